This is an optimization exercise on Yosys and OpenROAD, whose aim is a short achievable clock period and few clock cycles, not a production implementation.
RTL that was checked went through simulation tests only; none was proved equivalent to the original.
Runs are listed by start time; runs that overlapped did not see each other's results, and the first one shown may already differ from the original design.
Not every run is shown, and edits may drop behaviour that the tests do not exercise.
No functional check of the RTL was part of runs 2 to 4.
Power figures rest on the tool's default switching activity, not on a simulated workload.

File: design/flow/config.mk
export PLATFORM = sky130hd
export DESIGN_NAME = cpu
export DESIGN_NICKNAME = cpu
export VERILOG_FILES = /design/flow/design.v
export SDC_FILE = /design/flow/constraint.sdc
export NUM_CORES = 4
export LEC_CHECK = 0
export CAP_MARGIN = 20
export CORE_MARGIN = 2
export CORE_UTILIZATION = 40
export SLEW_MARGIN = 20
File: design/flow/constraint.sdc
create_clock -name core_clock -period 9.5 [get_ports {clk}]
set_input_delay 1.9000 -clock core_clock [delete_from_list [all_inputs] [get_ports {clk}]]
set_output_delay 1.9000 -clock core_clock [all_outputs]
set_load 0.01 [all_outputs]
File: design/flow/design.v
package pcmux; 
typedef enum bit {
    pc_plus4  = 1'b0
    ,alu_plus4 = 1'b1
} pcmux_sel_t;
endpackage
package marmux;
typedef enum bit {
    pc_out = 1'b0
    ,alu_out = 1'b1
} marmux_sel_t;
endpackage
package cmpmux;
typedef enum bit {
    rs2_out = 1'b0
    ,i_imm = 1'b1
} cmpmux_sel_t;
endpackage
package alumux;
typedef enum bit {
    rs1_out = 1'b0
    ,pc_out = 1'b1
} alumux1_sel_t;
typedef enum bit [2:0] {
    i_imm    = 3'b000
    ,u_imm   = 3'b001
    ,b_imm   = 3'b010
    ,s_imm   = 3'b011
    ,j_imm   = 3'b100
    ,rs2_out = 3'b101
} alumux2_sel_t;
typedef enum bit {
    alu_out  = 1'b0
    ,cmp_out = 1'b1
} arithmux_sel_t;
endpackage
package regfilemux;
typedef enum bit [3:0] {
    alu_out   = 4'b0000
    ,br_en    = 4'b0001
    ,u_imm    = 4'b0010
    ,lw       = 4'b0011
    ,pc_plus4 = 4'b0100
    ,lb        = 4'b0101
    ,lbu       = 4'b0110   
    ,lh        = 4'b0111
    ,lhu       = 4'b1000   
} regfilemux_sel_t;
endpackage
package iaddrmux;
typedef enum bit [1:0] {
    always_pc   = 2'b00
    ,always_alu = 2'b01
    ,br_en      = 2'b10
} iaddrmux_sel_t;
endpackage
package rv32i_types;
typedef logic [31:0] rv32i_word;
typedef logic [4:0] rv32i_reg;
typedef logic [3:0] rv32i_mem_wmask;
typedef enum bit [6:0] {
    op_lui   = 7'b0110111,  
    op_auipc = 7'b0010111,  
    op_jal   = 7'b1101111,  
    op_jalr  = 7'b1100111,  
    op_br    = 7'b1100011,  
    op_load  = 7'b0000011,  
    op_store = 7'b0100011,  
    op_imm   = 7'b0010011,  
    op_reg   = 7'b0110011,  
    op_csr   = 7'b1110011   
} rv32i_opcode;
typedef enum bit [2:0] {
    beq  = 3'b000,
    bne  = 3'b001,
    blt  = 3'b100,
    bge  = 3'b101,
    bltu = 3'b110,
    bgeu = 3'b111
} branch_funct3_t;
typedef enum bit [2:0] {
    lb  = 3'b000,
    lh  = 3'b001,
    lw  = 3'b010,
    lbu = 3'b100,
    lhu = 3'b101
} load_funct3_t;
typedef enum bit [2:0] {
    sb = 3'b000,
    sh = 3'b001,
    sw = 3'b010
} store_funct3_t;
typedef enum bit [2:0] {
    add  = 3'b000,  
    sll  = 3'b001,
    slt  = 3'b010,
    sltu = 3'b011,
    axor = 3'b100,
    sr   = 3'b101,  
    aor  = 3'b110,
    aand = 3'b111
} arith_funct3_t;
typedef enum bit [2:0] {
    alu_add = 3'b000,
    alu_sll = 3'b001,
    alu_sra = 3'b010,
    alu_sub = 3'b011,
    alu_xor = 3'b100,
    alu_srl = 3'b101,
    alu_or  = 3'b110,
    alu_and = 3'b111
} alu_ops;
typedef struct packed {
    logic load_latch;
    logic icache_read;
    logic load_pc;
    logic [2:0] aluop;      
    logic alumux1_sel;         
    logic [2:0] alumux2_sel;   
    logic [2:0] cmpop;      
    logic cmpmux_sel;          
    logic arithmux_sel;        
    logic [1:0] iaddrmux_sel;  
    logic dcache_write;
    logic dcache_read;
    logic [3:0] regfilemux_sel;  
    logic load_regfile;
} rv32i_control_word;
typedef struct packed {
    logic [2:0] funct3;
    logic [6:0] funct7;
    logic [6:0] opcode;     
    logic word_valid;
} rv32i_funct_word;
endpackage
package forwardermux; 
typedef enum bit [1:0] {
    no_hazard      = 2'b00
    ,ex_hazard     = 2'b01
    ,mem_hazard    = 2'b10
    ,double_hazard = 2'b11
} forwardermux_sel_t;
endpackage
module alu
(
    input logic [2:0] aluop,
    input [31:0] a, b,
    output logic [31:0] f
);
always_comb
begin
    unique case (aluop)
        rv32i_types::alu_add:  f = a + b;
        rv32i_types::alu_sll:  f = a << b[4:0];
        rv32i_types::alu_sra:  f = $signed(a) >>> b[4:0];
        rv32i_types::alu_sub:  f = a - b;
        rv32i_types::alu_xor:  f = a ^ b;
        rv32i_types::alu_srl:  f = a >> b[4:0];
        rv32i_types::alu_or:   f = a | b;
        rv32i_types::alu_and:  f = a & b;
    endcase
end
endmodule
module cmp
(
    input logic [2:0] cmpop,
    input [31:0] a, b,
    output logic br_en
);
always_comb
begin
    unique case (cmpop)
        rv32i_types::beq:   br_en = (a == b) ? 1'b1:1'b0;
        rv32i_types::bne:   br_en = (a != b) ? 1'b1:1'b0;
        rv32i_types::blt:   br_en = ($signed(a) <  $signed(b)) ? 1'b1:1'b0;
        rv32i_types::bge:   br_en = ($signed(a) >= $signed(b)) ? 1'b1:1'b0;
        rv32i_types::bltu:  br_en = (a <  b) ? 1'b1:1'b0;
        rv32i_types::bgeu:  br_en = (a >= b) ? 1'b1:1'b0;
        default: br_en = 1'bx;
    endcase
end
endmodule
module regfile
(
    input clk,
    input rst,
    input load,
    input [31:0] in,
    input [4:0] src_a, src_b, dest,
    output logic [31:0] reg_a, reg_b
);
logic [31:0] data [32];
always_ff @(posedge clk)
begin
    if (rst)
    begin
        for (int i=0; i<32; i=i+1) begin
            data[i] <= '0;
        end
    end
    else if (load && dest)
    begin
        data[dest] <= in;
    end
end
always_comb
begin  
    reg_a = src_a ? ((src_a == dest & load) ? in : data[src_a]) : 0;
    reg_b = src_b ? ((src_b == dest & load) ? in : data[src_b]) : 0;
end
endmodule
module pc_register #(parameter width = 32)
(
    input clk,
    input rst,
    input load,
    input [width-1:0] in,
    output logic [width-1:0] out
);
logic [width-1:0] data;
always_ff @(posedge clk)
begin
    if (rst)
    begin
        data <= 32'h00000060;
    end
    else if (load)
    begin
        data <= in;
    end
    else
    begin
        data <= data;
    end
end
always_comb
begin
    out = data;
end
endmodule
module ilatch
(
    input clk,
    input rst,
    input load,
    input valid_in,  
    input valid_ctl,  
    input [31:0] instr_latch_in,
    input [31:0] pc_latch_in,
    input [31:0] rs1_latch_in,
    input [31:0] rs2_latch_in,
    input [31:0] alu_latch_in,
    input [31:0] dc_latch_in,
    output [2:0] funct3,
    output [6:0] funct7,
    output logic [6:0] opcode,
    output [31:0] i_imm,
    output [31:0] s_imm,
    output [31:0] b_imm,
    output [31:0] u_imm,
    output [31:0] j_imm,
    output [4:0] rs1,
    output [4:0] rs2,
    output [4:0] rd,
    output valid_out,
    output [31:0] instr_latch_out,
    output [31:0] pc_latch_out,
    output [31:0] rs1_latch_out,
    output [31:0] rs2_latch_out,
    output [31:0] alu_latch_out,
    output [31:0] dc_latch_out
);
logic valid_hold;
logic [31:0] instr_data, pc_data, rs1_data, rs2_data, alu_data, dc_data;
assign funct3 = instr_data[14:12];
assign funct7 = instr_data[31:25];
assign opcode = (instr_data[6:0]);
assign i_imm = {{21{instr_data[31]}}, instr_data[30:20]};
assign s_imm = {{21{instr_data[31]}}, instr_data[30:25], instr_data[11:7]};
assign b_imm = {{20{instr_data[31]}}, instr_data[7], instr_data[30:25], instr_data[11:8], 1'b0};
assign u_imm = {instr_data[31:12], 12'h000};
assign j_imm = {{12{instr_data[31]}}, instr_data[19:12], instr_data[20], instr_data[30:21], 1'b0};
assign rs1 = instr_data[19:15];
assign rs2 = instr_data[24:20];
assign rd = instr_data[11:7];
assign valid_out = valid_hold;
assign instr_latch_out = instr_data;
assign pc_latch_out = pc_data;
assign rs1_latch_out = rs1_data;
assign rs2_latch_out = rs2_data;
assign alu_latch_out = alu_data;
assign dc_latch_out = dc_data;
always_ff @(posedge clk)
begin
    if (rst)
    begin
        valid_hold <= '0;
        instr_data <= '0;
        pc_data <= '0;
        rs1_data <= '0;
        rs2_data <= '0;
        alu_data <= '0;
        dc_data <= '0;
    end
    else if (load == 1)
    begin
        valid_hold <= valid_in & valid_ctl;
        instr_data <= instr_latch_in;
        pc_data <= pc_latch_in;
        rs1_data <= rs1_latch_in;
        rs2_data <= rs2_latch_in;
        alu_data <= alu_latch_in;
        dc_data <= dc_latch_in;
    end
    else
    begin
        valid_hold <= valid_hold;
        instr_data <= instr_data;
        pc_data <= pc_data;
        rs1_data <= rs1_data;
        rs2_data <= rs2_data;
        alu_data <= alu_data;
        dc_data <= dc_data;
    end
end
endmodule
module forwarder(
    input [31:0] de_rs1_latch_out, de_rs2_latch_out,
    input [31:0] em_alu_latch_out,
    input [31:0] regfilemux_out,  
    input [4:0] de_rs1, de_rs2,
    input [4:0] em_rd, mw_rd,
    input logic [6:0] em_opcode, mw_opcode,
    input em_valid_out, mw_valid_out,
    output logic [31:0] rs1_forwarder_out,
    output logic [31:0] rs2_forwarder_out
);
always_comb
begin
    rs1_forwarder_out = de_rs1_latch_out;
    case ({de_rs1 == mw_rd && mw_valid_out &&
           !(mw_opcode == rv32i_types::op_br || mw_opcode == rv32i_types::op_store || mw_rd == '0),
           de_rs1 == em_rd && em_valid_out &&
           !(em_opcode == rv32i_types::op_br || em_opcode == rv32i_types::op_store || em_rd == '0)})
        forwardermux::no_hazard:
            rs1_forwarder_out = de_rs1_latch_out;
        forwardermux::ex_hazard:
            rs1_forwarder_out = em_alu_latch_out;
        forwardermux::mem_hazard:
            rs1_forwarder_out = regfilemux_out;
        forwardermux::double_hazard:
            rs1_forwarder_out = em_alu_latch_out;
    endcase
    rs2_forwarder_out = de_rs2_latch_out;
    case ({de_rs2 == mw_rd && mw_valid_out &&
           !(mw_opcode == rv32i_types::op_br || mw_opcode == rv32i_types::op_store || mw_rd == '0),
           de_rs2 == em_rd && em_valid_out &&
           !(em_opcode == rv32i_types::op_br || em_opcode == rv32i_types::op_store || em_rd == '0)})
        forwardermux::no_hazard:
            rs2_forwarder_out = de_rs2_latch_out;
        forwardermux::ex_hazard:
            rs2_forwarder_out = em_alu_latch_out;
        forwardermux::mem_hazard:
            rs2_forwarder_out = regfilemux_out;
        forwardermux::double_hazard:
            rs2_forwarder_out = em_alu_latch_out;
    endcase
end
endmodule
module control(
    input icache_resp,
    input dcache_resp,
    input rv32i_types::rv32i_funct_word fd_word,
    input rv32i_types::rv32i_funct_word de_word,
    input rv32i_types::rv32i_funct_word em_word,
    input rv32i_types::rv32i_funct_word mw_word,
    output rv32i_types::rv32i_control_word ctl_word
);
function void set_default();
    ctl_word.load_latch = 1'b1;
    ctl_word.icache_read = 1'b0;
    ctl_word.load_pc = 1'b0;
    ctl_word.aluop = rv32i_types::alu_add;
    ctl_word.alumux1_sel = alumux::rs1_out;
    ctl_word.alumux2_sel = alumux::rs2_out;
    ctl_word.cmpop = rv32i_types::beq;
    ctl_word.cmpmux_sel = cmpmux::rs2_out;
    ctl_word.arithmux_sel = alumux::alu_out;
    ctl_word.iaddrmux_sel = iaddrmux::always_pc;
    ctl_word.dcache_write = 1'b0;
    ctl_word.dcache_read = 1'b0;
    ctl_word.regfilemux_sel = regfilemux::alu_out;
    ctl_word.load_regfile = 1'b0;
endfunction
function void if_stage();
   ctl_word.icache_read = 1'b1;
   ctl_word.load_pc     = 1'b1;
endfunction
function void id_stage(rv32i_types::rv32i_funct_word fd_word);
endfunction
function void set_imm(logic [2:0] funct3, logic bit30);
    case((funct3))
        rv32i_types::slt:  ctl_word.cmpop = rv32i_types::blt;
        rv32i_types::sltu: ctl_word.cmpop = rv32i_types::bltu;
        rv32i_types::sr: begin  
            if(bit30)  
                ctl_word.aluop = rv32i_types::alu_sra;
            else  
                ctl_word.aluop = rv32i_types::alu_srl;
        end
        rv32i_types::add, rv32i_types::sll, rv32i_types::axor, rv32i_types::aor, rv32i_types::aand:
            ctl_word.aluop = (funct3);
    endcase
endfunction
function void set_reg(logic [2:0] funct3, logic bit30);
    case((funct3))
        rv32i_types::slt:  ctl_word.cmpop = rv32i_types::blt;
        rv32i_types::sltu: ctl_word.cmpop = rv32i_types::bltu;
        rv32i_types::sr: begin  
            if(bit30)  
                ctl_word.aluop = rv32i_types::alu_sra;
            else  
                ctl_word.aluop = rv32i_types::alu_srl;
        end
        rv32i_types::add: begin  
            if(bit30)  
                ctl_word.aluop = rv32i_types::alu_sub;
            else  
                ctl_word.aluop = rv32i_types::alu_add;
        end
        rv32i_types::sll, rv32i_types::axor, rv32i_types::aor, rv32i_types::aand:
            ctl_word.aluop = (funct3);
    endcase
endfunction
function void ex_stage(rv32i_types::rv32i_funct_word de_word);
    if(de_word.word_valid) begin  
        case(de_word.opcode)
            rv32i_types::op_lui: begin
            end
            rv32i_types::op_auipc: begin
                ctl_word.alumux1_sel = alumux::pc_out;
                ctl_word.alumux2_sel = alumux::u_imm;
                ctl_word.aluop = rv32i_types::alu_add;
            end
            rv32i_types::op_jal: begin
                ctl_word.alumux1_sel = alumux::pc_out;
                ctl_word.alumux2_sel = alumux::j_imm;
                ctl_word.aluop = rv32i_types::alu_add;
                ctl_word.iaddrmux_sel = iaddrmux::always_alu;
            end
            rv32i_types::op_jalr: begin
                ctl_word.alumux1_sel = alumux::rs1_out;
                ctl_word.alumux2_sel = alumux::i_imm;
                ctl_word.aluop = rv32i_types::alu_add;
                ctl_word.iaddrmux_sel = iaddrmux::always_alu;
            end
            rv32i_types::op_br: begin
                ctl_word.alumux1_sel = alumux::pc_out;
                ctl_word.alumux2_sel = alumux::b_imm;
                ctl_word.aluop = rv32i_types::alu_add;
                ctl_word.iaddrmux_sel = iaddrmux::br_en;
                ctl_word.cmpmux_sel = cmpmux::rs2_out;
                ctl_word.cmpop = (de_word.funct3);
            end
            rv32i_types::op_load: begin
                ctl_word.alumux1_sel = alumux::rs1_out;
                ctl_word.alumux2_sel = alumux::i_imm;
                ctl_word.aluop = rv32i_types::alu_add;
            end
            rv32i_types::op_store: begin
                ctl_word.alumux1_sel = alumux::rs1_out;
                ctl_word.alumux2_sel = alumux::s_imm;
                ctl_word.aluop = rv32i_types::alu_add;
            end
            rv32i_types::op_imm: begin
                ctl_word.alumux1_sel = alumux::rs1_out;
                ctl_word.alumux2_sel = alumux::i_imm;
                ctl_word.cmpmux_sel = cmpmux::i_imm;
                set_imm((de_word.funct3), de_word.funct7[5]);
                if(((de_word.funct3) == rv32i_types::slt)
                || ((de_word.funct3) == rv32i_types::sltu))
                    ctl_word.arithmux_sel = alumux::cmp_out;
            end
            rv32i_types::op_reg: begin
                ctl_word.alumux1_sel = alumux::rs1_out;
                ctl_word.alumux2_sel = alumux::rs2_out;
                ctl_word.cmpmux_sel = cmpmux::rs2_out;
                set_reg((de_word.funct3), de_word.funct7[5]);
                if(((de_word.funct3) == rv32i_types::slt)
                || ((de_word.funct3) == rv32i_types::sltu))
                    ctl_word.arithmux_sel = alumux::cmp_out;
            end
            default:;
        endcase
    end
endfunction
function void mem_stage(rv32i_types::rv32i_funct_word em_word);
    if(em_word.word_valid) begin  
        case(em_word.opcode)
            rv32i_types::op_store: ctl_word.dcache_write = 1'b1;
            rv32i_types::op_load:  ctl_word.dcache_read  = 1'b1;
            default:;
        endcase
    end
endfunction
function void wb_stage(rv32i_types::rv32i_funct_word mw_word);
    if(mw_word.word_valid) begin  
        case(mw_word.opcode)
            rv32i_types::op_lui: begin
                ctl_word.regfilemux_sel = regfilemux::u_imm;
                ctl_word.load_regfile = 1'b1;
            end
            rv32i_types::op_auipc: begin
                ctl_word.regfilemux_sel = regfilemux::alu_out;
                ctl_word.load_regfile = 1'b1;
            end
            rv32i_types::op_jal, rv32i_types::op_jalr: begin
                ctl_word.regfilemux_sel = regfilemux::pc_plus4;
                ctl_word.load_regfile = 1'b1;
            end
            rv32i_types::op_load: begin
                unique case((mw_word.funct3))
                    rv32i_types::lb : ctl_word.regfilemux_sel = regfilemux::lb;
                    rv32i_types::lh : ctl_word.regfilemux_sel = regfilemux::lh;
                    rv32i_types::lw : ctl_word.regfilemux_sel = regfilemux::lw;
                    rv32i_types::lbu: ctl_word.regfilemux_sel = regfilemux::lbu;
                    rv32i_types::lhu: ctl_word.regfilemux_sel = regfilemux::lhu;
                endcase
                ctl_word.load_regfile = 1'b1;
            end
            rv32i_types::op_imm, rv32i_types::op_reg: begin
                ctl_word.regfilemux_sel = regfilemux::alu_out;
                ctl_word.load_regfile = 1'b1;
            end
            default:;
        endcase
    end
endfunction
always_comb begin
    set_default();
    if_stage();
    ex_stage(de_word);
    mem_stage(em_word);
    wb_stage(mw_word);
    if((!icache_resp && ctl_word.icache_read) || (!dcache_resp && (ctl_word.dcache_read || ctl_word.dcache_write))) begin
        ctl_word.load_latch   = 1'b0;
        ctl_word.load_pc      = 1'b0;
        ctl_word.load_regfile = 1'b0;
    end
end
endmodule
module datapath(
    input clk,
    input rst,
    input rv32i_types::rv32i_word icache_rdata,
    output [31:0] icache_addr,
    output icache_read,
    input rv32i_types::rv32i_word dcache_rdata,
    output [31:0] dcache_addr,
    output dcache_read,
    output dcache_write,
    output logic [3:0] dcache_byte_en,
    output rv32i_types::rv32i_word dcache_wdata,
    input rv32i_types::rv32i_control_word ctl_word,
    output rv32i_types::rv32i_funct_word fd_word,
    output rv32i_types::rv32i_funct_word de_word,
    output rv32i_types::rv32i_funct_word em_word,
    output rv32i_types::rv32i_funct_word mw_word
);
logic fd_valid_out;
logic [31:0] fd_instr_latch_out, fd_pc_latch_out, fd_rs1_latch_out, fd_rs2_latch_out;
logic [31:0] fd_alu_latch_out, fd_dc_latch_out;
logic [2:0] fd_funct3;
logic [6:0] fd_funct7;
logic [6:0] fd_opcode;
logic [31:0] fd_i_imm, fd_s_imm, fd_b_imm, fd_u_imm, fd_j_imm;
logic [4:0] fd_rs1, fd_rs2, fd_rd;
logic de_valid_out;
logic [31:0] de_instr_latch_out, de_pc_latch_out, de_rs1_latch_out, de_rs2_latch_out;
logic [31:0] de_alu_latch_out, de_dc_latch_out;
logic [2:0] de_funct3;
logic [6:0] de_funct7;
logic [6:0] de_opcode;
logic [31:0] de_i_imm, de_s_imm, de_b_imm, de_u_imm, de_j_imm;
logic [4:0] de_rs1, de_rs2, de_rd;
logic em_valid_out;
logic [31:0] em_instr_latch_out, em_pc_latch_out, em_rs1_latch_out, em_rs2_latch_out;
logic [31:0] em_alu_latch_out, em_dc_latch_out;
logic [2:0] em_funct3;
logic [6:0] em_funct7;
logic [6:0] em_opcode;
logic [31:0] em_i_imm, em_s_imm, em_b_imm, em_u_imm, em_j_imm;
logic [4:0] em_rs1, em_rs2, em_rd;
logic mw_valid_out;
logic [31:0] mw_instr_latch_out, mw_pc_latch_out, mw_rs1_latch_out, mw_rs2_latch_out;
logic [31:0] mw_alu_latch_out, mw_dc_latch_out;
logic [2:0] mw_funct3;
logic [6:0] mw_funct7;
logic [6:0] mw_opcode;
logic [31:0] mw_i_imm, mw_s_imm, mw_b_imm, mw_u_imm, mw_j_imm;
logic [4:0] mw_rs1, mw_rs2, mw_rd;
rv32i_types::rv32i_word pcmux_out, pc_out;
logic [31:0] rs1_out, rs2_out;
logic add_bubble;
logic br_en;
logic [31:0] cmpmux_out;
logic [31:0] alu_out;
logic [31:0] arithmux_out, alumux1_out, alumux2_out;
logic keep_delay_slot;
logic [31:0] regfilemux_out;
logic [31:0] rs1_forwarder_out;
logic [31:0] rs2_forwarder_out;
alu ALU(
    .aluop(ctl_word.aluop),
    .a(alumux1_out), .b(alumux2_out),
    .f(alu_out)
);
cmp CMP(
    .cmpop(ctl_word.cmpop),
    .a(rs1_forwarder_out), .b(cmpmux_out),
    .br_en(br_en)
);
regfile REGFILE(
    .clk(clk), .rst(rst),
    .load(ctl_word.load_regfile), .in(regfilemux_out), .dest(mw_rd),
    .src_a(fd_rs1), .reg_a(rs1_out),
    .src_b(fd_rs2), .reg_b(rs2_out)
);
pc_register PC_REGISTER(
    .clk(clk), .rst(rst),
    .load(ctl_word.load_pc & ~add_bubble), .in(pcmux_out), .out(pc_out)
);
forwarder FORWARDER(.*);
ilatch FD_LATCH(  
    .clk(clk), .rst(rst), .load(ctl_word.load_latch & ~add_bubble),
    .valid_in(1'b1), .valid_ctl(keep_delay_slot), .valid_out(fd_valid_out),
    .instr_latch_in(icache_rdata), .instr_latch_out(fd_instr_latch_out),
    .pc_latch_in(pc_out), .pc_latch_out(fd_pc_latch_out),
    .rs1_latch_in(32'b0), .rs1_latch_out(fd_rs1_latch_out),
    .rs2_latch_in(32'b0), .rs2_latch_out(fd_rs2_latch_out),
    .alu_latch_in(32'b0), .alu_latch_out(fd_alu_latch_out),
    .dc_latch_in(32'b0), .dc_latch_out(fd_dc_latch_out),
    .funct3(fd_funct3), .funct7(fd_funct7), .opcode(fd_opcode),
    .i_imm(fd_i_imm), .s_imm(fd_s_imm), .b_imm(fd_b_imm), .u_imm(fd_u_imm), .j_imm(fd_j_imm),
    .rs1(fd_rs1), .rs2(fd_rs2), .rd(fd_rd)
);
ilatch DE_LATCH(  
    .clk(clk), .rst(rst), .load(ctl_word.load_latch),
    .valid_in(fd_valid_out), .valid_ctl(keep_delay_slot & ~add_bubble), .valid_out(de_valid_out),
    .instr_latch_in(fd_instr_latch_out), .instr_latch_out(de_instr_latch_out),
    .pc_latch_in(fd_pc_latch_out), .pc_latch_out(de_pc_latch_out),
    .rs1_latch_in(rs1_out), .rs1_latch_out(de_rs1_latch_out),
    .rs2_latch_in(rs2_out), .rs2_latch_out(de_rs2_latch_out),
    .alu_latch_in(32'b0), .alu_latch_out(de_alu_latch_out),
    .dc_latch_in(32'b0), .dc_latch_out(de_dc_latch_out),
    .funct3(de_funct3), .funct7(de_funct7), .opcode(de_opcode),
    .i_imm(de_i_imm), .s_imm(de_s_imm), .b_imm(de_b_imm), .u_imm(de_u_imm), .j_imm(de_j_imm),
    .rs1(de_rs1), .rs2(de_rs2), .rd(de_rd)
);
ilatch EM_LATCH(  
    .clk(clk), .rst(rst), .load(ctl_word.load_latch),
    .valid_in(de_valid_out), .valid_ctl(1'b1), .valid_out(em_valid_out),
    .instr_latch_in(de_instr_latch_out), .instr_latch_out(em_instr_latch_out),
    .pc_latch_in(de_pc_latch_out), .pc_latch_out(em_pc_latch_out),
    .rs1_latch_in(rs1_forwarder_out), .rs1_latch_out(em_rs1_latch_out),
    .rs2_latch_in(rs2_forwarder_out), .rs2_latch_out(em_rs2_latch_out),
    .alu_latch_in(arithmux_out), .alu_latch_out(em_alu_latch_out),
    .dc_latch_in(32'b0), .dc_latch_out(em_dc_latch_out),
    .funct3(em_funct3), .funct7(em_funct7), .opcode(em_opcode),
    .i_imm(em_i_imm), .s_imm(em_s_imm), .b_imm(em_b_imm), .u_imm(em_u_imm), .j_imm(em_j_imm),
    .rs1(em_rs1), .rs2(em_rs2), .rd(em_rd)
);
ilatch MW_LATCH(  
    .clk(clk), .rst(rst), .load(ctl_word.load_latch),
    .valid_in(em_valid_out), .valid_ctl(1'b1), .valid_out(mw_valid_out),
    .instr_latch_in(em_instr_latch_out), .instr_latch_out(mw_instr_latch_out),
    .pc_latch_in(em_pc_latch_out), .pc_latch_out(mw_pc_latch_out),
    .rs1_latch_in(em_rs1_latch_out), .rs1_latch_out(mw_rs1_latch_out),
    .rs2_latch_in(em_rs2_latch_out), .rs2_latch_out(mw_rs2_latch_out),
    .alu_latch_in(em_alu_latch_out), .alu_latch_out(mw_alu_latch_out),
    .dc_latch_in(dcache_rdata), .dc_latch_out(mw_dc_latch_out),
    .funct3(mw_funct3), .funct7(mw_funct7), .opcode(mw_opcode),
    .i_imm(mw_i_imm), .s_imm(mw_s_imm), .b_imm(mw_b_imm), .u_imm(mw_u_imm), .j_imm(mw_j_imm),
    .rs1(mw_rs1), .rs2(mw_rs2), .rd(mw_rd)
);
assign fd_word.funct3      = fd_funct3;
assign fd_word.funct7      = fd_funct7;
assign fd_word.opcode      = fd_opcode;
assign fd_word.word_valid  = fd_valid_out;
assign de_word.funct3      = de_funct3;
assign de_word.funct7      = de_funct7;
assign de_word.opcode      = de_opcode;
assign de_word.word_valid  = de_valid_out;
assign em_word.funct3      = em_funct3;
assign em_word.funct7      = em_funct7;
assign em_word.opcode      = em_opcode;
assign em_word.word_valid  = em_valid_out;
assign mw_word.funct3      = mw_funct3;
assign mw_word.funct7      = mw_funct7;
assign mw_word.opcode      = mw_opcode;
assign mw_word.word_valid  = mw_valid_out;
assign icache_addr = pc_out;
assign icache_read = ctl_word.icache_read;
assign dcache_addr = em_alu_latch_out;
assign dcache_read = ctl_word.dcache_read;
assign dcache_write = ctl_word.dcache_write;
function void set_default();
    pcmux_out = pc_out + 4;
    alumux1_out = rs1_forwarder_out;
    alumux2_out = de_i_imm;
    cmpmux_out = rs2_forwarder_out;
    arithmux_out = alu_out;
    dcache_byte_en = 4'b1111;
    dcache_wdata = em_rs2_latch_out;
    regfilemux_out = mw_alu_latch_out;
endfunction
always_comb
begin
    set_default();
    unique case(ctl_word.iaddrmux_sel)
        iaddrmux::always_pc : begin
            pcmux_out = pc_out + 4;
        end
        iaddrmux::always_alu: begin
            pcmux_out = {alu_out[31:1],1'b0};
        end
        iaddrmux::br_en     : begin
            unique case (br_en)
                pcmux::pc_plus4: pcmux_out = pc_out + 4;
                pcmux::alu_plus4: pcmux_out = {alu_out[31:1],1'b0};
                default: ;
            endcase
        end
        default: ;
    endcase
    if(de_valid_out && de_opcode == rv32i_types::op_load && de_rd != '0 &&
       (de_rd == fd_rs1 || de_rd == fd_rs2))  
        add_bubble = 1'b1;
    else
        add_bubble = 1'b0;  
    unique case(ctl_word.alumux1_sel)
        alumux::rs1_out : alumux1_out = rs1_forwarder_out;
        alumux::pc_out  : alumux1_out = de_pc_latch_out;
        default: ;
    endcase
    unique case(ctl_word.alumux2_sel)
        alumux::i_imm   : alumux2_out = de_i_imm;
        alumux::u_imm   : alumux2_out = de_u_imm;
        alumux::b_imm   : alumux2_out = de_b_imm;
        alumux::s_imm   : alumux2_out = de_s_imm;
        alumux::j_imm   : alumux2_out = de_j_imm;
        alumux::rs2_out : alumux2_out = rs2_forwarder_out;
        default: ;
    endcase
    unique case(ctl_word.cmpmux_sel)
        cmpmux::rs2_out: cmpmux_out = rs2_forwarder_out;
        cmpmux::i_imm  : cmpmux_out = de_i_imm;
        default: ;
    endcase
    unique case(ctl_word.arithmux_sel)
        alumux::alu_out: arithmux_out = alu_out;
        alumux::cmp_out: arithmux_out = {31'd0, br_en};
        default: ;
    endcase
    if (de_opcode == rv32i_types::op_lui)
        arithmux_out = de_u_imm;
    if ((ctl_word.iaddrmux_sel == iaddrmux::always_alu) || (ctl_word.iaddrmux_sel == iaddrmux::br_en && br_en))
        keep_delay_slot = 1'b0;
    else
        keep_delay_slot = 1'b1;
    case((em_funct3))
        rv32i_types::sb: begin
            dcache_byte_en = 4'b0001 << em_alu_latch_out[1:0];
            dcache_wdata = em_rs2_latch_out << {em_alu_latch_out[1:0], 3'd0};
        end
        rv32i_types::sh: begin
            dcache_byte_en = 4'b0011 << {em_alu_latch_out[1], 1'b0};
            dcache_wdata = em_rs2_latch_out << {em_alu_latch_out[1], 4'd0};
        end
        rv32i_types::sw: begin
            dcache_byte_en = 4'b1111;
            dcache_wdata = em_rs2_latch_out;
        end
        default: begin
            dcache_byte_en = '0;
            dcache_wdata = '0;
        end
    endcase
    unique case (ctl_word.regfilemux_sel)
        regfilemux::alu_out:  regfilemux_out = mw_alu_latch_out;
        regfilemux::u_imm:    regfilemux_out = mw_u_imm;
        regfilemux::lw:       regfilemux_out = mw_dc_latch_out;
        regfilemux::pc_plus4: regfilemux_out = mw_pc_latch_out + 4;
        regfilemux::lb:
            case(mw_alu_latch_out[1:0])
                2'b00: regfilemux_out = {{24{mw_dc_latch_out[ 7]}}, mw_dc_latch_out[ 7: 0]};
                2'b01: regfilemux_out = {{24{mw_dc_latch_out[15]}}, mw_dc_latch_out[15: 8]};
                2'b10: regfilemux_out = {{24{mw_dc_latch_out[23]}}, mw_dc_latch_out[23:16]};
                2'b11: regfilemux_out = {{24{mw_dc_latch_out[31]}}, mw_dc_latch_out[31:24]};
            endcase
        regfilemux::lbu:
            case(mw_alu_latch_out[1:0])
                2'b00: regfilemux_out = {24'd0, mw_dc_latch_out[ 7: 0]};
                2'b01: regfilemux_out = {24'd0, mw_dc_latch_out[15: 8]};
                2'b10: regfilemux_out = {24'd0, mw_dc_latch_out[23:16]};
                2'b11: regfilemux_out = {24'd0, mw_dc_latch_out[31:24]};
            endcase
        regfilemux::lh:
            case(mw_alu_latch_out[1])
                1'b0: regfilemux_out = {{16{mw_dc_latch_out[15]}}, mw_dc_latch_out[15: 0]};
                1'b1: regfilemux_out = {{16{mw_dc_latch_out[31]}}, mw_dc_latch_out[31:16]};
            endcase
        regfilemux::lhu:
            case(mw_alu_latch_out[1])
                1'b0: regfilemux_out = {16'd0, mw_dc_latch_out[15: 0]};
                1'b1: regfilemux_out = {16'd0, mw_dc_latch_out[31:16]};
            endcase
        default: ;
    endcase
end
endmodule
module cpu(
    input clk,
    input rst,
    input [31:0] icache_rdata,
    input icache_resp,
    output [31:0] icache_addr,
    output icache_read,
    input [31:0] dcache_rdata,
    input dcache_resp,
    output [31:0] dcache_addr,
    output dcache_read,
    output dcache_write,
    output [3:0] dcache_byte_en,
    output [31:0] dcache_wdata
);
rv32i_types::rv32i_control_word ctl_word;
rv32i_types::rv32i_funct_word fd_word;
rv32i_types::rv32i_funct_word de_word;
rv32i_types::rv32i_funct_word em_word;
rv32i_types::rv32i_funct_word mw_word;
datapath DATAPATH(.*);
control CONTROL(.*);
endmodule
File: design/flow/run.sh
#!/bin/bash
# synth_recipe.tcl (not shown) runs the flow's synth.tcl, then flattens the netlist and writes it again
# the make line also repeats each setting of config.mk as NAME=value (left out here)
make -C /OpenROAD-flow-scripts/flow DESIGN_CONFIG=/design/flow/config.mk WORK_HOME=/design/flow/orfs CLKGATE_MAP_FILE= SYNTH_SCRIPT=/design/flow/synth_recipe.tcl finish
==> impl_metrics.toml, run 1 <==
[clock_network]
postCtsSetupRepairBufs = 0
cts_buffers = 163
cts.sinks = 1513
clockBufferDepth = 3
cts_max_level = 4
insertion_delay_ns = 0.84
tritoncts = "done"
cts_root_buf = "clkbuf_16"
hold_buffers = 0
cts.clk_slew.worst_paths_ns = 0.07
cts-resized-gates = 0

[status]
status = "finished clean"

[synthesis]
synth_top_area_share = 0.3596
syn_inst = 7897
ys_types = 114
synth.area.top_cells = "edfxtp_1 (36%), mux4_2 (17%), dfxtp_1 (11%)"
synth_top_family_by_area = "multiplexers"
synth_edf_count = 1024
yosys.area_share.simple = 0.1410
synth_fa_ha_area_frac = 0.01984
synth_ff_type = "edfxtp_1"
synth_warnings = 8
synth_seq_cells = 1513
yosysTopAreaCell = "edfxtp_1"
async_flop_share = 0
synth_mux_area_frac = 0.2071
synth-compound-area-share = 0.1066
synth_xor_area_frac = 0.01352
avgSynthCellArea_um2 = 10.83
synth_area_um2 = 85510
synth_seq_area_share = 0.4741

[placement]
port_buffers = 168
dpl.hpwl_um = 256400
placed_area_um2 = 90830
gp_congestion = 1.100

[timing]
period_share = 0.9151
fmax_mhz = 115.0
period_needed_ns = 8.694
maxSlewViolCount = 0
max_slew.worst_pin.slew_ns = 1.262
rsz0062_at_grt = "no"
fin_skew_ns = 0.05967
whs_ns = 0.4454
setup_tns_ns = 0
setup_viol = 0
slew_headroom = 0.1586
hold_violations = 0

[final_layout]
final_core_util = 0.4535
largest_reg_flops = 1024
top_register = "DATAPATH.REGFILE.data"
final_area_um2 = 96280
final_cell_mix = "nor2_1 (1426), edfxtp_1 (1024), nand2_1 (973), mux4_2 (640), a21oi_1 (507)"
drive_gt1_frac = 0.1734
area_growth_pct = 12.60
final_nets = 8027
layout_commonest_cell = "nor2_1"

[setup_path]
critPathKind = "register to register"
endpoint_kind = "register"
slowest_delay_ns = 0.98
required_ns = 10.15
slowest_stage = "dfxtp_1"
cp.arrival_ns = 9.34
crit_chain = "mux2_2 -> mux2i_1 -> o32ai_1 -> nor4_1 -> o311ai_1 -> a221oi_4 -> buf_4 -> nand4_1 -> nor4_4 -> a21oi_1 -> xnor2_1 -> ha_1 -> a21oi_1 -> nand2_1 -> o311ai_0 -> o21ai_0 -> xor2_1 -> a222oi_1 -> o31a_1 -> o41a_1 -> o311ai_0 -> a211oi_1 -> o22ai_1"
cp-start-kind = "register"
path_buf_inv = 1
cp_top_family = "compound AO/OA/AOI/OAI gates"
crit_fanout = 47

[floorplan]
initial_core_util = 0.4028
fp.dieArea_um2 = 217500
core_region_area_um2 = 212300
die_h_um = 466.4
rows = 169
num_io_pins = 171
die_w_um = 466.4

[route]
route.detailed.drc = 0
wl_um = 379000
routedWlPerCell_um = 35.16
first_pass_iters = 9
num_vias = 70620
via_per_inst = 6.551
drt_iter0_drc = 10390
ant_nets = 0

[pwr]
peakVddDrop_mv = 0.1999
total_power_mw = 17.35
p_per_area_nw_per_um2 = 180.2
leakage_nw = 32.70

[grt]
antenna_found_initial = 18
grt_pass1_vias = 67410
grt_pass1_wl_um = 525500
grt_usage = 0.3410
overflow = 0
grt_max_degree = 211

[hold_path]
hold_class = "register to register"

[run]
maxCapViolations = 0
per-layer routing:
layer	up-vias	wire, um	part of all wire	track usage
met2	4946	167700	0.44	0.5170
met4	12	29700	0.078	0.2199
met5	-	92	0.00024	0
met1	35480	136900	0.36	0.4360
li1	29110	-	-	-
met3	1074	44550	0.12	0.08387
cells in the mapped netlist (all sizes together) (25+ instances only):
cell	count
nand2	1035
nor2	1432
a211oi	46
a22oi	38
o22ai	58
a32oi	73
mux2i	305
nor3	100
nand3	117
nor4	29
nand4	25
o211ai	30
o21ai	229
dfxtp	489
a21oi	512
and3	42
inv	103
a221o	29
clkbuf	571
o221ai	27
edfxtp	1024
xnor2	71
or3	32
mux4	640
ha	134
buf	155
a221oi	43
a21o	42
a31oi	52
xor2	61
power by group:
part	leakage [nW]	internal, mW	switching [mW]	total, mW
Sequential	14.5	7.27	0.266	7.54
Combinational	15.6	1.15	2.15	3.31
Clock	2.63	3.63	2.88	6.51
worst paths after layout:
check | start | to | slack, ns | cells after the start
setup / recovery | DATAPATH.MW_LATCH.alu_data[1]$_SDFFE_PP0N_ | DATAPATH.EM_LATCH.alu_data[18]$_SDFFE_PP0N_ | 0.81 | 23
hold / removal | DATAPATH.EM_LATCH.pc_data[11]$_SDFFE_PP0N_ | DATAPATH.MW_LATCH.pc_data[11]$_SDFFE_PP0N_ | 0.45 | 2
setup reg to reg | DATAPATH.MW_LATCH.alu_data[1]$_SDFFE_PP0N_ | DATAPATH.EM_LATCH.alu_data[18]$_SDFFE_PP0N_ | 0.81 | 23
hold reg to reg | DATAPATH.EM_LATCH.pc_data[11]$_SDFFE_PP0N_ | DATAPATH.MW_LATCH.pc_data[11]$_SDFFE_PP0N_ | 0.45 | 2
cell type report:
cell class	count	area [um^2]
diodes	2	5.005
clock buffers	205	4412
clock inverters	93	973.4
fillers	19540	116000
inverters	106	397.9
multi-input cells	5584	42410
flip-flops and latches	1513	40570
well taps	2821	3530
repair buffers	456	3984
kinds of logic (layout without fill, tap and decap cells):
family                     count (synthesis)  in the layout
and+or+nand+nor                         2927           2927
DFF                                     1513           1513
AOI/OAI and AO/OA                       1390           1390
muxes                                    966            966
buffers and inverters                    832            860
adders and majority gates                135            135
xor gates and xnor gates                 132            132
other                                      2             36
stage by stage:
stage	setup WS [ns]	cells
final	0.8065	10780
after global placement	1.079	10480
after CTS	0.9397	10780
after global routing	0.5319	10780
after detailed placement	1.008	10480
after floorplan	3.191	7929
worst register-to-register path: cells and delay by family, from the launching register on:
kind	cells	cell delay, ns
compound gates	13	4.40
xor+xnor	2	0.40
fa+ha+maj	1	0.38
mux	2	0.62
flops	1	0.98
buf+inv	1	0.63
simple gates	4	1.13
Testbench counts, summed over its fixed seeds: cycles 99,862.
==> inputs of run 2 (changes only) <==
==> design/flow/design.v (replaced) <==
module cpu(
    input clk,
    input rst,
    input [31:0] icache_rdata,
    input icache_resp,
    output [31:0] icache_addr,
    output icache_read,
    input [31:0] dcache_rdata,
    input dcache_resp,
    output [31:0] dcache_addr,
    output dcache_read,
    output dcache_write,
    output [3:0] dcache_byte_en,
    output [31:0] dcache_wdata
);
logic [31:2] pc;
logic        id_valid;
logic [31:0] id_instr;
logic [31:2] id_pc;
logic [31:0] ex_a, ex_b, ex_sd;             
logic        ex_a_fm, ex_a_fw;              
logic        ex_b_fm, ex_b_fw;
logic        ex_sd_fm, ex_sd_fw;
logic        ex_wen;                        
logic [4:0]  ex_rd;
logic        ex_op_add, ex_op_sub, ex_op_sll, ex_op_slt, ex_op_sltu;
logic        ex_op_xor, ex_op_srl, ex_op_sra, ex_op_or, ex_op_and, ex_op_pres;
logic [31:0] ex_pres;                       
logic        ex_br, ex_pred;                
logic        ex_c_eq, ex_c_ne, ex_c_lt, ex_c_ge, ex_c_ltu, ex_c_geu;
logic [31:2] ex_alt;                        
logic        ex_load, ex_store, ex_jalr;
logic [2:0]  ex_f3;
logic        mem_wen;
logic [4:0]  mem_rd;
logic [31:0] mem_res;
logic        mem_rreq, mem_wreq;
logic [3:0]  mem_be;
logic [31:0] mem_wdata;
logic [2:0]  mem_f3;
logic        mem_jalr;
logic [31:2] mem_target;
logic        wb_wen;
logic [4:0]  wb_rd;
logic [31:0] wb_res;
logic [31:0] rf [1:31];
assign icache_addr    = {pc, 2'b00};
assign icache_read    = 1'b1;
assign dcache_addr    = mem_res;
assign dcache_read    = mem_rreq;
assign dcache_write   = mem_wreq;
assign dcache_byte_en = mem_be;
assign dcache_wdata   = mem_wdata;
wire mstall = (mem_rreq | mem_wreq) & ~dcache_resp;
wire [6:0] opc = id_instr[6:0];
wire [2:0] f3  = id_instr[14:12];
wire [4:0] rs1 = id_instr[19:15];
wire [4:0] rs2 = id_instr[24:20];
wire [4:0] rd  = id_instr[11:7];
wire       b30 = id_instr[30];
wire is_lui   = opc[6:2] == 5'b01101;
wire is_auipc = opc[6:2] == 5'b00101;
wire is_jal   = opc[6:2] == 5'b11011;
wire is_jalr  = opc[6:2] == 5'b11001;
wire is_br    = opc[6:2] == 5'b11000;
wire is_load  = opc[6:2] == 5'b00000;
wire is_store = opc[6:2] == 5'b01000;
wire is_opimm = opc[6:2] == 5'b00100;
wire is_op    = opc[6:2] == 5'b01100;
wire [31:0] i_imm = {{21{id_instr[31]}}, id_instr[30:20]};
wire [31:0] s_imm = {{21{id_instr[31]}}, id_instr[30:25], id_instr[11:7]};
wire [31:0] b_imm = {{20{id_instr[31]}}, id_instr[7], id_instr[30:25], id_instr[11:8], 1'b0};
wire [31:0] u_imm = {id_instr[31:12], 12'h000};
wire [31:0] j_imm = {{12{id_instr[31]}}, id_instr[19:12], id_instr[20], id_instr[30:21], 1'b0};
wire uses_rs1 = ~(is_lui | is_auipc | is_jal);
wire uses_rs2 = is_br | is_store | is_op;
wire id_wen   = (is_lui | is_auipc | is_jal | is_jalr | is_load | is_opimm | is_op) & (rd != 5'd0);
wire [31:0] id_pcw   = {id_pc, 2'b00};
wire [31:0] id_pc4   = id_pcw + 32'd4;
wire [31:0] id_tgt   = id_pcw + (is_jal ? j_imm : is_br ? b_imm : u_imm);
wire        id_pred  = is_br & id_instr[31];           
wire [31:0] rv1 = (rs1 == 5'd0) ? 32'd0 : (wb_wen && wb_rd == rs1) ? wb_res : rf[rs1];
wire [31:0] rv2 = (rs2 == 5'd0) ? 32'd0 : (wb_wen && wb_rd == rs2) ? wb_res : rf[rs2];
wire a_fm = ex_wen  && ex_rd  == rs1;
wire a_fw = mem_wen && mem_rd == rs1 && !a_fm;
wire r2_fm = ex_wen  && ex_rd  == rs2;
wire r2_fw = mem_wen && mem_rd == rs2 && !r2_fm;
wire id_stall = id_valid & ex_load & ex_wen &
                ((uses_rs1 && ex_rd == rs1) || (uses_rs2 && ex_rd == rs2));
wire redirect_id = id_valid & (is_jal | id_pred);
wire [31:0] A  = ex_a_fm  ? mem_res : ex_a_fw  ? wb_res : ex_a;
wire [31:0] B  = ex_b_fm  ? mem_res : ex_b_fw  ? wb_res : ex_b;
wire [31:0] SD = ex_sd_fm ? mem_res : ex_sd_fw ? wb_res : ex_sd;
wire [31:0] sum  = A + B;
wire [31:0] diff = A - B;
wire        eq   = A == B;
wire        lt   = $signed(A) < $signed(B);
wire        ltu  = A < B;
wire [31:0] sll  = A << B[4:0];
wire [31:0] srl  = A >> B[4:0];
wire [31:0] sra  = $signed(A) >>> B[4:0];
wire [31:0] ex_res =
      ({32{ex_op_add}}  & sum)
    | ({32{ex_op_sub}}  & diff)
    | ({32{ex_op_sll}}  & sll)
    | ({32{ex_op_slt}}  & {31'd0, lt})
    | ({32{ex_op_sltu}} & {31'd0, ltu})
    | ({32{ex_op_xor}}  & (A ^ B))
    | ({32{ex_op_srl}}  & srl)
    | ({32{ex_op_sra}}  & sra)
    | ({32{ex_op_or}}   & (A | B))
    | ({32{ex_op_and}}  & (A & B))
    | ({32{ex_op_pres}} & ex_pres);
wire taken = (ex_c_eq & eq) | (ex_c_ne & ~eq) | (ex_c_lt & lt) | (ex_c_ge & ~lt)
           | (ex_c_ltu & ltu) | (ex_c_geu & ~ltu);
wire mispredict = ex_br & (taken ^ ex_pred);
logic [3:0]  st_be;
logic [31:0] st_data;
always_comb begin
    case (ex_f3[1:0])
        2'b00: begin
            st_be   = 4'b0001 << sum[1:0];
            st_data = {4{SD[7:0]}};
        end
        2'b01: begin
            st_be   = sum[1] ? 4'b1100 : 4'b0011;
            st_data = {2{SD[15:0]}};
        end
        default: begin
            st_be   = 4'b1111;
            st_data = SD;
        end
    endcase
end
logic [31:0] ld_val;
always_comb begin
    logic [7:0]  by;
    logic [15:0] hw;
    case (mem_res[1:0])
        2'b00: by = dcache_rdata[7:0];
        2'b01: by = dcache_rdata[15:8];
        2'b10: by = dcache_rdata[23:16];
        default: by = dcache_rdata[31:24];
    endcase
    hw = mem_res[1] ? dcache_rdata[31:16] : dcache_rdata[15:0];
    case (mem_f3)
        3'b000:  ld_val = {{24{by[7]}}, by};
        3'b001:  ld_val = {{16{hw[15]}}, hw};
        3'b100:  ld_val = {24'd0, by};
        3'b101:  ld_val = {16'd0, hw};
        default: ld_val = dcache_rdata;
    endcase
end
wire flush_mem = mem_jalr;                  
wire flush_ex  = flush_mem | mispredict;    
always_ff @(posedge clk) begin
    if (rst) begin
        pc       <= 30'h18;                 
        id_valid <= 1'b0;
        ex_wen   <= 1'b0;
        ex_br    <= 1'b0;
        ex_load  <= 1'b0;
        ex_store <= 1'b0;
        ex_jalr  <= 1'b0;
        mem_wen  <= 1'b0;
        mem_rreq <= 1'b0;
        mem_wreq <= 1'b0;
        mem_jalr <= 1'b0;
        wb_wen   <= 1'b0;
    end else if (!mstall) begin
        wb_wen <= mem_wen;
        wb_rd  <= mem_rd;
        wb_res <= mem_rreq ? ld_val : mem_res;
        mem_wen    <= ex_wen   & ~flush_mem;
        mem_rreq   <= ex_load  & ~flush_mem;
        mem_wreq   <= ex_store & ~flush_mem;
        mem_jalr   <= ex_jalr  & ~flush_mem;
        mem_rd     <= ex_rd;
        mem_res    <= ex_res;
        mem_be     <= st_be;
        mem_wdata  <= st_data;
        mem_f3     <= ex_f3;
        mem_target <= sum[31:2];
        if (flush_ex || id_stall || !id_valid) begin
            ex_wen   <= 1'b0;
            ex_br    <= 1'b0;
            ex_load  <= 1'b0;
            ex_store <= 1'b0;
            ex_jalr  <= 1'b0;
        end else begin
            ex_wen   <= id_wen;
            ex_br    <= is_br;
            ex_load  <= is_load;
            ex_store <= is_store;
            ex_jalr  <= is_jalr;
        end
        ex_rd    <= rd;
        ex_a     <= rv1;
        ex_a_fm  <= a_fm;
        ex_a_fw  <= a_fw;
        ex_b     <= (is_op | is_br) ? rv2 : is_store ? s_imm : i_imm;
        ex_b_fm  <= (is_op | is_br) & r2_fm;
        ex_b_fw  <= (is_op | is_br) & r2_fw;
        ex_sd    <= rv2;
        ex_sd_fm <= r2_fm;
        ex_sd_fw <= r2_fw;
        ex_pres  <= is_lui ? u_imm : is_auipc ? id_tgt : id_pc4;
        ex_op_pres <= is_lui | is_auipc | is_jal | is_jalr;
        ex_op_add  <= is_load | is_store | ((is_opimm | is_op) & f3 == 3'b000 & ~(is_op & b30));
        ex_op_sub  <= is_op & f3 == 3'b000 & b30;
        ex_op_sll  <= (is_opimm | is_op) & f3 == 3'b001;
        ex_op_slt  <= (is_opimm | is_op) & f3 == 3'b010;
        ex_op_sltu <= (is_opimm | is_op) & f3 == 3'b011;
        ex_op_xor  <= (is_opimm | is_op) & f3 == 3'b100;
        ex_op_srl  <= (is_opimm | is_op) & f3 == 3'b101 & ~b30;
        ex_op_sra  <= (is_opimm | is_op) & f3 == 3'b101 & b30;
        ex_op_or   <= (is_opimm | is_op) & f3 == 3'b110;
        ex_op_and  <= (is_opimm | is_op) & f3 == 3'b111;
        ex_c_eq  <= f3 == 3'b000;
        ex_c_ne  <= f3 == 3'b001;
        ex_c_lt  <= f3 == 3'b100;
        ex_c_ge  <= f3 == 3'b101;
        ex_c_ltu <= f3 == 3'b110;
        ex_c_geu <= f3 == 3'b111;
        ex_pred  <= id_pred;
        ex_alt   <= id_pred ? id_pc4[31:2] : id_tgt[31:2];
        ex_f3    <= f3;
        if (flush_mem) begin
            id_valid <= 1'b0;
            pc       <= mem_target;
        end else if (mispredict) begin
            id_valid <= 1'b0;
            pc       <= ex_alt;
        end else if (id_stall) begin
        end else if (redirect_id) begin
            id_valid <= 1'b0;
            pc       <= id_tgt[31:2];
        end else begin
            id_valid <= icache_resp;
            id_instr <= icache_rdata;
            id_pc    <= pc;
            if (icache_resp)
                pc <= pc + 30'd1;
        end
    end
end
always_ff @(posedge clk) begin
    if (wb_wen)
        rf[wb_rd] <= wb_res;
end
endmodule
--- a/design/flow/config.mk
+++ b/design/flow/config.mk
@@ -6,6 +6,8 @@
 export NUM_CORES = 4
 export LEC_CHECK = 0
+export ABC_CLOCK_PERIOD_IN_PS = 3500
 export CAP_MARGIN = 20
 export CORE_MARGIN = 2
 export CORE_UTILIZATION = 40
+export SETUP_SLACK_MARGIN = 5
 export SLEW_MARGIN = 20
==> impl_metrics.toml, run 2 <==
[status]
status = "finished clean"

[floorplan]
fp.dieArea_um2 = 195900
die_h_um = 442.6
rows = 160
initial_core_util = 0.4037
die_w_um = 442.6
core_region_area_um2 = 190600
num_io_pins = 171

[synthesis]
synth_top_area_share = 0.5402
yosysTopAreaCell = "edfxtp_1"
synth_edf_count = 1384
avgSynthCellArea_um2 = 13.53
async_flop_share = 0
synth_area_um2 = 76930
synth_common_cells = "edfxtp_1 (1384), mux4_2 (508), nor2_1 (449)"
synth.area.top_cells = "edfxtp_1 (54%), mux4_2 (15%), mux2i_1 (5.5%)"
synth-compound-area-share = 0.1053
synth_mux_area_frac = 0.2066
synth_seq_area_share = 0.5522
post-synth-top-count-cell = "edfxtp_1"
synth_ff_type = "edfxtp_1"
synth_xor_area_frac = 0.01662
synth_warnings = 1
ys_types = 82
syn_inst = 5686
synth_fa_ha_area_frac = 0.02160
synth_top_family_by_area = "multiplexers"
yosys.area_share.simple = 0.06777
synth_seq_cells = 1430

[timing]
period_needed_ns = 4.639
fin_skew_ns = 0.04862
slew_headroom = 0.1694
hold_violations = 0
fmax_mhz = 215.6
setup_viol = 0
rsz0062_at_grt = "yes"
max_slew.worst_pin.slew_ns = 1.246
maxSlewViolCount = 0
period_share = 0.4883

[route]
routedWlPerCell_um = 33.93
first_pass_iters = 9
wl_um = 289700
route.detailed.drc = 0
ant_nets = 0
num_vias = 54850
drt_iter0_drc = 7444
via_per_inst = 6.424

[placement]
gp_congestion = 0.9681
placed_area_um2 = 81610
dpl.hpwl_um = 180100
port_buffers = 165

[clock_network]
cts_root_buf = "clkbuf_16"
cts.sinks = 1430
clockBufferDepth = 3
cts.clk_slew.worst_paths_ns = 0.06
insertion_delay_ns = 0.85
cts_buffers = 155
cts_max_level = 4
tritoncts = "done"

[setup_path]
crit_fanout = 7
critPathKind = "register to register"
cp-start-kind = "register"
endpoint_kind = "register"
cp.arrival_ns = 5.39
required_ns = 10.25

[final_layout]
top_register = "rf"
nFillCells = 16520
drive_gt1_frac = 0.2219
register_area_um2 = 42500
final_core_util = 0.4731
layout_commonest_cell = "edfxtp_1"
final_cell_mix = "edfxtp_1 (1384), mux4_2 (508), nand2_1 (417), mux2i_1 (416), nor2_1 (407)"
final_nets = 6100
largest_reg_flops = 992
multi_input_area_um2 = 33750
final_area_um2 = 90160
area_growth_pct = 17.19

[run]
maxCapViolations = 0

[grt]
grt_pass1_vias = 52940
grt_usage = 0.2872
grt_util_met1 = 0.3657
grt_use_met2 = 0.4563
use_met3 = 0.04988
antenna_found_initial = 6
grt_max_degree = 149
grt-busiest-layer = "met2"
overflow = 0
grt_pass1_wl_um = 401700

[pwr]
p_per_area_nw_per_um2 = 186.7
peakVddDrop_mv = 0.2190
leakage_nw = 30.87

[hold_path]
hold_class = "register to register"
## run 2: kinds of logic (layout without fill, tap and decap cells)
group,Yosys count,after routing
compound gates,1249,1251
xor+xnor,146,146
fa+ha+maj,131,131
buf+inv,585,919
flops,1430,1430
mux,949,949
other cells,2,5
simple gates,1194,1196
## run 2: per-stage QoR
stage | power, mW | hold WS, ns | std cells | worst slack, ns | setup TNS [ns]
6_report | 16.83 | 0.4335 | 8538 | 4.861 | 0
5_1_grt | 17.31 | 0.4355 | 8537 | 4.773 | 0
4_1_cts | 16.72 | 0.4289 | 8471 | 4.874 | 0
3_5_place_dp | 10.43 | 0.4203 | 8077 | 3.090 | 0
3_3_place_gp | 10.42 | 0.4100 | 8076 | 3.149 | 0
2_1_floorplan | 9.281 | 0.4003 | 5688 | -0.8031 | -44.39
## run 2: area by class of cell
class,count,area share
Inverter,155,0.006842
Antenna cell,1,0.00002776
Multi-Input combinational cell,3677,0.3743
Tap cell,2511,0.03485
Sequential cell,1430,0.4714
Clock buffer,198,0.04540
Timing Repair Buffer,481,0.05603
Clock inverter,84,0.01105
Timing Repair inverter,1,0.00006939
## run 2: critical path, cell delays in order (launching register included)
cell	delay (ns)
edfxtp_1	0.44
buf_12	0.18
buf_8	0.13
buf_16	0.14
mux2i_1	0.12
o21a_2	0.27
ha_4	0.30
clkinvlp_4	0.10
a311oi_2	0.34
nor2_2	0.09
o41ai_4	0.43
o211a_1	0.26
mux2_4	0.34
mux2i_4	0.28
buf_6	0.15
o31ai_4	0.08
buf_12	0.18
buf_12	0.13
or4_1	0.41
o22ai_1	0.14
## run 2: path summary, 6_finish.rpt
path / slack (ns) / startpoint / end / cells past startpoint
max reg2reg: 4.86 / ex_b_fw$_DFFE_PP_ / pc[31]$_SDFFE_PP0P_ / 19
max: 4.86 / ex_b_fw$_DFFE_PP_ / pc[31]$_SDFFE_PP0P_ / 19
min: 0.43 / ex_f3[2]$_DFFE_PP_ / mem_f3[2]$_DFFE_PP_ / 0
min reg2reg: 0.43 / ex_f3[2]$_DFFE_PP_ / mem_f3[2]$_DFFE_PP_ / 0
## run 2: metal layers
| layer | wire length (um) | share of wire |
|---|---|---|
| met1 | 108400 | 0.37 |
| met2 | 134800 | 0.47 |
| met3 | 25030 | 0.086 |
| met4 | 21410 | 0.074 |
| met5 | 38 | 0.00013 |
## run 2: power breakdown
part	internal, mW	switching (mW)
clock network	3.44	2.66
registers	7.20	0.194
logic	1.26	2.08
## run 2: repair_timing
action	CTS	global route
setup endpoints to repair	207	137
hold buffers	0	0
setup buffers	98	54
gates cloned	14	12
gates resized for setup	231	123
pin swaps	28	53
==> inputs of run 3 (changes only) <==
--- a/design/flow/design.v
+++ b/design/flow/design.v
@@ -15,7 +15,10 @@
 );
 logic [31:2] pc;
+logic        btb_valid;
+logic [31:2] btb_pc, btb_tgt;
 logic        id_valid;
 logic [31:0] id_instr;
 logic [31:2] id_pc;
+logic        id_bp;                         
 logic [31:0] ex_a, ex_b, ex_sd;             
 logic        ex_a_fm, ex_a_fw;              
@@ -39,5 +42,5 @@
 logic [31:0] mem_wdata;
 logic [2:0]  mem_f3;
-logic        mem_jalr;
+logic        mem_redir;                     
 logic [31:2] mem_target;
 logic        wb_wen;
@@ -88,5 +91,8 @@
 wire id_stall = id_valid & ex_load & ex_wen &
                 ((uses_rs1 && ex_rd == rs1) || (uses_rs2 && ex_rd == rs2));
-wire redirect_id = id_valid & (is_jal | id_pred);
+wire id_taken    = is_jal | id_pred;
+wire redirect_id = id_valid & (id_taken ^ id_bp);
+wire [31:2] id_rtgt = id_taken ? id_tgt[31:2] : id_pc4[31:2];
+wire btb_hit = btb_valid && btb_pc == pc;
 wire [31:0] A  = ex_a_fm  ? mem_res : ex_a_fw  ? wb_res : ex_a;
 wire [31:0] B  = ex_b_fm  ? mem_res : ex_b_fw  ? wb_res : ex_b;
@@ -152,6 +158,5 @@
     endcase
 end
-wire flush_mem = mem_jalr;                  
-wire flush_ex  = flush_mem | mispredict;    
+wire flush_mem = mem_redir;                 
 always_ff @(posedge clk) begin
     if (rst) begin
@@ -163,8 +168,9 @@
         ex_store <= 1'b0;
         ex_jalr  <= 1'b0;
+        btb_valid <= 1'b0;
         mem_wen  <= 1'b0;
         mem_rreq <= 1'b0;
         mem_wreq <= 1'b0;
-        mem_jalr <= 1'b0;
+        mem_redir <= 1'b0;
         wb_wen   <= 1'b0;
     end else if (!mstall) begin
@@ -175,5 +181,5 @@
         mem_rreq   <= ex_load  & ~flush_mem;
         mem_wreq   <= ex_store & ~flush_mem;
-        mem_jalr   <= ex_jalr  & ~flush_mem;
+        mem_redir  <= (ex_jalr | mispredict) & ~flush_mem;
         mem_rd     <= ex_rd;
         mem_res    <= ex_res;
@@ -181,6 +187,6 @@
         mem_wdata  <= st_data;
         mem_f3     <= ex_f3;
-        mem_target <= sum[31:2];
-        if (flush_ex || id_stall || !id_valid) begin
+        mem_target <= ex_jalr ? sum[31:2] : ex_alt;
+        if (flush_mem || id_stall || !id_valid) begin
             ex_wen   <= 1'b0;
             ex_br    <= 1'b0;
@@ -229,17 +235,20 @@
             id_valid <= 1'b0;
             pc       <= mem_target;
-        end else if (mispredict) begin
-            id_valid <= 1'b0;
-            pc       <= ex_alt;
         end else if (id_stall) begin
         end else if (redirect_id) begin
             id_valid <= 1'b0;
-            pc       <= id_tgt[31:2];
+            pc       <= id_rtgt;
+            if (id_pred && !id_bp) begin
+                btb_valid <= 1'b1;
+                btb_pc    <= id_pc;
+                btb_tgt   <= id_tgt[31:2];
+            end
         end else begin
             id_valid <= icache_resp;
             id_instr <= icache_rdata;
             id_pc    <= pc;
+            id_bp    <= btb_hit;
             if (icache_resp)
-                pc <= pc + 30'd1;
+                pc <= btb_hit ? btb_tgt : pc + 30'd1;
         end
     end
==> design/flow/flow/run.sh (new file) <==
#!/bin/bash
set -euo pipefail
bash standard.sh SETUP_SLACK_MARGIN=6.0 finish > standard_make.log 2>&1
==> design/flow/standard.sh (new file) <==
#!/bin/bash
# synth_recipe.tcl (not shown) runs the flow's synth.tcl, then flattens the netlist and writes it again
# the make line also repeats each setting of config.mk as NAME=value (left out here)
make -C /OpenROAD-flow-scripts/flow DESIGN_CONFIG=/design/flow/config.mk WORK_HOME=/design/flow/orfs CLKGATE_MAP_FILE= SYNTH_SCRIPT=/design/flow/synth_recipe.tcl "${@:-finish}"
--- a/design/flow/config.mk
+++ b/design/flow/config.mk
@@ -6,8 +6,7 @@
 export NUM_CORES = 4
 export LEC_CHECK = 0
-export ABC_CLOCK_PERIOD_IN_PS = 3500
+export ABC_CLOCK_PERIOD_IN_PS = 3000
 export CAP_MARGIN = 20
 export CORE_MARGIN = 2
 export CORE_UTILIZATION = 40
-export SETUP_SLACK_MARGIN = 5
 export SLEW_MARGIN = 20
removed: design/flow/run.sh
==> impl_metrics.toml, run 3 <==
[timing]
rsz0062_at_grt = "yes"
setup_viol = 0
setup_tns_ns = 0
setup_slack_ns = 5.318
fmax_mhz = 239.1
maxSlewViolCount = 0
period_share = 0.4403
fin_skew_ns = 0.08303
period_needed_ns = 4.182
hold_violations = 0
max_slew.worst_pin.slew_ns = 1.277
slew_headroom = 0.1394

[setup_path]
r2r_end = "mem_res[24]$_DFFE_PP_"
endpoint_kind = "register"
critPathLaunch = "ex_a_fw$_DFFE_PP_"
cp-start-kind = "register"
crit_fanout = 7
critPathKind = "register to register"
cp.arrival_ns = 4.80
worstSetupEndpoint = "mem_res[24]$_DFFE_PP_"
required_ns = 10.11
rrSetupSlack_ns = 5.32
reg2reg_depth = 19
reg2reg_from = "ex_a_fw$_DFFE_PP_"

[final_layout]
layout_commonest_cell = "edfxtp_1"
final_cells = 9214
top_register = "rf"
largest_reg_flops = 992
final_area_um2 = 100200
final_cell_mix = "edfxtp_1 (1445), mux4_2 (536), nand2_1 (442), nor2_1 (367), mux2i_1 (364)"
drive_gt1_frac = 0.3217
final_nets = 6615
area_growth_pct = 23.87

[route]
wl_um = 313300
routedWlPerCell_um = 34.00
first_pass_iters = 6
drt_iter0_drc = 7449
ant_nets = 0
via_per_inst = 6.348
route.detailed.drc = 0
num_vias = 58490

[placement]
place_ws_ns = 3.855
dpl.hpwl_um = 190300
place_inst = 8492
placed_area_um2 = 86060
port_buffers = 165
gp_congestion = 0.9747

[synthesis]
syn_inst = 5950
avgSynthCellArea_um2 = 13.60
synth_warnings = 1
synth_seq_area_share = 0.5479
ys_types = 101
yosysTopAreaCell = "edfxtp_1"
synth.area.top_cells = "edfxtp_1 (54%), mux4_2 (15%), mux2i_1 (5.2%)"
post-synth-top-count-cell = "edfxtp_1"
synth_ff_type = "edfxtp_1"
async_flop_share = 0
synth_edf_count = 1445
synth_area_um2 = 80910
synth_common_cells = "edfxtp_1 (1445), mux4_2 (536), nand2_1 (470)"
synth_top_area_share = 0.5363
synth_seq_cells = 1492

[clock_network]
cts_buffers = 167
cts_max_level = 4
cts.sinks = 1492
clockBufferDepth = 3
insertion_delay_ns = 0.86
hold_buffers = 0
cts.clk_slew.worst_paths_ns = 0.06
tritoncts = "done"
cts_root_buf = "clkbuf_16"

[pwr]
leakage_nw = 34.54
p_per_area_nw_per_um2 = 187.2
peakVddDrop_mv = 0.1991

[grt]
antenna_found_initial = 6
grt_max_degree = 169
grt_usage = 0.2963
grt_pass1_vias = 56110
overflow = 0
grt_pass1_wl_um = 431500

[run]
maxCapViolations = 0

[floorplan]
core_region_area_um2 = 201700
fp.dieArea_um2 = 205900
die_h_um = 453.8
rows = 165
initial_core_util = 0.4012
die_w_um = 453.8
num_io_pins = 171

[hold_path]
hold_class = "register to register"

[status]
status = "finished clean"
run 3: final cells by class:
| cell class | instances | area (um^2) |
|---|---|---|
| Antenna cell | 1 | 2.502 |
| Clock buffer | 211 | 4387 |
| Clock inverter | 83 | 837.1 |
| Fill cell | 17090 | 101500 |
| Inverter | 180 | 732.0 |
| Multi-Input combinational cell | 3841 | 38750 |
| Sequential cell | 1492 | 44460 |
| Tap cell | 2672 | 3343 |
| Timing Repair Buffer | 733 | 7706 |
| Timing Repair inverter | 1 | 8.758 |
run 3: worst min-delay path by stage:
stage | from | to | slack [ns] | cells after the start
4_1_cts | btb_valid$_SDFFE_PP0P_ | btb_valid$_SDFFE_PP0P_ | 0.47 | 1
3_3_place_gp | btb_valid$_SDFFE_PP0P_ | btb_valid$_SDFFE_PP0P_ | 0.44 | 1
2_1_floorplan | ex_f3[2]$_DFFE_PP_ | mem_f3[2]$_DFFE_PP_ | 0.40 | 0
5_1_grt | btb_valid$_SDFFE_PP0P_ | btb_valid$_SDFFE_PP0P_ | 0.49 | 1
6_report | btb_valid$_SDFFE_PP0P_ | btb_valid$_SDFFE_PP0P_ | 0.46 | 1
3_5_place_dp | btb_valid$_SDFFE_PP0P_ | btb_valid$_SDFFE_PP0P_ | 0.45 | 1
run 3: metal layers:
layer	global-route usage	share of wire	vias up
met1	0.3755	0.37	30080
met3	0.05629	0.087	766
li1	-	-	24400
met4	0.1711	0.068	4
met5	0	0.000054	-
met2	0.4761	0.47	3240
run 3: report_power, final:
| group | total, mW | switching (mW) | internal (mW) |
|---|---|---|---|
| combinational | 4.77 | 2.78 | 2.00 |
| sequential | 7.69 | 0.185 | 7.51 |
| clock | 6.30 | 2.81 | 3.48 |
run 3: stage by stage:
stage                     hold slack, ns  power (mW)    util
after floorplan                   0.4003       10.00       -
after global placement            0.4366       11.34  0.4265
after detailed placement          0.4536       11.35  0.4267
after CTS                         0.4670       18.46  0.4859
after global routing              0.4889       19.30  0.4969
final                             0.4614       18.77  0.4969
run 3: worst max-delay path, stage by stage, from the launching register on:
cell       delay, ns
edfxtp_1        0.38
buf_12          0.16
buf_16          0.15
mux2i_4         0.38
o21ai_2         0.11
buf_6           0.16
buf_6           0.12
ha_4            0.16
fa_2            0.35
a21o_1          0.23
a21oi_4         0.21
o21ai_4         0.10
a211o_1         0.32
a21oi_4         0.22
buf_6           0.13
o31a_1          0.12
buf_6           0.15
a2bb2oi_2       0.15
o22ai_1         0.09
a211o_1         0.24
run 3: cells by family after synthesis:
group	share of synthesized area
compound gates	0.09785
fa+ha+maj	0.02054
buf+inv	0.03173
mux	0.2117
xor+xnor	0.01992
other cells	0.00009282
flops	0.5479
simple gates	0.07028
run 3: what timing repair did:
item | in CTS | in global routing
endpoints found under the setup margin | 799 | 323
pin swaps | 219 | 184
cloned | 23 | 8
resized for setup | 1068 | 287
setup buffers | 314 | 81
==> inputs of run 4 (changes only) <==
--- a/design/flow/design.v
+++ b/design/flow/design.v
@@ -22,7 +22,5 @@
 logic        id_bp;                         
 logic [31:0] ex_a, ex_b, ex_sd;             
-logic        ex_a_fm, ex_a_fw;              
-logic        ex_b_fm, ex_b_fw;
-logic        ex_sd_fm, ex_sd_fw;
+logic        ex_a_fm, ex_b_fm, ex_sd_fm;    
 logic        ex_wen;                        
 logic [4:0]  ex_rd;
@@ -95,7 +93,7 @@
 wire [31:2] id_rtgt = id_taken ? id_tgt[31:2] : id_pc4[31:2];
 wire btb_hit = btb_valid && btb_pc == pc;
-wire [31:0] A  = ex_a_fm  ? mem_res : ex_a_fw  ? wb_res : ex_a;
-wire [31:0] B  = ex_b_fm  ? mem_res : ex_b_fw  ? wb_res : ex_b;
-wire [31:0] SD = ex_sd_fm ? mem_res : ex_sd_fw ? wb_res : ex_sd;
+wire [31:0] A  = ex_a_fm  ? mem_res : ex_a;
+wire [31:0] B  = ex_b_fm  ? mem_res : ex_b;
+wire [31:0] SD = ex_sd_fm ? mem_res : ex_sd;
 wire [31:0] sum  = A + B;
 wire [31:0] diff = A - B;
@@ -158,4 +156,5 @@
     endcase
 end
+wire [31:0] mem_val = mem_rreq ? ld_val : mem_res;
 wire flush_mem = mem_redir;                 
 always_ff @(posedge clk) begin
@@ -177,5 +176,5 @@
         wb_wen <= mem_wen;
         wb_rd  <= mem_rd;
-        wb_res <= mem_rreq ? ld_val : mem_res;
+        wb_res <= mem_val;
         mem_wen    <= ex_wen   & ~flush_mem;
         mem_rreq   <= ex_load  & ~flush_mem;
@@ -202,13 +201,10 @@
         end
         ex_rd    <= rd;
-        ex_a     <= rv1;
+        ex_a     <= a_fw ? mem_val : rv1;
         ex_a_fm  <= a_fm;
-        ex_a_fw  <= a_fw;
-        ex_b     <= (is_op | is_br) ? rv2 : is_store ? s_imm : i_imm;
+        ex_b     <= (is_op | is_br) ? (r2_fw ? mem_val : rv2) : is_store ? s_imm : i_imm;
         ex_b_fm  <= (is_op | is_br) & r2_fm;
-        ex_b_fw  <= (is_op | is_br) & r2_fw;
-        ex_sd    <= rv2;
+        ex_sd    <= r2_fw ? mem_val : rv2;
         ex_sd_fm <= r2_fm;
-        ex_sd_fw <= r2_fw;
         ex_pres  <= is_lui ? u_imm : is_auipc ? id_tgt : id_pc4;
         ex_op_pres <= is_lui | is_auipc | is_jal | is_jalr;
==> impl_metrics.toml, run 4 <==
[status]
status = "finished clean"

[floorplan]
initial_core_util = 0.4024
core_region_area_um2 = 197400
die_h_um = 449.7
fp.dieArea_um2 = 202200
rows = 163
num_io_pins = 171
die_w_um = 449.7

[grt]
grt_usage = 0.2873
grt-busiest-layer = "met2"
grt_max_degree = 178
use_met3 = 0.05223
grt_util_met1 = 0.3694
grt_pass1_wl_um = 415700
grt_use_met2 = 0.4596
antenna_found_initial = 11
grt_pass1_vias = 55020
overflow = 0

[final_layout]
nFillCells = 16760
layout_commonest_cell = "edfxtp_1"
final_core_util = 0.5000
top_register = "rf"
final_nets = 6460
drive_gt1_frac = 0.3270
area_growth_pct = 24.25
final_cells = 9032
largest_reg_flops = 992
num_antenna_cells = 0
final_cell_mix = "edfxtp_1 (1442), mux4_2 (555), nand2_1 (380), nor2_1 (375), buf_4 (358)"
final_area_um2 = 98720

[synthesis]
yosys.area_share.simple = 0.06561
synth_xor_area_frac = 0.02050
synth_mux_area_frac = 0.2015
async_flop_share = 0
synth_top_family_by_area = "multiplexers"
syn_inst = 5798
ys_types = 87
post-synth-top-count-cell = "edfxtp_1"
synth_top_area_share = 0.5450
synth-compound-area-share = 0.1028
synth_area_um2 = 79450
synth_common_cells = "edfxtp_1 (1442), mux4_2 (555), nor2_1 (434)"
synth_seq_area_share = 0.5581
synth_seq_cells = 1494
synth_warnings = 1
synth.area.top_cells = "edfxtp_1 (55%), mux4_2 (16%), mux2i_1 (3.7%)"
synth_ff_type = "edfxtp_1"
synth_fa_ha_area_frac = 0.02091
avgSynthCellArea_um2 = 13.70
synth_edf_count = 1442
yosysTopAreaCell = "edfxtp_1"

[timing]
hold_violations = 0
max_slew.worst_pin.slew_ns = 1.146
maxSlewViolCount = 0
period_needed_ns = 4.254
period_share = 0.4478
slew_headroom = 0.2358
setup_viol = 0
rsz0062_at_grt = "yes"
setup_tns_ns = 0
fmax_mhz = 235.1
setup_slack_ns = 5.246
whs_ns = 0.4506
fin_skew_ns = 0.05956

[pwr]
switching_share = 0.3123
power_switching_mw = 5.985
p_int_mw = 13.18
p_clk_frac = 0.331
peakVddDrop_mv = 0.2138
p_per_area_nw_per_um2 = 194.1
total_power_mw = 19.16
sequentialPowerShare = 0.408
pwr-share-comb = 0.261
leakage_nw = 33.28

[run]
maxCapViolations = 0

[setup_path]
cp.arrival_ns = 4.85
cp-start-kind = "register"
critPathKind = "register to register"
rrSetupSlack_ns = 5.25
r2r_end = "mem_target[31]$_DFFE_PP_"
reg2reg_depth = 16
reg2reg_from = "ex_b_fm$_DFFE_PP_"
crit_fanout = 7
required_ns = 10.10
endpoint_kind = "register"

[placement]
gp_congestion = 1.005
place_inst = 8278
placed_area_um2 = 84420
place_ws_ns = 4.038
dpl.hpwl_um = 183100
port_buffers = 165

[clock_network]
cts_root_buf = "clkbuf_16"
insertion_delay_ns = 0.85
cts.clk_slew.worst_paths_ns = 0.06
cts_max_level = 4
tritoncts = "done"
cts_buffers = 163
clockBufferDepth = 3
cts.sinks = 1494
hold_buffers = 0

[route]
routedWlPerCell_um = 33.30
num_vias = 57200
first_pass_iters = 5
wl_um = 300800
drt_iter0_drc = 7042
route.detailed.drc = 0
via_per_inst = 6.333
ant_nets = 0

[hold_path]
hold_class = "register to register"
whs_path_depth = 2
min_from = "ex_br$_SDFFE_PP0N_"
hold_end = "mem_redir$_SDFFE_PP0N_"
-- run 4: changes by cell type after synthesis, moves of 19 or more --
cell,change
o21a_1,-31
o22ai_1,+40
mux4_2,+19
buf_1,+23
buf_2,-49
nand2_1,-66
o21ai_0,+20
a21oi_1,+68
mux2i_1,-127
clkbuf_1,+46
nand3_1,-24
-- run 4: metal layers --
metal  up-vias  routed length (um)
li1      23810                   -
met1     29570              112500
met2      3165              141900
met3       638               26590
met4         8               19810
met5         -                  51
-- run 4: timing repair --
item | CTS | global route
setup endpoints to repair | 490 | 451
cloned | 19 | 9
setup buffers | 290 | 121
pin swaps | 182 | 160
gates resized for setup | 960 | 309
-- run 4: power groups by stage --
stage / registers [mW] / logic [mW] / clock network [mW]
floorplan: 7.83 / 2.32 / 0
global placement: 8.07 / 3.51 / 0
detailed placement: 8.08 / 3.51 / 0
CTS: 7.87 / 4.44 / 6.43
global route: 7.83 / 5.20 / 6.68
finish: 7.82 / 5.01 / 6.34
-- run 4: cell type report --
class | count | area (um^2) | share of cell area
flip-flops and latches | 1494 | 44490 | 0.4507
repair buffers | 743 | 7895 | 0.07998
clock buffers | 199 | 4224 | 0.04279
well taps | 2640 | 3303 | 0.03346
inverters | 169 | 689.4 | 0.006984
clock inverters | 97 | 1065 | 0.01079
multi-input cells | 3690 | 37050 | 0.3753
-- run 4: critical path: stages (launching register included) --
cell,delay [ns]
edfxtp_1,0.42
buf_6,0.16
buf_12,0.14
buf_4,0.15
buf_6,0.13
mux2i_4,0.36
inv_2,0.09
ha_4,0.20
a21o_1,0.17
a21o_1,0.19
a221o_1,0.31
a21o_4,0.23
a221oi_4,0.31
o21ai_2,0.14
o41a_1,0.42
xnor2_4,0.25
mux2_4,0.30
-- run 4: kinds of logic after synthesis --
group           after synthesis
compound gates             1284
buf+inv                     618
other cells                   2
mux                         899
simple gates               1184
fa+ha+maj                   131
xor+xnor                    186
flops                      1494
-- run 4: how the worst max path moves through the flow --
stage                            from                       end  depth (start not counted)  slack, ns
floorplan                         rst         ex_a[0]$_DFFE_PP_                          3       2.04
global placement    ex_b_fm$_DFFE_PP_  mem_target[28]$_DFFE_PP_                         15       4.04
detailed placement  ex_b_fm$_DFFE_PP_  mem_target[28]$_DFFE_PP_                         15       4.04
CTS                 ex_a_fm$_DFFE_PP_    mem_redir$_SDFFE_PP0N_                         17       5.29
global route        ex_a_fm$_DFFE_PP_    mem_redir$_SDFFE_PP0N_                         16       5.21
finish              ex_b_fm$_DFFE_PP_  mem_target[31]$_DFFE_PP_                         16       5.25
==> inputs of run 5 (changes only) <==
==> design/flow/design.v (replaced) <==
module cpu(
    input clk,
    input rst,
    input [31:0] icache_rdata,
    input icache_resp,
    output [31:0] icache_addr,
    output icache_read,
    input [31:0] dcache_rdata,
    input dcache_resp,
    output [31:0] dcache_addr,
    output dcache_read,
    output dcache_write,
    output [3:0] dcache_byte_en,
    output [31:0] dcache_wdata
);
logic [31:2] pc;
logic        btb_valid;
logic [31:2] btb_pc, btb_tgt;
logic        id_valid;
logic [31:0] id_instr;
logic [31:2] id_pc;
logic        id_bp;                         
logic        id_lui, id_auipc, id_jal, id_jalr, id_br;
logic        id_load, id_store, id_opimm, id_op;
logic [31:0] id_timm;                       
logic [31:0] id_bimm;                       
logic [31:0] ex_a, ex_b, ex_sd;             
logic        ex_wen;                        
logic [4:0]  ex_rd;
logic        ex_op_add, ex_op_sub, ex_op_sll, ex_op_slt, ex_op_sltu;
logic        ex_op_xor, ex_op_srl, ex_op_sra, ex_op_or, ex_op_and, ex_op_pres;
logic [31:0] ex_pres;                       
logic        ex_br, ex_pred;                
logic        ex_c_eq, ex_c_ne, ex_c_lt, ex_c_ge, ex_c_ltu, ex_c_geu;
logic [31:2] ex_alt;                        
logic        ex_load, ex_store, ex_jalr;
logic [2:0]  ex_f3;
logic        mem_wen;
logic [4:0]  mem_rd;
logic [31:0] mem_res;
logic        mem_rreq, mem_wreq;
logic [3:0]  mem_be;
logic [31:0] mem_wdata;
logic        mem_nl;                        
logic        ml_b0, ml_b1, ml_b2, ml_b3;    
logic        ml_h1, ml_h3;                  
logic        ml_w;                          
logic        ml_e1, ml_e2;                  
logic        ml_s0, ml_s1, ml_s2, ml_s3;    
logic        mem_redir;                     
logic [31:2] mem_target;
logic        wb_wen;
logic [4:0]  wb_rd;
logic [31:0] wb_res;
logic [31:0] rf [1:31];
assign icache_addr    = {pc, 2'b00};
assign icache_read    = 1'b1;
assign dcache_addr    = mem_res;
assign dcache_read    = mem_rreq;
assign dcache_write   = mem_wreq;
assign dcache_byte_en = mem_be;
assign dcache_wdata   = mem_wdata;
wire mstall = (mem_rreq | mem_wreq) & ~dcache_resp;
wire [31:0] fi = icache_rdata;
wire f_jal   = fi[6:2] == 5'b11011;
wire f_br    = fi[6:2] == 5'b11000;
wire f_store = fi[6:2] == 5'b01000;
wire [31:0] f_timm = f_jal ? {{12{fi[31]}}, fi[19:12], fi[20], fi[30:21], 1'b0}
                   : f_br  ? {{20{fi[31]}}, fi[7], fi[30:25], fi[11:8], 1'b0}
                   :         {fi[31:12], 12'h000};
wire [31:0] f_bimm = f_store ? {{21{fi[31]}}, fi[30:25], fi[11:7]}
                   :           {{21{fi[31]}}, fi[30:20]};
wire [2:0] f3  = id_instr[14:12];
wire [4:0] rs1 = id_instr[19:15];
wire [4:0] rs2 = id_instr[24:20];
wire [4:0] rd  = id_instr[11:7];
wire       b30 = id_instr[30];
wire uses_rs1 = ~(id_lui | id_auipc | id_jal);
wire uses_rs2 = id_br | id_store | id_op;
wire id_wen   = (id_lui | id_auipc | id_jal | id_jalr | id_load | id_opimm | id_op) & (rd != 5'd0);
wire [31:0] id_pcw   = {id_pc, 2'b00};
wire [31:0] id_pc4   = id_pcw + 32'd4;
wire [31:0] id_tgt   = id_pcw + id_timm;
wire        id_pred  = id_br & id_instr[31];           
wire [31:0] rv1 = (rs1 == 5'd0) ? 32'd0 : (wb_wen && wb_rd == rs1) ? wb_res : rf[rs1];
wire [31:0] rv2 = (rs2 == 5'd0) ? 32'd0 : (wb_wen && wb_rd == rs2) ? wb_res : rf[rs2];
wire a_fm  = ex_wen  && ex_rd  == rs1;
wire a_fw  = mem_wen && mem_rd == rs1;
wire r2_fm = ex_wen  && ex_rd  == rs2;
wire r2_fw = mem_wen && mem_rd == rs2;
wire id_stall = id_valid & ex_load & ex_wen &
                ((uses_rs1 && ex_rd == rs1) || (uses_rs2 && ex_rd == rs2));
wire id_taken    = id_jal | id_pred;
wire redirect_id = id_valid & (id_taken ^ id_bp);
wire [31:2] id_rtgt = id_taken ? id_tgt[31:2] : id_pc4[31:2];
wire btb_hit = btb_valid && btb_pc == pc;
wire [31:0] A  = ex_a;
wire [31:0] B  = ex_b;
wire [31:0] SD = ex_sd;
wire [31:0] sum  = A + B;
wire [31:0] diff = A - B;
wire        eq   = A == B;
wire        lt   = $signed(A) < $signed(B);
wire        ltu  = A < B;
wire [31:0] sll  = A << B[4:0];
wire [31:0] srl  = A >> B[4:0];
wire [31:0] sra  = $signed(A) >>> B[4:0];
wire [31:0] ex_res_other =
      ({32{ex_op_sub}}  & diff)
    | ({32{ex_op_sll}}  & sll)
    | ({32{ex_op_slt}}  & {31'd0, lt})
    | ({32{ex_op_sltu}} & {31'd0, ltu})
    | ({32{ex_op_xor}}  & (A ^ B))
    | ({32{ex_op_srl}}  & srl)
    | ({32{ex_op_sra}}  & sra)
    | ({32{ex_op_or}}   & (A | B))
    | ({32{ex_op_and}}  & (A & B))
    | ({32{ex_op_pres}} & ex_pres);
wire [31:0] ex_res = ex_op_add ? sum : ex_res_other;
wire taken = (ex_c_eq & eq) | (ex_c_ne & ~eq) | (ex_c_lt & lt) | (ex_c_ge & ~lt)
           | (ex_c_ltu & ltu) | (ex_c_geu & ~ltu);
wire mispredict = ex_br & (taken ^ ex_pred);
logic [3:0]  st_be;
logic [31:0] st_data;
always_comb begin
    case (ex_f3[1:0])
        2'b00: begin
            st_be   = 4'b0001 << sum[1:0];
            st_data = {4{SD[7:0]}};
        end
        2'b01: begin
            st_be   = sum[1] ? 4'b1100 : 4'b0011;
            st_data = {2{SD[15:0]}};
        end
        default: begin
            st_be   = 4'b1111;
            st_data = SD;
        end
    endcase
end
wire ld_sign = (ml_s0 & dcache_rdata[7])  | (ml_s1 & dcache_rdata[15])
             | (ml_s2 & dcache_rdata[23]) | (ml_s3 & dcache_rdata[31]);
wire [31:0] mem_val;
assign mem_val[7:0]   = ({8{ml_b0}} & dcache_rdata[7:0])   | ({8{ml_b1}} & dcache_rdata[15:8])
                      | ({8{ml_b2}} & dcache_rdata[23:16]) | ({8{ml_b3}} & dcache_rdata[31:24])
                      | ({8{mem_nl}} & mem_res[7:0]);
assign mem_val[15:8]  = ({8{ml_h1}} & dcache_rdata[15:8])  | ({8{ml_h3}} & dcache_rdata[31:24])
                      | ({8{ml_e1}} & {8{ld_sign}})        | ({8{mem_nl}} & mem_res[15:8]);
assign mem_val[31:16] = ({16{ml_w}} & dcache_rdata[31:16]) | ({16{ml_e2}} & {16{ld_sign}})
                      | ({16{mem_nl}} & mem_res[31:16]);
wire [1:0] lo = sum[1:0];
wire ld_b  = ex_f3[1:0] == 2'b00;           
wire ld_h  = ex_f3[1:0] == 2'b01;           
wire ld_w  = ex_f3[1:0] == 2'b10;           
wire ld_sg = ~ex_f3[2];                     
wire flush_mem = mem_redir;                 
wire [31:0] nx_a  = a_fm  ? ex_res : a_fw  ? mem_val : rv1;
wire [31:0] nx_r2 = r2_fm ? ex_res : r2_fw ? mem_val : rv2;
always_ff @(posedge clk) begin
    if (rst) begin
        pc       <= 30'h18;                 
        btb_valid <= 1'b0;
        id_valid <= 1'b0;
        ex_wen   <= 1'b0;
        ex_br    <= 1'b0;
        ex_load  <= 1'b0;
        ex_store <= 1'b0;
        ex_jalr  <= 1'b0;
        mem_wen  <= 1'b0;
        mem_rreq <= 1'b0;
        mem_wreq <= 1'b0;
        mem_redir <= 1'b0;
        wb_wen   <= 1'b0;
    end else if (!mstall) begin
        wb_wen <= mem_wen;
        wb_rd  <= mem_rd;
        wb_res <= mem_val;
        mem_wen    <= ex_wen   & ~flush_mem;
        mem_rreq   <= ex_load  & ~flush_mem;
        mem_wreq   <= ex_store & ~flush_mem;
        mem_redir  <= (ex_jalr | mispredict) & ~flush_mem;
        mem_rd     <= ex_rd;
        mem_res    <= ex_res;
        mem_be     <= st_be;
        mem_wdata  <= st_data;
        mem_nl     <= ~ex_load;
        ml_b0      <= ex_load & lo == 2'b00;
        ml_b1      <= ex_load & ld_b & lo == 2'b01;
        ml_b2      <= ex_load & ~ld_w & lo == 2'b10;
        ml_b3      <= ex_load & ld_b & lo == 2'b11;
        ml_h1      <= ex_load & (ld_w | ld_h & ~lo[1]);
        ml_h3      <= ex_load & ld_h & lo[1];
        ml_w       <= ex_load & ld_w;
        ml_e1      <= ex_load & ld_b;
        ml_e2      <= ex_load & ~ld_w;
        ml_s0      <= ex_load & ld_sg & ld_b & lo == 2'b00;
        ml_s1      <= ex_load & ld_sg & (ld_b & lo == 2'b01 | ld_h & ~lo[1]);
        ml_s2      <= ex_load & ld_sg & ld_b & lo == 2'b10;
        ml_s3      <= ex_load & ld_sg & (ld_b & lo == 2'b11 | ld_h & lo[1]);
        mem_target <= ex_jalr ? sum[31:2] : ex_alt;
        if (flush_mem || id_stall || !id_valid) begin
            ex_wen   <= 1'b0;
            ex_br    <= 1'b0;
            ex_load  <= 1'b0;
            ex_store <= 1'b0;
            ex_jalr  <= 1'b0;
        end else begin
            ex_wen   <= id_wen;
            ex_br    <= id_br;
            ex_load  <= id_load;
            ex_store <= id_store;
            ex_jalr  <= id_jalr;
        end
        ex_rd    <= rd;
        ex_a     <= nx_a;
        ex_b     <= ((id_op | id_br) & r2_fm) ? ex_res
                  : (id_op | id_br) ? (r2_fw ? mem_val : rv2) : id_bimm;
        ex_sd    <= nx_r2;
        ex_pres  <= id_lui ? id_timm : id_auipc ? id_tgt : id_pc4;
        ex_op_pres <= id_lui | id_auipc | id_jal | id_jalr;
        ex_op_add  <= id_load | id_store | ((id_opimm | id_op) & f3 == 3'b000 & ~(id_op & b30));
        ex_op_sub  <= id_op & f3 == 3'b000 & b30;
        ex_op_sll  <= (id_opimm | id_op) & f3 == 3'b001;
        ex_op_slt  <= (id_opimm | id_op) & f3 == 3'b010;
        ex_op_sltu <= (id_opimm | id_op) & f3 == 3'b011;
        ex_op_xor  <= (id_opimm | id_op) & f3 == 3'b100;
        ex_op_srl  <= (id_opimm | id_op) & f3 == 3'b101 & ~b30;
        ex_op_sra  <= (id_opimm | id_op) & f3 == 3'b101 & b30;
        ex_op_or   <= (id_opimm | id_op) & f3 == 3'b110;
        ex_op_and  <= (id_opimm | id_op) & f3 == 3'b111;
        ex_c_eq  <= f3 == 3'b000;
        ex_c_ne  <= f3 == 3'b001;
        ex_c_lt  <= f3 == 3'b100;
        ex_c_ge  <= f3 == 3'b101;
        ex_c_ltu <= f3 == 3'b110;
        ex_c_geu <= f3 == 3'b111;
        ex_pred  <= id_pred;
        ex_alt   <= id_pred ? id_pc4[31:2] : id_tgt[31:2];
        ex_f3    <= f3;
        if (flush_mem) begin
            id_valid <= 1'b0;
            pc       <= mem_target;
        end else if (id_stall) begin
        end else if (redirect_id) begin
            id_valid <= 1'b0;
            pc       <= id_rtgt;
            if (id_pred && !id_bp) begin
                btb_valid <= 1'b1;
                btb_pc    <= id_pc;
                btb_tgt   <= id_tgt[31:2];
            end
        end else begin
            id_valid <= icache_resp;
            id_instr <= icache_rdata;
            id_pc    <= pc;
            id_bp    <= btb_hit;
            id_lui   <= fi[6:2] == 5'b01101;
            id_auipc <= fi[6:2] == 5'b00101;
            id_jal   <= f_jal;
            id_jalr  <= fi[6:2] == 5'b11001;
            id_br    <= f_br;
            id_load  <= fi[6:2] == 5'b00000;
            id_store <= f_store;
            id_opimm <= fi[6:2] == 5'b00100;
            id_op    <= fi[6:2] == 5'b01100;
            id_timm  <= f_timm;
            id_bimm  <= f_bimm;
            if (icache_resp)
                pc <= btb_hit ? btb_tgt : pc + 30'd1;
        end
    end
end
always_ff @(posedge clk) begin
    if (wb_wen)
        rf[wb_rd] <= wb_res;
end
endmodule
==> impl_metrics.toml, run 5 <==
[final_layout]
final_core_util = 0.4814
final_area_um2 = 98480
final_cells = 8931
final_nets = 6315
area_growth_pct = 19.53
final_cell_mix = "edfxtp_1 (1489), mux4_2 (612), nand2_1 (392), nor2_1 (311), buf_4 (286)"
top_register = "rf"
layout_commonest_cell = "edfxtp_1"
largest_reg_flops = 992
drive_gt1_frac = 0.2967

[timing]
period_share = 0.3793
fin_skew_ns = 0.07743
setup_tns_ns = 0
rsz0062_at_grt = "yes"
setup_viol = 0
fmax_mhz = 277.5
hold_violations = 0
max_slew.worst_pin.slew_ns = 1.130
slew_headroom = 0.2469
maxSlewViolCount = 0
setup_slack_ns = 5.896
period_needed_ns = 3.604

[grt]
grt_pass1_vias = 56290
overflow = 0
antenna_found_initial = 7
grt_pass1_wl_um = 429700
grt_max_degree = 86
grt_usage = 0.2880

[pwr]
peakVddDrop_mv = 0.1876
p_per_area_nw_per_um2 = 211.2
leakage_nw = 33.18

[route]
routedWlPerCell_um = 34.66
num_vias = 58040
first_pass_iters = 7
wl_um = 309600
route.detailed.drc = 0
drt_iter0_drc = 7812
ant_nets = 0
via_per_inst = 6.499

[floorplan]
core_region_area_um2 = 204600
die_h_um = 457.8
rows = 166
num_io_pins = 171
fp.dieArea_um2 = 209600
initial_core_util = 0.4027
die_w_um = 457.8

[placement]
place_ws_ns = 3.883
dpl.hpwl_um = 192600
placed_area_um2 = 87040
gp_congestion = 0.9773
place_inst = 8355
port_buffers = 165

[synthesis]
ys_types = 107
synth_ff_type = "edfxtp_1"
synth_warnings = 1
synth_common_cells = "edfxtp_1 (1489), mux4_2 (610), nand2_1 (404)"
yosysTopAreaCell = "edfxtp_1"
async_flop_share = 0
post-synth-top-count-cell = "edfxtp_1"
syn_inst = 5803
synth_area_um2 = 82390
synth_seq_cells = 1541
avgSynthCellArea_um2 = 14.20
synth.area.top_cells = "edfxtp_1 (54%), mux4_2 (17%), mux2i_1 (2.3%)"
synth_seq_area_share = 0.5553
synth_top_area_share = 0.5427
synth_edf_count = 1489

[setup_path]
crit_fanout = 12
critPathKind = "register to register"
cp.arrival_ns = 4.16
required_ns = 10.06
endpoint_kind = "register"
cp-start-kind = "register"

[run]
maxCapViolations = 0

[hold_path]
hold_class = "register to register"

[clock_network]
cts.sinks = 1541
cts.clk_slew.worst_paths_ns = 0.06
tritoncts = "done"
insertion_delay_ns = 0.84
cts_root_buf = "clkbuf_16"
clockBufferDepth = 3
cts_max_level = 4
cts_buffers = 169
hold_buffers = 0

[status]
status = "finished clean"
## run 5: changes by cell type in the layout (fill, tap and decap cells not counted), sizes merged, moves of 27 or more
cell and delta:
buf -196, a21oi -140, mux2i -102, nor2 -77, mux4 +61, mux2 +57, o22ai -55, edfxtp +47
xnor2 -30, nor3 +29, a211oi +27, a22oi +27
## run 5: routing by layer
layer,vias to the layer above,global-route usage,routed length (um)
li1,23950,-,-
met1,30080,0.3667,114600
met2,3313,0.4674,148300
met3,703,0.05441,28110
met4,4,0.1535,18480
met5,-,0,27
## run 5: worst paths after layout
kind                                             from                     to  slack [ns]  depth (start not counted)
worst max-delay path                ex_b[1]$_DFFE_PP_      ex_b[6]$_DFFE_PP_        5.90                         11
worst min-delay path            ex_store$_SDFFE_PP0N_  ex_store$_SDFFE_PP0N_        0.46                          2
worst max register to register      ex_b[1]$_DFFE_PP_      ex_b[6]$_DFFE_PP_        5.90                         11
worst min register to register  ex_store$_SDFFE_PP0N_  ex_store$_SDFFE_PP0N_        0.46                          2
## run 5: timing repair
item | CTS | global route
gates cloned | 29 | 5
setup endpoints to repair | 604 | 245
setup buffers | 159 | 65
pin swaps | 80 | 72
resized for setup | 643 | 190
## run 5: layout make-up
cell class,instances,area (um^2)
flip-flops and latches,1541,45900
inverters,179,757.0
diodes,2,5.005
clock buffers,199,4363
repair inverters,4,45.04
multi-input cells,3656,37110
repair buffers,565,6008
well taps,2688,3363
fillers,17460,106100
clock inverters,97,933.4
## run 5: power by group
group          total (mW)  switching (mW)  internal (mW)  leakage, nW
clock network        6.41            2.84           3.57         2.55
registers            8.37           0.432           7.94         14.1
logic                6.03            3.56           2.47         16.5
total                20.8            6.83           14.0         33.2
## run 5: kinds of logic after synthesis
kind of cell / after synthesis / share of synthesized area
DFF: 1541 / 0.5553
and+or+nand+nor: 1216 / 0.06769
AOI/OAI and AO/OA: 1215 / 0.1002
muxes: 915 / 0.2069
buffers and inverters: 610 / 0.03125
xor gates and xnor gates: 173 / 0.01839
adders and majority gates: 131 / 0.02017
other: 2 / 0.00009115
## run 5: worst max-delay path, stage by stage (launching register included)
cell,delay [ns]
edfxtp_1,0.35
buf_8,0.17
buf_12,0.15
buf_16,0.15
mux4_2,0.53
mux2i_2,0.30
o21ai_0,0.23
a221oi_1,0.45
o21ai_2,0.22
o22ai_2,0.26
a21oi_2,0.21
mux2_2,0.33
## run 5: stage by stage
stage | hold WS (ns) | power [mW]
finish | 0.4595 | 20.80
global route | 0.4715 | 21.38
CTS | 0.4578 | 20.40
detailed placement | 0.4419 | 13.28
global placement | 0.4388 | 13.27
floorplan | 0.4169 | 11.31
Testbench counts for the RTL of run 5, summed over its fixed seeds: cycles 94,341.
==> inputs of run 6 (changes only) <==
--- a/design/flow/design.v
+++ b/design/flow/design.v
@@ -36,4 +36,5 @@
 logic        ex_load, ex_store, ex_jalr;
 logic [2:0]  ex_f3;
+logic [31:2] ex_pc4;
 logic        mem_wen;
 logic [4:0]  mem_rd;
@@ -49,4 +50,6 @@
 logic        ml_s0, ml_s1, ml_s2, ml_s3;    
 logic        mem_redir;                     
+logic [31:2] mem_pc4;                       
+logic        fail_q;                        
 logic [31:2] mem_target;
 logic        wb_wen;
@@ -61,5 +64,5 @@
 assign dcache_byte_en = mem_be;
 assign dcache_wdata   = mem_wdata;
-wire mstall = (mem_rreq | mem_wreq) & ~dcache_resp;
+wire mfail = (mem_rreq | mem_wreq) & ~dcache_resp;    
 wire [31:0] fi = icache_rdata;
 wire f_jal   = fi[6:2] == 5'b11011;
@@ -155,29 +158,69 @@
 wire ld_sg = ~ex_f3[2];                     
 wire flush_mem = mem_redir;                 
+wire kill_ex   = flush_mem | fail_q;        
 wire [31:0] nx_a  = a_fm  ? ex_res : a_fw  ? mem_val : rv1;
 wire [31:0] nx_r2 = r2_fm ? ex_res : r2_fw ? mem_val : rv2;
 always_ff @(posedge clk) begin
     if (rst) begin
-        pc       <= 30'h18;                 
+        pc        <= 30'h18;                
         btb_valid <= 1'b0;
-        id_valid <= 1'b0;
-        ex_wen   <= 1'b0;
-        ex_br    <= 1'b0;
-        ex_load  <= 1'b0;
-        ex_store <= 1'b0;
-        ex_jalr  <= 1'b0;
-        mem_wen  <= 1'b0;
-        mem_rreq <= 1'b0;
-        mem_wreq <= 1'b0;
+        id_valid  <= 1'b0;
+        ex_wen    <= 1'b0;
+        ex_br     <= 1'b0;
+        ex_load   <= 1'b0;
+        ex_store  <= 1'b0;
+        ex_jalr   <= 1'b0;
+        mem_wen   <= 1'b0;
+        mem_rreq  <= 1'b0;
+        mem_wreq  <= 1'b0;
         mem_redir <= 1'b0;
-        wb_wen   <= 1'b0;
-    end else if (!mstall) begin
-        wb_wen <= mem_wen;
-        wb_rd  <= mem_rd;
-        wb_res <= mem_val;
-        mem_wen    <= ex_wen   & ~flush_mem;
-        mem_rreq   <= ex_load  & ~flush_mem;
-        mem_wreq   <= ex_store & ~flush_mem;
-        mem_redir  <= (ex_jalr | mispredict) & ~flush_mem;
+        wb_wen    <= 1'b0;
+        fail_q    <= 1'b0;
+    end else begin
+        fail_q <= mfail;
+        wb_wen <= mem_wen & ~mfail;
+        if (!mfail) begin
+            mem_wen   <= ex_wen   & ~kill_ex;
+            mem_rreq  <= ex_load  & ~kill_ex;
+            mem_wreq  <= ex_store & ~kill_ex;
+            mem_redir <= (ex_jalr | mispredict) & ~kill_ex;
+        end
+        if (kill_ex || id_stall || !id_valid) begin
+            ex_wen   <= 1'b0;
+            ex_br    <= 1'b0;
+            ex_load  <= 1'b0;
+            ex_store <= 1'b0;
+            ex_jalr  <= 1'b0;
+        end else begin
+            ex_wen   <= id_wen;
+            ex_br    <= id_br;
+            ex_load  <= id_load;
+            ex_store <= id_store;
+            ex_jalr  <= id_jalr;
+        end
+        if (fail_q) begin
+            id_valid <= 1'b0;
+            pc       <= mem_pc4;
+        end else if (flush_mem) begin
+            id_valid <= 1'b0;
+            pc       <= mem_target;
+        end else if (id_stall) begin
+        end else if (redirect_id) begin
+            id_valid <= 1'b0;
+            pc       <= id_rtgt;
+            if (id_pred && !id_bp)
+                btb_valid <= 1'b1;
+        end else begin
+            id_valid <= icache_resp;
+            if (icache_resp)
+                pc <= btb_hit ? btb_tgt : pc + 30'd1;
+        end
+    end
+end
+always_ff @(posedge clk) begin
+    wb_rd  <= mem_rd;
+    wb_res <= mem_val;
+    if (!mfail) begin
+        mem_pc4    <= ex_pc4;
         mem_rd     <= ex_rd;
         mem_res    <= ex_res;
@@ -199,57 +242,39 @@
         ml_s3      <= ex_load & ld_sg & (ld_b & lo == 2'b11 | ld_h & lo[1]);
         mem_target <= ex_jalr ? sum[31:2] : ex_alt;
-        if (flush_mem || id_stall || !id_valid) begin
-            ex_wen   <= 1'b0;
-            ex_br    <= 1'b0;
-            ex_load  <= 1'b0;
-            ex_store <= 1'b0;
-            ex_jalr  <= 1'b0;
-        end else begin
-            ex_wen   <= id_wen;
-            ex_br    <= id_br;
-            ex_load  <= id_load;
-            ex_store <= id_store;
-            ex_jalr  <= id_jalr;
-        end
-        ex_rd    <= rd;
-        ex_a     <= nx_a;
-        ex_b     <= ((id_op | id_br) & r2_fm) ? ex_res
-                  : (id_op | id_br) ? (r2_fw ? mem_val : rv2) : id_bimm;
-        ex_sd    <= nx_r2;
-        ex_pres  <= id_lui ? id_timm : id_auipc ? id_tgt : id_pc4;
-        ex_op_pres <= id_lui | id_auipc | id_jal | id_jalr;
-        ex_op_add  <= id_load | id_store | ((id_opimm | id_op) & f3 == 3'b000 & ~(id_op & b30));
-        ex_op_sub  <= id_op & f3 == 3'b000 & b30;
-        ex_op_sll  <= (id_opimm | id_op) & f3 == 3'b001;
-        ex_op_slt  <= (id_opimm | id_op) & f3 == 3'b010;
-        ex_op_sltu <= (id_opimm | id_op) & f3 == 3'b011;
-        ex_op_xor  <= (id_opimm | id_op) & f3 == 3'b100;
-        ex_op_srl  <= (id_opimm | id_op) & f3 == 3'b101 & ~b30;
-        ex_op_sra  <= (id_opimm | id_op) & f3 == 3'b101 & b30;
-        ex_op_or   <= (id_opimm | id_op) & f3 == 3'b110;
-        ex_op_and  <= (id_opimm | id_op) & f3 == 3'b111;
-        ex_c_eq  <= f3 == 3'b000;
-        ex_c_ne  <= f3 == 3'b001;
-        ex_c_lt  <= f3 == 3'b100;
-        ex_c_ge  <= f3 == 3'b101;
-        ex_c_ltu <= f3 == 3'b110;
-        ex_c_geu <= f3 == 3'b111;
-        ex_pred  <= id_pred;
-        ex_alt   <= id_pred ? id_pc4[31:2] : id_tgt[31:2];
-        ex_f3    <= f3;
-        if (flush_mem) begin
-            id_valid <= 1'b0;
-            pc       <= mem_target;
-        end else if (id_stall) begin
-        end else if (redirect_id) begin
-            id_valid <= 1'b0;
-            pc       <= id_rtgt;
+    end
+    ex_rd    <= rd;
+    ex_a     <= nx_a;
+    ex_b     <= ((id_op | id_br) & r2_fm) ? ex_res
+              : (id_op | id_br) ? (r2_fw ? mem_val : rv2) : id_bimm;
+    ex_sd    <= nx_r2;
+    ex_pres  <= id_lui ? id_timm : id_auipc ? id_tgt : id_pc4;
+    ex_op_pres <= id_lui | id_auipc | id_jal | id_jalr;
+    ex_op_add  <= id_load | id_store | ((id_opimm | id_op) & f3 == 3'b000 & ~(id_op & b30));
+    ex_op_sub  <= id_op & f3 == 3'b000 & b30;
+    ex_op_sll  <= (id_opimm | id_op) & f3 == 3'b001;
+    ex_op_slt  <= (id_opimm | id_op) & f3 == 3'b010;
+    ex_op_sltu <= (id_opimm | id_op) & f3 == 3'b011;
+    ex_op_xor  <= (id_opimm | id_op) & f3 == 3'b100;
+    ex_op_srl  <= (id_opimm | id_op) & f3 == 3'b101 & ~b30;
+    ex_op_sra  <= (id_opimm | id_op) & f3 == 3'b101 & b30;
+    ex_op_or   <= (id_opimm | id_op) & f3 == 3'b110;
+    ex_op_and  <= (id_opimm | id_op) & f3 == 3'b111;
+    ex_c_eq  <= f3 == 3'b000;
+    ex_c_ne  <= f3 == 3'b001;
+    ex_c_lt  <= f3 == 3'b100;
+    ex_c_ge  <= f3 == 3'b101;
+    ex_c_ltu <= f3 == 3'b110;
+    ex_c_geu <= f3 == 3'b111;
+    ex_pred  <= id_pred;
+    ex_alt   <= id_pred ? id_pc4[31:2] : id_tgt[31:2];
+    ex_f3    <= f3;
+    ex_pc4   <= id_pc4[31:2];
+    if (!fail_q && !flush_mem && !id_stall) begin
+        if (redirect_id) begin
             if (id_pred && !id_bp) begin
-                btb_valid <= 1'b1;
-                btb_pc    <= id_pc;
-                btb_tgt   <= id_tgt[31:2];
+                btb_pc  <= id_pc;
+                btb_tgt <= id_tgt[31:2];
             end
         end else begin
-            id_valid <= icache_resp;
             id_instr <= icache_rdata;
             id_pc    <= pc;
@@ -266,6 +291,4 @@
             id_timm  <= f_timm;
             id_bimm  <= f_bimm;
-            if (icache_resp)
-                pc <= btb_hit ? btb_tgt : pc + 30'd1;
         end
     end
==> impl_metrics.toml, run 6 <==
[timing]
period_needed_ns = 3.617
period_share = 0.3807
max_slew.worst_pin.slew_ns = 1.154
fin_skew_ns = 0.08257
whs_ns = 0.3683
maxSlewViolCount = 0
slew_headroom = 0.2223
rsz0062_at_grt = "yes"
hold_violations = 0
fmax_mhz = 276.5
setup_tns_ns = 0
setup_viol = 0

[synthesis]
yosysTopAreaCell = "edfxtp_1"
synth_seq_cells = 1602
syn_inst = 5906
post-synth-top-count-cell = "edfxtp_1"
synth_top_area_share = 0.4759
synth_warnings = 1
avgSynthCellArea_um2 = 13.88
synth_ff_type = "edfxtp_1"
synth.area.top_cells = "edfxtp_1 (48%), mux4_2 (17%), dfxtp_1 (7.4%)"
synth_area_um2 = 81970
synth_edf_count = 1299
synth_common_cells = "edfxtp_1 (1299), mux4_2 (622), nand2_1 (395)"
ys_types = 98
async_flop_share = 0
synth_seq_area_share = 0.5499

[clock_network]
tritoncts = "done"
hold_buffers = 0
cts_max_level = 4
cts_buffers = 170
insertion_delay_ns = 0.85
clockBufferDepth = 3
cts_root_buf = "clkbuf_16"
cts.clk_slew.worst_paths_ns = 0.07
cts.sinks = 1602

[pwr]
leakage_nw = 33.92
peakVddDrop_mv = 0.2222
total_power_mw = 22.35
pwr-share-comb = 0.268
power_switching_mw = 7.442
sequentialPowerShare = 0.423
p_clk_frac = 0.309
switching_share = 0.3329
p_int_mw = 14.91
p_per_area_nw_per_um2 = 232.1

[setup_path]
required_ns = 10.14
cp.arrival_ns = 4.26
rrSetupSlack_ns = 5.88
reg2reg_depth = 6
critPathKind = "register to register"
r2r_end = "ex_a[11]$_DFF_P_"
endpoint_kind = "register"
cp-start-kind = "register"
crit_fanout = 32

[placement]
port_buffers = 165
placed_area_um2 = 86640
dpl.hpwl_um = 193500
gp_congestion = 0.9794

[grt]
grt-busiest-layer = "met2"
grt_pass1_vias = 55060
grt_usage = 0.2845
antenna_found_initial = 29
grt_use_met2 = 0.4570
grt_pass1_wl_um = 421900
grt_util_met1 = 0.3679
use_met3 = 0.05451
grt_max_degree = 82
overflow = 0

[hold_path]
hold_class = "register to register"
whs_path_depth = 0
min_from = "id_instr[7]$_DFFE_PP_"
hold_end = "ex_rd[0]$_DFF_P_"

[status]
status = "finished clean"

[final_layout]
final_cell_mix = "edfxtp_1 (1299), mux4_2 (622), nand2_1 (390), nor2_1 (350), a21oi_1 (267)"
final_nets = 6295
layout_commonest_cell = "edfxtp_1"
final_area_um2 = 96310
area_growth_pct = 17.50
top_register = "rf"
largest_reg_flops = 992
final_core_util = 0.4717
drive_gt1_frac = 0.2693

[floorplan]
core_region_area_um2 = 204200
fp.dieArea_um2 = 208600
rows = 166
die_h_um = 456.7
initial_core_util = 0.4015
num_io_pins = 171
die_w_um = 456.7

[route]
via_per_inst = 6.432
route.detailed.drc = 0
wl_um = 305200
first_pass_iters = 7
drt_iter0_drc = 8098
num_vias = 57520
routedWlPerCell_um = 34.13
ant_nets = 0

[run]
maxCapViolations = 0
-- run 6: changes by cell type after synthesis, moves of 13 or more --
cell,delta
dfxtp_1,+251
edfxtp_1,-190
o21ai_0,-45
nor2_1,+37
nand3_1,-29
inv_1,+25
mux2_2,-25
clkbuf_1,+23
a21oi_1,+21
xnor2_1,+18
xor2_1,-16
mux2i_1,+13
-- run 6: worst max-delay path by stage --
stage / slack, ns / end / from
floorplan: 4.73 / mem_redir$_SDFFE_PP0N_ / dcache_resp
global placement: 4.58 / id_timm[28]$_DFFE_PP_ / icache_rdata[2]
detailed placement: 4.50 / id_timm[27]$_DFFE_PP_ / icache_rdata[2]
CTS: 5.95 / ex_b[10]$_DFF_P_ / ex_b[0]$_DFF_P_
global route: 5.93 / ex_a[30]$_DFF_P_ / ex_a[0]$_DFF_P_
finish: 5.88 / ex_a[11]$_DFF_P_ / register
-- run 6: area by class of cell --
type	instances	area (um^2)
clock buffers	224	4691
fillers	17680	107900
diodes	12	30.03
flip-flops and latches	1602	45280
clock inverters	94	1120
well taps	2688	3363
repair buffers	473	5044
inverters	199	774.5
multi-input cells	3650	36010
-- run 6: worst max-delay path, stage by stage, from the launching register on --
cell and delay, ns:
dfxtp_4 0.77, buf_6 0.45, mux4_2 0.33, mux2i_1 0.07, o21ai_0 0.92, a22oi_1 0.23
a21oi_1 0.55
-- run 6: per-layer routing --
layer	up-vias	share of wire	wire length (um)
met4	14	0.056	17150
met5	-	0.00028	84
li1	23770	-	-
met1	29790	0.37	114300
met3	662	0.092	28160
met2	3278	0.48	145500
-- run 6: power by group through the flow --
stage	combinational (mW)	sequential [mW]	clock, mW
final	6.00	9.45	6.90
after global routing	6.21	9.51	7.27
after CTS	5.56	9.43	6.98
after detailed placement	5.00	9.62	0
after global placement	4.99	9.60	0
after floorplan	3.15	9.12	0
-- run 6: repair_timing --
action,in CTS,in global routing
resized for setup,526,151
endpoints found under the setup margin,460,302
gates cloned,13,6
pin swaps,29,50
setup buffers,81,65
-- run 6: logic make-up (layout without fill, tap and decap cells) --
logic type               Yosys count  after routing  share of synthesized area
buffers and inverters            656            990                    0.03315
XOR/XNOR                         175            175                    0.01870
multiplexers                     911            911                     0.2086
flip-flops                      1602           1602                     0.5499
AO/OA/AOI/OAI                   1208           1208                     0.1012
adder cells (fa/ha/maj)          131            131                    0.02027
AND/OR/NAND/NOR                 1221           1222                    0.06809
other                              2             15                 0.00009162
-- run 6: stage by stage --
step / cells / setup slack [ns]
after CTS: 8859 / 5.951
after global routing: 8935 / 5.926
after floorplan: 5907 / 4.727
final: 8942 / 5.883
after global placement: 8446 / 4.583
after detailed placement: 8447 / 4.503
Testbench counts for the RTL of run 6, summed over its fixed seeds: cycles 94,341.
==> inputs of run 7 (changes only) <==
--- a/design/flow/design.v
+++ b/design/flow/design.v
@@ -26,4 +26,6 @@
 logic [31:0] id_bimm;                       
 logic [31:0] ex_a, ex_b, ex_sd;             
+logic [4:0]  ex_shl, ex_shr;                
+logic [31:0] ex_sa;                         
 logic        ex_wen;                        
 logic [4:0]  ex_rd;
@@ -31,6 +33,5 @@
 logic        ex_op_xor, ex_op_srl, ex_op_sra, ex_op_or, ex_op_and, ex_op_pres;
 logic [31:0] ex_pres;                       
-logic        ex_br, ex_pred;                
-logic        ex_c_eq, ex_c_ne, ex_c_lt, ex_c_ge, ex_c_ltu, ex_c_geu;
+logic        ex_m_eq, ex_m_ne, ex_m_lt, ex_m_ge, ex_m_ltu, ex_m_geu;
 logic [31:2] ex_alt;                        
 logic        ex_load, ex_store, ex_jalr;
@@ -39,5 +40,7 @@
 logic        mem_wen;
 logic [4:0]  mem_rd;
-logic [31:0] mem_res;
+logic [31:1] mem_we;                        
+logic [31:0] mem_res;                       
+logic [31:0] mem_addr;                      
 logic        mem_rreq, mem_wreq;
 logic [3:0]  mem_be;
@@ -55,9 +58,10 @@
 logic        wb_wen;
 logic [4:0]  wb_rd;
+logic [31:1] wb_we;                         
 logic [31:0] wb_res;
 logic [31:0] rf [1:31];
 assign icache_addr    = {pc, 2'b00};
 assign icache_read    = 1'b1;
-assign dcache_addr    = mem_res;
+assign dcache_addr    = mem_addr;
 assign dcache_read    = mem_rreq;
 assign dcache_write   = mem_wreq;
@@ -106,7 +110,7 @@
 wire        lt   = $signed(A) < $signed(B);
 wire        ltu  = A < B;
-wire [31:0] sll  = A << B[4:0];
-wire [31:0] srl  = A >> B[4:0];
-wire [31:0] sra  = $signed(A) >>> B[4:0];
+wire [31:0] sll  = ex_sa << ex_shl;
+wire [31:0] srl  = ex_sa >> ex_shr;
+wire [31:0] sra  = $signed(ex_sa) >>> ex_shr;
 wire [31:0] ex_res_other =
       ({32{ex_op_sub}}  & diff)
@@ -121,7 +125,6 @@
     | ({32{ex_op_pres}} & ex_pres);
 wire [31:0] ex_res = ex_op_add ? sum : ex_res_other;
-wire taken = (ex_c_eq & eq) | (ex_c_ne & ~eq) | (ex_c_lt & lt) | (ex_c_ge & ~lt)
-           | (ex_c_ltu & ltu) | (ex_c_geu & ~ltu);
-wire mispredict = ex_br & (taken ^ ex_pred);
+wire mispredict = (ex_m_eq & eq) | (ex_m_ne & ~eq) | (ex_m_lt & lt) | (ex_m_ge & ~lt)
+                | (ex_m_ltu & ltu) | (ex_m_geu & ~ltu);
 logic [3:0]  st_be;
 logic [31:0] st_data;
@@ -159,4 +162,27 @@
 wire flush_mem = mem_redir;                 
 wire kill_ex   = flush_mem | fail_q;        
+wire ex_redir  = mispredict & ~kill_ex;     
+wire [2:0] mf3 = f3 ^ {2'b00, id_pred};
+logic [31:2] pc_seq;
+logic        idv_seq;
+always_comb begin
+    pc_seq  = pc;
+    idv_seq = id_valid;
+    if (fail_q) begin
+        idv_seq = 1'b0;
+        pc_seq  = mem_pc4;
+    end else if (flush_mem) begin
+        idv_seq = 1'b0;
+        pc_seq  = mem_target;
+    end else if (id_stall) begin
+    end else if (redirect_id) begin
+        idv_seq = 1'b0;
+        pc_seq  = id_rtgt;
+    end else begin
+        idv_seq = icache_resp;
+        if (icache_resp)
+            pc_seq = btb_hit ? btb_tgt : pc + 30'd1;
+    end
+end
 wire [31:0] nx_a  = a_fm  ? ex_res : a_fw  ? mem_val : rv1;
 wire [31:0] nx_r2 = r2_fm ? ex_res : r2_fw ? mem_val : rv2;
@@ -167,5 +193,10 @@
         id_valid  <= 1'b0;
         ex_wen    <= 1'b0;
-        ex_br     <= 1'b0;
+        ex_m_eq   <= 1'b0;
+        ex_m_ne   <= 1'b0;
+        ex_m_lt   <= 1'b0;
+        ex_m_ge   <= 1'b0;
+        ex_m_ltu  <= 1'b0;
+        ex_m_geu  <= 1'b0;
         ex_load   <= 1'b0;
         ex_store  <= 1'b0;
@@ -176,17 +207,27 @@
         mem_redir <= 1'b0;
         wb_wen    <= 1'b0;
+        wb_we     <= '0;
+        mem_we    <= '0;
         fail_q    <= 1'b0;
     end else begin
         fail_q <= mfail;
         wb_wen <= mem_wen & ~mfail;
+        wb_we  <= mem_we & {31{~mfail}};
         if (!mfail) begin
             mem_wen   <= ex_wen   & ~kill_ex;
+            for (int i = 1; i < 32; i++)
+                mem_we[i] <= ex_wen && !kill_ex && ex_rd == i;
             mem_rreq  <= ex_load  & ~kill_ex;
             mem_wreq  <= ex_store & ~kill_ex;
-            mem_redir <= (ex_jalr | mispredict) & ~kill_ex;
+            mem_redir <= ex_jalr & ~kill_ex;
         end
-        if (kill_ex || id_stall || !id_valid) begin
+        if (kill_ex || ex_redir || id_stall || !id_valid) begin
             ex_wen   <= 1'b0;
-            ex_br    <= 1'b0;
+            ex_m_eq  <= 1'b0;
+            ex_m_ne  <= 1'b0;
+            ex_m_lt  <= 1'b0;
+            ex_m_ge  <= 1'b0;
+            ex_m_ltu <= 1'b0;
+            ex_m_geu <= 1'b0;
             ex_load  <= 1'b0;
             ex_store <= 1'b0;
@@ -194,26 +235,18 @@
         end else begin
             ex_wen   <= id_wen;
-            ex_br    <= id_br;
+            ex_m_eq  <= id_br && mf3 == 3'b000;
+            ex_m_ne  <= id_br && mf3 == 3'b001;
+            ex_m_lt  <= id_br && mf3 == 3'b100;
+            ex_m_ge  <= id_br && mf3 == 3'b101;
+            ex_m_ltu <= id_br && mf3 == 3'b110;
+            ex_m_geu <= id_br && mf3 == 3'b111;
             ex_load  <= id_load;
             ex_store <= id_store;
             ex_jalr  <= id_jalr;
         end
-        if (fail_q) begin
-            id_valid <= 1'b0;
-            pc       <= mem_pc4;
-        end else if (flush_mem) begin
-            id_valid <= 1'b0;
-            pc       <= mem_target;
-        end else if (id_stall) begin
-        end else if (redirect_id) begin
-            id_valid <= 1'b0;
-            pc       <= id_rtgt;
-            if (id_pred && !id_bp)
-                btb_valid <= 1'b1;
-        end else begin
-            id_valid <= icache_resp;
-            if (icache_resp)
-                pc <= btb_hit ? btb_tgt : pc + 30'd1;
-        end
+        pc       <= ex_redir ? ex_alt : pc_seq;
+        id_valid <= idv_seq & ~ex_redir;
+        if (!fail_q && !flush_mem && !id_stall && redirect_id && id_pred && !id_bp)
+            btb_valid <= 1'b1;
     end
 end
@@ -221,8 +254,9 @@
     wb_rd  <= mem_rd;
     wb_res <= mem_val;
+    mem_res <= ex_res;
     if (!mfail) begin
         mem_pc4    <= ex_pc4;
         mem_rd     <= ex_rd;
-        mem_res    <= ex_res;
+        mem_addr   <= sum;
         mem_be     <= st_be;
         mem_wdata  <= st_data;
@@ -241,11 +275,14 @@
         ml_s2      <= ex_load & ld_sg & ld_b & lo == 2'b10;
         ml_s3      <= ex_load & ld_sg & (ld_b & lo == 2'b11 | ld_h & lo[1]);
-        mem_target <= ex_jalr ? sum[31:2] : ex_alt;
+        mem_target <= sum[31:2];
     end
     ex_rd    <= rd;
     ex_a     <= nx_a;
+    ex_sa    <= (f3[1:0] == 2'b01) ? nx_a : 32'd0;
     ex_b     <= ((id_op | id_br) & r2_fm) ? ex_res
               : (id_op | id_br) ? (r2_fw ? mem_val : rv2) : id_bimm;
     ex_sd    <= nx_r2;
+    ex_shl   <= (f3 == 3'b001) ? (id_op ? nx_r2[4:0] : id_bimm[4:0]) : 5'd0;
+    ex_shr   <= (f3 == 3'b101) ? (id_op ? nx_r2[4:0] : id_bimm[4:0]) : 5'd0;
     ex_pres  <= id_lui ? id_timm : id_auipc ? id_tgt : id_pc4;
     ex_op_pres <= id_lui | id_auipc | id_jal | id_jalr;
@@ -260,11 +297,4 @@
     ex_op_or   <= (id_opimm | id_op) & f3 == 3'b110;
     ex_op_and  <= (id_opimm | id_op) & f3 == 3'b111;
-    ex_c_eq  <= f3 == 3'b000;
-    ex_c_ne  <= f3 == 3'b001;
-    ex_c_lt  <= f3 == 3'b100;
-    ex_c_ge  <= f3 == 3'b101;
-    ex_c_ltu <= f3 == 3'b110;
-    ex_c_geu <= f3 == 3'b111;
-    ex_pred  <= id_pred;
     ex_alt   <= id_pred ? id_pc4[31:2] : id_tgt[31:2];
     ex_f3    <= f3;
@@ -295,6 +325,7 @@
 end
 always_ff @(posedge clk) begin
-    if (wb_wen)
-        rf[wb_rd] <= wb_res;
+    for (int i = 1; i < 32; i++)
+        if (wb_we[i])
+            rf[i] <= wb_res;
 end
 endmodule
--- a/design/flow/config.mk
+++ b/design/flow/config.mk
@@ -6,7 +6,6 @@
 export NUM_CORES = 4
 export LEC_CHECK = 0
-export ABC_CLOCK_PERIOD_IN_PS = 3000
 export CAP_MARGIN = 20
 export CORE_MARGIN = 2
-export CORE_UTILIZATION = 40
+export CORE_UTILIZATION = 55
 export SLEW_MARGIN = 20
==> impl_metrics.toml, run 7 <==
[final_layout]
drive_gt1_frac = 0.2086
area_growth_pct = 20.73
largest_reg_flops = 992
final_cell_mix = "edfxtp_1 (1269), a22oi_1 (824), nand2_1 (620), buf_4 (422), nor2_1 (317)"
top_register = "rf"
register_area_um2 = 46880
final_cells = 9367
multi_input_area_um2 = 33440
nFillCells = 10610
final_nets = 7506
layout_commonest_cell = "edfxtp_1"

[synthesis]
ys_types = 117
synth_edf_count = 1269
synth_warnings = 34
synth_seq_area_share = 0.5840
synth_ff_type = "edfxtp_1"
post-synth-top-count-cell = "edfxtp_1"
synth_common_cells = "edfxtp_1 (1269), a22oi_1 (837), nand2_1 (634)"
synth.area.top_cells = "edfxtp_1 (48%), dfxtp_1 (11%), a22oi_1 (7.9%)"
yosysTopAreaCell = "edfxtp_1"
synth_area_um2 = 79880
synth_seq_cells = 1696
async_flop_share = 0
synth_top_area_share = 0.4770
syn_inst = 6903
avgSynthCellArea_um2 = 11.57

[route]
num_vias = 71990
drt_iter0_drc = 15170
via_per_inst = 7.685
first_pass_iters = 13
wl_um = 386300
route.detailed.drc = 0
routedWlPerCell_um = 41.24
ant_nets = 0

[clock_network]
cts.sinks = 1696
tritoncts = "done"
clockBufferDepth = 3
cts_max_level = 4
cts_buffers = 174
cts_root_buf = "clkbuf_16"
hold_buffers = 0
cts.clk_slew.worst_paths_ns = 0.07
insertion_delay_ns = 0.90

[pwr]
switching_share = 0.3473
peakVddDrop_mv = 0.1922
p_int_mw = 15.90
leakage_nw = 34.93
total_power_mw = 24.36
p_clk_frac = 0.296
pwr-share-comb = 0.283
power_switching_mw = 8.463
sequentialPowerShare = 0.421
p_per_area_nw_per_um2 = 252.6

[timing]
rsz0062_at_grt = "yes"
hold_violations = 0
period_share = 0.4263
period_needed_ns = 4.050
maxSlewViolCount = 0
fin_skew_ns = 0.05716
max_slew.worst_pin.slew_ns = 1.224
slew_headroom = 0.1838
setup_tns_ns = 0
fmax_mhz = 246.9
setup_viol = 0

[placement]
port_buffers = 165
place_inst = 8681
dpl.hpwl_um = 229700
gp_congestion = 1.022

[status]
status = "finished clean"

[setup_path]
cp.arrival_ns = 4.80
critPathKind = "register to register"
endpoint_kind = "register"
crit_fanout = 14
cp-start-kind = "register"
rrSetupSlack_ns = 5.45
required_ns = 10.25

[grt]
grt_pass1_vias = 65620
grt_usage = 0.5001
antenna_found_initial = 19
overflow = 0
grt_max_degree = 94
grt_pass1_wl_um = 513800

[floorplan]
die_h_um = 385.1
fp.dieArea_um2 = 148300
initial_core_util = 0.5554
num_io_pins = 171
core_region_area_um2 = 143800
rows = 139
die_w_um = 385.1

[hold_path]
hold_class = "register to register"

[run]
maxCapViolations = 0
run 7: changes by cell type after synthesis, sizes merged, moves of 38 or more:
cell and delta:
a211oi -74, a222oi +45, nand3 +75, dfxtp +124
mux2i -88, nand4 +99, a221oi +50, and2 +38
mux4 -596, a22oi +778, and3 +39, nand2 +239
run 7: worst max-delay path, stage by stage (launching register included):
cell and delay [ns]:
edfxtp_1 0.43, buf_12 0.20, or3b_4 0.46, nor2_4 0.34, buf_8 0.28, buf_16 0.24, a22oi_1 0.12, and4_1 0.22
nand4_1 0.67, o211ai_1 0.26, a21oi_2 0.25, a211oi_2 0.07, o31ai_1 0.27
run 7: path summary, 6_finish.rpt:
path / start / endpoint / cells after the start
setup / recovery: id_instr[22]$_DFFE_PP_ / ex_b[25]$_DFF_P_ / 12
setup reg to reg: id_instr[22]$_DFFE_PP_ / ex_b[25]$_DFF_P_ / 12
hold / removal: ex_pc4[23]$_DFF_P_ / mem_pc4[23]$_DFFE_PN_ / 0
hold reg to reg: ex_pc4[23]$_DFF_P_ / mem_pc4[23]$_DFFE_PN_ / 0
run 7: area by class of cell:
type,count,area share
Sequential cell,1696,0.4861
Timing Repair Buffer,713,0.07070
Tap cell,1903,0.02469
Multi-Input combinational cell,4497,0.3467
Clock inverter,105,0.01435
Clock buffer,217,0.04808
Timing Repair inverter,1,0.00005189
Antenna cell,10,0.0002595
Inverter,225,0.009094
run 7: per-layer routing:
| metal | GRT usage | up-vias | share of wire |
|---|---|---|---|
| li1 | - | 27700 | - |
| met1 | 0.5954 | 34310 | 0.32 |
| met2 | 0.7147 | 7581 | 0.41 |
| met3 | 0.2073 | 2369 | 0.16 |
| met4 | 0.3899 | 36 | 0.11 |
| met5 | 0.01787 | - | 0.0019 |
run 7: power by group through the flow:
| stage | Clock [mW] | Sequential, mW | Combinational [mW] |
|---|---|---|---|
| after floorplan | 0 | 9.93 | 3.06 |
| after global routing | 7.48 | 10.3 | 7.07 |
| final | 7.22 | 10.3 | 6.89 |
| after detailed placement | 0 | 10.4 | 5.30 |
| after global placement | 0 | 10.4 | 5.27 |
| after CTS | 7.16 | 10.2 | 5.98 |
run 7: timing repair:
| action | in CTS | in global routing |
|---|---|---|
| gates cloned | 5 | 11 |
| pin swaps | 116 | 126 |
| setup buffers | 184 | 154 |
| endpoints found under the setup margin | 431 | 178 |
| resized for setup | 634 | 340 |
run 7: per-stage QoR:
step	setup slack [ns]	hold slack (ns)	util	instance area, um^2
after floorplan	5.484	0.3389	-	79950
after global placement	4.535	0.3699	0.5832	83890
after detailed placement	4.444	0.3547	0.5832	83890
after CTS	5.973	0.3760	0.6496	93430
after global routing	5.574	0.3846	0.6704	96430
final	5.450	0.3717	0.6706	96450
run 7: cell families after synthesis:
family,Yosys count,share of synthesized area
flops,1696,0.5840
xor+xnor,185,0.02028
simple gates,1799,0.1089
buf+inv,714,0.03617
compound gates,2162,0.1966
other cells,2,0.00009401
mux,215,0.03324
fa+ha+maj,130,0.02064
Testbench counts for the RTL of run 7, summed over its fixed seeds: cycles 92,639.
==> inputs of run 8 (changes only) <==
--- a/design/flow/design.v
+++ b/design/flow/design.v
@@ -25,4 +25,5 @@
 logic [31:0] id_timm;                       
 logic [31:0] id_bimm;                       
+logic [31:1] id_rs1_oh, id_rs2_oh;          
 logic [31:0] ex_a, ex_b, ex_sd;             
 logic [4:0]  ex_shl, ex_shr;                
@@ -36,4 +37,5 @@
 logic [31:2] ex_alt;                        
 logic        ex_load, ex_store, ex_jalr;
+logic        ex_auipc;
 logic [2:0]  ex_f3;
 logic [31:2] ex_pc4;
@@ -90,6 +92,15 @@
 wire [31:0] id_tgt   = id_pcw + id_timm;
 wire        id_pred  = id_br & id_instr[31];           
-wire [31:0] rv1 = (rs1 == 5'd0) ? 32'd0 : (wb_wen && wb_rd == rs1) ? wb_res : rf[rs1];
-wire [31:0] rv2 = (rs2 == 5'd0) ? 32'd0 : (wb_wen && wb_rd == rs2) ? wb_res : rf[rs2];
+logic [31:0] rf1, rf2;
+always_comb begin
+    rf1 = 32'd0;
+    rf2 = 32'd0;
+    for (int i = 1; i < 32; i++) begin
+        rf1 = rf1 | (rf[i] & {32{id_rs1_oh[i]}});
+        rf2 = rf2 | (rf[i] & {32{id_rs2_oh[i]}});
+    end
+end
+wire [31:0] rv1 = (wb_wen && wb_rd == rs1) ? wb_res : rf1;
+wire [31:0] rv2 = (wb_wen && wb_rd == rs2) ? wb_res : rf2;
 wire a_fm  = ex_wen  && ex_rd  == rs1;
 wire a_fw  = mem_wen && mem_rd == rs1;
@@ -98,7 +109,9 @@
 wire id_stall = id_valid & ex_load & ex_wen &
                 ((uses_rs1 && ex_rd == rs1) || (uses_rs2 && ex_rd == rs2));
-wire id_taken    = id_jal | id_pred;
+wire id_fused    = id_jalr & ex_wen & ex_auipc & (ex_rd == rs1);
+wire [31:0] fused_tgt = ex_pres + id_bimm;
+wire id_taken    = id_jal | id_pred | id_fused;
 wire redirect_id = id_valid & (id_taken ^ id_bp);
-wire [31:2] id_rtgt = id_taken ? id_tgt[31:2] : id_pc4[31:2];
+wire [31:2] id_rtgt = id_fused ? fused_tgt[31:2] : id_taken ? id_tgt[31:2] : id_pc4[31:2];
 wire btb_hit = btb_valid && btb_pc == pc;
 wire [31:0] A  = ex_a;
@@ -243,5 +256,5 @@
             ex_load  <= id_load;
             ex_store <= id_store;
-            ex_jalr  <= id_jalr;
+            ex_jalr  <= id_jalr & ~id_fused;
         end
         pc       <= ex_redir ? ex_alt : pc_seq;
@@ -299,4 +312,5 @@
     ex_alt   <= id_pred ? id_pc4[31:2] : id_tgt[31:2];
     ex_f3    <= f3;
+    ex_auipc <= id_auipc;
     ex_pc4   <= id_pc4[31:2];
     if (!fail_q && !flush_mem && !id_stall) begin
@@ -320,4 +334,8 @@
             id_op    <= fi[6:2] == 5'b01100;
             id_timm  <= f_timm;
+            for (int i = 1; i < 32; i++) begin
+                id_rs1_oh[i] <= fi[19:15] == i;
+                id_rs2_oh[i] <= fi[24:20] == i;
+            end
             id_bimm  <= f_bimm;
         end
--- a/design/flow/config.mk
+++ b/design/flow/config.mk
@@ -8,4 +8,4 @@
 export CAP_MARGIN = 20
 export CORE_MARGIN = 2
-export CORE_UTILIZATION = 55
+export CORE_UTILIZATION = 40
 export SLEW_MARGIN = 20
==> impl_metrics.toml, run 8 <==
[placement]
placed_area_um2 = 86580
port_buffers = 165
dpl.hpwl_um = 228800
gp_congestion = 0.9807

[route]
via_per_inst = 7.102
num_vias = 70050
wl_um = 386500
routedWlPerCell_um = 39.18
drt_iter0_drc = 13760
first_pass_iters = 12
ant_nets = 0
route.detailed.drc = 0

[synthesis]
syn_inst = 6775
yosysTopAreaCell = "edfxtp_1"
post-synth-top-count-cell = "edfxtp_1"
synth.area.top_cells = "edfxtp_1 (49%), dfxtp_1 (10%), a22o_1 (3.6%)"
synth_top_area_share = 0.4886
synth_seq_area_share = 0.5934
synth_ff_type = "edfxtp_1"
async_flop_share = 0
ys_types = 101
synth_common_cells = "edfxtp_1 (1331), dfxtp_1 (428), nand2_1 (420)"
synth_area_um2 = 81790
synth_seq_cells = 1759
synth_warnings = 2
synth_edf_count = 1331
avgSynthCellArea_um2 = 12.07

[timing]
fmax_mhz = 268.6
setup_viol = 0
max_slew.worst_pin.slew_ns = 1.247
period_needed_ns = 3.723
fin_skew_ns = 0.1255
rsz0062_at_grt = "yes"
hold_violations = 0
setup_tns_ns = 0
maxSlewViolCount = 0
slew_headroom = 0.1636
period_share = 0.3919

[grt]
grt_pass1_vias = 65610
grt_usage = 0.3555
grt_max_degree = 104
overflow = 0
grt_pass1_wl_um = 522000
antenna_found_initial = 13

[final_layout]
drive_gt1_frac = 0.1644
final_cell_mix = "edfxtp_1 (1331), nand2_1 (411), nor2_1 (377), a22o_1 (334), dfxtp_1 (333)"
final_core_util = 0.4749
top_register = "rf"
final_area_um2 = 96270
area_growth_pct = 17.70
largest_reg_flops = 992
layout_commonest_cell = "edfxtp_1"
final_nets = 7245

[pwr]
leakage_nw = 34.14
p_per_area_nw_per_um2 = 251.7
peakVddDrop_mv = 0.2165
total_power_mw = 24.23

[setup_path]
slowest_delay_ns = 0.73
cp.arrival_ns = 4.48
slowest_stage = "o22ai_1"
required_ns = 10.26
cp-start-kind = "register"
crit_chain = "buf_4 -> buf_4 -> a22o_1 -> a221oi_1 -> and3_1 -> nand4_1 -> o22ai_1 -> o21ai_0 -> nand2_1 -> o31ai_2 -> mux2i_1 -> nor2_1"
reg2reg_from = "id_rs2_oh[9]$_DFFE_PP_"
critPathLaunch = "id_rs2_oh[9]$_DFFE_PP_"
crit_fanout = 18
crit_top_cell = "buf_4"
critPathKind = "register to register"
endpoint_kind = "register"

[floorplan]
rows = 165
core_region_area_um2 = 202700
num_io_pins = 171
die_h_um = 456.2
die_w_um = 456.2
fp.dieArea_um2 = 208100
initial_core_util = 0.4035

[hold_path]
min_from = "id_instr[8]$_DFFE_PP_"
hold_class = "register to register"

[clock_network]
cts.sinks = 1759
cts_root_buf = "clkbuf_16"
tritoncts = "done"
cts_buffers = 186
clockBufferDepth = 3
cts.clk_slew.worst_paths_ns = 0.06
hold_buffers = 0
cts_max_level = 4
insertion_delay_ns = 0.90

[run]
maxCapViolations = 0

[status]
status = "finished clean"
[run 8: changes by cell type after synthesis, sizes merged, moves of 36 or more]
cell    change
a22oi     -508
a22o      +283
a221oi    +260
nand2     -214
edfxtp     +62
buf        -59
a211oi     +46
clkbuf     +38
and2       -36
[run 8: worst paths after layout]
| check | endpoint | slack [ns] | cells past startpoint |
|---|---|---|---|
| max reg2reg | ex_shr[0]$_SDFF_PP0_ | 5.78 | 12 |
| max | ex_shr[0]$_SDFF_PP0_ | 5.78 | 12 |
| min | ex_rd[1]$_DFF_P_ | 0.36 | 0 |
| min reg2reg | ex_rd[1]$_DFF_P_ | 0.36 | 0 |
[run 8: per-layer routing]
| layer | up-vias | global-route usage | routed length (um) |
|---|---|---|---|
| li1 | 27400 | - | - |
| met4 | 8 | 0.2721 | 37010 |
| met1 | 33870 | 0.4242 | 129400 |
| met3 | 1981 | 0.1304 | 57710 |
| met5 | - | 0.001607 | 89 |
| met2 | 6791 | 0.5212 | 162200 |
[run 8: kinds of logic after synthesis]
logic type      after synthesis  synth area share
flops                      1759            0.5934
mux                         224           0.03471
buf+inv                     672           0.03183
other cells                   2        0.00009182
compound gates             2179            0.1995
fa+ha+maj                   160           0.02484
simple gates               1571           0.09331
xor+xnor                    208           0.02227
[run 8: final cells by class]
type	count	area (um^2)
sequential	1759	48740
multi-input combinational	4350	32580
antenna	14	35.03
clock inverter	94	1145
timing repair buffer	516	4514
fill	18050	106500
inverter	204	787.0
tap	2672	3343
clock buffer	255	5129
[run 8: per-stage QoR]
stage / cells / hold WS (ns) / setup WS, ns
6_report: 9864 / 0.3553 / 5.777
2_1_floorplan: 6776 / 0.3389 / 4.904
5_1_grt: 9852 / 0.3636 / 5.756
3_5_place_dp: 9339 / 0.3602 / 4.548
3_3_place_gp: 9336 / 0.3469 / 4.603
4_1_cts: 9789 / 0.3540 / 5.882
[run 8: where the power goes]
part / internal (mW) / leakage [nW] / switching (mW)
Sequential: 9.29 / 16.4 / 0.881
Clock: 4.25 / 3.04 / 3.28
Combinational: 2.29 / 14.7 / 4.24
[run 8: timing repair]
action	4_1_cts	5_1_grt
gates resized for setup	541	192
cloned	7	2
endpoints found under the hold margin	0	0
endpoints found under the setup margin	619	365
buffers inserted	94	59
pin swaps	34	62
[run 8: worst max-delay path: cells and delay by family (launching register included)]
family	cells	cell delay [ns]
AND/OR/NAND/NOR	4	0.59
multiplexers	1	0.22
flip-flops	1	0.37
AO/OA/AOI/OAI	5	1.75
buffers and inverters	2	0.73
Testbench counts for the RTL of run 8, summed over its fixed seeds: cycles 91,897.
==> inputs of run 9 (changes only) <==
--- a/design/flow/design.v
+++ b/design/flow/design.v
@@ -34,8 +34,8 @@
 logic        ex_op_xor, ex_op_srl, ex_op_sra, ex_op_or, ex_op_and, ex_op_pres;
 logic [31:0] ex_pres;                       
-logic        ex_m_eq, ex_m_ne, ex_m_lt, ex_m_ge, ex_m_ltu, ex_m_geu;
+logic        ex_br, ex_pred;                
+logic        ex_c_eq, ex_c_ne, ex_c_lt, ex_c_ge, ex_c_ltu, ex_c_geu;
 logic [31:2] ex_alt;                        
 logic        ex_load, ex_store, ex_jalr;
-logic        ex_auipc;
 logic [2:0]  ex_f3;
 logic [31:2] ex_pc4;
@@ -109,9 +109,7 @@
 wire id_stall = id_valid & ex_load & ex_wen &
                 ((uses_rs1 && ex_rd == rs1) || (uses_rs2 && ex_rd == rs2));
-wire id_fused    = id_jalr & ex_wen & ex_auipc & (ex_rd == rs1);
-wire [31:0] fused_tgt = ex_pres + id_bimm;
-wire id_taken    = id_jal | id_pred | id_fused;
+wire id_taken    = id_jal | id_pred;
 wire redirect_id = id_valid & (id_taken ^ id_bp);
-wire [31:2] id_rtgt = id_fused ? fused_tgt[31:2] : id_taken ? id_tgt[31:2] : id_pc4[31:2];
+wire [31:2] id_rtgt = id_taken ? id_tgt[31:2] : id_pc4[31:2];
 wire btb_hit = btb_valid && btb_pc == pc;
 wire [31:0] A  = ex_a;
@@ -138,6 +136,7 @@
     | ({32{ex_op_pres}} & ex_pres);
 wire [31:0] ex_res = ex_op_add ? sum : ex_res_other;
-wire mispredict = (ex_m_eq & eq) | (ex_m_ne & ~eq) | (ex_m_lt & lt) | (ex_m_ge & ~lt)
-                | (ex_m_ltu & ltu) | (ex_m_geu & ~ltu);
+wire taken = (ex_c_eq & eq) | (ex_c_ne & ~eq) | (ex_c_lt & lt) | (ex_c_ge & ~lt)
+           | (ex_c_ltu & ltu) | (ex_c_geu & ~ltu);
+wire mispredict = ex_br & (taken ^ ex_pred);
 logic [3:0]  st_be;
 logic [31:0] st_data;
@@ -175,27 +174,4 @@
 wire flush_mem = mem_redir;                 
 wire kill_ex   = flush_mem | fail_q;        
-wire ex_redir  = mispredict & ~kill_ex;     
-wire [2:0] mf3 = f3 ^ {2'b00, id_pred};
-logic [31:2] pc_seq;
-logic        idv_seq;
-always_comb begin
-    pc_seq  = pc;
-    idv_seq = id_valid;
-    if (fail_q) begin
-        idv_seq = 1'b0;
-        pc_seq  = mem_pc4;
-    end else if (flush_mem) begin
-        idv_seq = 1'b0;
-        pc_seq  = mem_target;
-    end else if (id_stall) begin
-    end else if (redirect_id) begin
-        idv_seq = 1'b0;
-        pc_seq  = id_rtgt;
-    end else begin
-        idv_seq = icache_resp;
-        if (icache_resp)
-            pc_seq = btb_hit ? btb_tgt : pc + 30'd1;
-    end
-end
 wire [31:0] nx_a  = a_fm  ? ex_res : a_fw  ? mem_val : rv1;
 wire [31:0] nx_r2 = r2_fm ? ex_res : r2_fw ? mem_val : rv2;
@@ -206,10 +182,5 @@
         id_valid  <= 1'b0;
         ex_wen    <= 1'b0;
-        ex_m_eq   <= 1'b0;
-        ex_m_ne   <= 1'b0;
-        ex_m_lt   <= 1'b0;
-        ex_m_ge   <= 1'b0;
-        ex_m_ltu  <= 1'b0;
-        ex_m_geu  <= 1'b0;
+        ex_br     <= 1'b0;
         ex_load   <= 1'b0;
         ex_store  <= 1'b0;
@@ -233,14 +204,9 @@
             mem_rreq  <= ex_load  & ~kill_ex;
             mem_wreq  <= ex_store & ~kill_ex;
-            mem_redir <= ex_jalr & ~kill_ex;
+            mem_redir <= (ex_jalr | mispredict) & ~kill_ex;
         end
-        if (kill_ex || ex_redir || id_stall || !id_valid) begin
+        if (kill_ex || id_stall || !id_valid) begin
             ex_wen   <= 1'b0;
-            ex_m_eq  <= 1'b0;
-            ex_m_ne  <= 1'b0;
-            ex_m_lt  <= 1'b0;
-            ex_m_ge  <= 1'b0;
-            ex_m_ltu <= 1'b0;
-            ex_m_geu <= 1'b0;
+            ex_br    <= 1'b0;
             ex_load  <= 1'b0;
             ex_store <= 1'b0;
@@ -248,18 +214,26 @@
         end else begin
             ex_wen   <= id_wen;
-            ex_m_eq  <= id_br && mf3 == 3'b000;
-            ex_m_ne  <= id_br && mf3 == 3'b001;
-            ex_m_lt  <= id_br && mf3 == 3'b100;
-            ex_m_ge  <= id_br && mf3 == 3'b101;
-            ex_m_ltu <= id_br && mf3 == 3'b110;
-            ex_m_geu <= id_br && mf3 == 3'b111;
+            ex_br    <= id_br;
             ex_load  <= id_load;
             ex_store <= id_store;
-            ex_jalr  <= id_jalr & ~id_fused;
+            ex_jalr  <= id_jalr;
+        end
+        if (fail_q) begin
+            id_valid <= 1'b0;
+            pc       <= mem_pc4;
+        end else if (flush_mem) begin
+            id_valid <= 1'b0;
+            pc       <= mem_target;
+        end else if (id_stall) begin
+        end else if (redirect_id) begin
+            id_valid <= 1'b0;
+            pc       <= id_rtgt;
+            if (id_pred && !id_bp)
+                btb_valid <= 1'b1;
+        end else begin
+            id_valid <= icache_resp;
+            if (icache_resp)
+                pc <= btb_hit ? btb_tgt : pc + 30'd1;
         end
-        pc       <= ex_redir ? ex_alt : pc_seq;
-        id_valid <= idv_seq & ~ex_redir;
-        if (!fail_q && !flush_mem && !id_stall && redirect_id && id_pred && !id_bp)
-            btb_valid <= 1'b1;
     end
 end
@@ -288,5 +262,5 @@
         ml_s2      <= ex_load & ld_sg & ld_b & lo == 2'b10;
         ml_s3      <= ex_load & ld_sg & (ld_b & lo == 2'b11 | ld_h & lo[1]);
-        mem_target <= sum[31:2];
+        mem_target <= ex_jalr ? sum[31:2] : ex_alt;
     end
     ex_rd    <= rd;
@@ -310,7 +284,13 @@
     ex_op_or   <= (id_opimm | id_op) & f3 == 3'b110;
     ex_op_and  <= (id_opimm | id_op) & f3 == 3'b111;
+    ex_c_eq  <= f3 == 3'b000;
+    ex_c_ne  <= f3 == 3'b001;
+    ex_c_lt  <= f3 == 3'b100;
+    ex_c_ge  <= f3 == 3'b101;
+    ex_c_ltu <= f3 == 3'b110;
+    ex_c_geu <= f3 == 3'b111;
+    ex_pred  <= id_pred;
     ex_alt   <= id_pred ? id_pc4[31:2] : id_tgt[31:2];
     ex_f3    <= f3;
-    ex_auipc <= id_auipc;
     ex_pc4   <= id_pc4[31:2];
     if (!fail_q && !flush_mem && !id_stall) begin
==> impl_metrics.toml, run 9 <==
[status]
status = "finished clean"

[setup_path]
reg2reg_depth = 9
rrSetupSlack_ns = 5.81
r2r_end = "ex_sa[5]$_SDFF_PP0_"
required_ns = 10.16
worstSetupEndpoint = "ex_sa[5]$_SDFF_PP0_"
reg2reg_from = "id_rs1_oh[11]$_DFFE_PP_"
cp-start-kind = "register"
cp.arrival_ns = 4.36
critPathKind = "register to register"
crit_fanout = 23
endpoint_kind = "register"
critPathLaunch = "id_rs1_oh[11]$_DFFE_PP_"

[route]
num_vias = 68060
via_per_inst = 7.074
first_pass_iters = 12
drt_iter0_drc = 13800
ant_nets = 0
routedWlPerCell_um = 39.33
wl_um = 378400
route.detailed.drc = 0

[clock_network]
insertion_delay_ns = 0.89
cts_max_level = 4
cts_buffers = 183
cts.sinks = 1790
cts_root_buf = "clkbuf_16"
clockBufferDepth = 3
tritoncts = "done"
cts.clk_slew.worst_paths_ns = 0.06
hold_buffers = 0

[timing]
fmax_mhz = 270.7
fin_skew_ns = 0.09669
maxSlewViolCount = 0
max_slew.worst_pin.slew_ns = 1.195
rsz0062_at_grt = "yes"
hold_violations = 0
whs_ns = 0.3725
setup_viol = 0
period_share = 0.3889
slew_headroom = 0.1960
period_needed_ns = 3.695
setup_tns_ns = 0

[pwr]
sequentialPowerShare = 0.417
peakVddDrop_mv = 0.2198
p_int_mw = 16.50
switching_share = 0.3678
p_clk_frac = 0.284
p_per_area_nw_per_um2 = 276.3
power_switching_mw = 9.600
leakage_nw = 33.19
pwr-share-comb = 0.298

[grt]
antenna_found_initial = 18
grt_usage = 0.3487
grt_pass1_wl_um = 509300
grt_max_degree = 121
overflow = 0
grt_pass1_vias = 63640

[synthesis]
syn_inst = 6634
post-synth-top-count-cell = "edfxtp_1"
synth_area_um2 = 81660
yosysTopAreaCell = "edfxtp_1"
avgSynthCellArea_um2 = 12.31
ys_types = 99
async_flop_share = 0
synth_top_area_share = 0.5005
synth.area.top_cells = "edfxtp_1 (50%), dfxtp_1 (11%), a221oi_1 (3.7%)"
synth_seq_cells = 1790
synth_edf_count = 1361
synth_ff_type = "edfxtp_1"
synth_warnings = 2
synth_seq_area_share = 0.6057
synth_common_cells = "edfxtp_1 (1361), nand2_1 (448), dfxtp_1 (429)"

[floorplan]
core_region_area_um2 = 202500
rows = 165
fp.dieArea_um2 = 207800
initial_core_util = 0.4032
die_h_um = 455.8
die_w_um = 455.8
num_io_pins = 171

[final_layout]
final_area_um2 = 94490
final_cell_mix = "edfxtp_1 (1361), nand2_1 (442), nor2_1 (394), a221oi_1 (342), dfxtp_1 (338)"
register_area_um2 = 49650
nFillCells = 17960
area_growth_pct = 15.71
top_register = "rf"
layout_commonest_cell = "edfxtp_1"
final_nets = 6986
drive_gt1_frac = 0.1470
largest_reg_flops = 992
multi_input_area_um2 = 30840

[hold_path]
min_from = "id_instr[10]$_DFFE_PP_"
hold_class = "register to register"

[placement]
placed_area_um2 = 86480
dpl.hpwl_um = 228000
port_buffers = 165
gp_congestion = 0.9906

[run]
maxCapViolations = 0
-- run 9: power groups by stage --
stage / combinational (mW) / sequential [mW] / clock (mW)
floorplan: 3.77 / 10.6 / 0
global placement: 6.81 / 11.0 / 0
detailed placement: 6.83 / 11.0 / 0
CTS: 7.24 / 10.8 / 7.44
global route: 7.99 / 10.9 / 7.73
finish: 7.78 / 10.9 / 7.42
-- run 9: final cells by class --
cell class	count	area share
timing repair buffer	426	0.03861
timing repair inverter	3	0.0001854
clock inverter	93	0.01098
antenna	9	0.0002384
multi-input combinational	4176	0.3264
tap	2672	0.03538
sequential	1790	0.5254
inverter	208	0.008528
clock buffer	244	0.05425
-- run 9: routing by layer --
layer | part of all wire | GRT usage
met1 | 0.34 | 0.4177
met2 | 0.42 | 0.5206
met3 | 0.15 | 0.1211
met4 | 0.092 | 0.2524
met5 | 0.00076 | 0.007118
-- run 9: how the worst min path moves through the flow --
| stage | end | depth (start not counted) | slack, ns |
|---|---|---|---|
| CTS | ex_rd[3]$_DFF_P_ | 0 | 0.37 |
| global route | mem_pc4[25]$_DFFE_PN_ | 0 | 0.39 |
| detailed placement | ex_rd[3]$_DFF_P_ | 0 | 0.35 |
| floorplan | ex_rd[3]$_DFF_P_ | 0 | 0.34 |
| finish | ex_rd[3]$_DFF_P_ | 0 | 0.37 |
| global placement | ex_rd[3]$_DFF_P_ | 0 | 0.35 |
-- run 9: what timing repair did --
action | CTS | global route
pin swaps | 20 | 17
setup endpoints to repair | 556 | 260
setup buffers | 34 | 22
gates cloned | 5 | 2
gates resized for setup | 351 | 99
-- run 9: logic make-up after synthesis --
| kind of cell | after synthesis | synth area share |
|---|---|---|
| flip-flops | 1790 | 0.6057 |
| multiplexers | 232 | 0.03851 |
| AO/OA/AOI/OAI | 2086 | 0.1939 |
| AND/OR/NAND/NOR | 1547 | 0.09062 |
| XOR/XNOR | 175 | 0.01877 |
| adder cells (fa/ha/maj) | 130 | 0.02020 |
| buffers and inverters | 672 | 0.03227 |
| other | 2 | 0.00009197 |
-- run 9: per-stage QoR --
step	power [mW]	instances	setup WS, ns	util
2_1_floorplan	14.33	6635	5.910	-
3_3_place_gp	17.81	9211	4.839	0.4269
3_5_place_dp	17.85	9212	4.804	0.4270
4_1_cts	25.51	9588	5.912	0.4631
5_1_grt	26.65	9613	5.975	0.4665
6_report	26.10	9621	5.805	0.4666
-- run 9: worst max-delay path, stage by stage, from the launching register on --
cell and delay, ns:
edfxtp_1 0.46, buf_4 0.31, buf_4 0.71, a22o_1 0.25, a221oi_1 0.05, nand3_1 0.10, nor3_1 0.10, a211oi_1 0.52
a21oi_1 0.22, a211oi_1 0.73
Testbench counts for the RTL of run 9, summed over its fixed seeds: cycles 94,341.

==> what the ideal ports hide <==
The flow's constraints put no driver on any port. The routed layouts listed below were extracted and timed again, unchanged, in two steps.
Step 1 (the two cells are an assumption about what drives the block):
set clk [get_ports {clk}]
set_driving_cell -lib_cell sky130_fd_sc_hd__clkbuf_16 $clk
set_driving_cell -lib_cell sky130_fd_sc_hd__buf_2 [delete_from_list [all_inputs] $clk]
Step 2 adds t to the input delays and takes it off the output delays; t is the mean of the earliest and latest rising clock arrival at the registers after step 1. Input paths then give back, and output paths get back, about the clock's delay inside the block.
Slacks: no drivers / after step 1 / after step 2; pairs: no drivers / after step 1.
run | shift t [ns] | setup slack, ns | worst setup path at the end | worst register clock-pin slew, ns | worst slew at a driven data input, ns
run 1 | 0.893 | 0.806 / 0.806 / 0.806 | register to register | 0.07 / 0.07 | 0.08
run 2 | 0.919 | 4.861 / 4.861 / 4.597 | input to register | 0.07 / 0.07 | 0.08
run 3 | 0.904 | 5.318 / 5.318 / 5.027 | input to register | 0.07 / 0.07 | 0.10
run 4 | 0.914 | 5.246 / 5.246 / 5.039 | input to register | 0.08 / 0.08 | 0.08
run 5 | 0.885 | 5.896 / 5.896 / 5.195 | input to register | 0.08 / 0.08 | 0.09
run 6 | 0.900 | 5.883 / 5.883 / 5.156 | input to register | 0.07 / 0.07 | 0.15
run 7 | 0.959 | 5.450 / 5.450 / 5.117 | input to register | 0.07 / 0.07 | 0.06
run 8 | 0.928 | 5.777 / 5.777 / 5.079 | input to register | 0.07 / 0.07 | 0.13
run 9 | 0.931 | 5.805 / 5.805 / 5.097 | input to register | 0.07 / 0.07 | 0.12
After both steps setup and hold are still met in every run listed. For run 6, which loses most, drivers alone change the setup slack by 0.000 ns; drivers and shift together by -0.727 ns.
